Source: an optimization exercise on an open RTL-to-GDS flow (aim: small area, a short achievable clock period and few clock cycles). Production flows keep margins and buffers that such runs may drop. RTL that was checked went through simulation tests only; none was proved equivalent to the original. The runs stand in the order in which they began. Some may have run side by side, so a run need not build on the results above it, and the first need not be the original design. The series may have gaps, and a smaller design here may also do less where the tests do not look. Function not checked in runs 1 to 5, 8, 10 to 13 and 15: the RTL went through the layout flow alone. No activity file was given, so power comes from the tool's default toggle rates.

## flow/design.v

```verilog
`timescale 1ns/ 1ns
module ALU(op1, op2, ALU_func, result, zero, pos);
    input signed [31:0] op1, op2;
    input [2:0] ALU_func;
    output zero, pos;
    output reg signed[31:0] result;
    parameter [2:0]
    ADD = 0, SUB = 1, AND = 2, OR = 3, SLT = 4, XOR = 5, SLTU = 6;
    assign zero = ~(|{result});
    assign pos = ~(op1 < op2);
    always @(ALU_func, op1, op2) begin
        case(ALU_func)
            ADD: result = op1 + op2;
            SUB: result = op1 - op2;
            AND: result = op1 & op2;
            OR: result = op1 | op2;
            SLT: result = (op1 < op2) ? 32'd1 : 32'd0;
            XOR: result = op1 ^ op2;
            SLTU: begin
                if ((op1[31] == 1) && (op2[31] == 0)) begin
                    result = 0;
                end
                else if ((op1[31] == 0) && (op2[31] == 1)) begin
                    result = 1;
                end
                else begin
                    result = (op1 < op2) ? 1 : 0;
                end
            end
            default: result = 32'b0;
        endcase
    end
endmodule
`timescale 1ns/1ns
module ALU_controller(ALU_opc, func3, func7, ALU_cntr);
    input [2:0] func3;
    input [1:0] ALU_opc;
    input [6:0] func7;
    output reg [2:0] ALU_cntr;
    parameter [2:0]
    ADD = 0, SUB = 1, AND = 2, OR = 3, SLT = 4, XOR = 5, SLTU = 6;
    always @(ALU_opc, func3, func7) begin
        case (ALU_opc)
            2'b00   : ALU_cntr <= ADD;
            2'b01   : ALU_cntr <= SUB;
            2'b10   : ALU_cntr <= (func3 == 3'h0 & func7 == 7'h00 ) ? ADD:
                                (func3 == 3'h0 & func7 == 7'h20) ? SUB:
                                (func3 == 3'h7) ? AND:
                                (func3 == 3'h6) ? OR:
                                (func3 == 3'h2) ? SLT:
                                (func3 == 3'h3) ? SLTU:3'b000;
            2'b11   : ALU_cntr <= (func3 == 3'h0) ? ADD:
                                (func3 == 3'h4) ? XOR:
                                (func3 == 3'h6) ? OR:
                                (func3 == 3'h2) ? SLT:
                                (func3 == 3'h3) ? SLTU:3'b000;
            default: ALU_cntr <= ADD;
        endcase
    end
endmodule
`timescale 1ns/1ns
module BranchController(JumpE, BranchE, zero, pos, PCSrcE);
    input zero, pos;
    input [1:0] JumpE;
    input [2:0] BranchE;
    output reg [1:0] PCSrcE;
    always @(JumpE, BranchE, zero, pos) begin
        case(BranchE)
            3'b000 : PCSrcE <= (JumpE == 2'b01)  ? 2'b01 :
                             (JumpE == 2'b10) ? 2'b10 : 2'b00;
            3'b001 : PCSrcE <= (zero) ? 2'b01 : 2'b00;
            3'b010 : PCSrcE <= (~zero) ? 2'b01 : 2'b00;
            3'b011 : PCSrcE <= (~pos & ~zero) ? 2'b01 : 2'b00;
            3'b100 : PCSrcE <= (zero | pos) ? 2'b01 : 2'b00;
            default: PCSrcE <= 2'b00;
        endcase
    end
endmodule
`timescale 1ns/1ns
module Controller(opc, func3, func7,
                  RegWriteD, ResultSrcD, MemWriteD, JumpD, BranchD, ALUControlD, ALUSrcD, ImmSrcD, luiD);
    input [6:0] opc, func7;
    input [2:0] func3;
    output ALUSrcD, MemWriteD, RegWriteD, luiD;
    output [1:0] ResultSrcD, JumpD;
    output [2:0] ALUControlD, ImmSrcD, BranchD;
    wire [1:0] ALU_opc;
    ALU_controller ALU_controller(.ALU_opc(ALU_opc), .func3(func3), .func7(func7), .ALU_cntr(ALUControlD));
    Main_controller Main_controller(.opc(opc), .func3(func3), .RegWriteD(RegWriteD), .MemWriteD(MemWriteD),
                                    .ALU_opc(ALU_opc),.ResultSrcD(ResultSrcD), .JumpD(JumpD), .BranchD(BranchD),
                                    .ALUSrcD(ALUSrcD), .ImmSrcD(ImmSrcD), .luiD(luiD));
endmodule
module Main_controller(opc, func3, RegWriteD, MemWriteD, ALU_opc,
                      ResultSrcD, JumpD, BranchD, ALUSrcD, ImmSrcD, luiD);
    input [2:0] func3;
    input [6:0] opc;
    output reg RegWriteD, MemWriteD, ALUSrcD, luiD;
    output reg [1:0] ResultSrcD, ALU_opc, JumpD;
    output reg [2:0] BranchD, ImmSrcD;
    always @(opc, func3) begin
        {ALU_opc, RegWriteD, MemWriteD, ALUSrcD, ResultSrcD, JumpD, BranchD, ImmSrcD, luiD} <= 16'b0;
        case (opc)
            7'b0110011: begin
                ALU_opc <= 2'b10;
                RegWriteD <= 1'b1;
            end
            7'b0010011: begin
                ALU_opc <= 2'b11;
                ImmSrcD <= 3'b000;
                ALUSrcD <= 1'b1;
                ResultSrcD <= 2'b00;
                RegWriteD  <= 1'b1;
            end
            7'b0100011: begin
                ALU_opc <= 2'b00;
                ImmSrcD <= 3'b001;
                ALUSrcD <= 1'b1;
                MemWriteD  <= 1'b1;
            end
            7'b1100011: begin
                ALU_opc <= 2'b01;
                ImmSrcD <= 3'b010;
                case(func3)
                    3'b000   : BranchD <= 3'b001;
                    3'b001   : BranchD <= 3'b010;
                    3'b100   : BranchD <= 3'b011;
                    3'b101   : BranchD <= 3'b100;
                    default: BranchD <= 3'b000;
                endcase
            end
            7'b1100111: begin
                ALU_opc <= 2'b00;
                ImmSrcD <= 3'b000;
                RegWriteD <= 1'b1;
                ALUSrcD <= 1'b1;
                JumpD <= 2'b10;
                ResultSrcD <= 2'b10;
            end
            7'b0000011: begin
                ALU_opc <= 2'b00;
                ImmSrcD <= 3'b000;
                ALUSrcD <= 1'b1;
                RegWriteD  <= 1'b1;
                ResultSrcD <= 2'b01;
            end
            7'b1101111: begin
                ResultSrcD <= 2'b10;
                RegWriteD <= 1'b1;
                ImmSrcD <= 3'b011;
                JumpD <= 2'b01;
            end
            7'b0110111: begin
                ImmSrcD <= 3'b100;
                ResultSrcD <= 2'b11;
                RegWriteD <= 1'b1;
                luiD <= 1'b1;
            end
        endcase
    end
endmodule
`timescale 1ns/1ns
module ImmExtension(Imm_in, Imm_src, result);
    input [24:0] Imm_in;
    input [2:0] Imm_src;
    output reg [31:0] result;
    parameter [2:0]
    I_type = 0, S_type = 1, B_type = 2, J_type = 3, U_type = 4;
    always @(Imm_in, Imm_src) begin
        case(Imm_src)
            I_type   : result <= {{20{Imm_in[24]}}, Imm_in[24:13]};
            S_type   : result <= {{20{Imm_in[24]}}, Imm_in[24:18], Imm_in[4:0]};
            B_type   : result <= {{20{Imm_in[24]}}, Imm_in[0], Imm_in[23:18], Imm_in[4:1], 1'b0};
            J_type   : result <= {{12{Imm_in[24]}}, Imm_in[12:5], Imm_in[13], Imm_in[23:14], 1'b0};
            U_type  : result <= {Imm_in[24:5], {12{1'b0}}};
            default: result <= 32'b0;
        endcase
    end
endmodule
`timescale 1ns/1ns
module Hazard_Unit(Rs1D, Rs2D, RdE, Rs2E, Rs1E, PCSrcE,
                   ResultSrcE0, RdM, RegWriteM, RdW, RegWriteW,
                   StallF, StallD, FlushD, FlushE, ForwardAE, ForwardBE);
    input ResultSrcE0, RegWriteM, RegWriteW;
    input [1:0] PCSrcE;
    input [4:0] Rs1D, Rs2D, RdE, Rs2E, Rs1E, RdM, RdW;
    output reg StallF, StallD, FlushD, FlushE;
    output reg [1:0] ForwardAE, ForwardBE;
    always @(RegWriteM, RegWriteW, Rs1E, RdM, RdW) begin
        if(((Rs1E == RdM) && RegWriteM) && Rs1E)
            ForwardAE <= 2'b10;
        else if(((Rs1E == RdW) && RegWriteW) && Rs1E)
            ForwardAE <= 2'b01;
        else
            ForwardAE <= 2'b00;
    end    
    always @(RegWriteM, RegWriteW, Rs2E, RdM, RdW) begin
        if(((Rs2E == RdM) && RegWriteM) && Rs2E)
            ForwardBE <= 2'b10;
        else if(((Rs2E == RdW) && RegWriteW) && Rs2E)
            ForwardBE <= 2'b01;
        else
            ForwardBE <= 2'b00;
    end    
    wire lwStall;
    assign lwStall = (((Rs1D == RdE) || (Rs2D == RdE)) && ResultSrcE0) ? 1'b1 : 1'b0;
    assign StallF = lwStall;
    assign StallD = lwStall;
    assign FlushD = (PCSrcE != 2'b00 ) ? 1'b1 : 1'b0;
    assign FlushE = lwStall || (PCSrcE != 2'b00);
endmodule
`timescale 1ns/ 1ns
module Adder(op1, op2, adder_res);
    parameter N = 32;
    input [N-1:0] op1, op2;
    output [N-1:0] adder_res;
    assign adder_res = op1 + op2;
endmodule
module Mux_2_to_1(op1, op2, select, result);
    input [31:0] op1, op2;
    input select;
    output [31:0] result;
    assign result = (select == 1'b1) ? op2 : op1;
endmodule
module Mux_4_to_1(op1, op2, op3, op4, select, result);
    input [31:0] op1, op2, op3, op4;
    input [1:0] select;
    output [31:0] result;
    assign result = (select == 2'b00) ? op1:
                    (select == 2'b01) ? op2:
                    (select == 2'b10) ? op3:
                    (select == 2'b11) ? op4:
                    op1;
endmodule
module Register_F(clk, rst, EN, CLR, PCF, InstrF, PCPlus4F, InstD, PCD, PCPlus4D);
    input clk, rst, EN, CLR;
    input [31:0] PCF, InstrF, PCPlus4F;
    output reg [31:0] InstD, PCD, PCPlus4D;
    always @(posedge clk, posedge rst) begin
        if(rst) begin
            InstD <= 32'b0;
            PCD <= 32'b0;
            PCPlus4D <= 3'b0;
        end 
        else if(CLR) begin
            InstD <= 32'b0;
            PCD <= 32'b0;
            PCPlus4D <= 3'b0;
        end 
        else if(EN) begin
            InstD <= InstrF;
            PCD <= PCF;
            PCPlus4D <= PCPlus4F;
        end
    end
endmodule
module Register_D(clk, rst, CLR, RegWriteD, ResultSrcD, MemWriteD, JumpD,
                BranchD, ALUControlD, ALUSrcD, luiD, RD1D, RD2D, PCD, Rs1D,
                Rs2D, RdD, ExtImmD, PCPlus4D, RegWriteE, ResultSrcE, MemWriteE, 
                JumpE, BranchE, ALUControlE, ALUSrcE, luiE, RD1E, RD2E, PCE, Rs1E, Rs2E,
                RdE, ExtImmE, PCPlus4E);
    input clk, rst, CLR, ALUSrcD, RegWriteD, MemWriteD, luiD;
    input [31:0] PCD, RD1D, RD2D, PCPlus4D, ExtImmD;
    input [4:0] Rs1D, Rs2D, RdD;
    input [2:0] BranchD, ALUControlD;
    input [1:0] JumpD, ResultSrcD;
    output reg ALUSrcE, RegWriteE, MemWriteE, luiE;
    output reg [31:0] RD1E, RD2E, PCE, PCPlus4E, ExtImmE;
    output reg [4:0] Rs1E, Rs2E, RdE;
    output reg [2:0] BranchE, ALUControlE;
    output reg [1:0] JumpE, ResultSrcE;
    always @(posedge clk or posedge rst) begin
        if (rst) begin
            luiE <= 1'b0;
            ALUSrcE <= 1'b0;
            RegWriteE <= 1'b0;
            MemWriteE <= 1'b0;
            RD1E <= 32'b0;
            RD2E <= 32'b0;
            PCE <= 32'b0;
            PCPlus4E <= 32'b0;
            ExtImmE <= 32'b0;
            Rs1E <= 5'b0;
            Rs2E <= 5'b0;
            RdE <= 5'b0;
            BranchE <= 3'b0;
            ALUControlE <= 3'b000;
            JumpE <= 2'b0;
            ResultSrcE <= 2'b00;
        end
        else if (CLR) begin
            luiE <= 1'b0;
            ALUSrcE <= 1'b0;
            RegWriteE <= 1'b0;
            MemWriteE <= 1'b0;
            RD1E <= 32'b0;
            RD2E <= 32'b0;
            PCE <= 32'b0;
            PCPlus4E <= 32'b0;
            ExtImmE <= 32'b0;
            Rs1E <= 5'b0;
            Rs2E <= 5'b0;
            RdE <= 5'b0;
            BranchE <= 3'b0;
            ALUControlE <= 3'b000;
            JumpE <= 2'b0;
            ResultSrcE <= 2'b00;
        end
        else begin
            luiE <= luiD;
            ALUSrcE <= ALUSrcD;
            RegWriteE <= RegWriteD;
            MemWriteE <= MemWriteD;
            ALUControlE <= ALUControlD;
            RD1E <= RD1D;
            RD2E <= RD2D;
            PCE <= PCD;
            PCPlus4E <= PCPlus4D;
            ExtImmE <= ExtImmD;
            Rs1E <= Rs1D;
            Rs2E <= Rs2D;
            RdE <= RdD;
            BranchE <= BranchD;
            JumpE <= JumpD;
            ResultSrcE <= ResultSrcD;
        end
    end
endmodule
module Register_EX(clk, rst, RegWriteE, ResultSrcE, MemWriteE, luiE, 
                 ALUResultE, WriteDataE, RdE, PCPlus4E, ExtImmE,
                 RegWriteM, ResultSrcM, MemWriteM, luiM, ALUResultM,
                 WriteDataM, RdM, PCPlus4M, ExtImmM);
    input clk, rst, RegWriteE, MemWriteE, luiE;
    input [1:0] ResultSrcE;
    input [4:0] RdE;
    input [31:0] ALUResultE, WriteDataE, PCPlus4E, ExtImmE;
    output reg RegWriteM, MemWriteM, luiM;
    output reg [1:0] ResultSrcM;
    output reg [4:0] RdM;
    output reg [31:0] ALUResultM, WriteDataM, PCPlus4M, ExtImmM;
    always @(posedge clk or posedge rst) begin
        if (rst) begin
            RdM <= 5'b0;
            ALUResultM <= 32'b0;
            WriteDataM <= 32'b0;
            PCPlus4M <= 32'b0;
            ExtImmM <= 32'b0;
            RegWriteM <= 1'b0;
            MemWriteM <= 1'b0;
            ResultSrcM <= 2'b0;
            luiM <= 1'b0;
        end 
        else begin
            RdM <= RdE;
            ALUResultM <= ALUResultE;
            WriteDataM <= WriteDataE;
            PCPlus4M <= PCPlus4E;
            RegWriteM <= RegWriteE;
            MemWriteM <= MemWriteE;
            ResultSrcM <= ResultSrcE;
            luiM <= luiE;
            ExtImmM <= ExtImmE;
        end
    end
endmodule
module Register_MEM(clk, rst, RegWriteM, ResultSrcM, ALUResultM, ReadDataM, RdM, ExtImmM, PCPlus4M,
                    RegWriteW, ResultSrcW, ALUResultW, ReadDataW, ExtImmW, PCPlus4W, RdW);
    input clk, rst, RegWriteM;
    input [1:0] ResultSrcM;
    input [4:0] RdM;
    input [31:0] ALUResultM, ReadDataM, ExtImmM, PCPlus4M;
    output reg RegWriteW;
    output reg [1:0] ResultSrcW;
    output reg [4:0] RdW;
    output reg [31:0] ALUResultW, ReadDataW, ExtImmW, PCPlus4W;
    always @(posedge clk, posedge rst) begin
        if (rst) begin
            RegWriteW <= 32'b0;
            ResultSrcW <= 2'b0;
            ALUResultW <= 32'b0;
            ReadDataW <= 32'b0;
            ExtImmW <= 32'b0;
            PCPlus4W <= 32'b0;
            RdW <= 5'b0;
        end 
        else begin
            RegWriteW <= RegWriteM; 
            ResultSrcW <= ResultSrcM;
            ALUResultW <= ALUResultM;
            ReadDataW <= ReadDataM;
            ExtImmW <= ExtImmM;
            PCPlus4W <= PCPlus4M;
            RdW <= RdM;
        end 
    end
endmodule
module reg_32_bit_load(clk, rst, load, reg_in, reg_out);
    input clk, rst, load;
    input [31:0] reg_in;
    output reg[31:0] reg_out;
    always @(posedge clk, posedge rst) begin
        if(rst)
            reg_out <= 32'b0;
        else if(load)
            reg_out <= reg_in;
    end
endmodule
module Register_file(clk, A1, A2, A3, WD, RD1, RD2, Reg_write);
    input clk, Reg_write;
    input [4:0] A1, A2, A3;
    input [31:0] WD;
    output [31:0] RD1, RD2;
    reg [31:0] register_file [1:31];
    always @(posedge clk) begin
        if(Reg_write) begin
            if(A3 != 5'b00000)
                register_file[A3] <= WD;
        end
    end
    assign RD1 = (A1 == 5'b00000) ? 32'd0 :
                 (Reg_write && (A3 == A1)) ? WD : register_file[A1];
    assign RD2 = (A2 == 5'b00000) ? 32'd0 :
                 (Reg_write && (A3 == A2)) ? WD : register_file[A2];
endmodule
`timescale 1ns/1ns
module Datapath(clk, rst, RegWriteD, ResultSrcD, MemWriteD, JumpD,
                BranchD, ALUControlD, ALUSrcD, ImmSrcD, luiD, opc, func3, func7,
                imem_addr, imem_rdata, dmem_addr, dmem_wdata, dmem_we, dmem_rdata);
    input clk, rst, RegWriteD, MemWriteD, ALUSrcD, luiD;
    input [1:0] ResultSrcD, JumpD;
    input [2:0] BranchD, ALUControlD, ImmSrcD;
    output [6:0] opc, func7;
    output [2:0] func3;
    output [31:0] imem_addr, dmem_addr, dmem_wdata;
    output dmem_we;
    input [31:0] imem_rdata, dmem_rdata;
    wire RegWriteE, MemWriteE, ALUSrcE, luiE, 
         RegWriteM, MemWriteM, luiM, RegWriteW,
         StallF, StallD, FlushD, FlushE,
         zero, pos;
    wire [1:0] ResultSrcE, JumpE, PCSrcE, ResultSrcM, ResultSrcW,
               ForwardAE, ForwardBE;
    wire [2:0] BranchE, ALUControlE;
    wire [4:0] Rs1D, Rs2D, RdD, Rs1E, Rs2E, RdE, RdM, RdW;
    wire [31:0] PCF, PCPlus4F, PCFprime, InstrF, PCTargetE, ALUResultE, InstD, PCD, PCPlus4D, ResultW, RD1D, RD2D, luiForward, 
                ExtImmD, RD1E, RD2E, PCE, ExtImmE, PCPlus4E, SrcAE, SrcBE, WriteDataE, ALUResultM, WriteDataM,
                PCPlus4M, ExtImmM, ReadDataM, ALUResultW, ReadDataW, ExtImmW, PCPlus4W;
    Mux_4_to_1 mux_PCF(.op1(PCPlus4F), .op2(PCTargetE), .op3(ALUResultE), .op4(32'b0), .select(PCSrcE), .result(PCFprime));
    reg_32_bit_load reg_PCF(.clk(clk), .rst(rst), .load(~StallF), .reg_in(PCFprime), .reg_out(PCF));
    Adder Adder_PCF(.op1(PCF), .op2(32'd4), .adder_res(PCPlus4F));
    assign imem_addr = PCF;
    assign InstrF = imem_rdata;
    Register_F Register_F(.clk(clk), .rst(rst), .EN(~StallD), .CLR(FlushD), .PCF(PCF), .InstrF(InstrF), .PCPlus4F(PCPlus4F), .InstD(InstD), .PCD(PCD), .PCPlus4D(PCPlus4D));
    assign opc = InstD[6:0];
    assign func3 = InstD[14:12];
    assign func7 = InstD[31:25];
    assign Rs1D = InstD[19:15];
    assign Rs2D = InstD[24:20];
    Register_file Register_file(.clk(clk), .A1(InstD[19:15]), .A2(InstD[24:20]), .A3(RdW), .WD(ResultW), .RD1(RD1D), .RD2(RD2D), .Reg_write(RegWriteW));
    ImmExtension ImmExtension(.Imm_in(InstD[31:7]), .Imm_src(ImmSrcD), .result(ExtImmD));
    Register_D Register_D(.clk(clk), .rst(rst), .CLR(FlushE), .RegWriteD(RegWriteD), .ResultSrcD(ResultSrcD), .MemWriteD(MemWriteD), .JumpD(JumpD),
                .BranchD(BranchD), .ALUControlD(ALUControlD), .ALUSrcD(ALUSrcD), .luiD(luiD), .RD1D(RD1D), .RD2D(RD2D), .PCD(PCD), .Rs1D(Rs1D),
                .Rs2D(Rs2D), .RdD(InstD[11:7]), .ExtImmD(ExtImmD), .PCPlus4D(PCPlus4D), .RegWriteE(RegWriteE), .ResultSrcE(ResultSrcE), .MemWriteE(MemWriteE), 
                .JumpE(JumpE), .BranchE(BranchE), .ALUControlE(ALUControlE), .ALUSrcE(ALUSrcE), .luiE(luiE), .RD1E(RD1E), .RD2E(RD2E), .PCE(PCE), .Rs1E(Rs1E), .Rs2E(Rs2E),
                .RdE(RdE), .ExtImmE(ExtImmE), .PCPlus4E(PCPlus4E));
    Mux_4_to_1 mux_A_EX(.op1(RD1E), .op2(ResultW), .op3(luiForward), .op4(32'b0), .select(ForwardAE), .result(SrcAE));
    Mux_4_to_1 mux_B_EX(.op1(RD2E), .op2(ResultW), .op3(luiForward), .op4(32'b0), .select(ForwardBE), .result(WriteDataE));
    Mux_2_to_1 mux_SrcB_EX(.op1(WriteDataE), .op2(ExtImmE), .select(ALUSrcE), .result(SrcBE));
    Adder Adder_PCE(.op1(PCE), .op2(ExtImmE), .adder_res(PCTargetE));
    ALU ALU(.op1(SrcAE), .op2(SrcBE), .ALU_func(ALUControlE), .result(ALUResultE), .zero(zero), .pos(pos));
    Register_EX Register_EX(.clk(clk), .rst(rst), .RegWriteE(RegWriteE), .ResultSrcE(ResultSrcE), .MemWriteE(MemWriteE), .luiE(luiE), 
                 .ALUResultE(ALUResultE), .WriteDataE(WriteDataE), .RdE(RdE), .PCPlus4E(PCPlus4E), .ExtImmE(ExtImmE),
                 .RegWriteM(RegWriteM), .ResultSrcM(ResultSrcM), .MemWriteM(MemWriteM), .luiM(luiM), .ALUResultM(ALUResultM),
                 .WriteDataM(WriteDataM), .RdM(RdM), .PCPlus4M(PCPlus4M), .ExtImmM(ExtImmM));
    Mux_2_to_1 lui_forward(.op1(ALUResultM), .op2(ExtImmM), .select(luiM), .result(luiForward));
    assign dmem_addr = ALUResultM;
    assign dmem_wdata = WriteDataM;
    assign dmem_we = MemWriteM;
    assign ReadDataM = dmem_rdata;
    Register_MEM Register_MEM(.clk(clk), .rst(rst), .RegWriteM(RegWriteM), .ResultSrcM(ResultSrcM), .ALUResultM(ALUResultM), .ReadDataM(ReadDataM), .RdM(RdM), .ExtImmM(ExtImmM), .PCPlus4M(PCPlus4M),
                    .RegWriteW(RegWriteW), .ResultSrcW(ResultSrcW), .ALUResultW(ALUResultW), .ReadDataW(ReadDataW), .ExtImmW(ExtImmW), .PCPlus4W(PCPlus4W), .RdW(RdW)); 
    Mux_4_to_1 mux_Res_WBop1(.op1(ALUResultW), .op2(ReadDataW), .op3(PCPlus4W), .op4(ExtImmW), .select(ResultSrcW), .result(ResultW));
    Hazard_Unit Hazard_Unit(.Rs1D(Rs1D), .Rs2D(Rs2D), .RdE(RdE), .Rs2E(Rs2E), .Rs1E(Rs1E), .PCSrcE(PCSrcE),
                   .ResultSrcE0(ResultSrcE[0]), .RdM(RdM), .RegWriteM(RegWriteM), .RdW(RdW), .RegWriteW(RegWriteW),
                   .StallF(StallF), .StallD(StallD), .FlushD(FlushD), .FlushE(FlushE), .ForwardAE(ForwardAE), .ForwardBE(ForwardBE));
    BranchController BranchController(.JumpE(JumpE), .BranchE(BranchE), .zero(zero), .pos(pos), .PCSrcE(PCSrcE));
endmodule
`timescale 1ns/1ns
module RISC_V_Pipeline(clk, rst, imem_addr, imem_rdata, dmem_addr, dmem_wdata, dmem_we, dmem_rdata);
    input clk, rst;
    output [31:0] imem_addr, dmem_addr, dmem_wdata;
    output dmem_we;
    input [31:0] imem_rdata, dmem_rdata;
    wire RegWriteD, MemWriteD, ALUSrcD, luiD;
    wire [1:0] ResultSrcD, JumpD;
    wire [2:0] BranchD, ALUControlD, ImmSrcD, func3; 
    wire [6:0] opc, func7;
    Datapath Datapath(.clk(clk), .rst(rst), .RegWriteD(RegWriteD), .ResultSrcD(ResultSrcD), .MemWriteD(MemWriteD), .JumpD(JumpD),
                      .BranchD(BranchD), .ALUControlD(ALUControlD), .ALUSrcD(ALUSrcD), .ImmSrcD(ImmSrcD), .luiD(luiD),
                      .opc(opc), .func3(func3), .func7(func7),
                      .imem_addr(imem_addr), .imem_rdata(imem_rdata), .dmem_addr(dmem_addr), .dmem_wdata(dmem_wdata),
                      .dmem_we(dmem_we), .dmem_rdata(dmem_rdata));
    Controller Controller(.opc(opc), .func3(func3), .func7(func7),
                          .RegWriteD(RegWriteD), .ResultSrcD(ResultSrcD), .MemWriteD(MemWriteD), .JumpD(JumpD), .BranchD(BranchD),
                          .ALUControlD(ALUControlD), .ALUSrcD(ALUSrcD), .ImmSrcD(ImmSrcD), .luiD(luiD));
endmodule
```

## flow/constraint.sdc

```tcl
create_clock -name core_clock -period 11.0 [get_ports {clk}]
set_input_delay 2.2000 -clock core_clock [delete_from_list [all_inputs] [get_ports {clk}]]
set_output_delay 2.2000 -clock core_clock [all_outputs]
set_load 0.01 [all_outputs]
```

## flow/config.mk

```make
export PLATFORM = sky130hd
export DESIGN_NAME = RISC_V_Pipeline
export DESIGN_NICKNAME = RISC_V_Pipeline
export VERILOG_FILES = /design/flow/design.v
export SDC_FILE = /design/flow/constraint.sdc
export NUM_CORES = 4
export LEC_CHECK = 0
export CAP_MARGIN = 20
export CORE_MARGIN = 2
export CORE_UTILIZATION = 40
export SLEW_MARGIN = 20
```

## flow/run.sh

```bash
#!/bin/bash
# synth_recipe.tcl (not shown) runs the flow's synth.tcl, then flattens the netlist and writes it again
# the make line also repeats each setting of config.mk as NAME=value (left out here)
make -C /OpenROAD-flow-scripts/flow DESIGN_CONFIG=/design/flow/config.mk WORK_HOME=/design/flow/orfs CLKGATE_MAP_FILE= SYNTH_SCRIPT=/design/flow/synth_recipe.tcl finish
```

==> results.ini, run 1 <==
[power]
power.static_leakage_nw = 30.84
total_power_mw = 16.92
cellPowerDensity_nw_per_um2 = 194.8
peak_supply_drop_v = 0.0001786

[min_path]
holdCritPathClass = reg -> reg

[finish]
layout.cells.most_common_list = sky130_fd_sc_hd__edfxtp_1, sky130_fd_sc_hd__dfrtp_1, sky130_fd_sc_hd__mux4_2
area_growth_pct = 13.87
sequential_cell_area_in_the_final_layout_um2 = 44520
multi_input_area_um2 = 30100
final_layout_size_suffix_gt1_frac = 0.2046
layout.nets = 5486
fin_cells = 7935
layout.filler_cells = 16450
mostFrequentLayoutCell = sky130_fd_sc_hd__edfxtp_1

[floorplan]
die_area_um2 = 194100
i_o_pins = 163
design.core.area_um2 = 189800
floorplan.die.height_um = 440.6
num_rows = 160
floorplan.die.width_um = 440.6
start_util = 0.4017

[timing]
final.period_utilization = 0.9559
finClkSkew_ns = 0.03830
maxSlewViolCount = 0
setup-violations-final = 0
min_period_ns = 10.51
worst_slack_ns = 0.4852
hold_slack_ns = 0.3462
rsz0062_at_grt = no
tightest_slew_ns = 1.073
report.final.hold_viol_count = 0
tns_setup_ns = 0
slew_headroom = 0.2731
clock.fmax_mhz = 95.10

[clocking]
clock_tree.buffer_depth = 3
ctsResizeCount = 0
clkLatencyLatePin_ns = 0.85
post-cts-setup-buffers = 0
cts-root-buf = sky130_fd_sc_hd__clkbuf_16
cts_sinks = 1579
cts.reportedPaths.clkPinSlew_ns = 0.07
max_h_tree_level = 4
tritoncts_clock_tree = done
cts_buffers = 169
ctsHoldBuffers = 0

[grt]
grt_start_max_net_pins = 151
first_global_vias = 48620
grt_usage = 0.2568
number_of_antenna_violations_at_the_first_check_in_global_routing = 8
global_route_wire_length_before_repair_um = 358000
global_route.overflow_total = 0

[critical_path]
cpMaxStageDelayCell = sky130_fd_sc_hd__a21oi_1
path_common_cell = sky130_fd_sc_hd__or4_1
kind_of_cell_adding_the_most_delay_to_the_critical_path = simple AND/OR/NAND/NOR gates
critical_path.max_stage_delay_ns = 0.66
worst_setup_path_start_kind = register
timing.setup.critical_path_class = reg -> reg
timing.critical_path.fanout_max = 69
worst-endpoint-required_ns = 11.71
timing.critical_path.buf_inv = 5
worst_ep_arrival_time_ns = 11.22
setup.worst_path.end_class = register

[synth]
synth_area_per_cell_um2 = 14.76
synth_warnings = 16
distinct_cell_type_count_of_the_synthesized_netlist = 94
synth-seq-area-share = 0.5834
post_synth_mux_area_share = 0.2049
synth_edf_count = 992
synth.ff_latch_count = 1579
largest_family_of_logic_cells_by_synthesized_area = multiplexers
adder_cell_share_of_the_synthesized_area = 0.02255
ys_async_sr_fraction = 0.3718
syn-instance-count = 5167
synth_simple_gate_area_share = 0.06581
synth_area_um2 = 76240
synth_top_flop_cell = sky130_fd_sc_hd__edfxtp_1
synth-compound-area-share = 0.08537
synth_xor_xnor_area_share = 0.01183

[flow_run]
max_cap_violations = 0

[placed_design]
pre_cts_slack_ns = 0.7508
placedCellCount = 7624
globalplace.congestion = 0.9751
dp_hpwl_um = 162500
io_buffer_count = 162

[detailed_routing]
route.final.wire_length_um = 249900
firstDrtPassIters = 5
viasPerCell = 6.169
drt-wirelength-per-cell_um = 31.49
antenna_violating_nets_post_route = 0
detailed_route_iter0_violations = 5488
num_vias = 48950
dr_drc_count = 0

[outcome]
status = finished clean

[per-layer routing]
metal | track usage | up-vias | wire length [um]
met1 | 0.3551 | 25850 | 103100
met4 | 0.1067 | 4 | 10970
met5 | 0 | - | 21
met2 | 0.4005 | 2197 | 116400
li1 | - | 20480 | -
met3 | 0.04702 | 431 | 19330
[stage by stage]
| step | util | area, um^2 |
|---|---|---|
| final | 0.4575 | 86820 |
| after global routing | 0.4574 | 86810 |
| after CTS | 0.4573 | 86780 |
| after detailed placement | 0.4288 | 81380 |
| after global placement | 0.4288 | 81380 |
| after floorplan | - | 76240 |
[cells in the mapped netlist, drive strengths merged, types with 74 or more instances]
cell type    n  area, um^2
edfxtp     992       29790
dfrtp      587       14690
mux4       564       12700
a21oi      306        1531
nor2       306        1151
clkbuf     268        1006
mux2i      265        2653
nand2      254       953.4
a211oi     243        1939
ha         131        1639
inv        130       488.0
buf        114       491.7
o21ai      104       524.3
and2       101       631.9
nand3       74       375.4
[layout make-up]
| class | count | area share |
|---|---|---|
| timing repair buffer | 329 | 0.03638 |
| inverter | 131 | 0.005707 |
| tap | 2511 | 0.03619 |
| antenna | 4 | 0.0001153 |
| clock buffer | 234 | 0.05281 |
| sequential | 1579 | 0.5128 |
| clock inverter | 72 | 0.009325 |
| multi-input combinational | 3075 | 0.3467 |
[power by group]
part | internal [mW] | total [mW] | switching, mW
Clock | 3.15 | 5.62 | 2.47
Sequential | 7.28 | 7.77 | 0.489
Combinational | 1.26 | 3.53 | 2.26
Total | 11.7 | 16.9 | 5.22
[worst paths after layout]
path / depth (start not counted) / to / from / slack (ns)
worst max-delay path: 38 / Datapath.Register_D.RD2E[5] / Datapath.Register_D.Rs2E[0] / 0.49
worst min-delay path: 0 / Datapath.Register_EX.PCPlus4M[25] / Datapath.Register_D.PCPlus4E[25] / 0.35
worst max register to register: 38 / Datapath.Register_D.RD2E[5] / Datapath.Register_D.Rs2E[0] / 0.49
worst min register to register: 0 / Datapath.Register_EX.PCPlus4M[25] / Datapath.Register_D.PCPlus4E[25] / 0.35
max in group asynchronous: 4 / Datapath.Register_D.RD2E[6] / rst / 6.91
min in group asynchronous: 2 / Datapath.Register_MEM.PCPlus4W[22] / rst / 1.87
[flip-flops by register name, summed over array words and instances, names as in the netlist, 5 cells and up]
register / cells
Datapath.Register_D.ExtImmE: 32
Datapath.Register_D.PCE: 32
Datapath.Register_D.PCPlus4E: 30
Datapath.Register_D.RD1E: 32
Datapath.Register_D.RD2E: 32
Datapath.Register_D.RdE: 5
Datapath.Register_D.Rs1E: 5
Datapath.Register_D.Rs2E: 5
Datapath.Register_EX.ALUResultM: 32
Datapath.Register_EX.ExtImmM: 32
Datapath.Register_EX.PCPlus4M: 32
Datapath.Register_EX.RdM: 5
Datapath.Register_EX.WriteDataM: 32
Datapath.Register_F.InstD: 32
Datapath.Register_F.PCD: 32
Datapath.Register_F.PCPlus4D: 30
Datapath.Register_MEM.ALUResultW: 32
Datapath.Register_MEM.ExtImmW: 32
Datapath.Register_MEM.PCPlus4W: 32
Datapath.Register_MEM.RdW: 5
Datapath.Register_MEM.ReadDataW: 32
Datapath.Register_file.register_file: 992
Datapath.reg_PCF.reg_out: 32
[kinds of logic (layout without fill, tap and decap cells)]
group           Yosys count  count (layout)
simple gates           1029            1029
other cells               0               4
mux                     853             853
buf+inv                 513             766
fa+ha+maj               135             135
xor+xnor                103             103
flops                  1579            1579
compound gates          955             955
==> inputs of run 2 (changes only) <==
==> flow/design.v (replaced) <==
`timescale 1ns/1ns
module RISC_V_Pipeline(clk, rst, imem_addr, imem_rdata, dmem_addr, dmem_wdata, dmem_we, dmem_rdata);
    input clk, rst;
    output [31:0] imem_addr, dmem_addr, dmem_wdata;
    output dmem_we;
    input [31:0] imem_rdata, dmem_rdata;
    reg [31:0] pcF;
    reg [31:0] irX;
    reg        vX;
    reg [31:0] mRes, mWdata;
    reg        mWe, mRegW, mLoad;
    reg [4:0]  mRd;
    reg [31:0] rf [1:31];
    assign imem_addr  = pcF;
    assign dmem_addr  = mRes;
    assign dmem_wdata = mWdata;
    assign dmem_we    = mWe;
    wire [31:0] wbData = mLoad ? dmem_rdata : mRes;
    always @(posedge clk) begin
        if (mRegW)
            rf[mRd] <= wbData;
    end
    wire [6:0] opc = irX[6:0];
    wire [2:0] f3  = irX[14:12];
    wire [4:0] rs1 = irX[19:15];
    wire [4:0] rs2 = irX[24:20];
    wire [4:0] rd  = irX[11:7];
    wire isR    = (opc == 7'b0110011);
    wire isI    = (opc == 7'b0010011);
    wire isLoad = (opc == 7'b0000011);
    wire isStore= (opc == 7'b0100011);
    wire isBr   = (opc == 7'b1100011);
    wire isJalr = (opc == 7'b1100111);
    wire isJal  = (opc == 7'b1101111);
    wire isLui  = (opc == 7'b0110111);
    wire useRs1 = ~(isLui | isJal);
    wire useRs2 = isR | isStore | isBr;
    wire writesRd = isR | isI | isLoad | isJalr | isJal | isLui;
    wire [31:0] immI = {{20{irX[31]}}, irX[31:20]};
    wire [31:0] immS = {{20{irX[31]}}, irX[31:25], irX[11:7]};
    wire [31:0] immB = {{20{irX[31]}}, irX[7], irX[30:25], irX[11:8], 1'b0};
    wire [31:0] immJ = {{12{irX[31]}}, irX[19:12], irX[20], irX[30:21], 1'b0};
    wire [31:0] immU = {irX[31:12], 12'b0};
    wire fwdA = mRegW & (mRd == rs1);
    wire fwdB = mRegW & (mRd == rs2);
    wire [31:0] rfA = (rs1 == 5'd0) ? 32'd0 : rf[rs1];
    wire [31:0] rfB = (rs2 == 5'd0) ? 32'd0 : rf[rs2];
    wire [31:0] a = fwdA ? mRes : rfA;
    wire [31:0] b = fwdB ? mRes : rfB;
    wire stall = vX & mLoad & ((useRs1 & (mRd == rs1)) | (useRs2 & (mRd == rs2)));
    wire go = vX & ~stall;
    wire immOp = isI | isLoad | isStore | isJalr;
    wire [31:0] opB = isStore ? immS : (immOp ? immI : b);
    wire isSub = isR & irX[30];
    wire [31:0] sum = isSub ? (a - opB) : (a + opB);
    wire ltu = a < opB;
    wire lts = (a[31] ^ opB[31]) ? a[31] : ltu;
    wire eq  = (a == opB);
    reg [31:0] aluRes;
    always @(*) begin
        case (f3)
            3'd2: aluRes = {31'd0, lts};
            3'd3: aluRes = {31'd0, ltu};
            3'd4: aluRes = a ^ opB;
            3'd6: aluRes = a | opB;
            3'd7: aluRes = a & opB;
            default: aluRes = sum;
        endcase
    end
    wire [31:0] result = isLui ? immU :
                         (isJal | isJalr) ? pcF :
                         (isR | isI) ? aluRes : sum;
    reg cond;
    always @(*) begin
        case (f3)
            3'd0: cond = eq;
            3'd1: cond = ~eq;
            3'd4: cond = lts;
            3'd5: cond = ~lts;
            default: cond = 1'b0;
        endcase
    end
    wire taken = go & ((isBr & cond) | isJal | isJalr);
    wire [31:0] pcX = pcF - 32'd4;
    wire [31:0] brTarget = pcX + (isJal ? immJ : immB);
    wire [31:0] target = isJalr ? sum : brTarget;
    always @(posedge clk or posedge rst) begin
        if (rst) begin
            pcF <= 32'd0;
            vX <= 1'b0;
            mWe <= 1'b0;
            mRegW <= 1'b0;
            mLoad <= 1'b0;
        end else begin
            if (taken) begin
                pcF <= target;
                vX <= 1'b0;
            end else if (!stall) begin
                pcF <= pcF + 32'd4;
                vX <= 1'b1;
            end
            mWe <= go & isStore;
            mRegW <= go & writesRd & (rd != 5'd0);
            mLoad <= go & isLoad & (rd != 5'd0);
        end
    end
    always @(posedge clk) begin
        if (!stall)
            irX <= imem_rdata;
        mRes <= result;
        mWdata <= b;
        mRd <= rd;
    end
endmodule
==> run 2 against run 1 <==
Effect of this change: combinational power is 11% lower; sequential power decreased by 26%; sequential cell count decreased by 440; core utilization is 0.36 points lower; critical path depth down 16; global-route usage rose by 0.50 points; sequential share of layout area decreased by 2.2 points; routed wire length shrank 19%; hold slack improved by 0.14 ns; fmax up 38%.
==> results.ini, run 2 <==
[flow_run]
max_cap_violations = 0

[timing]
final.period_utilization = 0.6925
setup-violations-final = 0
rsz0062_at_grt = no
finClkSkew_ns = 0.03520
tightest_slew_ns = 1.079
tns_setup_ns = 0
report.final.hold_viol_count = 0
min_period_ns = 7.618
maxSlewViolCount = 0
clock.fmax_mhz = 131.3
slew_headroom = 0.2728

[clocking]
cts.reportedPaths.clkPinSlew_ns = 0.07
post-cts-setup-buffers = 0
tritoncts_clock_tree = done
clock_tree.buffer_depth = 3
cts_buffers = 116
clkLatencyLatePin_ns = 0.76
cts_sinks = 1139
ctsHoldBuffers = 0
max_h_tree_level = 3
ctsResizeCount = 0
cts-root-buf = sky130_fd_sc_hd__clkbuf_16

[detailed_routing]
detail_route.wirelength.met1_um = 78810
detailed_route_iter0_violations = 4349
firstDrtPassIters = 5
route.final.wire_length_um = 202100
num_vias = 38770
antenna_violating_nets_post_route = 0
dr_drc_count = 0
drt-wirelength-per-cell_um = 32.83
wl_met2_um = 96980
wl_met3_um = 16650
top_signal_layer_used = met4
viasPerCell = 6.299

[floorplan]
start_util = 0.4013
i_o_pins = 163
floorplan.die.height_um = 391.2
floorplan.die.width_um = 391.2
design.core.area_um2 = 149400
die_area_um2 = 153000
num_rows = 142

[power]
power_report.internal_total_mw = 8.798
total_power_mw = 12.93
clock_power_share = 0.311
cellPowerDensity_nw_per_um2 = 190.6
sw_share = 0.3194
peak_supply_drop_v = 0.0001280
power.static_leakage_nw = 22.88
power_frac_seq = 0.446
switching_power_total_mw = 4.129
share_comb_of_total_power = 0.243

[min_path]
holdCritPathClass = reg -> reg
whs_endpoint = mRd[2]
whs_path_depth = 0
min_from = irX[9]

[synth]
yosys.cell_count.top_type = sky130_fd_sc_hd__edfxtp_1
synth.ff_latch_count = 1139
ys_top_cells_by_count = sky130_fd_sc_hd__edfxtp_1, sky130_fd_sc_hd__mux4_2, sky130_fd_sc_hd__nor2_1
synth_area_um2 = 59970
distinct_cell_type_count_of_the_synthesized_netlist = 93
ys_async_sr_fraction = 0.03161
synth_top_area_frac = 0.5128
netlist.top_cell.by_area = sky130_fd_sc_hd__edfxtp_1
syn-instance-count = 3958
synthTopCellsByArea = sky130_fd_sc_hd__edfxtp_1, sky130_fd_sc_hd__mux4_2, sky130_fd_sc_hd__ha_1
synth_area_per_cell_um2 = 15.15
synth_top_flop_cell = sky130_fd_sc_hd__edfxtp_1
synth_warnings = 1
synth_edf_count = 1024
synth-seq-area-share = 0.5542

[critical_path]
worst_setup_path_start_kind = register
setup.worst_path.end_class = register
timing.critical_path.fanout_max = 45
timing.setup.critical_path_class = reg -> reg
worst-endpoint-required_ns = 11.64
timing.rr.end = pcF[8]
cpMaxStageDelayCell = sky130_fd_sc_hd__nor2_1
critical_path.max_stage_delay_ns = 0.73
critical_path.reg2reg.startpoint = irX[5]
reg2reg_depth = 22
path_common_cell = sky130_fd_sc_hd__buf_4
timing.critical_path.cells = nor2b_1, nand3_1, buf_4, nor2_2, buf_4, nor2_1, o21ai_2, buf_4, nand2_1, o21ai_0, ha_1, nor4_1, and4_1, and3_1, a211oi_1, a21boi_1, a2bb2oi_2, mux2_4, nor2_8, inv_2, a31o_1, a22o_1
worst_ep_arrival_time_ns = 8.26
regToRegSetupSlack_ns = 3.38

[grt]
global_route.overflow_total = 0
first_global_vias = 37880
grt_start_max_net_pins = 101
number_of_antenna_violations_at_the_first_check_in_global_routing = 5
grt_usage = 0.2618
global_route_wire_length_before_repair_um = 283800

[finish]
layout.nets = 4267
final_cell_area_um2 = 67810
layout.cells.most_common_list = sky130_fd_sc_hd__edfxtp_1, sky130_fd_sc_hd__mux4_2, sky130_fd_sc_hd__nor2_1
mostFrequentLayoutCell = sky130_fd_sc_hd__edfxtp_1
register_with_the_highest_flop_count = rf
layout.filler_cells = 12950
final_layout_size_suffix_gt1_frac = 0.2260
largest_reg_flops = 992
area_growth_pct = 13.08

[placed_design]
globalplace.congestion = 1.004
placement.cell_area_um2 = 63990
dp_hpwl_um = 123800
io_buffer_count = 162

[outcome]
status = finished clean

[run 2: cell types whose count changed in the layout (fill, tap and decap cells not counted), moves of 53 or more]
cell                        before  now
sky130_fd_sc_hd__o21ai_0        93  153
sky130_fd_sc_hd__nand2_1       253  165
sky130_fd_sc_hd__mux2i_1       265  145
sky130_fd_sc_hd__buf_4         145   70
sky130_fd_sc_hd__a21oi_1       306  171
sky130_fd_sc_hd__dfxtp_1         0   69
sky130_fd_sc_hd__a211oi_1      220  102
sky130_fd_sc_hd__dfrtp_1       572   35
sky130_fd_sc_hd__clkbuf_16     170  117
sky130_fd_sc_hd__nor2_1        279  208
sky130_fd_sc_hd__and2_1        100    9
sky130_fd_sc_hd__inv_1         129  203
[run 2: kinds of logic after synthesis]
logic type      synth area share
mux                       0.2389
fa+ha+maj                0.03355
compound gates           0.08335
buf+inv                  0.03261
xor+xnor                 0.01154
flops                     0.5542
simple gates             0.04590
[run 2: worst max-delay path, delay by kind of cell, from the launching register on]
kind,cells,cell delay (ns)
multiplexers,1,0.37
adder cells (fa/ha/maj),1,0.66
AO/OA/AOI/OAI,7,1.95
flip-flops,1,0.52
buffers and inverters,4,1.39
AND/OR/NAND/NOR,9,2.54
[run 2: per-stage QoR]
step           hold WS (ns)  cells  setup slack, ns  utilization
3_5_place_dp         0.4681   5940            3.538       0.4283
2_1_floorplan        0.3790   3958            5.268            -
5_1_grt              0.5053   6154            3.029       0.4538
3_3_place_gp         0.4640   5940            3.655       0.4283
6_report             0.4860   6155            3.382       0.4538
4_1_cts              0.4882   6154            3.520       0.4538
[run 2: worst max-delay path by stage]
stage | startpoint | end | cells after the start
2_1_floorplan | register | pcF[9] | 21
3_3_place_gp | irX[5] | pcF[8] | 22
3_5_place_dp | register | pcF[8] | 21
4_1_cts | irX[5] | pcF[8] | 22
5_1_grt | register | pcF[8] | 18
6_report | irX[5] | pcF[8] | 22
[run 2: final cells by class]
cell class	instances	area, um^2	share of cell area
antenna	1	2.502	0.00003690
clock buffer	135	2995	0.04417
clock inverter	79	822.0	0.01212
inverter	207	777.0	0.01146
multi-input combinational	2335	25050	0.3695
sequential	1139	33270	0.4906
tap	2016	2522	0.03720
timing repair buffer	243	2367	0.03491
[run 2: per-layer routing]
layer | up-vias | GRT usage
met3 | 424 | 0.03827
met4 | 0 | 0.1183
met1 | 20230 | 0.3493
met2 | 2036 | 0.4254
met5 | - | 0
li1 | 16080 | -
[run 2: power by group through the flow]
stage	Clock [mW]	Sequential, mW	Combinational [mW]
after detailed placement	0	5.84	3.09
final	4.02	5.76	3.14
after global routing	4.24	5.76	3.38
after CTS	4.07	5.75	3.10
after global placement	0	5.84	3.07
after floorplan	0	5.64	1.91
==> inputs of run 3 (changes only) <==
==> flow/design.v (replaced) <==
`timescale 1ns/1ns
module RegReadAndOr(regs, sel, val);
    input [32*31-1:0] regs;    
    input [31:1] sel;
    output reg [31:0] val;
    integer i;
    always @(*) begin
        val = 32'd0;
        for (i = 1; i < 32; i = i + 1)
            val = val | (regs[32*(i-1) +: 32] & {32{sel[i]}});
    end
endmodule
module PrefixAdder(x, y, cin, s, cout);
    parameter N = 32;
    input [N-1:0] x, y;
    input cin;
    output reg [N-1:0] s;
    output reg cout;
    reg [N-1:0] g, p, gn, pn;
    integer k, j;
    always @(*) begin
        g = x & y;
        p = x ^ y;
        g[0] = g[0] | (p[0] & cin);
        for (k = 1; k < N; k = k * 2) begin
            gn = g;
            pn = p;
            for (j = 0; j < N; j = j + 1) begin
                if ((j / k) % 2 == 1) begin
                    gn[j] = g[j] | (p[j] & g[(j / k) * k - 1]);
                    pn[j] = p[j] & p[(j / k) * k - 1];
                end
            end
            g = gn;
            p = pn;
        end
        s = (x ^ y) ^ {g[N-2:0], cin};
        cout = g[N-1];
    end
endmodule
module IncDec(x, inc, dec);
    parameter N = 11;
    input [N-1:0] x;
    output [N-1:0] inc, dec;
    assign inc = x + 1'b1;
    assign dec = x - 1'b1;
endmodule
`timescale 1ns/1ns
module RISC_V_Pipeline(clk, rst, imem_addr, imem_rdata, dmem_addr, dmem_wdata, dmem_we, dmem_rdata);
    input clk, rst;
    output [31:0] imem_addr, dmem_addr, dmem_wdata;
    output dmem_we;
    input [31:0] imem_rdata, dmem_rdata;
    localparam OP_R    = 7'b0110011, OP_I    = 7'b0010011, OP_LOAD = 7'b0000011,
               OP_S    = 7'b0100011, OP_B    = 7'b1100011, OP_JALR = 7'b1100111,
               OP_JAL  = 7'b1101111, OP_LUI  = 7'b0110111;
    reg [31:0] pcF;
    reg        rdr;           
    reg [31:0] rdrT;
    reg [31:0] irX;
    reg        vX;
    reg [31:0] altX;          
    reg [31:1] selA, selB;    
    reg        fwdA, fwdB;    
    reg        fwdLA, fwdLB;  
    reg xLoad, xStore, xJalr, xImm, xWr;
    reg xAddB, xAddNB;        
    reg xEq, xNe, xLt, xGe;   
    reg rSum, rSlt, rSltu, rXor, rOr, rAnd, rLui, rLink;
    reg [31:0] mRes, mWdata;
    reg        mWe, mRegW, mLoad;
    reg [4:0]  mRd;
    reg [31:0] rf [1:31];
    wire [31:0] fa = rdr ? rdrT : pcF;
    assign imem_addr  = fa;
    assign dmem_addr  = mRes;
    assign dmem_wdata = mWdata;
    assign dmem_we    = mWe;
    wire [31:0] wbData = mLoad ? dmem_rdata : mRes;
    always @(posedge clk) begin
        if (mRegW)
            rf[mRd] <= wbData;
    end
    wire [4:0] rd = irX[11:7];
    wire [31:0] immI = {{20{irX[31]}}, irX[31:20]};
    wire [31:0] immS = {{20{irX[31]}}, irX[31:25], irX[11:7]};
    wire [31:0] immU = {irX[31:12], 12'b0};
    wire [31:0] imm = xStore ? immS : immI;
    wire [32*31-1:0] rfBits;
    genvar gi;
    generate
        for (gi = 1; gi < 32; gi = gi + 1) begin : rfb
            assign rfBits[32*(gi-1) +: 32] = rf[gi];
        end
    endgenerate
    wire [31:0] rdA, rdB;
    RegReadAndOr readA(.regs(rfBits), .sel(selA), .val(rdA));
    RegReadAndOr readB(.regs(rfBits), .sel(selB), .val(rdB));
    wire [31:0] aAdd = rdA | ({32{fwdA}} & mRes);
    wire [31:0] bAdd = rdB | ({32{fwdB}} & mRes);
    wire [31:0] a = aAdd | ({32{fwdLA}} & dmem_rdata);
    wire [31:0] b = bAdd | ({32{fwdLB}} & dmem_rdata);
    wire [31:0] opAdd = ({32{xImm}} & imm) | ({32{xAddB}} & bAdd) | ({32{xAddNB}} & ~bAdd);
    wire [31:0] sum;
    wire sumC;
    PrefixAdder #(32) adder(.x(aAdd), .y(opAdd), .cin(xAddNB), .s(sum), .cout(sumC));
    wire [31:0] opB = xImm ? imm : b;
    wire ltu = a < opB;
    wire lts = (a[31] ^ opB[31]) ? a[31] : ltu;
    wire [31:0] result = ({32{rSum}} & sum) |
                         ({32{rSlt}} & {31'd0, lts}) |
                         ({32{rSltu}} & {31'd0, ltu}) |
                         ({32{rXor}} & (a ^ opB)) |
                         ({32{rOr}} & (a | opB)) |
                         ({32{rAnd}} & (a & opB)) |
                         ({32{rLui}} & immU) |
                         ({32{rLink}} & altX);
    wire eqB = (a == b);
    wire ltB = $signed(a) < $signed(b);
    wire redirect = vX & (xJalr | (xEq & eqB) | (xNe & ~eqB) | (xLt & ltB) | (xGe & ~ltB));
    wire [31:0] target = xJalr ? sum : altX;
    wire [6:0] opcF = imem_rdata[6:0];
    wire [2:0] f3F  = imem_rdata[14:12];
    wire [4:0] rdF  = imem_rdata[11:7];
    wire [4:0] rs1F = imem_rdata[19:15];
    wire [4:0] rs2F = imem_rdata[24:20];
    wire fR = opcF == OP_R, fI = opcF == OP_I, fLoad = opcF == OP_LOAD, fS = opcF == OP_S,
         fB = opcF == OP_B, fJalr = opcF == OP_JALR, fJal = opcF == OP_JAL, fLui = opcF == OP_LUI;
    wire fAlu = fR | fI;
    wire fAdd = fAlu & (f3F == 3'd0);
    wire pJal = opcF[3];
    wire pB = opcF[6] & ~opcF[2];
    wire bwd = imem_rdata[31];
    wire predF = pJal | (pB & bwd);
    wire [20:0] offF = pJal ? {imem_rdata[31], imem_rdata[19:12], imem_rdata[20], imem_rdata[30:21], 1'b0}
                            : {{9{imem_rdata[31]}}, imem_rdata[7], imem_rdata[30:25], imem_rdata[11:8], 1'b0};
    wire [20:0] lowF;
    wire lowC;
    PrefixAdder #(21) tadder(.x(fa[20:0]), .y(offF), .cin(1'b0), .s(lowF), .cout(lowC));
    wire [10:0] hiInc, hiDec;
    IncDec #(11) hiIncDec(.x(fa[31:21]), .inc(hiInc), .dec(hiDec));
    wire [10:0] hiF = (lowC & ~bwd) ? hiInc :
                      (~lowC & bwd) ? hiDec : fa[31:21];
    wire [31:0] predTarget = {hiF, lowF};
    wire [31:0] fa4 = fa + 32'd4;
    wire xWrites = vX & xWr;
    wire matchA = xWrites & (rd == rs1F);
    wire matchB = xWrites & (rd == rs2F);
    wire hold = xLoad & ((matchA & (fAdd | fLoad | fS | fJalr)) | (matchB & fR & (f3F == 3'd0)));
    reg [31:1] selAF, selBF;
    integer k;
    always @(*) begin
        for (k = 1; k < 32; k = k + 1) begin
            selAF[k] = (rs1F == k) & ~matchA;
            selBF[k] = (rs2F == k) & ~matchB;
        end
    end
    always @(posedge clk or posedge rst) begin
        if (rst) begin
            pcF <= 32'd0;
            rdr <= 1'b0;
            vX <= 1'b0;
            mWe <= 1'b0;
            mRegW <= 1'b0;
            mLoad <= 1'b0;
        end else begin
            rdr <= redirect;
            vX <= ~redirect & ~hold;
            pcF <= hold ? fa : predF ? predTarget : fa4;
            mWe <= vX & xStore;
            mRegW <= xWrites;
            mLoad <= xWrites & xLoad;
        end
    end
    always @(posedge clk) begin
        irX <= imem_rdata;
        altX <= (pB & ~bwd) ? predTarget : fa4;
        selA <= selAF;
        selB <= selBF;
        fwdA <= matchA & ~xLoad;
        fwdB <= matchB & ~xLoad;
        fwdLA <= matchA & xLoad;
        fwdLB <= matchB & xLoad;
        xLoad <= fLoad;
        xStore <= fS;
        xJalr <= fJalr;
        xImm <= fI | fLoad | fS | fJalr;
        xAddB <= fR & ~imem_rdata[30];
        xAddNB <= fR & imem_rdata[30];
        xWr <= (fAlu | fLoad | fJalr | fJal | fLui) & (rdF != 5'd0);
        xEq <= fB & ((f3F == 3'd0) & ~bwd | (f3F == 3'd1) & bwd);
        xNe <= fB & ((f3F == 3'd1) & ~bwd | (f3F == 3'd0) & bwd);
        xLt <= fB & ((f3F == 3'd4) & ~bwd | (f3F == 3'd5) & bwd);
        xGe <= fB & ((f3F == 3'd5) & ~bwd | (f3F == 3'd4) & bwd);
        rSum <= fAdd | fLoad | fS;
        rSlt <= fAlu & (f3F == 3'd2);
        rSltu <= fAlu & (f3F == 3'd3);
        rXor <= fAlu & (f3F == 3'd4);
        rOr <= fAlu & (f3F == 3'd6);
        rAnd <= fAlu & (f3F == 3'd7);
        rLui <= fLui;
        rLink <= fJal | fJalr;
        rdrT <= target;
        mRes <= result;
        mWdata <= b;
        mRd <= rd;
    end
endmodule
==> flow/flow/run.sh (new file) <==
#!/bin/bash
set -euo pipefail
bash standard.sh SETUP_SLACK_MARGIN=7 'BUFFER_PORTS_ARGS=-buffer_cell sky130_fd_sc_hd__buf_2' finish > standard.log 2>&1
==> flow/standard.sh (new file) <==
#!/bin/bash
# synth_recipe.tcl (not shown) runs the flow's synth.tcl, then flattens the netlist and writes it again
# the make line also repeats each setting of config.mk as NAME=value (left out here)
make -C /OpenROAD-flow-scripts/flow DESIGN_CONFIG=/design/flow/config.mk WORK_HOME=/design/flow/orfs CLKGATE_MAP_FILE= SYNTH_SCRIPT=/design/flow/synth_recipe.tcl "${@:-finish}"
--- a/flow/config.mk
+++ b/flow/config.mk
@@ -9,3 +9,6 @@
 export CORE_MARGIN = 2
 export CORE_UTILIZATION = 40
+export PLACE_DENSITY = 0.5
+export SETUP_SLACK_MARGIN = 5
 export SLEW_MARGIN = 20
+export SYNTH_HIERARCHICAL = 1
removed: flow/run.sh
==> run 3 against run 2 <==
Effect of this change: hold slack worse by 0.030 ns; largest power group unchanged; final area increased by 4.0%; sequential cell count grew 133; register-to-register slack improved by 2.8 ns; die area fell by 2.3%; clock power up about 20%; combinational power shrank about 10%; clock skew down 0.0090 ns; first-iteration DRC count rose by 40%.
==> results.ini, run 3 <==
[placed_design]
pre_cts_slack_ns = 5.171
placedCellCount = 6489
io_buffer_count = 162
globalplace.congestion = 0.8866
dp_hpwl_um = 153200

[timing]
min_period_ns = 4.867
report.final.hold_viol_count = 0
slew_headroom = 0.1198
clock.fmax_mhz = 205.5
setup-violations-final = 0
finClkSkew_ns = 0.02618
tightest_slew_ns = 1.320
worst_slack_ns = 6.133
tns_setup_ns = 0
rsz0062_at_grt = yes
maxSlewViolCount = 0
final.period_utilization = 0.4424
hold_slack_ns = 0.4561

[critical_path]
worst_ep_arrival_time_ns = 5.50
cpMaxStageDelayCell = sky130_fd_sc_hd__or4_4
timing.rr.end = mRes[31]
critical_path.reg2reg.startpoint = selB[18]
worst-endpoint-required_ns = 11.64
reg2reg_depth = 18
critical_path.max_stage_delay_ns = 0.62
timing.critical_path.cells = buf_12, buf_6, a222oi_1, nand3_1, or4_4, a21oi_2, mux2i_1, nand2_1, ha_1, a21oi_1, o21ai_2, a2111oi_4, a21oi_4, a41o_1, a41o_1, xor2_1, a221oi_2, nand2_1
worst_setup_path_start_kind = register
regToRegSetupSlack_ns = 6.13
timing.critical_path.fanout_max = 8
timing.setup.critical_path_class = reg -> reg
setup.worst_path.end_class = register

[grt]
first_global_vias = 42760
number_of_antenna_violations_at_the_first_check_in_global_routing = 11
global_route_wire_length_before_repair_um = 327200
grt_start_max_net_pins = 40
global_route.overflow_total = 0
grt_usage = 0.3067

[clocking]
clkLatencyLatePin_ns = 0.77
clock_tree.buffer_depth = 3
cts_sinks = 1272
cts-root-buf = sky130_fd_sc_hd__clkbuf_16
cts_buffers = 145
cts.reportedPaths.clkPinSlew_ns = 0.06
max_h_tree_level = 4
tritoncts_clock_tree = done

[floorplan]
design.core.area_um2 = 145600
start_util = 0.4023
i_o_pins = 163
die_area_um2 = 149500
num_rows = 140
floorplan.die.width_um = 386.6
floorplan.die.height_um = 386.6

[flow_run]
max_cap_violations = 0

[detailed_routing]
dr_drc_count = 0
drt-wirelength-per-cell_um = 34.35
detailed_route_iter0_violations = 6068
firstDrtPassIters = 8
num_vias = 44920
route.final.wire_length_um = 237700
antenna_violating_nets_post_route = 0
viasPerCell = 6.491

[finish]
largest_reg_flops = 992
mostFrequentLayoutCell = sky130_fd_sc_hd__edfxtp_1
fin_cells = 6920
layout.nets = 5145
final_layout_size_suffix_gt1_frac = 0.2434
register_with_the_highest_flop_count = rf
layout.cells.most_common_list = sky130_fd_sc_hd__edfxtp_1, sky130_fd_sc_hd__a22oi_1, sky130_fd_sc_hd__nand2_1
area_growth_pct = 20.41

[min_path]
whs_endpoint = mRd[0]
min_from = irX[7]
holdCritPathClass = reg -> reg
whs_path_depth = 0

[power]
clock_power_share = 0.366
cellPowerDensity_nw_per_um2 = 187.3
power.static_leakage_nw = 25.63
peak_supply_drop_v = 0.0001206
sw_share = 0.2854
share_comb_of_total_power = 0.214
power_report.internal_total_mw = 9.439
switching_power_total_mw = 3.769
power_frac_seq = 0.420
total_power_mw = 13.21

[synth]
synth_area_um2 = 58560
synth_warnings = 10
synth_area_per_cell_um2 = 12.79
syn-instance-count = 4580

[outcome]
status = finished clean

run 3: cell count changes in the layout (fill, tap and decap cells not counted), sizes merged, moves of 98 or more:
cell / previous run / this run
a22oi: 46 / 799
mux4: 549 / 0
buf: 81 / 441
dfxtp: 79 / 243
clkdlybuf4s50: 162 / 0
nand3: 29 / 167
nand4: 15 / 142
o21ai: 178 / 80
run 3: power groups by stage:
| stage | logic (mW) | registers (mW) | clock network (mW) |
|---|---|---|---|
| 6_report | 2.82 | 5.55 | 4.84 |
| 3_5_place_dp | 2.05 | 5.61 | 0 |
| 5_1_grt | 3.00 | 5.56 | 5.09 |
| 3_3_place_gp | 2.05 | 5.61 | 0 |
| 4_1_cts | 2.54 | 5.55 | 4.89 |
| 2_1_floorplan | 1.37 | 5.53 | 0 |
run 3: worst max path at each step:
stage | start | endpoint | slack (ns) | depth (start not counted)
6_report | selB[18] | mRes[31] | 6.13 | 18
5_1_grt | selB[14] | mRes[23] | 6.04 | 23
4_1_cts | selB[2] | mRes[31] | 6.27 | 22
3_5_place_dp | imem_rdata[31] | pcF[22] | 5.17 | 18
3_3_place_gp | imem_rdata[31] | pcF[22] | 5.11 | 18
2_1_floorplan | imem_rdata[31] | pcF[21] | 6.15 | 19
run 3: critical path: cells and delay by family (launching register included):
family                   cells  cell delay [ns]
AND/OR/NAND/NOR              4             1.01
buffers and inverters        2             0.34
flip-flops                   1             0.35
multiplexers                 1             0.21
AO/OA/AOI/OAI                9             2.33
adder cells (fa/ha/maj)      1             0.31
XOR/XNOR                     1             0.18
run 3: area by class of cell:
class                   instances  area [um^2]
fillers                     12820        75050
repair buffers                447         3945
inverters                     174        684.4
well taps                    1917         2399
clock buffers                 194         4028
multi-input cells            2847        23100
flip-flops and latches       1272        35670
diodes                          2        5.005
clock inverters                67        679.4
run 3: metal layers:
metal | GRT usage | part of all wire
met5 | 0 | 0
met1 | 0.4246 | 0.41
met2 | 0.4684 | 0.44
met4 | 0.1383 | 0.050
met3 | 0.05663 | 0.095
run 3: timing repair:
| item | in CTS | in global routing |
|---|---|---|
| cloned | 5 | 4 |
| gates resized for setup | 368 | 202 |
| pin swaps | 73 | 109 |
| hold buffers | 0 | 0 |
| setup endpoints to repair | 145 | 138 |
| buffers inserted | 96 | 63 |
run 3: stage by stage:
stage	cell area [um^2]	util
floorplan	58710	-
global placement	61790	0.4245
detailed placement	61810	0.4246
CTS	69000	0.4740
global route	70510	0.4844
finish	70510	0.4844
==> inputs of run 4 (changes only) <==
==> flow/design.v (replaced) <==
`timescale 1ns/1ns
module G_INV(a, y);            input a;          output y; assign y = ~a; endmodule
module G_NAND2(a, b, y);       input a, b;       output y; assign y = ~(a & b); endmodule
module G_NAND3(a, b, c, y);    input a, b, c;    output y; assign y = ~(a & b & c); endmodule
module G_NAND4(a, b, c, d, y); input a, b, c, d; output y; assign y = ~(a & b & c & d); endmodule
module G_NOR2(a, b, y);        input a, b;       output y; assign y = ~(a | b); endmodule
module G_AOI21(a, b, c, y);    input a, b, c;    output y; assign y = ~((a & b) | c); endmodule
module G_OAI21(a, b, c, y);    input a, b, c;    output y; assign y = ~((a | b) & c); endmodule
module G_AOI22(a, b, c, d, y); input a, b, c, d; output y; assign y = ~((a & b) | (c & d)); endmodule
module G_AO21(a, b, c, y);     input a, b, c;    output y; assign y = (a & b) | c; endmodule
module G_XOR2(a, b, y);        input a, b;       output y; assign y = a ^ b; endmodule
module G_XNOR2(a, b, y);       input a, b;       output y; assign y = ~(a ^ b); endmodule
module G_ANDN(a, bn, y);       input a, bn;      output y; assign y = a & ~bn; endmodule
module G_MUX2I(a0, a1, s, y);  input a0, a1, s;  output y; assign y = ~(s ? a1 : a0); endmodule
module G_MUX2(a0, a1, s, y);   input a0, a1, s;  output y; assign y = s ? a1 : a0; endmodule
module G_NOR3(a, b, c, y);     input a, b, c;    output y; assign y = ~(a | b | c); endmodule
module ReadBit(r, s, n0, n1);
    input [30:0] r, s;
    output n0, n1;
    wire [30:0] m = r & s;
    assign n0 = ~(|m[15:0]);
    assign n1 = ~(|m[30:16]);
endmodule
module Inc4(x, y);
    input [31:0] x;
    output [31:0] y;
    assign y = x + 32'd4;
endmodule
module KSAdder(x, ny, cin, s, ncout, eq);
    parameter N = 32;    
    localparam L = 5;
    input [N-1:0] x, ny;
    input cin;
    output [N-1:0] s;
    output ncout, eq;
    wire [N-1:0] g [0:L];
    wire [N-1:0] p [0:L];
    wire [N-1:0] p0;
    genvar i, l;
    generate
        for (i = 0; i < N; i = i + 1) begin : pg
            G_XNOR2 px(.a(x[i]), .b(ny[i]), .y(p0[i]));
            if (i == 0) begin : c0
                wire gx;
                G_ANDN gn(.a(x[i]), .bn(ny[i]), .y(gx));
                G_AO21 gc(.a(p0[i]), .b(cin), .c(gx), .y(g[0][i]));
            end else begin : cn
                G_ANDN gn(.a(x[i]), .bn(ny[i]), .y(g[0][i]));
            end
            assign p[0][i] = p0[i];
        end
        for (l = 1; l <= L; l = l + 1) begin : lv
            for (i = 0; i < N; i = i + 1) begin : b
                if (i >= (1 << (l - 1))) begin : m
                    if (l % 2 == 1) begin : odd    
                        G_AOI21 gc(.a(p[l-1][i]), .b(g[l-1][i - (1 << (l - 1))]), .c(g[l-1][i]), .y(g[l][i]));
                        if (i >= (1 << l)) begin : pp
                            G_NAND2 pc(.a(p[l-1][i]), .b(p[l-1][i - (1 << (l - 1))]), .y(p[l][i]));
                        end else begin : pz
                            assign p[l][i] = 1'b1;
                        end
                    end else begin : even          
                        G_OAI21 gc(.a(p[l-1][i]), .b(g[l-1][i - (1 << (l - 1))]), .c(g[l-1][i]), .y(g[l][i]));
                        if (i >= (1 << l)) begin : pp
                            G_NOR2 pc(.a(p[l-1][i]), .b(p[l-1][i - (1 << (l - 1))]), .y(p[l][i]));
                        end else begin : pz
                            assign p[l][i] = 1'b0;
                        end
                    end
                end else begin : t
                    G_INV gc(.a(g[l-1][i]), .y(g[l][i]));
                    assign p[l][i] = (l % 2 == 1) ? 1'b1 : 1'b0;
                end
            end
        end
        for (i = 0; i < N; i = i + 1) begin : sm
            if (i == 0) begin : s0
                G_XOR2 sx(.a(p0[0]), .b(cin), .y(s[0]));
            end else begin : so
                G_XNOR2 sx(.a(p0[i]), .b(g[L][i-1]), .y(s[i]));
            end
        end
        wire [7:0] e1;
        wire [3:0] e2;
        wire ne;
        for (i = 0; i < 8; i = i + 1) begin : eq1
            G_NAND4 e(.a(p0[4*i]), .b(p0[4*i+1]), .c(p0[4*i+2]), .d(p0[4*i+3]), .y(e1[i]));
        end
        for (i = 0; i < 4; i = i + 1) begin : eq2
            G_NOR2 e(.a(e1[2*i]), .b(e1[2*i+1]), .y(e2[i]));
        end
        G_NAND4 eq3(.a(e2[0]), .b(e2[1]), .c(e2[2]), .d(e2[3]), .y(ne));
        G_INV eq4(.a(ne), .y(eq));
    endgenerate
    assign ncout = g[L][N-1];
endmodule
`timescale 1ns/1ns
module RISC_V_Pipeline(clk, rst, imem_addr, imem_rdata, dmem_addr, dmem_wdata, dmem_we, dmem_rdata);
    input clk, rst;
    output [31:0] imem_addr, dmem_addr, dmem_wdata;
    output dmem_we;
    input [31:0] imem_rdata, dmem_rdata;
    localparam OP_R    = 7'b0110011, OP_I    = 7'b0010011, OP_LOAD = 7'b0000011,
               OP_S    = 7'b0100011, OP_B    = 7'b1100011, OP_JALR = 7'b1100111,
               OP_JAL  = 7'b1101111, OP_LUI  = 7'b0110111;
    reg [31:0] pcF;
    reg        rdr;           
    reg        holdR;         
    reg [31:0] rdrT;
    reg [31:0] irX, pcX;
    reg        vX;
    reg [31:1] selA, selB;    
    reg        fwdA, fwdB;    
    reg        fwdSD;         
    reg xLoad, xStore, xJal, xJalr, xJmp, xImm, xWr;
    reg xAddB, xAddNB;        
    reg xAddNI;               
    reg xCin;                 
    reg xBeq, xBne, xBlt, xBge;
    reg rSum, rSlt, rSltu, rXor, rOr, rAnd, rLui, rLink;
    reg [31:0] mRes, mWdata;
    reg        mWe, mRegW, mLoad;
    reg [4:0]  mRd;
    reg [31:0] rf [1:31];
    wire [31:0] fa = rdr ? rdrT : holdR ? pcX : pcF;
    wire [31:0] fa4;
    Inc4 faInc(.x(fa), .y(fa4));
    assign imem_addr  = fa;
    assign dmem_addr  = mRes;
    assign dmem_wdata = mWdata;
    assign dmem_we    = mWe;
    wire [31:0] wbData = mLoad ? dmem_rdata : mRes;
    always @(posedge clk) begin
        if (mRegW)
            rf[mRd] <= wbData;
    end
    wire [4:0] rd = irX[11:7];
    wire [31:0] immI = {{20{irX[31]}}, irX[31:20]};
    wire [31:0] immS = {{20{irX[31]}}, irX[31:25], irX[11:7]};
    wire [31:0] immB = {{20{irX[31]}}, irX[7], irX[30:25], irX[11:8], 1'b0};
    wire [31:0] immJ = {{12{irX[31]}}, irX[19:12], irX[20], irX[30:21], 1'b0};
    wire [31:0] immU = {irX[31:12], 12'b0};
    wire [31:0] imm = xStore ? immS : immI;
    wire [31:0] a, b;
    genvar j, r;
    generate
        for (j = 0; j < 32; j = j + 1) begin : rdbit
            wire [30:0] col;
            for (r = 1; r < 32; r = r + 1) begin : c
                assign col[r-1] = rf[r][j];
            end
            wire a0, a1, b0, b1, fa_n, fb_n;
            ReadBit ra(.r(col), .s(selA), .n0(a0), .n1(a1));
            ReadBit rb(.r(col), .s(selB), .n0(b0), .n1(b1));
            G_NAND2 fan(.a(fwdA), .b(mRes[j]), .y(fa_n));
            G_NAND2 fbn(.a(fwdB), .b(mRes[j]), .y(fb_n));
            G_NAND3 ao(.a(a0), .b(a1), .c(fa_n), .y(a[j]));
            G_NAND3 bo(.a(b0), .b(b1), .c(fb_n), .y(b[j]));
        end
    endgenerate
    wire [31:0] tImm = ({32{xImm}} & imm) | ({32{xAddNI}} & ~imm);
    wire [31:0] uOp = tImm | {32{xAddB}};
    wire [31:0] vOp = tImm | {32{xAddNB}};
    wire [31:0] nOpAdd;
    wire [31:0] sum;
    wire nCout, eqB;
    generate
        for (j = 0; j < 32; j = j + 1) begin : opm
            G_MUX2I m(.a0(vOp[j]), .a1(uOp[j]), .s(b[j]), .y(nOpAdd[j]));
        end
    endgenerate
    KSAdder #(32) adder(.x(a), .ny(nOpAdd), .cin(xCin), .s(sum), .ncout(nCout), .eq(eqB));
    wire [31:0] opB = (xImm | xAddNI) ? imm : b;
    wire ltu = nCout;
    wire lts = (a[31] ^ opB[31]) ? a[31] : ltu;
    wire [31:0] pcX4 = pcX + 32'd4;
    wire [31:0] result = ({32{rSum}} & sum) |
                         ({32{rSlt}} & {31'd0, lts}) |
                         ({32{rSltu}} & {31'd0, ltu}) |
                         ({32{rXor}} & (a ^ opB)) |
                         ({32{rOr}} & (a | opB)) |
                         ({32{rAnd}} & (a & opB)) |
                         ({32{rLui}} & immU) |
                         ({32{rLink}} & pcX4);
    wire sgnDiff = a[31] ^ opB[31];
    wire ltIfC = sgnDiff ? (a[31] ? xBlt : xBge) : xBlt;    
    wire ltIfNC = sgnDiff ? (a[31] ? xBlt : xBge) : xBge;   
    wire tLt, tEq, nTaken;
    G_MUX2 mlt(.a0(ltIfNC), .a1(ltIfC), .s(nCout), .y(tLt));
    G_MUX2 meq(.a0(xBne), .a1(xBeq), .s(eqB), .y(tEq));
    G_NOR3 tk(.a(tLt), .b(tEq), .c(xJmp), .y(nTaken));
    wire taken = vX & ~nTaken;
    wire [31:0] brTarget = pcX + (xJal ? immJ : immB);
    wire [31:0] target = xJalr ? sum : brTarget;
    wire [6:0] opcF = imem_rdata[6:0];
    wire [2:0] f3F  = imem_rdata[14:12];
    wire [4:0] rdF  = imem_rdata[11:7];
    wire [4:0] rs1F = imem_rdata[19:15];
    wire [4:0] rs2F = imem_rdata[24:20];
    wire fR = opcF == OP_R, fI = opcF == OP_I, fLoad = opcF == OP_LOAD, fS = opcF == OP_S,
         fB = opcF == OP_B, fJalr = opcF == OP_JALR, fJal = opcF == OP_JAL, fLui = opcF == OP_LUI;
    wire fAlu = fR | fI;
    wire useRs1F = fAlu | fLoad | fS | fB | fJalr;
    wire useRs2F = fR | fB;            
    wire xWrites = vX & xWr;
    wire matchA = xWrites & (rd == rs1F);
    wire matchB = xWrites & (rd == rs2F);
    wire hold = xLoad & ((matchA & useRs1F) | (matchB & useRs2F));
    reg [31:1] selAF, selBF;
    integer k;
    always @(*) begin
        for (k = 1; k < 32; k = k + 1) begin
            selAF[k] = (rs1F == k) & ~matchA;
            selBF[k] = (rs2F == k) & ~matchB;
        end
    end
    always @(posedge clk or posedge rst) begin
        if (rst) begin
            pcF <= 32'd0;
            rdr <= 1'b0;
            holdR <= 1'b0;
            vX <= 1'b0;
            mWe <= 1'b0;
            mRegW <= 1'b0;
            mLoad <= 1'b0;
        end else begin
            rdr <= taken;
            vX <= ~taken & ~hold;
            holdR <= hold;
            pcF <= fa4;
            mWe <= vX & xStore;
            mRegW <= xWrites;
            mLoad <= xWrites & xLoad;
        end
    end
    always @(posedge clk) begin
        irX <= imem_rdata;
        pcX <= fa;
        selA <= selAF;
        selB <= selBF;
        fwdA <= matchA & ~xLoad;
        fwdB <= matchB & ~xLoad;
        fwdSD <= matchB & xLoad;
        xLoad <= fLoad;
        xStore <= fS;
        xJal <= fJal;
        xJalr <= fJalr;
        xJmp <= fJal | fJalr;
        xImm <= (fI & ~f3F[1]) | fLoad | fS | fJalr;
        xAddNI <= fI & f3F[1];
        xAddB <= fR & ~imem_rdata[30] & ~f3F[1];
        xAddNB <= (fR & (imem_rdata[30] | f3F[1])) | fB;
        xCin <= (fR & (imem_rdata[30] | f3F[1])) | (fI & f3F[1]) | fB;
        xWr <= (fAlu | fLoad | fJalr | fJal | fLui) & (rdF != 5'd0);
        xBeq <= fB & (f3F == 3'd0);
        xBne <= fB & (f3F == 3'd1);
        xBlt <= fB & (f3F == 3'd4);
        xBge <= fB & (f3F == 3'd5);
        rSum <= (fAlu & (f3F == 3'd0)) | fLoad | fS;
        rSlt <= fAlu & (f3F == 3'd2);
        rSltu <= fAlu & (f3F == 3'd3);
        rXor <= fAlu & (f3F == 3'd4);
        rOr <= fAlu & (f3F == 3'd6);
        rAnd <= fAlu & (f3F == 3'd7);
        rLui <= fLui;
        rLink <= fJal | fJalr;
        rdrT <= target;
        mRes <= result;
        mWdata <= fwdSD ? dmem_rdata : b;
        mRd <= rd;
    end
endmodule
==> run 4 against run 3 <==
Effect of this change: still clean; non-clock buffer count shrank 63; synthesized cell count fell by 5.7%; combinational power down 33%; critical path depth shrank 14; sequential cell count rose by 3; highest routed layer is now met5.
==> results.ini, run 4 <==
[clocking]
max_h_tree_level = 4
cts_sinks = 1275
tritoncts_clock_tree = done
cts-root-buf = sky130_fd_sc_hd__clkbuf_16
clkLatencyLatePin_ns = 0.80
clock_tree.buffer_depth = 3
cts_buffers = 143
cts.reportedPaths.clkPinSlew_ns = 0.06

[critical_path]
timing.critical_path.cells = clkbuf_16, mux2i_1, o21ai_2, buf_2
cpMaxStageDelayCell = sky130_fd_sc_hd__dfrtp_2
critical_path.max_stage_delay_ns = 0.50
timing.critical_path.buf_inv = 2
regToRegSetupSlack_ns = 7.06
kind_of_cell_adding_the_most_delay_to_the_critical_path = flip-flops
timing.setup.critical_path_class = reg -> out
timing.critical_path.fanout_max = 8
setup.worst_path.end_class = output pin
worst_ep_arrival_time_ns = 2.11
worst_setup_path_start_kind = register
worst-endpoint-required_ns = 8.80

[detailed_routing]
top_signal_layer_used = met5
wl_met2_um = 113700
wl_met3_um = 23810
num_vias = 44730
viasPerCell = 6.568
detail_route.wirelength.met1_um = 101200
detailed_route_iter0_violations = 5859
route.final.wire_length_um = 249900
drt-wirelength-per-cell_um = 36.70
antenna_violating_nets_post_route = 0
dr_drc_count = 0
firstDrtPassIters = 10

[finish]
area_growth_pct = 21.13
layout.cells.most_common_list = sky130_fd_sc_hd__edfxtp_1, sky130_fd_sc_hd__a22oi_1, sky130_fd_sc_hd__nand2_1
final_layout_size_suffix_gt1_frac = 0.2939
mostFrequentLayoutCell = sky130_fd_sc_hd__edfxtp_1
layout.filler_cells = 12810
antenna-diode-count = 0
multi_input_area_um2 = 24680
register_with_the_highest_flop_count = rf
largest_reg_flops = 992
layout.nets = 4936
sequential_cell_area_in_the_final_layout_um2 = 35730

[placed_design]
globalplace.congestion = 0.9732
io_buffer_count = 162
dp_hpwl_um = 155000

[power]
sw_share = 0.2688
peak_supply_drop_v = 0.0001361
share_comb_of_total_power = 0.151
switching_power_total_mw = 3.350
power_report.internal_total_mw = 9.112
power_frac_seq = 0.445
power.static_leakage_nw = 25.06
clock_power_share = 0.404
cellPowerDensity_nw_per_um2 = 175.3

[timing]
setup-violations-final = 0
clock.fmax_mhz = 232.0
final.period_utilization = 0.3918
min_period_ns = 4.310
tightest_slew_ns = 0.9901
finClkSkew_ns = 0.03485
slew_headroom = 0.3380
maxSlewViolCount = 0
hold_slack_ns = 0.4577
tns_setup_ns = 0
rsz0062_at_grt = yes
report.final.hold_viol_count = 0

[synth]
syn-instance-count = 4320
synthTopCellsByArea = sky130_fd_sc_hd__edfxtp_1, sky130_fd_sc_hd__dfxtp_1, sky130_fd_sc_hd__a221oi_2
ys_top_cells_by_count = sky130_fd_sc_hd__edfxtp_1, sky130_fd_sc_hd__a22oi_1, sky130_fd_sc_hd__nand2_1
synth_area_um2 = 58680
synth_edf_count = 992
distinct_cell_type_count_of_the_synthesized_netlist = 84
synth_top_flop_cell = sky130_fd_sc_hd__edfxtp_1
synth.ff_latch_count = 1275
synth_area_per_cell_um2 = 13.58
synth_top_area_frac = 0.5076
synth_warnings = 8
synth-seq-area-share = 0.6074
netlist.top_cell.by_area = sky130_fd_sc_hd__edfxtp_1
yosys.cell_count.top_type = sky130_fd_sc_hd__edfxtp_1
ys_async_sr_fraction = 0.02980

[grt]
number_of_antenna_violations_at_the_first_check_in_global_routing = 20
grt_usage = 0.3225
first_global_vias = 43040
grt_start_max_net_pins = 57
global_route_wire_length_before_repair_um = 339300
global_route.overflow_total = 0

[floorplan]
design.core.area_um2 = 145700
i_o_pins = 163
floorplan.die.height_um = 387.0
num_rows = 140
die_area_um2 = 149800
start_util = 0.4026
floorplan.die.width_um = 387.0

[min_path]
holdCritPathClass = reg -> reg

[flow_run]
max_cap_violations = 0

[outcome]
status = finished clean

run 4: per-stage QoR:
step | total power [mW] | worst slack (ns) | cells | cell area (um^2) | util
final | 12.46 | 6.690 | 6810 | 71080 | 0.4877
after floorplan | 6.522 | 7.015 | 4320 | 58680 | -
after global placement | 7.171 | 5.534 | 6439 | 62750 | 0.4306
after detailed placement | 7.169 | 5.677 | 6439 | 62750 | 0.4306
after global routing | 12.85 | 6.627 | 6810 | 71080 | 0.4877
after CTS | 12.37 | 6.705 | 6755 | 69740 | 0.4785
run 4: cell families (layout without fill, tap and decap cells):
kind of cell             Yosys count  count (layout)  share of synthesized area
AND/OR/NAND/NOR                 1054            1054                    0.09271
adder cells (fa/ha/maj)           97              97                    0.02081
XOR/XNOR                         143             143                    0.02134
flip-flops                      1275            1275                     0.6074
AO/OA/AOI/OAI                   1385            1385                     0.2151
multiplexers                     162             162                    0.02934
buffers and inverters            204             777                    0.01330
run 4: final cells by class:
cell class | instances | area share
Clock buffer | 198 | 0.05600
Clock inverter | 67 | 0.01299
Inverter | 128 | 0.006760
Multi-Input combinational cell | 2841 | 0.3472
Sequential cell | 1275 | 0.5027
Tap cell | 1917 | 0.03375
Timing Repair Buffer | 384 | 0.04061
run 4: power by group through the flow:
| stage | logic (mW) | clock network [mW] | registers [mW] |
|---|---|---|---|
| after floorplan | 0.952 | 0 | 5.57 |
| after global placement | 1.53 | 0 | 5.64 |
| after detailed placement | 1.53 | 0 | 5.64 |
| after CTS | 1.72 | 5.11 | 5.54 |
| after global routing | 2.00 | 5.29 | 5.55 |
| final | 1.88 | 5.04 | 5.54 |
run 4: what timing repair did:
item / in CTS / in global routing
gates resized for setup: 372 / 196
endpoints found under the hold margin: 0 / 0
setup endpoints to repair: 94 / 71
pin swaps: 38 / 70
hold buffers: 0 / 0
gates cloned: 0 / 3
setup buffers: 51 / 52
run 4: worst paths after layout:
check	cells after the start	end	from
max in group asynchronous	3	rdr	rst
hold / removal	1	fwdB	xLoad
setup / recovery	4	imem_addr[22]	holdR
min in group asynchronous	3	pcF[22]	rst
setup reg to reg	17	vX	selB[22]
hold reg to reg	1	fwdB	xLoad
run 4: per-module statistics from Yosys, one instance, submodules excluded, excerpt:
module   cell area (um^2)  flip-flops and latches  cells inside
G_AO21              7.507                       0             1
G_XNOR2             8.758                       0             1
G_MUX2              15.01                       0             1
G_NAND3             5.005                       0             1
G_XOR2              8.758                       0             1
G_ANDN              13.76                       0             1
G_MUX2I             10.01                       0             1
run 4: per-layer routing:
metal	vias to the layer above	global-route usage
met3	545	0.07971
met4	12	0.1413
met2	2527	0.5042
met1	22960	0.4253
met5	-	0
li1	18690	-
==> inputs of run 5 (changes only) <==
==> flow/flow/run.sh (replaced) <==
#!/bin/bash
set -euo pipefail
ARGS=(SETUP_SLACK_MARGIN=7 'BUFFER_PORTS_ARGS=-buffer_cell sky130_fd_sc_hd__buf_2')
bash standard.sh "${ARGS[@]}" synth > synth.log 2>&1
SYNTH_ODB=orfs/results/$FLOW_PLATFORM/RISC_V_Pipeline/base/1_synth.odb openroad -no_init -exit flow/downsize.tcl > downsize.log 2>&1
bash standard.sh "${ARGS[@]}" finish > standard.log 2>&1
==> flow/flow/downsize.tcl (new file) <==
# Set every combinational cell of the synthesized netlist to its drive
# strength 1 (where the library has one); placement and timing repair then
# size up only the cells that need it. Flip-flops are left as synthesized.
read_db $::env(SYNTH_ODB)
set db [ord::get_db]
set n 0
foreach inst [[ord::get_db_block] getInsts] {
    set name [[$inst getMaster] getName]
    if {[regexp {^sky130_fd_sc_hd__([a-z0-9]+)_([0-9]+)$} $name -> base drv]} {
        if {$drv > 1 && ![regexp {^(df|edf|sdf|dl|conb|tap|fill|decap|clk)} $base]} {
            set m [$db findMaster "sky130_fd_sc_hd__${base}_1"]
            if {$m ne "NULL"} {
                $inst swapMaster $m
                incr n
            }
        }
    }
}
puts "downsized $n cells"
write_db $::env(SYNTH_ODB)
==> run 5 against run 4 <==
Effect of this change: still clean; synthesized cell count unchanged; sequential power about the same; die area decreased by 3.8%; sequential cell count unchanged; critical endpoint is now imem_addr[27]; largest cell class unchanged.
==> results.ini, run 5 <==
[outcome]
status = finished clean

[min_path]
holdCritPathClass = reg -> reg

[critical_path]
critical_path.max_stage_delay_ns = 0.43
reg2reg_depth = 16
worst_ep_arrival_time_ns = 2.03
worst_setup_endpoint = imem_addr[27]
timing.rr.end = vX
worst-endpoint-required_ns = 8.80
timing.critical_path.buf_inv = 3
timing.critical_path.fanout_max = 15
kind_of_cell_adding_the_most_delay_to_the_critical_path = buffers and inverters
path_common_cell = sky130_fd_sc_hd__buf_12
startpoint = holdR
critical_path.reg2reg.startpoint = selB[7]
setup.worst_path.end_class = output pin
timing.setup.critical_path_class = reg -> out
worst_setup_path_start_kind = register
worstSetupPathDepth = 5
timing.critical_path.cells = buf_12, buf_12, mux2i_1, o21ai_2, buf_2
cpMaxStageDelayCell = sky130_fd_sc_hd__dfrtp_2
regToRegSetupSlack_ns = 7.07

[grt]
global_route_wire_length_before_repair_um = 330300
number_of_antenna_violations_at_the_first_check_in_global_routing = 20
grt_usage = 0.3249
first_global_vias = 42950
global_route.overflow_total = 0
grt_start_max_net_pins = 65

[detailed_routing]
detailed_route_iter0_violations = 6388
dr_drc_count = 0
route.final.wire_length_um = 243800
antenna_violating_nets_post_route = 0
num_vias = 44720
drt-wirelength-per-cell_um = 35.99
firstDrtPassIters = 9
viasPerCell = 6.601

[timing]
tightest_slew_ns = 1.169
setup-violations-final = 0
finClkSkew_ns = 0.02306
min_period_ns = 4.230
tns_setup_ns = 0
report.final.hold_viol_count = 0
hold_slack_ns = 0.4360
worst_slack_ns = 6.770
clock.fmax_mhz = 236.4
rsz0062_at_grt = yes
final.period_utilization = 0.3846
maxSlewViolCount = 0
slew_headroom = 0.2207

[finish]
final_layout_size_suffix_gt1_frac = 0.2118
largest_reg_flops = 992
layout.nets = 4941
layout.cells.most_common_list = sky130_fd_sc_hd__edfxtp_1, sky130_fd_sc_hd__a22oi_1, sky130_fd_sc_hd__nand2_1
register_with_the_highest_flop_count = rf
area_growth_pct = 21.75
mostFrequentLayoutCell = sky130_fd_sc_hd__edfxtp_1

[placed_design]
dp_hpwl_um = 151500
pre_cts_slack_ns = 6.059
globalplace.congestion = 0.9321
io_buffer_count = 162

[floorplan]
design.core.area_um2 = 139700
i_o_pins = 163
num_rows = 137
die_area_um2 = 144000
floorplan.die.width_um = 379.5
start_util = 0.4038
floorplan.die.height_um = 379.5

[synth]
synth_area_um2 = 56410
synth_area_per_cell_um2 = 13.06
syn-instance-count = 4320
synth_warnings = 8

[clocking]
cts_buffers = 145
clkLatencyLatePin_ns = 0.80
clock_tree.buffer_depth = 3
cts-root-buf = sky130_fd_sc_hd__clkbuf_16
tritoncts_clock_tree = done
cts_sinks = 1275
ctsHoldBuffers = 0
cts.reportedPaths.clkPinSlew_ns = 0.06
max_h_tree_level = 4

[power]
power.static_leakage_nw = 24.22
cellPowerDensity_nw_per_um2 = 177.2
peak_supply_drop_v = 0.0001312

[flow_run]
max_cap_violations = 0

## run 5: cell types whose count changed in the layout (fill, tap and decap cells not counted), moves of 12 or more
cell	change
sky130_fd_sc_hd__a21oi_1	+38
sky130_fd_sc_hd__o21ai_1	+12
sky130_fd_sc_hd__nor2b_1	+33
sky130_fd_sc_hd__a21oi_2	-29
sky130_fd_sc_hd__nor2b_4	-33
sky130_fd_sc_hd__and4_4	+14
sky130_fd_sc_hd__a221oi_2	-219
sky130_fd_sc_hd__mux2_1	+65
sky130_fd_sc_hd__a221oi_1	+222
sky130_fd_sc_hd__mux2_2	-63
## run 5: worst min-delay path by stage
stage	cells after the start	startpoint	end	slack, ns
after floorplan	0	irX[10]	mRd[3]	0.39
after global placement	1	xLoad	fwdB	0.43
after detailed placement	1	xLoad	fwdB	0.42
after CTS	1	xLoad	fwdB	0.43
after global routing	1	xLoad	fwdB	0.45
final	1	xLoad	fwdB	0.44
## run 5: routing by layer
metal,up-vias,track usage,share of wire
li1,18680,-,-
met1,22780,0.4296,0.40
met2,2655,0.4992,0.45
met3,595,0.07852,0.10
met4,8,0.1616,0.053
met5,-,0,0.00023
## run 5: metrics by stage
step | util | total power [mW] | instance area [um^2] | instances
global route | 0.4916 | 12.54 | 68670 | 6774
CTS | 0.4804 | 12.10 | 67110 | 6736
global placement | 0.4337 | 7.097 | 60580 | 6417
detailed placement | 0.4339 | 7.096 | 60610 | 6418
finish | 0.4916 | 12.17 | 68670 | 6775
floorplan | - | 6.454 | 56410 | 4320
## run 5: final cells by class
cell class                      instances  area [um^2]
Clock inverter                         64        656.9
Inverter                              128        480.5
Fill cell                           12360        71030
Sequential cell                      1275        35730
Multi-Input combinational cell       2842        22540
Tap cell                             1876         2347
Clock buffer                          202         4073
Timing Repair Buffer                  386         2840
Antenna cell                            2        5.005
## run 5: report_power, final
group | internal, mW | total [mW] | switching (mW) | leakage [nW]
registers | 5.34 | 5.53 | 0.186 | 12.3
logic | 0.691 | 1.77 | 1.08 | 9.67
clock network | 2.83 | 4.87 | 2.04 | 2.29
total | 8.87 | 12.2 | 3.30 | 24.2
## run 5: repair_timing
action                                  in CTS  in global routing
resized for setup                          336                265
endpoints found under the setup margin      96                 74
pin swaps                                   56                 82
cloned                                       2                  4
buffers inserted                            50                 32
==> inputs of run 6 (changes only) <==
--- a/flow/design.v
+++ b/flow/design.v
@@ -21,4 +21,11 @@
     assign n0 = ~(|m[15:0]);
     assign n1 = ~(|m[30:16]);
+endmodule
+module IncDec(x, inc, dec);
+    parameter N = 11;
+    input [N-1:0] x;
+    output [N-1:0] inc, dec;
+    assign inc = x + 1'b1;
+    assign dec = x - 1'b1;
 endmodule
 module Inc4(x, y);
@@ -81,4 +88,5 @@
             end
         end
+        if (N == 32) begin : eqt
         wire [7:0] e1;
         wire [3:0] e2;
@@ -92,4 +100,7 @@
         G_NAND4 eq3(.a(e2[0]), .b(e2[1]), .c(e2[2]), .d(e2[3]), .y(ne));
         G_INV eq4(.a(ne), .y(eq));
+        end else begin : noeq
+            assign eq = 1'b0;
+        end
     endgenerate
     assign ncout = g[L][N-1];
@@ -105,17 +116,17 @@
                OP_JAL  = 7'b1101111, OP_LUI  = 7'b0110111;
     reg [31:0] pcF;
-    reg        rdr;           
-    reg        holdR;         
+    reg        rdr, rdrO;     
     reg [31:0] rdrT;
-    reg [31:0] irX, pcX;
+    reg [31:0] irX;
     reg        vX;
+    reg [31:0] altX;          
     reg [31:1] selA, selB;    
     reg        fwdA, fwdB;    
     reg        fwdSD;         
-    reg xLoad, xStore, xJal, xJalr, xJmp, xImm, xWr;
+    reg xLoad, xStore, xJalr, xImm, xWr;
     reg xAddB, xAddNB;        
     reg xAddNI;               
     reg xCin;                 
-    reg xBeq, xBne, xBlt, xBge;
+    reg xEq, xNe, xLt, xGe;   
     reg rSum, rSlt, rSltu, rXor, rOr, rAnd, rLui, rLink;
     reg [31:0] mRes, mWdata;
@@ -123,8 +134,13 @@
     reg [4:0]  mRd;
     reg [31:0] rf [1:31];
-    wire [31:0] fa = rdr ? rdrT : holdR ? pcX : pcF;
+    wire [31:0] fa = rdr ? rdrT : pcF;
     wire [31:0] fa4;
     Inc4 faInc(.x(fa), .y(fa4));
-    assign imem_addr  = fa;
+    genvar j, r;
+    generate
+        for (j = 0; j < 32; j = j + 1) begin : fo
+            G_MUX2 m(.a0(pcF[j]), .a1(rdrT[j]), .s(rdrO), .y(imem_addr[j]));
+        end
+    endgenerate
     assign dmem_addr  = mRes;
     assign dmem_wdata = mWdata;
@@ -138,10 +154,7 @@
     wire [31:0] immI = {{20{irX[31]}}, irX[31:20]};
     wire [31:0] immS = {{20{irX[31]}}, irX[31:25], irX[11:7]};
-    wire [31:0] immB = {{20{irX[31]}}, irX[7], irX[30:25], irX[11:8], 1'b0};
-    wire [31:0] immJ = {{12{irX[31]}}, irX[19:12], irX[20], irX[30:21], 1'b0};
     wire [31:0] immU = {irX[31:12], 12'b0};
     wire [31:0] imm = xStore ? immS : immI;
     wire [31:0] a, b;
-    genvar j, r;
     generate
         for (j = 0; j < 32; j = j + 1) begin : rdbit
@@ -174,5 +187,4 @@
     wire ltu = nCout;
     wire lts = (a[31] ^ opB[31]) ? a[31] : ltu;
-    wire [31:0] pcX4 = pcX + 32'd4;
     wire [31:0] result = ({32{rSum}} & sum) |
                          ({32{rSlt}} & {31'd0, lts}) |
@@ -182,15 +194,16 @@
                          ({32{rAnd}} & (a & opB)) |
                          ({32{rLui}} & immU) |
-                         ({32{rLink}} & pcX4);
+                         ({32{rLink}} & altX);
     wire sgnDiff = a[31] ^ opB[31];
-    wire ltIfC = sgnDiff ? (a[31] ? xBlt : xBge) : xBlt;    
-    wire ltIfNC = sgnDiff ? (a[31] ? xBlt : xBge) : xBge;   
-    wire tLt, tEq, nTaken;
+    wire ltIfC = sgnDiff ? (a[31] ? xLt : xGe) : xLt;     
+    wire ltIfNC = sgnDiff ? (a[31] ? xLt : xGe) : xGe;    
+    wire tLt, tEq, nRedir;
     G_MUX2 mlt(.a0(ltIfNC), .a1(ltIfC), .s(nCout), .y(tLt));
-    G_MUX2 meq(.a0(xBne), .a1(xBeq), .s(eqB), .y(tEq));
-    G_NOR3 tk(.a(tLt), .b(tEq), .c(xJmp), .y(nTaken));
-    wire taken = vX & ~nTaken;
-    wire [31:0] brTarget = pcX + (xJal ? immJ : immB);
-    wire [31:0] target = xJalr ? sum : brTarget;
+    G_MUX2 meq(.a0(xNe), .a1(xEq), .s(eqB), .y(tEq));
+    G_NOR3 rd3(.a(tLt), .b(tEq), .c(xJalr), .y(nRedir));
+    wire redirect, redirectO;
+    G_ANDN rda(.a(vX), .bn(nRedir), .y(redirect));
+    G_ANDN rdb(.a(vX), .bn(nRedir), .y(redirectO));
+    wire [31:0] target = xJalr ? sum : altX;
     wire [6:0] opcF = imem_rdata[6:0];
     wire [2:0] f3F  = imem_rdata[14:12];
@@ -203,4 +216,24 @@
     wire useRs1F = fAlu | fLoad | fS | fB | fJalr;
     wire useRs2F = fR | fB;            
+    wire pJal = opcF[3];
+    wire pB = opcF[6] & ~opcF[2];
+    wire bwd = imem_rdata[31];
+    wire predF = pJal | (pB & bwd);
+    wire [20:0] offF = pJal ? {imem_rdata[31], imem_rdata[19:12], imem_rdata[20], imem_rdata[30:21], 1'b0}
+                            : {{9{imem_rdata[31]}}, imem_rdata[7], imem_rdata[30:25], imem_rdata[11:8], 1'b0};
+    wire [20:0] lowF;
+    wire lowNC;
+    KSAdder #(21) tadder(.x(fa[20:0]), .ny(~offF), .cin(1'b0), .s(lowF), .ncout(lowNC), .eq());
+    wire [10:0] hiInc, hiDec;
+    IncDec #(11) hiIncDec(.x(fa[31:21]), .inc(hiInc), .dec(hiDec));
+    wire [10:0] hiIfC = bwd ? fa[31:21] : hiInc;
+    wire [10:0] hiIfNC = bwd ? hiDec : fa[31:21];
+    wire [10:0] hiF;
+    generate
+        for (j = 0; j < 11; j = j + 1) begin : hs
+            G_MUX2 m(.a0(hiIfC[j]), .a1(hiIfNC[j]), .s(lowNC), .y(hiF[j]));
+        end
+    endgenerate
+    wire [31:0] predTarget = {hiF, lowF};
     wire xWrites = vX & xWr;
     wire matchA = xWrites & (rd == rs1F);
@@ -215,9 +248,17 @@
         end
     end
+    wire takeP = ~hold & predF;
+    wire [31:0] seqNext = hold ? fa : fa4;
+    wire [31:0] pcNext;
+    generate
+        for (j = 0; j < 32; j = j + 1) begin : pn
+            G_MUX2 m(.a0(seqNext[j]), .a1(predTarget[j]), .s(takeP), .y(pcNext[j]));
+        end
+    endgenerate
     always @(posedge clk or posedge rst) begin
         if (rst) begin
             pcF <= 32'd0;
             rdr <= 1'b0;
-            holdR <= 1'b0;
+            rdrO <= 1'b0;
             vX <= 1'b0;
             mWe <= 1'b0;
@@ -225,8 +266,8 @@
             mLoad <= 1'b0;
         end else begin
-            rdr <= taken;
-            vX <= ~taken & ~hold;
-            holdR <= hold;
-            pcF <= fa4;
+            rdr <= redirect;
+            rdrO <= redirectO;
+            vX <= ~redirect & ~hold;
+            pcF <= pcNext;
             mWe <= vX & xStore;
             mRegW <= xWrites;
@@ -236,5 +277,5 @@
     always @(posedge clk) begin
         irX <= imem_rdata;
-        pcX <= fa;
+        altX <= (pB & ~bwd) ? predTarget : fa4;
         selA <= selAF;
         selB <= selBF;
@@ -244,7 +285,5 @@
         xLoad <= fLoad;
         xStore <= fS;
-        xJal <= fJal;
         xJalr <= fJalr;
-        xJmp <= fJal | fJalr;
         xImm <= (fI & ~f3F[1]) | fLoad | fS | fJalr;
         xAddNI <= fI & f3F[1];
@@ -253,8 +292,8 @@
         xCin <= (fR & (imem_rdata[30] | f3F[1])) | (fI & f3F[1]) | fB;
         xWr <= (fAlu | fLoad | fJalr | fJal | fLui) & (rdF != 5'd0);
-        xBeq <= fB & (f3F == 3'd0);
-        xBne <= fB & (f3F == 3'd1);
-        xBlt <= fB & (f3F == 3'd4);
-        xBge <= fB & (f3F == 3'd5);
+        xEq <= fB & ((f3F == 3'd0) & ~bwd | (f3F == 3'd1) & bwd);
+        xNe <= fB & ((f3F == 3'd1) & ~bwd | (f3F == 3'd0) & bwd);
+        xLt <= fB & ((f3F == 3'd4) & ~bwd | (f3F == 3'd5) & bwd);
+        xGe <= fB & ((f3F == 3'd5) & ~bwd | (f3F == 3'd4) & bwd);
         rSum <= (fAlu & (f3F == 3'd0)) | fLoad | fS;
         rSlt <= fAlu & (f3F == 3'd2);
==> flow/flow/run.sh (replaced) <==
#!/bin/bash
set -euo pipefail
bash standard.sh SETUP_SLACK_MARGIN=7 'BUFFER_PORTS_ARGS=-buffer_cell sky130_fd_sc_hd__buf_2' finish > standard.log 2>&1
removed: flow/flow/downsize.tcl
==> run 6 against run 5 <==
Effect of this change: still clean; total power up 7.6%; via count decreased by 0.53%; clock skew grew 0.010 ns; non-clock buffer count fell by 59; global-route usage decreased by 0.35 points; clock power shrank 2%; combinational power grew 58%; final area increased by 4.8%; final cell count up 1.9%; core utilization down 1.1 points; synthesized cell count is 1.1% higher; largest cell class unchanged; highest routed layer unchanged.
==> results.ini, run 6 <==
[detailed_routing]
drt-wirelength-per-cell_um = 36.47
route.final.wire_length_um = 251900
dr_drc_count = 0
num_vias = 44490
antenna_violating_nets_post_route = 0
viasPerCell = 6.442
detailed_route_iter0_violations = 5732
firstDrtPassIters = 9

[clocking]
ctsHoldBuffers = 0
clock_tree.buffer_depth = 3
cts_buffers = 144
max_h_tree_level = 4
clkLatencyLatePin_ns = 0.78
cts-root-buf = sky130_fd_sc_hd__clkbuf_16
cts_sinks = 1274
tritoncts_clock_tree = done
cts.reportedPaths.clkPinSlew_ns = 0.06

[timing]
min_period_ns = 4.180
setup-violations-final = 0
tns_setup_ns = 0
maxSlewViolCount = 0
tightest_slew_ns = 0.9898
clock.fmax_mhz = 239.2
final.period_utilization = 0.3800
finClkSkew_ns = 0.03301
slew_headroom = 0.3381
rsz0062_at_grt = yes
report.final.hold_viol_count = 0

[critical_path]
timing.critical_path.fanout_max = 16
worst-endpoint-required_ns = 8.80
timing.setup.critical_path_class = reg -> out
worst_setup_path_start_kind = register
reg2reg_depth = 16
worst_ep_arrival_time_ns = 1.98
setup.worst_path.end_class = output pin

[finish]
fin_cells = 6906
layout.filler_cells = 13230
final_layout_size_suffix_gt1_frac = 0.3309
area_growth_pct = 19.39
largest_reg_flops = 992
register_with_the_highest_flop_count = rf
layout.cells.most_common_list = sky130_fd_sc_hd__edfxtp_1, sky130_fd_sc_hd__a22oi_1, sky130_fd_sc_hd__a221oi_2, sky130_fd_sc_hd__a22o_1, sky130_fd_sc_hd__nand2_1
final_cell_area_um2 = 71970
layout.nets = 4901
mostFrequentLayoutCell = sky130_fd_sc_hd__edfxtp_1

[power]
cellPowerDensity_nw_per_um2 = 182.1
peak_supply_drop_v = 0.0001521
total_power_mw = 13.10
power.static_leakage_nw = 25.12

[placed_design]
globalplace.congestion = 0.9855
io_buffer_count = 162
placedCellCount = 6582
dp_hpwl_um = 154900
placement.cell_area_um2 = 64690

[grt]
number_of_antenna_violations_at_the_first_check_in_global_routing = 12
first_global_vias = 42940
global_route.overflow_total = 0
grt_usage = 0.3214
grt_start_max_net_pins = 39
global_route_wire_length_before_repair_um = 342600

[outcome]
status = finished clean

[floorplan]
i_o_pins = 163
design.core.area_um2 = 149800
num_rows = 142
die_area_um2 = 153800
floorplan.die.width_um = 392.2
start_util = 0.4025
floorplan.die.height_um = 392.2

[min_path]
whs_path_depth = 0
holdCritPathClass = reg -> reg

[synth]
syn-instance-count = 4368
synth_area_per_cell_um2 = 13.80
synth_area_um2 = 60280
synth_warnings = 9

[flow_run]
max_cap_violations = 0

## run 6: repair_timing
action	in CTS	in global routing
cloned	2	3
pin swaps	33	31
buffers inserted	30	21
setup endpoints to repair	151	111
gates resized for setup	309	132
## run 6: critical path, stage by stage, from the launching register on
cell and delay [ns]:
sky130_fd_sc_hd__dfrtp_2 0.41, sky130_fd_sc_hd__buf_12 0.22, sky130_fd_sc_hd__mux2_4 0.39, sky130_fd_sc_hd__buf_2 0.17
## run 6: layout make-up
type                            instances  area [um^2]  share of cell area
Sequential cell                      1274        35750              0.4967
Multi-Input combinational cell       2874        26060              0.3620
Inverter                              147        564.3            0.007841
Clock buffer                          201         4036             0.05608
Antenna cell                            4        10.01           0.0001391
Tap cell                             2016         2522             0.03505
Clock inverter                         63        561.8            0.007806
Timing Repair Buffer                  327         2472             0.03435
## run 6: layer usage
layer,track usage,part of all wire,vias to the layer above
met4,0.1359,0.047,4
met5,0,0.00014,-
met2,0.4818,0.44,2376
li1,-,-,18630
met1,0.4504,0.42,23000
met3,0.06836,0.092,479
## run 6: through the flow
step                      utilization  setup WS [ns]  hold slack, ns
after global placement         0.4319          5.486          0.4330
after global routing           0.4805          6.795          0.4586
after detailed placement       0.4319          5.481          0.4388
after floorplan                     -          6.567          0.3845
final                          0.4805          6.820          0.4431
after CTS                      0.4754          6.782          0.4469
## run 6: where the power goes
| group | switching, mW | internal [mW] |
|---|---|---|
| Sequential | 0.179 | 5.38 |
| Combinational | 1.55 | 1.24 |
| Clock | 2.03 | 2.72 |
| Total | 3.76 | 9.34 |
## run 6: path summary, 6_finish.rpt
path,from,end,slack [ns]
max,rdrO,imem_addr[0],6.82
min,irX[8],mRd[1],0.44
max reg2reg,selB[1],vX,6.92
min reg2reg,irX[8],mRd[1],0.44
max in group asynchronous,rst,mLoad,8.87
min in group asynchronous,rst,pcF[28],1.62
Testbench counts for the RTL of run 6, summed over its fixed seeds: cycles 19,810.
==> inputs of run 7 (changes only) <==
==> flow/design.v (replaced) <==
`timescale 1ns/1ns
module RegReadAndOr(regs, sel, val);
    input [32*31-1:0] regs;    
    input [31:1] sel;
    output reg [31:0] val;
    integer i;
    always @(*) begin
        val = 32'd0;
        for (i = 1; i < 32; i = i + 1)
            val = val | (regs[32*(i-1) +: 32] & {32{sel[i]}});
    end
endmodule
module PrefixAdder(x, y, cin, s, cout);
    parameter N = 32;
    input [N-1:0] x, y;
    input cin;
    output reg [N-1:0] s;
    output reg cout;
    reg [N-1:0] g, p, gn, pn;
    integer k, j;
    always @(*) begin
        g = x & y;
        p = x ^ y;
        g[0] = g[0] | (p[0] & cin);
        for (k = 1; k < N; k = k * 2) begin
            gn = g;
            pn = p;
            for (j = 0; j < N; j = j + 1) begin
                if ((j / k) % 2 == 1) begin
                    gn[j] = g[j] | (p[j] & g[(j / k) * k - 1]);
                    pn[j] = p[j] & p[(j / k) * k - 1];
                end
            end
            g = gn;
            p = pn;
        end
        s = (x ^ y) ^ {g[N-2:0], cin};
        cout = g[N-1];
    end
endmodule
module IncDec(x, inc, dec);
    parameter N = 11;
    input [N-1:0] x;
    output [N-1:0] inc, dec;
    assign inc = x + 1'b1;
    assign dec = x - 1'b1;
endmodule
`timescale 1ns/1ns
module RISC_V_Pipeline(clk, rst, imem_addr, imem_rdata, dmem_addr, dmem_wdata, dmem_we, dmem_rdata);
    input clk, rst;
    output [31:0] imem_addr, dmem_addr, dmem_wdata;
    output dmem_we;
    input [31:0] imem_rdata, dmem_rdata;
    localparam OP_R    = 7'b0110011, OP_I    = 7'b0010011, OP_LOAD = 7'b0000011,
               OP_S    = 7'b0100011, OP_B    = 7'b1100011, OP_JALR = 7'b1100111,
               OP_JAL  = 7'b1101111, OP_LUI  = 7'b0110111;
    reg [31:0] pcF;
    reg        rdr;           
    reg [31:0] rdrT;
    reg [31:0] irX;
    reg        vX;
    reg [31:0] altX;          
    reg [31:1] selA, selB;    
    reg        fwdA, fwdB;    
    reg        fwdLA, fwdLB;  
    reg xLoad, xStore, xJalr, xImm, xWr;
    reg xAddB, xAddNB;        
    reg xEq, xNe, xLt, xGe;   
    reg rSum, rSlt, rSltu, rXor, rOr, rAnd, rLui, rLink;
    reg [31:0] mRes, mWdata;
    reg        mWe, mRegW, mLoad;
    reg [4:0]  mRd;
    reg [31:0] rf [1:31];
    wire [31:0] fa = rdr ? rdrT : pcF;
    assign imem_addr  = fa;
    assign dmem_addr  = mRes;
    assign dmem_wdata = mWdata;
    assign dmem_we    = mWe;
    wire [31:0] wbData = mLoad ? dmem_rdata : mRes;
    always @(posedge clk) begin
        if (mRegW)
            rf[mRd] <= wbData;
    end
    wire [4:0] rd = irX[11:7];
    wire [31:0] immI = {{20{irX[31]}}, irX[31:20]};
    wire [31:0] immS = {{20{irX[31]}}, irX[31:25], irX[11:7]};
    wire [31:0] immU = {irX[31:12], 12'b0};
    wire [31:0] imm = xStore ? immS : immI;
    wire [32*31-1:0] rfBits;
    genvar gi;
    generate
        for (gi = 1; gi < 32; gi = gi + 1) begin : rfb
            assign rfBits[32*(gi-1) +: 32] = rf[gi];
        end
    endgenerate
    wire [31:0] rdA, rdB;
    RegReadAndOr readA(.regs(rfBits), .sel(selA), .val(rdA));
    RegReadAndOr readB(.regs(rfBits), .sel(selB), .val(rdB));
    wire [31:0] aAdd = rdA | ({32{fwdA}} & mRes);
    wire [31:0] bAdd = rdB | ({32{fwdB}} & mRes);
    wire [31:0] a = aAdd | ({32{fwdLA}} & dmem_rdata);
    wire [31:0] b = bAdd | ({32{fwdLB}} & dmem_rdata);
    wire [31:0] opAdd = ({32{xImm}} & imm) | ({32{xAddB}} & bAdd) | ({32{xAddNB}} & ~bAdd);
    wire [31:0] sum;
    wire sumC;
    PrefixAdder #(32) adder(.x(aAdd), .y(opAdd), .cin(xAddNB), .s(sum), .cout(sumC));
    wire [31:0] opB = xImm ? imm : b;
    wire ltu = a < opB;
    wire lts = (a[31] ^ opB[31]) ? a[31] : ltu;
    wire [31:0] result = ({32{rSum}} & sum) |
                         ({32{rSlt}} & {31'd0, lts}) |
                         ({32{rSltu}} & {31'd0, ltu}) |
                         ({32{rXor}} & (a ^ opB)) |
                         ({32{rOr}} & (a | opB)) |
                         ({32{rAnd}} & (a & opB)) |
                         ({32{rLui}} & immU) |
                         ({32{rLink}} & altX);
    wire eqB = (a == b);
    wire ltB = (a[31] ^ b[31]) ? a[31] : (a < b);
    wire redirect = vX & (xJalr | (xEq & eqB) | (xNe & ~eqB) | (xLt & ltB) | (xGe & ~ltB));
    wire [31:0] target = xJalr ? sum : altX;
    wire [6:0] opcF = imem_rdata[6:0];
    wire [2:0] f3F  = imem_rdata[14:12];
    wire [4:0] rdF  = imem_rdata[11:7];
    wire [4:0] rs1F = imem_rdata[19:15];
    wire [4:0] rs2F = imem_rdata[24:20];
    wire fR = opcF == OP_R, fI = opcF == OP_I, fLoad = opcF == OP_LOAD, fS = opcF == OP_S,
         fB = opcF == OP_B, fJalr = opcF == OP_JALR, fJal = opcF == OP_JAL, fLui = opcF == OP_LUI;
    wire fAlu = fR | fI;
    wire fAdd = fAlu & (f3F == 3'd0);
    wire pJal = opcF[3];
    wire pB = opcF[6] & ~opcF[2];
    wire bwd = imem_rdata[31];
    wire predF = pJal | (pB & bwd);
    wire [20:0] offF = pJal ? {imem_rdata[31], imem_rdata[19:12], imem_rdata[20], imem_rdata[30:21], 1'b0}
                            : {{9{imem_rdata[31]}}, imem_rdata[7], imem_rdata[30:25], imem_rdata[11:8], 1'b0};
    wire [20:0] lowF;
    wire lowC;
    PrefixAdder #(21) tadder(.x(fa[20:0]), .y(offF), .cin(1'b0), .s(lowF), .cout(lowC));
    wire [10:0] hiInc, hiDec;
    IncDec #(11) hiIncDec(.x(fa[31:21]), .inc(hiInc), .dec(hiDec));
    wire [10:0] hiF = (lowC & ~bwd) ? hiInc :
                      (~lowC & bwd) ? hiDec : fa[31:21];
    wire [31:0] predTarget = {hiF, lowF};
    wire [31:0] fa4 = fa + 32'd4;
    wire xWrites = vX & xWr;
    wire matchA = xWrites & (rd == rs1F);
    wire matchB = xWrites & (rd == rs2F);
    wire hold = xLoad & ((matchA & (fAdd | fLoad | fS | fJalr)) | (matchB & fR & (f3F == 3'd0)));
    reg [31:1] selAF, selBF;
    integer k;
    always @(*) begin
        for (k = 1; k < 32; k = k + 1) begin
            selAF[k] = (rs1F == k) & ~matchA;
            selBF[k] = (rs2F == k) & ~matchB;
        end
    end
    always @(posedge clk or posedge rst) begin
        if (rst) begin
            pcF <= 32'd0;
            rdr <= 1'b0;
            vX <= 1'b0;
            mWe <= 1'b0;
            mRegW <= 1'b0;
            mLoad <= 1'b0;
        end else begin
            rdr <= redirect;
            vX <= ~redirect & ~hold;
            pcF <= hold ? fa : predF ? predTarget : fa4;
            mWe <= vX & xStore;
            mRegW <= xWrites;
            mLoad <= xWrites & xLoad;
        end
    end
    always @(posedge clk) begin
        irX <= imem_rdata;
        altX <= (pB & ~bwd) ? predTarget : fa4;
        selA <= selAF;
        selB <= selBF;
        fwdA <= matchA & ~xLoad;
        fwdB <= matchB & ~xLoad;
        fwdLA <= matchA & xLoad;
        fwdLB <= matchB & xLoad;
        xLoad <= fLoad;
        xStore <= fS;
        xJalr <= fJalr;
        xImm <= fI | fLoad | fS | fJalr;
        xAddB <= fR & ~imem_rdata[30];
        xAddNB <= fR & imem_rdata[30];
        xWr <= (fAlu | fLoad | fJalr | fJal | fLui) & (rdF != 5'd0);
        xEq <= fB & ((f3F == 3'd0) & ~bwd | (f3F == 3'd1) & bwd);
        xNe <= fB & ((f3F == 3'd1) & ~bwd | (f3F == 3'd0) & bwd);
        xLt <= fB & ((f3F == 3'd4) & ~bwd | (f3F == 3'd5) & bwd);
        xGe <= fB & ((f3F == 3'd5) & ~bwd | (f3F == 3'd4) & bwd);
        rSum <= fAdd | fLoad | fS;
        rSlt <= fAlu & (f3F == 3'd2);
        rSltu <= fAlu & (f3F == 3'd3);
        rXor <= fAlu & (f3F == 3'd4);
        rOr <= fAlu & (f3F == 3'd6);
        rAnd <= fAlu & (f3F == 3'd7);
        rLui <= fLui;
        rLink <= fJal | fJalr;
        rdrT <= target;
        mRes <= result;
        mWdata <= b;
        mRd <= rd;
    end
endmodule
==> run 7 against run 6 <==
Effect of this change: largest power group unchanged; largest cell class unchanged; global-route usage is 0.28 points higher; worst setup slack got worse by 0.62 ns; register-to-register slack worse by 0.72 ns; non-clock buffer count rose by 154; critical path type is now reg -> reg; still clean; core utilization up 0.83 points; synthesized area fell by 2.8%; synthesized cell count up 5.1%.
==> results.ini, run 7 <==
[grt]
grt_start_max_net_pins = 44
global_route.overflow_total = 0
global_route_wire_length_before_repair_um = 343700
number_of_antenna_violations_at_the_first_check_in_global_routing = 20
first_global_vias = 43960
grt_usage = 0.3242

[floorplan]
floorplan.die.width_um = 386.8
start_util = 0.4027
design.core.area_um2 = 145600
floorplan.die.height_um = 386.8
num_rows = 140
die_area_um2 = 149600
i_o_pins = 163

[detailed_routing]
antenna_violating_nets_post_route = 0
route.final.wire_length_um = 249500
detailed_route_iter0_violations = 6710
viasPerCell = 6.575
dr_drc_count = 0
firstDrtPassIters = 10
drt-wirelength-per-cell_um = 35.82
num_vias = 45790

[power]
cellPowerDensity_nw_per_um2 = 184.9
peak_supply_drop_v = 0.0001196
power.static_leakage_nw = 25.79

[critical_path]
timing.critical_path.fanout_max = 32
cpMaxStageDelayCell = sky130_fd_sc_hd__or4_4
critical_path.max_stage_delay_ns = 0.67
setup.worst_path.end_class = register
timing.critical_path.buf_inv = 1
worst-endpoint-required_ns = 11.66
timing.critical_path.cells = buf_6, a221oi_2, nand3_1, or4_4, a21oi_1, mux2i_1, nand2_1, ha_1, nand2_1, nor2_4, a2111oi_4, a21oi_4, a41o_1, a41o_1, xor2_2, mux2_2
worst_ep_arrival_time_ns = 5.47
timing.setup.critical_path_class = reg -> reg
worst_setup_path_start_kind = register
kind_of_cell_adding_the_most_delay_to_the_critical_path = compound AO/OA/AOI/OAI gates

[synth]
syn-instance-count = 4589
synth_area_um2 = 58620
synth_warnings = 10
synth_area_per_cell_um2 = 12.77

[timing]
tns_setup_ns = 0
hold_slack_ns = 0.4363
slew_headroom = 0.2734
finClkSkew_ns = 0.02857
report.final.hold_viol_count = 0
clock.fmax_mhz = 208.1
tightest_slew_ns = 1.087
setup-violations-final = 0
final.period_utilization = 0.4368
min_period_ns = 4.805
rsz0062_at_grt = yes
maxSlewViolCount = 0

[placed_design]
placement.cell_area_um2 = 61840
dp_hpwl_um = 155600
io_buffer_count = 162
globalplace.congestion = 0.8974

[finish]
layout.nets = 5184
final_layout_size_suffix_gt1_frac = 0.2568
register_with_the_highest_flop_count = rf
final_cell_area_um2 = 71150
area_growth_pct = 21.37
mostFrequentLayoutCell = sky130_fd_sc_hd__edfxtp_1
largest_reg_flops = 992
layout.cells.most_common_list = sky130_fd_sc_hd__edfxtp_1, sky130_fd_sc_hd__a22oi_1, sky130_fd_sc_hd__nand2_1

[clocking]
max_h_tree_level = 4
tritoncts_clock_tree = done
clock_tree.buffer_depth = 3
cts_buffers = 144
cts-root-buf = sky130_fd_sc_hd__clkbuf_16
cts.reportedPaths.clkPinSlew_ns = 0.06
clkLatencyLatePin_ns = 0.80
cts_sinks = 1272

[min_path]
holdCritPathClass = reg -> reg

[outcome]
status = finished clean

[flow_run]
max_cap_violations = 0

[run 7: changes by cell type in the layout (fill, tap and decap cells not counted), sizes merged, moves of 79 or more]
cell    before  now
mux2       281   78
a22oi      413  798
nor2       289  210
a22o       256   64
ha          67  180
a221oi     270   80
buf        324  478
[run 7: worst register-to-register path, stage by stage (launching register included)]
cell	delay, ns
sky130_fd_sc_hd__dfxtp_2	0.32
sky130_fd_sc_hd__buf_6	0.26
sky130_fd_sc_hd__a221oi_2	0.44
sky130_fd_sc_hd__nand3_1	0.23
sky130_fd_sc_hd__or4_4	0.67
sky130_fd_sc_hd__a21oi_1	0.27
sky130_fd_sc_hd__mux2i_1	0.22
sky130_fd_sc_hd__nand2_1	0.08
sky130_fd_sc_hd__ha_1	0.36
sky130_fd_sc_hd__nand2_1	0.14
sky130_fd_sc_hd__nor2_4	0.07
sky130_fd_sc_hd__a2111oi_4	0.50
sky130_fd_sc_hd__a21oi_4	0.17
sky130_fd_sc_hd__a41o_1	0.28
sky130_fd_sc_hd__a41o_1	0.23
sky130_fd_sc_hd__xor2_2	0.18
sky130_fd_sc_hd__mux2_2	0.27
[run 7: path summary, 6_finish.rpt]
kind / from / endpoint / slack [ns] / cells past startpoint
setup / recovery: selB[20] / rdrT[31] / 6.20 / 16
hold / removal: irX[7] / mRd[0] / 0.44 / 0
setup reg to reg: selB[20] / rdrT[31] / 6.20 / 16
hold reg to reg: irX[7] / mRd[0] / 0.44 / 0
max in group asynchronous: rst / rdr / 8.89 / 3
min in group asynchronous: rst / pcF[25] / 1.57 / 3
[run 7: through the flow]
| stage | util | instances | total power [mW] | worst slack [ns] |
|---|---|---|---|---|
| after global routing | 0.4888 | 6963 | 13.60 | 6.050 |
| final | 0.4888 | 6964 | 13.15 | 6.195 |
| after CTS | 0.4815 | 6898 | 12.92 | 6.344 |
| after global placement | 0.4249 | 6495 | 7.667 | 5.259 |
| after floorplan | - | 4590 | 6.909 | 6.185 |
| after detailed placement | 0.4249 | 6495 | 7.674 | 5.314 |
[run 7: layout make-up]
type	count	area [um^2]
multi-input combinational	2847	23540
sequential	1272	35690
tap	1917	2399
clock buffer	188	3881
clock inverter	75	629.4
antenna	4	10.01
inverter	180	723.2
timing repair buffer	481	4279
fill	12770	74410
[run 7: power by group]
group,switching (mW),total (mW),leakage [nW],internal (mW)
logic,1.64,2.93,11.9,1.29
clock network,2.03,4.68,2.19,2.64
registers,0.191,5.55,11.7,5.36
total,3.86,13.2,25.8,9.29
[run 7: repair_timing]
item | CTS | global route
setup endpoints to repair | 133 | 126
hold buffers | 0 | 0
hold endpoints to repair | 0 | 0
buffers inserted | 129 | 60
pin swaps | 114 | 57
gates cloned | 11 | 1
gates resized for setup | 549 | 110
[run 7: metal layers]
metal | global-route usage | share of wire | up-vias
met4 | 0.1661 | 0.059 | 10
met5 | 0 | 0.00032 | -
met2 | 0.4962 | 0.44 | 2788
met3 | 0.06940 | 0.098 | 596
li1 | - | - | 19070
met1 | 0.4343 | 0.40 | 23330
Testbench counts for the RTL of run 7, summed over its fixed seeds: cycles 18,798.
==> inputs of run 8 (changes only) <==
==> flow/design.v (replaced) <==
`timescale 1ns/1ns
module G_INV(a, y);            input a;          output y; assign y = ~a; endmodule
module G_NAND2(a, b, y);       input a, b;       output y; assign y = ~(a & b); endmodule
module G_NAND3(a, b, c, y);    input a, b, c;    output y; assign y = ~(a & b & c); endmodule
module G_NAND4(a, b, c, d, y); input a, b, c, d; output y; assign y = ~(a & b & c & d); endmodule
module G_NOR2(a, b, y);        input a, b;       output y; assign y = ~(a | b); endmodule
module G_AOI21(a, b, c, y);    input a, b, c;    output y; assign y = ~((a & b) | c); endmodule
module G_OAI21(a, b, c, y);    input a, b, c;    output y; assign y = ~((a | b) & c); endmodule
module G_AOI22(a, b, c, d, y); input a, b, c, d; output y; assign y = ~((a & b) | (c & d)); endmodule
module G_AO21(a, b, c, y);     input a, b, c;    output y; assign y = (a & b) | c; endmodule
module G_XOR2(a, b, y);        input a, b;       output y; assign y = a ^ b; endmodule
module G_XNOR2(a, b, y);       input a, b;       output y; assign y = ~(a ^ b); endmodule
module G_ANDN(a, bn, y);       input a, bn;      output y; assign y = a & ~bn; endmodule
module G_MUX2I(a0, a1, s, y);  input a0, a1, s;  output y; assign y = ~(s ? a1 : a0); endmodule
module G_MUX2(a0, a1, s, y);   input a0, a1, s;  output y; assign y = s ? a1 : a0; endmodule
module G_NOR3(a, b, c, y);     input a, b, c;    output y; assign y = ~(a | b | c); endmodule
module ReadBit(r, s, n0, n1);
    input [30:0] r, s;
    output n0, n1;
    wire [15:0] t;    
    wire [3:0] q;     
    genvar i;
    generate
        for (i = 0; i < 15; i = i + 1) begin : pr
            G_AOI22 g(.a(r[2*i]), .b(s[2*i]), .c(r[2*i+1]), .d(s[2*i+1]), .y(t[i]));
        end
    endgenerate
    G_NAND2 last(.a(r[30]), .b(s[30]), .y(t[15]));
    G_NAND4 q0(.a(t[0]),  .b(t[1]),  .c(t[2]),  .d(t[3]),  .y(q[0]));
    G_NAND4 q1(.a(t[4]),  .b(t[5]),  .c(t[6]),  .d(t[7]),  .y(q[1]));
    G_NAND4 q2(.a(t[8]),  .b(t[9]),  .c(t[10]), .d(t[11]), .y(q[2]));
    G_NAND4 q3(.a(t[12]), .b(t[13]), .c(t[14]), .d(t[15]), .y(q[3]));
    G_NOR2 h0(.a(q[0]), .b(q[1]), .y(n0));
    G_NOR2 h1(.a(q[2]), .b(q[3]), .y(n1));
endmodule
module IncDec(x, inc, dec);
    parameter N = 11;
    input [N-1:0] x;
    output [N-1:0] inc, dec;
    assign inc = x + 1'b1;
    assign dec = x - 1'b1;
endmodule
module Inc4(x, y);
    input [31:0] x;
    output [31:0] y;
    assign y = x + 32'd4;
endmodule
module KSAdder(x, ny, cin, s, ncout, eq);
    parameter N = 32;    
    localparam L = 5;
    input [N-1:0] x, ny;
    input cin;
    output [N-1:0] s;
    output ncout, eq;
    wire [N-1:0] g [0:L];
    wire [N-1:0] p [0:L];
    wire [N-1:0] p0;
    genvar i, l;
    generate
        for (i = 0; i < N; i = i + 1) begin : pg
            G_XNOR2 px(.a(x[i]), .b(ny[i]), .y(p0[i]));
            if (i == 0) begin : c0
                wire gx;
                G_ANDN gn(.a(x[i]), .bn(ny[i]), .y(gx));
                G_AO21 gc(.a(p0[i]), .b(cin), .c(gx), .y(g[0][i]));
            end else begin : cn
                G_ANDN gn(.a(x[i]), .bn(ny[i]), .y(g[0][i]));
            end
            assign p[0][i] = p0[i];
        end
        for (l = 1; l <= L; l = l + 1) begin : lv
            for (i = 0; i < N; i = i + 1) begin : b
                if (i >= (1 << (l - 1))) begin : m
                    if (l % 2 == 1) begin : odd    
                        G_AOI21 gc(.a(p[l-1][i]), .b(g[l-1][i - (1 << (l - 1))]), .c(g[l-1][i]), .y(g[l][i]));
                        if (i >= (1 << l)) begin : pp
                            G_NAND2 pc(.a(p[l-1][i]), .b(p[l-1][i - (1 << (l - 1))]), .y(p[l][i]));
                        end else begin : pz
                            assign p[l][i] = 1'b1;
                        end
                    end else begin : even          
                        G_OAI21 gc(.a(p[l-1][i]), .b(g[l-1][i - (1 << (l - 1))]), .c(g[l-1][i]), .y(g[l][i]));
                        if (i >= (1 << l)) begin : pp
                            G_NOR2 pc(.a(p[l-1][i]), .b(p[l-1][i - (1 << (l - 1))]), .y(p[l][i]));
                        end else begin : pz
                            assign p[l][i] = 1'b0;
                        end
                    end
                end else begin : t
                    G_INV gc(.a(g[l-1][i]), .y(g[l][i]));
                    assign p[l][i] = (l % 2 == 1) ? 1'b1 : 1'b0;
                end
            end
        end
        for (i = 0; i < N; i = i + 1) begin : sm
            if (i == 0) begin : s0
                G_XOR2 sx(.a(p0[0]), .b(cin), .y(s[0]));
            end else begin : so
                G_XNOR2 sx(.a(p0[i]), .b(g[L][i-1]), .y(s[i]));
            end
        end
        if (N == 32) begin : eqt
        wire [7:0] e1;
        wire [3:0] e2;
        wire ne;
        for (i = 0; i < 8; i = i + 1) begin : eq1
            G_NAND4 e(.a(p0[4*i]), .b(p0[4*i+1]), .c(p0[4*i+2]), .d(p0[4*i+3]), .y(e1[i]));
        end
        for (i = 0; i < 4; i = i + 1) begin : eq2
            G_NOR2 e(.a(e1[2*i]), .b(e1[2*i+1]), .y(e2[i]));
        end
        G_NAND4 eq3(.a(e2[0]), .b(e2[1]), .c(e2[2]), .d(e2[3]), .y(ne));
        G_INV eq4(.a(ne), .y(eq));
        end else begin : noeq
            assign eq = 1'b0;
        end
    endgenerate
    assign ncout = g[L][N-1];
endmodule
`timescale 1ns/1ns
module RISC_V_Pipeline(clk, rst, imem_addr, imem_rdata, dmem_addr, dmem_wdata, dmem_we, dmem_rdata);
    input clk, rst;
    output [31:0] imem_addr, dmem_addr, dmem_wdata;
    output dmem_we;
    input [31:0] imem_rdata, dmem_rdata;
    localparam OP_R    = 7'b0110011, OP_I    = 7'b0010011, OP_LOAD = 7'b0000011,
               OP_S    = 7'b0100011, OP_B    = 7'b1100011, OP_JALR = 7'b1100111,
               OP_JAL  = 7'b1101111, OP_LUI  = 7'b0110111;
    reg [31:0] pcF;
    reg        rdr, rdrO;     
    reg [31:0] rdrT;
    reg [31:0] irX;
    reg        vX;
    reg [31:0] altX;          
    reg [31:1] selA, selB;    
    reg        fwdA, fwdB;    
    reg        fwdSD;         
    reg xLoad, xStore, xJalr, xImm, xWr;
    reg xAddB, xAddNB;        
    reg xAddNI;               
    reg xCin;                 
    reg xEq, xNe, xLt, xGe;   
    reg rSum, rSlt, rSltu, rXor, rOr, rAnd, rLui, rLink;
    reg [31:0] mRes, mWdata;
    reg        mWe, mRegW, mLoad;
    reg [4:0]  mRd;
    reg [31:0] rf [1:31];
    wire [31:0] fa = rdr ? rdrT : pcF;
    wire [31:0] fa4;
    Inc4 faInc(.x(fa), .y(fa4));
    genvar j, r;
    generate
        for (j = 0; j < 32; j = j + 1) begin : fo
            G_MUX2 m(.a0(pcF[j]), .a1(rdrT[j]), .s(rdrO), .y(imem_addr[j]));
        end
    endgenerate
    assign dmem_addr  = mRes;
    assign dmem_wdata = mWdata;
    assign dmem_we    = mWe;
    wire [31:0] wbData = mLoad ? dmem_rdata : mRes;
    always @(posedge clk) begin
        if (mRegW)
            rf[mRd] <= wbData;
    end
    wire [4:0] rd = irX[11:7];
    wire [31:0] immI = {{20{irX[31]}}, irX[31:20]};
    wire [31:0] immS = {{20{irX[31]}}, irX[31:25], irX[11:7]};
    wire [31:0] immU = {irX[31:12], 12'b0};
    wire [31:0] imm = xStore ? immS : immI;
    wire [31:0] a, b;
    generate
        for (j = 0; j < 32; j = j + 1) begin : rdbit
            wire [30:0] col;
            for (r = 1; r < 32; r = r + 1) begin : c
                assign col[r-1] = rf[r][j];
            end
            wire a0, a1, b0, b1, fa_n, fb_n;
            ReadBit ra(.r(col), .s(selA), .n0(a0), .n1(a1));
            ReadBit rb(.r(col), .s(selB), .n0(b0), .n1(b1));
            G_NAND2 fan(.a(fwdA), .b(mRes[j]), .y(fa_n));
            G_NAND2 fbn(.a(fwdB), .b(mRes[j]), .y(fb_n));
            G_NAND3 ao(.a(a0), .b(a1), .c(fa_n), .y(a[j]));
            G_NAND3 bo(.a(b0), .b(b1), .c(fb_n), .y(b[j]));
        end
    endgenerate
    wire [31:0] tImm = ({32{xImm}} & imm) | ({32{xAddNI}} & ~imm);
    wire [31:0] uOp = tImm | {32{xAddB}};
    wire [31:0] vOp = tImm | {32{xAddNB}};
    wire [31:0] nOpAdd;
    wire [31:0] sum;
    wire nCout, eqB;
    generate
        for (j = 0; j < 32; j = j + 1) begin : opm
            G_MUX2I m(.a0(vOp[j]), .a1(uOp[j]), .s(b[j]), .y(nOpAdd[j]));
        end
    endgenerate
    KSAdder #(32) adder(.x(a), .ny(nOpAdd), .cin(xCin), .s(sum), .ncout(nCout), .eq(eqB));
    wire [31:0] opB = (xImm | xAddNI) ? imm : b;
    wire ltu = nCout;
    wire lts = (a[31] ^ opB[31]) ? a[31] : ltu;
    wire [31:0] resOther = ({32{rSlt}} & {31'd0, lts}) |
                         ({32{rSltu}} & {31'd0, ltu}) |
                         ({32{rXor}} & (a ^ opB)) |
                         ({32{rOr}} & (a | opB)) |
                         ({32{rAnd}} & (a & opB)) |
                         ({32{rLui}} & immU) |
                         ({32{rLink}} & altX);
    wire [31:0] result;
    generate
        for (j = 0; j < 32; j = j + 1) begin : rs
            G_AO21 m(.a(sum[j]), .b(rSum), .c(resOther[j]), .y(result[j]));
        end
    endgenerate
    wire sgnDiff = a[31] ^ opB[31];
    wire ltIfC = sgnDiff ? (a[31] ? xLt : xGe) : xLt;     
    wire ltIfNC = sgnDiff ? (a[31] ? xLt : xGe) : xGe;    
    wire tLt, tEq, nRedir;
    G_MUX2 mlt(.a0(ltIfNC), .a1(ltIfC), .s(nCout), .y(tLt));
    G_MUX2 meq(.a0(xNe), .a1(xEq), .s(eqB), .y(tEq));
    G_NOR3 rd3(.a(tLt), .b(tEq), .c(xJalr), .y(nRedir));
    wire redirect, redirectO;
    G_ANDN rda(.a(vX), .bn(nRedir), .y(redirect));
    G_ANDN rdb(.a(vX), .bn(nRedir), .y(redirectO));
    wire [31:0] target;
    generate
        for (j = 0; j < 32; j = j + 1) begin : tg
            G_MUX2 m(.a0(altX[j]), .a1(sum[j]), .s(xJalr), .y(target[j]));
        end
    endgenerate
    wire [6:0] opcF = imem_rdata[6:0];
    wire [2:0] f3F  = imem_rdata[14:12];
    wire [4:0] rdF  = imem_rdata[11:7];
    wire [4:0] rs1F = imem_rdata[19:15];
    wire [4:0] rs2F = imem_rdata[24:20];
    wire fR = opcF == OP_R, fI = opcF == OP_I, fLoad = opcF == OP_LOAD, fS = opcF == OP_S,
         fB = opcF == OP_B, fJalr = opcF == OP_JALR, fJal = opcF == OP_JAL, fLui = opcF == OP_LUI;
    wire fAlu = fR | fI;
    wire useRs1F = fAlu | fLoad | fS | fB | fJalr;
    wire useRs2F = fR | fB;            
    wire pJal = opcF[3];
    wire pB = opcF[6] & ~opcF[2];
    wire bwd = imem_rdata[31];
    wire predF = pJal | (pB & bwd);
    wire [20:0] offF = pJal ? {imem_rdata[31], imem_rdata[19:12], imem_rdata[20], imem_rdata[30:21], 1'b0}
                            : {{9{imem_rdata[31]}}, imem_rdata[7], imem_rdata[30:25], imem_rdata[11:8], 1'b0};
    wire [20:0] lowF;
    wire lowNC;
    KSAdder #(21) tadder(.x(fa[20:0]), .ny(~offF), .cin(1'b0), .s(lowF), .ncout(lowNC), .eq());
    wire [10:0] hiInc, hiDec;
    IncDec #(11) hiIncDec(.x(fa[31:21]), .inc(hiInc), .dec(hiDec));
    wire [10:0] hiIfC = bwd ? fa[31:21] : hiInc;
    wire [10:0] hiIfNC = bwd ? hiDec : fa[31:21];
    wire [10:0] hiF;
    generate
        for (j = 0; j < 11; j = j + 1) begin : hs
            G_MUX2 m(.a0(hiIfC[j]), .a1(hiIfNC[j]), .s(lowNC), .y(hiF[j]));
        end
    endgenerate
    wire [31:0] predTarget = {hiF, lowF};
    wire xWrites = vX & xWr;
    wire matchA = xWrites & (rd == rs1F);
    wire matchB = xWrites & (rd == rs2F);
    wire hold = xLoad & ((matchA & useRs1F) | (matchB & useRs2F));
    reg [31:1] selAF, selBF;
    integer k;
    always @(*) begin
        for (k = 1; k < 32; k = k + 1) begin
            selAF[k] = (rs1F == k) & ~matchA;
            selBF[k] = (rs2F == k) & ~matchB;
        end
    end
    wire takeP = ~hold & predF;
    wire [31:0] seqNext = hold ? fa : fa4;
    wire [31:0] pcNext;
    generate
        for (j = 0; j < 32; j = j + 1) begin : pn
            G_MUX2 m(.a0(seqNext[j]), .a1(predTarget[j]), .s(takeP), .y(pcNext[j]));
        end
    endgenerate
    always @(posedge clk or posedge rst) begin
        if (rst) begin
            pcF <= 32'd0;
            rdr <= 1'b0;
            rdrO <= 1'b0;
            vX <= 1'b0;
            mWe <= 1'b0;
            mRegW <= 1'b0;
            mLoad <= 1'b0;
        end else begin
            rdr <= redirect;
            rdrO <= redirectO;
            vX <= ~redirect & ~hold;
            pcF <= pcNext;
            mWe <= vX & xStore;
            mRegW <= xWrites;
            mLoad <= xWrites & xLoad;
        end
    end
    always @(posedge clk) begin
        irX <= imem_rdata;
        altX <= (pB & ~bwd) ? predTarget : fa4;
        selA <= selAF;
        selB <= selBF;
        fwdA <= matchA & ~xLoad;
        fwdB <= matchB & ~xLoad;
        fwdSD <= matchB & xLoad;
        xLoad <= fLoad;
        xStore <= fS;
        xJalr <= fJalr;
        xImm <= (fI & ~f3F[1]) | fLoad | fS | fJalr;
        xAddNI <= fI & f3F[1];
        xAddB <= fR & ~imem_rdata[30] & ~f3F[1];
        xAddNB <= (fR & (imem_rdata[30] | f3F[1])) | fB;
        xCin <= (fR & (imem_rdata[30] | f3F[1])) | (fI & f3F[1]) | fB;
        xWr <= (fAlu | fLoad | fJalr | fJal | fLui) & (rdF != 5'd0);
        xEq <= fB & ((f3F == 3'd0) & ~bwd | (f3F == 3'd1) & bwd);
        xNe <= fB & ((f3F == 3'd1) & ~bwd | (f3F == 3'd0) & bwd);
        xLt <= fB & ((f3F == 3'd4) & ~bwd | (f3F == 3'd5) & bwd);
        xGe <= fB & ((f3F == 3'd5) & ~bwd | (f3F == 3'd4) & bwd);
        rSum <= (fAlu & (f3F == 3'd0)) | fLoad | fS;
        rSlt <= fAlu & (f3F == 3'd2);
        rSltu <= fAlu & (f3F == 3'd3);
        rXor <= fAlu & (f3F == 3'd4);
        rOr <= fAlu & (f3F == 3'd6);
        rAnd <= fAlu & (f3F == 3'd7);
        rLui <= fLui;
        rLink <= fJal | fJalr;
        rdrT <= target;
        mRes <= result;
        mWdata <= fwdSD ? dmem_rdata : b;
        mRd <= rd;
    end
endmodule
==> flow/flow/run.sh (replaced) <==
#!/bin/bash
set -euo pipefail
ARGS=(SETUP_SLACK_MARGIN=7 'BUFFER_PORTS_ARGS=-buffer_cell sky130_fd_sc_hd__buf_2')
bash standard.sh "${ARGS[@]}" synth > synth.log 2>&1
SYNTH_ODB=orfs/results/$FLOW_PLATFORM/RISC_V_Pipeline/base/1_synth.odb openroad -no_init -exit flow/downsize.tcl > downsize.log 2>&1
bash standard.sh "${ARGS[@]}" finish > standard.log 2>&1
==> flow/flow/downsize.tcl (new file) <==
# Set every combinational cell of the synthesized netlist to its drive
# strength 1 (where the library has one); placement and timing repair then
# size up only the cells that need it. Flip-flops are left as synthesized.
read_db $::env(SYNTH_ODB)
set db [ord::get_db]
set n 0
foreach inst [[ord::get_db_block] getInsts] {
    set name [[$inst getMaster] getName]
    if {[regexp {^sky130_fd_sc_hd__([a-z0-9]+)_([0-9]+)$} $name -> base drv]} {
        if {$drv > 1 && ![regexp {^(df|edf|sdf|dl|conb|tap|fill|decap|clk)} $base]} {
            set m [$db findMaster "sky130_fd_sc_hd__${base}_1"]
            if {$m ne "NULL"} {
                $inst swapMaster $m
                incr n
            }
        }
    }
}
puts "downsized $n cells"
write_db $::env(SYNTH_ODB)
--- a/flow/config.mk
+++ b/flow/config.mk
@@ -9,4 +9,6 @@
 export CORE_MARGIN = 2
 export CORE_UTILIZATION = 40
+export CTS_CLUSTER_DIAMETER = 70
+export CTS_CLUSTER_SIZE = 26
 export PLACE_DENSITY = 0.5
 export SETUP_SLACK_MARGIN = 5
==> run 8 against run 7 <==
Effect of this change: clock skew up 0.016 ns; routed wire length down 1.6%; worst setup slack better by 0.61 ns; register-to-register slack gained 0.66 ns; final cell count is 0.95% lower; die area fell by 2.0%; via count shrank 1.4%; synthesized area down 2.0%; fmax is 15% higher; critical endpoint is now imem_addr[6].
==> results.ini, run 8 <==
[finish]
largest_reg_flops = 992
mostFrequentLayoutCell = sky130_fd_sc_hd__edfxtp_1
postLayoutCoreUtil = 0.4731
layout.nets = 5025
area_growth_pct = 17.90
register_with_the_highest_flop_count = rf
final_layout_size_suffix_gt1_frac = 0.1749
layout.cells.most_common_list = sky130_fd_sc_hd__edfxtp_1, sky130_fd_sc_hd__a22oi_1, sky130_fd_sc_hd__nand2_1
fin_cells = 6898

[critical_path]
timing.setup.critical_path_class = reg -> out
worst_ep_arrival_time_ns = 1.99
cpMaxStageDelayCell = sky130_fd_sc_hd__dfrtp_2
worst-endpoint-required_ns = 8.80
kind_of_cell_adding_the_most_delay_to_the_critical_path = flip-flops
timing.critical_path.cells = buf_12, buf_16, mux2_4, buf_6
timing.critical_path.fanout_max = 8
worst_setup_path_start_kind = register
critical_path.max_stage_delay_ns = 0.45
setup.worst_path.end_class = output pin
timing.critical_path.buf_inv = 3

[grt]
first_global_vias = 42760
grt_usage = 0.3246
global_route_wire_length_before_repair_um = 334000
number_of_antenna_violations_at_the_first_check_in_global_routing = 25
global_route.overflow_total = 0
grt_start_max_net_pins = 39

[clocking]
cts_sinks = 1274
cts.reportedPaths.clkPinSlew_ns = 0.09
ctsHoldBuffers = 0
max_h_tree_level = 3
clock_tree.buffer_depth = 3
clkLatencyLatePin_ns = 0.77
cts-root-buf = sky130_fd_sc_hd__clkbuf_16
cts_buffers = 100
tritoncts_clock_tree = done

[detailed_routing]
detailed_route_iter0_violations = 6225
num_vias = 45130
route.final.wire_length_um = 245300
detail_route.wirelength.met1_um = 100600
antenna_violating_nets_post_route = 0
dr_drc_count = 0
viasPerCell = 6.542
top_signal_layer_used = met5
wl_met3_um = 25930
firstDrtPassIters = 8
wl_met2_um = 107900
drt-wirelength-per-cell_um = 35.57

[flow_run]
max_cap_violations = 0

[timing]
setup-violations-final = 0
maxSlewViolCount = 0
tightest_slew_ns = 1.106
worst_slack_ns = 6.809
clock.fmax_mhz = 238.6
tns_setup_ns = 0
report.final.hold_viol_count = 0
min_period_ns = 4.191
rsz0062_at_grt = yes
final.period_utilization = 0.3810
slew_headroom = 0.2620
hold_slack_ns = 0.4396
finClkSkew_ns = 0.04425

[placed_design]
io_buffer_count = 162
pre_cts_slack_ns = 5.607
dp_hpwl_um = 150800
placedCellCount = 6672
globalplace.congestion = 0.9905

[synth]
syn-instance-count = 4540
synth_area_um2 = 57440
synth_area_per_cell_um2 = 12.65
synth_warnings = 9

[floorplan]
die_area_um2 = 146600
design.core.area_um2 = 143100
num_rows = 139
floorplan.die.width_um = 382.9
start_util = 0.4013
i_o_pins = 163
floorplan.die.height_um = 382.9

[power]
cellPowerDensity_nw_per_um2 = 178.0
peak_supply_drop_v = 0.0001483
power.static_leakage_nw = 23.55

[outcome]
status = finished clean

[min_path]
holdCritPathClass = reg -> reg

==> run 8: cell count changes in the layout (fill, tap and decap cells not counted), moves of 56 or more <==
cell and change:
sky130_fd_sc_hd__nand2_1 +61, sky130_fd_sc_hd__mux2_1 +216, sky130_fd_sc_hd__a22oi_1 +171, sky130_fd_sc_hd__a222oi_1 -56, sky130_fd_sc_hd__nor2_1 +67, sky130_fd_sc_hd__buf_4 -82, sky130_fd_sc_hd__ha_1 -93, sky130_fd_sc_hd__a22o_1 -64
sky130_fd_sc_hd__nand3_1 -89, sky130_fd_sc_hd__nand4_1 +133, sky130_fd_sc_hd__a221oi_2 -68
==> run 8: path summary, 6_finish.rpt <==
check	startpoint	endpoint	slack [ns]	depth (start not counted)
worst max register to register	selA[25]	rdrT[28]	6.86	13
min in group asynchronous	rst	pcF[0]	1.57	2
worst min register to register	xWr	mLoad	0.44	2
max in group asynchronous	rst	pcF[22]	8.85	2
worst min-delay path	xWr	mLoad	0.44	2
worst max-delay path	rdrO	imem_addr[6]	6.81	4
==> run 8: area by class of cell <==
| cell class | count | area, um^2 |
|---|---|---|
| clock inverters | 86 | 1096 |
| well taps | 1903 | 2381 |
| inverters | 147 | 553.0 |
| repair buffers | 318 | 2262 |
| flip-flops and latches | 1274 | 35640 |
| multi-input cells | 3051 | 23210 |
| diodes | 15 | 37.54 |
| clock buffers | 104 | 2539 |
| fillers | 12840 | 75420 |
==> run 8: power by group <==
group	total [mW]	leakage (nW)	internal (mW)	switching (mW)
clock network	4.04	1.76	1.96	2.07
registers	5.56	12.0	5.37	0.186
logic	2.46	9.79	0.993	1.46
total	12.1	23.5	8.33	3.72
==> run 8: metal layers <==
metal  vias to the layer above  GRT usage
met4                        10     0.1302
met2                      2794     0.4907
met5                         -   0.005952
met3                       535    0.08478
met1                     22910     0.4434
li1                      18880          -
==> run 8: worst min-delay path, stage by stage, from the launching register on <==
cell and delay (ns):
sky130_fd_sc_hd__dfxtp_1 0.31, sky130_fd_sc_hd__nand2_1 0.07, sky130_fd_sc_hd__nor2_1 0.04
==> run 8: stage by stage <==
stage | instance area [um^2] | power [mW]
after floorplan | 57790 | 7.015
after global placement | 61910 | 7.853
after detailed placement | 61910 | 7.855
after CTS | 66530 | 11.98
after global routing | 67680 | 12.46
final | 67710 | 12.05
==> run 8: what timing repair did <==
action / in CTS / in global routing
cloned: 2 / 1
gates resized for setup: 197 / 206
endpoints found under the setup margin: 144 / 129
setup buffers: 7 / 11
pin swaps: 5 / 35
==> inputs of run 9 (changes only) <==
--- a/flow/design.v
+++ b/flow/design.v
@@ -18,19 +18,7 @@
     input [30:0] r, s;
     output n0, n1;
-    wire [15:0] t;    
-    wire [3:0] q;     
-    genvar i;
-    generate
-        for (i = 0; i < 15; i = i + 1) begin : pr
-            G_AOI22 g(.a(r[2*i]), .b(s[2*i]), .c(r[2*i+1]), .d(s[2*i+1]), .y(t[i]));
-        end
-    endgenerate
-    G_NAND2 last(.a(r[30]), .b(s[30]), .y(t[15]));
-    G_NAND4 q0(.a(t[0]),  .b(t[1]),  .c(t[2]),  .d(t[3]),  .y(q[0]));
-    G_NAND4 q1(.a(t[4]),  .b(t[5]),  .c(t[6]),  .d(t[7]),  .y(q[1]));
-    G_NAND4 q2(.a(t[8]),  .b(t[9]),  .c(t[10]), .d(t[11]), .y(q[2]));
-    G_NAND4 q3(.a(t[12]), .b(t[13]), .c(t[14]), .d(t[15]), .y(q[3]));
-    G_NOR2 h0(.a(q[0]), .b(q[1]), .y(n0));
-    G_NOR2 h1(.a(q[2]), .b(q[3]), .y(n1));
+    wire [30:0] m = r & s;
+    assign n0 = ~(|m[15:0]);
+    assign n1 = ~(|m[30:16]);
 endmodule
 module IncDec(x, inc, dec);
@@ -199,5 +187,6 @@
     wire ltu = nCout;
     wire lts = (a[31] ^ opB[31]) ? a[31] : ltu;
-    wire [31:0] resOther = ({32{rSlt}} & {31'd0, lts}) |
+    wire [31:0] result = ({32{rSum}} & sum) |
+                         ({32{rSlt}} & {31'd0, lts}) |
                          ({32{rSltu}} & {31'd0, ltu}) |
                          ({32{rXor}} & (a ^ opB)) |
@@ -206,10 +195,4 @@
                          ({32{rLui}} & immU) |
                          ({32{rLink}} & altX);
-    wire [31:0] result;
-    generate
-        for (j = 0; j < 32; j = j + 1) begin : rs
-            G_AO21 m(.a(sum[j]), .b(rSum), .c(resOther[j]), .y(result[j]));
-        end
-    endgenerate
     wire sgnDiff = a[31] ^ opB[31];
     wire ltIfC = sgnDiff ? (a[31] ? xLt : xGe) : xLt;     
@@ -222,10 +205,5 @@
     G_ANDN rda(.a(vX), .bn(nRedir), .y(redirect));
     G_ANDN rdb(.a(vX), .bn(nRedir), .y(redirectO));
-    wire [31:0] target;
-    generate
-        for (j = 0; j < 32; j = j + 1) begin : tg
-            G_MUX2 m(.a0(altX[j]), .a1(sum[j]), .s(xJalr), .y(target[j]));
-        end
-    endgenerate
+    wire [31:0] target = xJalr ? sum : altX;
     wire [6:0] opcF = imem_rdata[6:0];
     wire [2:0] f3F  = imem_rdata[14:12];
==> run 9 against run 8 <==
Effect of this change: still clean on timing, DRC and antenna; die area barely moved; fmax increased by 0.12%; critical path depth is the same; clock-buffer cell count unchanged; hold slack improved by 0.031 ns; first-iteration DRC count unchanged; largest cell class unchanged; largest power group unchanged.
==> results.ini, run 9 <==
[outcome]
status = finished clean

[finish]
final_cell_area_um2 = 68910
layout.nets = 4892
fin_cells = 6751
layout.filler_cells = 12760
multi_input_area_um2 = 23610
register_with_the_highest_flop_count = rf
area_growth_pct = 20.04
largest_reg_flops = 992
layout.cells.most_common_list = sky130_fd_sc_hd__edfxtp_1, sky130_fd_sc_hd__a22oi_1, sky130_fd_sc_hd__a22o_1
final_layout_size_suffix_gt1_frac = 0.2204
sequential_cell_area_in_the_final_layout_um2 = 35690
mostFrequentLayoutCell = sky130_fd_sc_hd__edfxtp_1

[placed_design]
pre_cts_slack_ns = 5.227
placement.cell_area_um2 = 61890
io_buffer_count = 162
globalplace.congestion = 0.9709
dp_hpwl_um = 148200
placedCellCount = 6492

[critical_path]
timing.setup.critical_path_class = reg -> out
worst-endpoint-required_ns = 8.80
cpMaxStageDelayCell = sky130_fd_sc_hd__dfrtp_2
worst_setup_path_start_kind = register
critical_path.max_stage_delay_ns = 0.44
timing.critical_path.cells = buf_6, buf_16, mux2_4, buf_6
setup.worst_path.end_class = output pin
timing.critical_path.fanout_max = 8
worst_ep_arrival_time_ns = 1.99
path_common_cell = sky130_fd_sc_hd__buf_6

[grt]
global_route.overflow_total = 0
global_route_wire_length_before_repair_um = 333700
groute.layer.met2.usage = 0.4930
grt_start_max_net_pins = 39
grt_usage = 0.3256
grt_util_met3 = 0.08231
met1_usage = 0.4444
number_of_antenna_violations_at_the_first_check_in_global_routing = 18
first_global_vias = 42210
gr-max-usage-layer = met2

[floorplan]
start_util = 0.4015
floorplan.die.height_um = 382.8
i_o_pins = 163
die_area_um2 = 146600
design.core.area_um2 = 143000
floorplan.die.width_um = 382.8
num_rows = 139

[clocking]
ctsHoldBuffers = 0
cts-root-buf = sky130_fd_sc_hd__clkbuf_16
cts_sinks = 1274
tritoncts_clock_tree = done
clkLatencyLatePin_ns = 0.78
cts.reportedPaths.clkPinSlew_ns = 0.10
max_h_tree_level = 3
clock_tree.buffer_depth = 3
cts_buffers = 99

[detailed_routing]
antenna_violating_nets_post_route = 0
dr_drc_count = 0
detailed_route_iter0_violations = 6225
firstDrtPassIters = 7
viasPerCell = 6.576
route.final.wire_length_um = 245100
drt-wirelength-per-cell_um = 36.30
num_vias = 44400

[synth]
syn-instance-count = 4368
synth_area_um2 = 57400
synth_area_per_cell_um2 = 13.14
synth_warnings = 9

[power]
peak_supply_drop_v = 0.0001395
clock_power_share = 0.334
switching_power_total_mw = 3.983
power_frac_seq = 0.447
power_report.internal_total_mw = 8.436
cellPowerDensity_nw_per_um2 = 180.2
sw_share = 0.3207
power.static_leakage_nw = 24.10
share_comb_of_total_power = 0.219

[timing]
maxSlewViolCount = 0
tightest_slew_ns = 1.091
setup-violations-final = 0
finClkSkew_ns = 0.06719
report.final.hold_viol_count = 0
final.period_utilization = 0.3805
hold_slack_ns = 0.4709
slew_headroom = 0.2728
clock.fmax_mhz = 238.9
tns_setup_ns = 0
rsz0062_at_grt = yes
worst_slack_ns = 6.814
min_period_ns = 4.186

[flow_run]
max_cap_violations = 0

[min_path]
holdCritPathClass = reg -> reg

[run 9: path summary, 6_finish.rpt]
path                                from             to  slack [ns]  cells past startpoint
worst max register to register  selB[20]        mRes[8]        6.99                     16
worst min register to register   altX[1]        rdrT[1]        0.47                      1
min in group asynchronous            rst        pcF[30]        1.60                      3
worst min-delay path             altX[1]        rdrT[1]        0.47                      1
max in group asynchronous            rst          mLoad        8.87                      3
worst max-delay path                rdrO  imem_addr[13]        6.81                      4
[run 9: per-stage QoR]
| step | util | total power [mW] |
|---|---|---|
| final | 0.4820 | 12.42 |
| after global routing | 0.4820 | 12.82 |
| after CTS | 0.4729 | 12.29 |
| after detailed placement | 0.4329 | 7.910 |
| after global placement | 0.4329 | 7.910 |
| after floorplan | - | 7.019 |
[run 9: final cells by class]
| cell class | count | share of cell area |
|---|---|---|
| diodes | 2 | 0.00007263 |
| clock buffers | 104 | 0.03729 |
| clock inverters | 84 | 0.01803 |
| inverters | 147 | 0.008062 |
| multi-input cells | 2872 | 0.3427 |
| flip-flops and latches | 1274 | 0.5179 |
| well taps | 1903 | 0.03455 |
| repair buffers | 364 | 0.04134 |
| repair inverters | 1 | 0.00007263 |
[run 9: power by group through the flow]
stage / clock network (mW) / logic (mW) / registers (mW)
floorplan: 0 / 1.44 / 5.58
global placement: 0 / 2.25 / 5.66
detailed placement: 0 / 2.25 / 5.66
CTS: 4.22 / 2.51 / 5.56
global route: 4.39 / 2.87 / 5.57
finish: 4.15 / 2.71 / 5.55
[run 9: per-layer routing]
metal,share of wire,vias up
li1,-,18600
met1,0.41,22760
met2,0.44,2539
met3,0.11,487
met4,0.045,6
met5,0.00017,-
[run 9: critical path, delay by kind of cell, from the launching register on]
kind / cells / cell delay (ns)
multiplexers: 1 / 0.34
flip-flops: 1 / 0.44
buffers and inverters: 3 / 0.44
[run 9: repair_timing]
action | CTS | global route
setup endpoints to repair | 152 | 113
setup buffers | 32 | 31
gates cloned | 5 | 1
pin swaps | 34 | 67
resized for setup | 378 | 230
Testbench counts for the RTL of run 9, summed over its fixed seeds: cycles 19,810.
==> inputs of run 10 (changes only) <==
--- a/flow/design.v
+++ b/flow/design.v
@@ -18,7 +18,19 @@
     input [30:0] r, s;
     output n0, n1;
-    wire [30:0] m = r & s;
-    assign n0 = ~(|m[15:0]);
-    assign n1 = ~(|m[30:16]);
+    wire [15:0] t;    
+    wire [3:0] q;     
+    genvar i;
+    generate
+        for (i = 0; i < 15; i = i + 1) begin : pr
+            G_AOI22 g(.a(r[2*i]), .b(s[2*i]), .c(r[2*i+1]), .d(s[2*i+1]), .y(t[i]));
+        end
+    endgenerate
+    G_NAND2 last(.a(r[30]), .b(s[30]), .y(t[15]));
+    G_NAND4 q0(.a(t[0]),  .b(t[1]),  .c(t[2]),  .d(t[3]),  .y(q[0]));
+    G_NAND4 q1(.a(t[4]),  .b(t[5]),  .c(t[6]),  .d(t[7]),  .y(q[1]));
+    G_NAND4 q2(.a(t[8]),  .b(t[9]),  .c(t[10]), .d(t[11]), .y(q[2]));
+    G_NAND4 q3(.a(t[12]), .b(t[13]), .c(t[14]), .d(t[15]), .y(q[3]));
+    G_NOR2 h0(.a(q[0]), .b(q[1]), .y(n0));
+    G_NOR2 h1(.a(q[2]), .b(q[3]), .y(n1));
 endmodule
 module IncDec(x, inc, dec);
@@ -116,5 +128,6 @@
                OP_JAL  = 7'b1101111, OP_LUI  = 7'b0110111;
     reg [31:0] pcF;
-    reg        rdr, rdrO;     
+    reg        rdr;           
+    reg [3:0]  rdrO;          
     reg [31:0] rdrT;
     reg [31:0] irX;
@@ -140,5 +153,5 @@
     generate
         for (j = 0; j < 32; j = j + 1) begin : fo
-            G_MUX2 m(.a0(pcF[j]), .a1(rdrT[j]), .s(rdrO), .y(imem_addr[j]));
+            G_MUX2 m(.a0(pcF[j]), .a1(rdrT[j]), .s(rdrO[j / 8]), .y(imem_addr[j]));
         end
     endgenerate
@@ -187,6 +200,5 @@
     wire ltu = nCout;
     wire lts = (a[31] ^ opB[31]) ? a[31] : ltu;
-    wire [31:0] result = ({32{rSum}} & sum) |
-                         ({32{rSlt}} & {31'd0, lts}) |
+    wire [31:0] resOther = ({32{rSlt}} & {31'd0, lts}) |
                          ({32{rSltu}} & {31'd0, ltu}) |
                          ({32{rXor}} & (a ^ opB)) |
@@ -195,4 +207,10 @@
                          ({32{rLui}} & immU) |
                          ({32{rLink}} & altX);
+    wire [31:0] result;
+    generate
+        for (j = 0; j < 32; j = j + 1) begin : rs
+            G_AO21 m(.a(sum[j]), .b(rSum), .c(resOther[j]), .y(result[j]));
+        end
+    endgenerate
     wire sgnDiff = a[31] ^ opB[31];
     wire ltIfC = sgnDiff ? (a[31] ? xLt : xGe) : xLt;     
@@ -202,8 +220,18 @@
     G_MUX2 meq(.a0(xNe), .a1(xEq), .s(eqB), .y(tEq));
     G_NOR3 rd3(.a(tLt), .b(tEq), .c(xJalr), .y(nRedir));
-    wire redirect, redirectO;
+    wire redirect;
+    wire [3:0] redirectO;
     G_ANDN rda(.a(vX), .bn(nRedir), .y(redirect));
-    G_ANDN rdb(.a(vX), .bn(nRedir), .y(redirectO));
-    wire [31:0] target = xJalr ? sum : altX;
+    generate
+        for (j = 0; j < 4; j = j + 1) begin : rdo
+            G_ANDN rdb(.a(vX), .bn(nRedir), .y(redirectO[j]));
+        end
+    endgenerate
+    wire [31:0] target;
+    generate
+        for (j = 0; j < 32; j = j + 1) begin : tg
+            G_MUX2 m(.a0(altX[j]), .a1(sum[j]), .s(xJalr), .y(target[j]));
+        end
+    endgenerate
     wire [6:0] opcF = imem_rdata[6:0];
     wire [2:0] f3F  = imem_rdata[14:12];
@@ -229,11 +257,4 @@
     wire [10:0] hiIfC = bwd ? fa[31:21] : hiInc;
     wire [10:0] hiIfNC = bwd ? hiDec : fa[31:21];
-    wire [10:0] hiF;
-    generate
-        for (j = 0; j < 11; j = j + 1) begin : hs
-            G_MUX2 m(.a0(hiIfC[j]), .a1(hiIfNC[j]), .s(lowNC), .y(hiF[j]));
-        end
-    endgenerate
-    wire [31:0] predTarget = {hiF, lowF};
     wire xWrites = vX & xWr;
     wire matchA = xWrites & (rd == rs1F);
@@ -249,9 +270,19 @@
     end
     wire takeP = ~hold & predF;
+    wire takeA = pB & ~bwd;
     wire [31:0] seqNext = hold ? fa : fa4;
-    wire [31:0] pcNext;
+    wire [10:0] pcHiC = takeP ? hiIfC : seqNext[31:21];
+    wire [10:0] pcHiNC = takeP ? hiIfNC : seqNext[31:21];
+    wire [10:0] altHiC = takeA ? hiIfC : fa4[31:21];
+    wire [10:0] altHiNC = takeA ? hiIfNC : fa4[31:21];
+    wire [31:0] pcNext, altNext;
     generate
-        for (j = 0; j < 32; j = j + 1) begin : pn
-            G_MUX2 m(.a0(seqNext[j]), .a1(predTarget[j]), .s(takeP), .y(pcNext[j]));
+        for (j = 0; j < 21; j = j + 1) begin : pn
+            G_MUX2 m(.a0(seqNext[j]), .a1(lowF[j]), .s(takeP), .y(pcNext[j]));
+            G_MUX2 n(.a0(fa4[j]), .a1(lowF[j]), .s(takeA), .y(altNext[j]));
+        end
+        for (j = 21; j < 32; j = j + 1) begin : ph
+            G_MUX2 m(.a0(pcHiC[j-21]), .a1(pcHiNC[j-21]), .s(lowNC), .y(pcNext[j]));
+            G_MUX2 n(.a0(altHiC[j-21]), .a1(altHiNC[j-21]), .s(lowNC), .y(altNext[j]));
         end
     endgenerate
@@ -260,5 +291,5 @@
             pcF <= 32'd0;
             rdr <= 1'b0;
-            rdrO <= 1'b0;
+            rdrO <= 4'd0;
             vX <= 1'b0;
             mWe <= 1'b0;
@@ -277,5 +308,5 @@
     always @(posedge clk) begin
         irX <= imem_rdata;
-        altX <= (pB & ~bwd) ? predTarget : fa4;
+        altX <= altNext;
         selA <= selAF;
         selB <= selBF;
==> run 10 against run 9 <==
Effect of this change: still clean on timing, DRC and antenna; final area is 0.72% lower; fmax is 2.1% higher; sequential share of layout area increased by 0.41 points; sequential power hardly changed; critical path type is now reg -> reg; largest cell class unchanged.
==> results.ini, run 10 <==
[critical_path]
timing.critical_path.fanout_max = 33
worst_ep_arrival_time_ns = 4.77
setup.worst_path.end_class = register
timing.setup.critical_path_class = reg -> reg
worst_setup_path_start_kind = register
critical_path.reg2reg.startpoint = selB[1]
worst-endpoint-required_ns = 11.67
timing.rr.end = vX
regToRegSetupSlack_ns = 6.90
reg2reg_depth = 16

[finish]
layout.filler_cells = 12830
layout.nets = 5088
sequential_cell_area_in_the_final_layout_um2 = 35720
multi_input_area_um2 = 23570
largest_reg_flops = 992
register_with_the_highest_flop_count = rf
layout.cells.most_common_list = sky130_fd_sc_hd__edfxtp_1, sky130_fd_sc_hd__a22oi_1, sky130_fd_sc_hd__nand2_1
mostFrequentLayoutCell = sky130_fd_sc_hd__edfxtp_1
final_layout_size_suffix_gt1_frac = 0.1875
area_growth_pct = 18.82

[grt]
global_route.overflow_total = 0
grt_usage = 0.3255
first_global_vias = 42970
number_of_antenna_violations_at_the_first_check_in_global_routing = 17
global_route_wire_length_before_repair_um = 335700
grt_start_max_net_pins = 42

[floorplan]
num_rows = 139
start_util = 0.4018
i_o_pins = 163
floorplan.die.width_um = 383.4
design.core.area_um2 = 143300
floorplan.die.height_um = 383.4
die_area_um2 = 147000

[synth]
synth_area_um2 = 57580
synth_warnings = 9
syn-instance-count = 4584
synth_area_per_cell_um2 = 12.56

[clocking]
cts-root-buf = sky130_fd_sc_hd__clkbuf_16
clock_tree.buffer_depth = 3
cts_sinks = 1277
cts_buffers = 97
clkLatencyLatePin_ns = 0.79
tritoncts_clock_tree = done
max_h_tree_level = 3
cts.reportedPaths.clkPinSlew_ns = 0.10

[detailed_routing]
dr_drc_count = 0
drt-wirelength-per-cell_um = 35.46
firstDrtPassIters = 8
route.final.wire_length_um = 246600
num_vias = 45670
viasPerCell = 6.566
antenna_violating_nets_post_route = 0
detailed_route_iter0_violations = 6402

[timing]
slew_headroom = 0.2760
tns_setup_ns = 0
tightest_slew_ns = 1.086
rsz0062_at_grt = yes
setup-violations-final = 0
report.final.hold_viol_count = 0
finClkSkew_ns = 0.07742
final.period_utilization = 0.3726
min_period_ns = 4.098
maxSlewViolCount = 0
clock.fmax_mhz = 244.0
hold_slack_ns = 0.5330

[min_path]
min_from = altX[25]
whs_path_depth = 1
whs_endpoint = rdrT[25]
holdCritPathClass = reg -> reg

[placed_design]
dp_hpwl_um = 152800
io_buffer_count = 162
globalplace.congestion = 1.001

[power]
power.static_leakage_nw = 23.76
peak_supply_drop_v = 0.0001588
cellPowerDensity_nw_per_um2 = 176.9

[flow_run]
max_cap_violations = 0

[outcome]
status = finished clean

-- run 10: cell types whose count changed in the layout (fill, tap and decap cells not counted), sizes merged, moves of 17 or more --
cell | previous run | this run
a22oi | 413 | 983
mux2 | 281 | 237
a222oi | 75 | 21
o22ai | 0 | 22
mux2i | 54 | 71
a22o | 256 | 0
a21oi | 128 | 150
nand2 | 251 | 315
nor2 | 289 | 315
buf | 361 | 343
nand3 | 151 | 84
a221oi | 270 | 0
and4 | 70 | 8
nand4 | 86 | 280
-- run 10: layout make-up --
class / instances / share of cell area
Inverter: 155 / 0.008504
Clock inverter: 77 / 0.01635
Sequential cell: 1277 / 0.5221
Timing Repair Buffer: 344 / 0.03685
Tap cell: 1903 / 0.03480
Multi-Input combinational cell: 3080 / 0.3445
Clock buffer: 107 / 0.03650
Antenna cell: 12 / 0.0004389
-- run 10: power breakdown --
group          internal [mW]  total, mW  switching [mW]
sequential              5.38       5.58           0.200
clock                   1.90       4.00            2.10
combinational           1.04       2.53            1.49
-- run 10: per-layer routing --
metal	up-vias	GRT usage	routed length (um)
met5	-	0	224
met1	23240	0.4342	99050
met2	2833	0.4931	109000
met3	505	0.1020	27400
met4	4	0.1292	10930
li1	19080	-	-
-- run 10: through the flow --
step	setup slack, ns	util	instances	power, mW	area (um^2)
6_report	6.902	0.4774	6955	12.10	68410
5_1_grt	6.897	0.4772	6944	12.50	68390
3_3_place_gp	5.765	0.4329	6715	7.838	62040
4_1_cts	6.919	0.4678	6909	11.97	67040
3_5_place_dp	5.694	0.4329	6715	7.843	62040
2_1_floorplan	6.707	-	4586	7.008	57940
-- run 10: worst max-delay path, cell delays in order, from the launching register on --
cell and delay, ns:
sky130_fd_sc_hd__dfxtp_1 0.32, sky130_fd_sc_hd__buf_6 0.21, sky130_fd_sc_hd__a22oi_1 0.29, sky130_fd_sc_hd__nand4_1 0.18, sky130_fd_sc_hd__nor2_2 0.31, sky130_fd_sc_hd__nand3_4 0.23, sky130_fd_sc_hd__mux2i_4 0.27, sky130_fd_sc_hd__xnor2_4 0.21
sky130_fd_sc_hd__a21oi_1 0.26, sky130_fd_sc_hd__o21ai_2 0.12, sky130_fd_sc_hd__a21oi_1 0.21, sky130_fd_sc_hd__o21ai_1 0.12, sky130_fd_sc_hd__a21oi_2 0.24, sky130_fd_sc_hd__mux2_2 0.40, sky130_fd_sc_hd__nor3_4 0.30, sky130_fd_sc_hd__nor2b_1 0.10
sky130_fd_sc_hd__nor2_1 0.11
-- run 10: worst max-delay path by stage --
stage          cells after the start       to     startpoint
2_1_floorplan                     10  pcF[31]  imem_rdata[3]
3_3_place_gp                       9  pcF[26]  imem_rdata[3]
3_5_place_dp                       9  pcF[27]  imem_rdata[3]
4_1_cts                           16       vX       selB[10]
5_1_grt                           16       vX       selB[19]
6_report                          16       vX        selB[1]
-- run 10: timing repair --
| action | in CTS | in global routing |
|---|---|---|
| gates cloned | 1 | 0 |
| setup endpoints to repair | 140 | 112 |
| gates resized for setup | 312 | 209 |
| pin swaps | 16 | 78 |
| hold buffers | 0 | 0 |
| setup buffers | 9 | 34 |
==> inputs of run 11 (changes only) <==
--- a/flow/design.v
+++ b/flow/design.v
@@ -135,4 +135,5 @@
     reg [31:0] altX;          
     reg [31:1] selA, selB;    
+    reg [31:1] selA2, selB2;  
     reg        fwdA, fwdB;    
     reg        fwdSD;         
@@ -177,6 +178,6 @@
             end
             wire a0, a1, b0, b1, fa_n, fb_n;
-            ReadBit ra(.r(col), .s(selA), .n0(a0), .n1(a1));
-            ReadBit rb(.r(col), .s(selB), .n0(b0), .n1(b1));
+            ReadBit ra(.r(col), .s(j < 16 ? selA : selA2), .n0(a0), .n1(a1));
+            ReadBit rb(.r(col), .s(j < 16 ? selB : selB2), .n0(b0), .n1(b1));
             G_NAND2 fan(.a(fwdA), .b(mRes[j]), .y(fa_n));
             G_NAND2 fbn(.a(fwdB), .b(mRes[j]), .y(fb_n));
@@ -261,12 +262,21 @@
     wire matchB = xWrites & (rd == rs2F);
     wire hold = xLoad & ((matchA & useRs1F) | (matchB & useRs2F));
-    reg [31:1] selAF, selBF;
+    reg [31:1] selAF, selBF, decA, decB;
     integer k;
     always @(*) begin
         for (k = 1; k < 32; k = k + 1) begin
-            selAF[k] = (rs1F == k) & ~matchA;
-            selBF[k] = (rs2F == k) & ~matchB;
+            decA[k] = (rs1F == k);
+            decB[k] = (rs2F == k);
+            selAF[k] = decA[k] & ~matchA;
+            selBF[k] = decB[k] & ~matchB;
         end
     end
+    wire [31:1] selAF2, selBF2;
+    generate
+        for (j = 1; j < 32; j = j + 1) begin : sd
+            G_ANDN ga(.a(decA[j]), .bn(matchA), .y(selAF2[j]));
+            G_ANDN gb(.a(decB[j]), .bn(matchB), .y(selBF2[j]));
+        end
+    endgenerate
     wire takeP = ~hold & predF;
     wire takeA = pB & ~bwd;
@@ -311,4 +321,6 @@
         selA <= selAF;
         selB <= selBF;
+        selA2 <= selAF2;
+        selB2 <= selBF2;
         fwdA <= matchA & ~xLoad;
         fwdB <= matchB & ~xLoad;
==> run 11 against run 10 <==
Effect of this change: combinational power fell by 6%; via count rose by 2.3%; clock power rose by 9.2%.
==> results.ini, run 11 <==
[floorplan]
start_util = 0.4040
i_o_pins = 163
die_area_um2 = 152800
design.core.area_um2 = 148200
floorplan.die.height_um = 390.9
floorplan.die.width_um = 390.9
num_rows = 141

[finish]
area_growth_pct = 16.87
fin_cells = 7202
final_cell_area_um2 = 69980
layout.nets = 5313
layout.cells.most_common_list = sky130_fd_sc_hd__edfxtp_1, sky130_fd_sc_hd__a22oi_1, sky130_fd_sc_hd__nand2_1
mostFrequentLayoutCell = sky130_fd_sc_hd__edfxtp_1
largest_reg_flops = 992
register_with_the_highest_flop_count = rf
antenna-diode-count = 0
final_layout_size_suffix_gt1_frac = 0.1736
layout.filler_cells = 13450

[grt]
grt_usage = 0.3135
gr-max-usage-layer = met2
global_route_wire_length_before_repair_um = 337700
grt_util_met3 = 0.05805
global_route.overflow_total = 0
grt_start_max_net_pins = 42
first_global_vias = 43340
number_of_antenna_violations_at_the_first_check_in_global_routing = 13
met1_usage = 0.4379
groute.layer.met2.usage = 0.4801

[synth]
syn-instance-count = 4861
synth_area_per_cell_um2 = 12.32
synth_area_um2 = 59870
synth_warnings = 9

[clocking]
cts.reportedPaths.clkPinSlew_ns = 0.09
clkLatencyLatePin_ns = 0.77
clock_tree.buffer_depth = 3
cts-root-buf = sky130_fd_sc_hd__clkbuf_16
cts_buffers = 104
cts_sinks = 1339
max_h_tree_level = 3
tritoncts_clock_tree = done
ctsHoldBuffers = 0

[outcome]
status = finished clean

[timing]
clock.fmax_mhz = 247.7
rsz0062_at_grt = yes
setup-violations-final = 0
maxSlewViolCount = 0
slew_headroom = 0.2726
tns_setup_ns = 0
min_period_ns = 4.038
finClkSkew_ns = 0.04811
tightest_slew_ns = 1.090
report.final.hold_viol_count = 0
final.period_utilization = 0.3671

[power]
cellPowerDensity_nw_per_um2 = 179.5
peak_supply_drop_v = 0.0001235
power_frac_seq = 0.464
sw_share = 0.3085
switching_power_total_mw = 3.874
power.static_leakage_nw = 24.75
share_comb_of_total_power = 0.189
power_report.internal_total_mw = 8.683
clock_power_share = 0.348

[critical_path]
worst_setup_path_start_kind = register
setup.worst_path.end_class = register
worst_ep_arrival_time_ns = 4.69
timing.critical_path.fanout_max = 16
timing.setup.critical_path_class = reg -> reg
reg2reg_depth = 15
worst-endpoint-required_ns = 11.65

[min_path]
whs_path_depth = 1
holdCritPathClass = reg -> reg

[detailed_routing]
drt-wirelength-per-cell_um = 34.31
detailed_route_iter0_violations = 6961
dr_drc_count = 0
firstDrtPassIters = 7
num_vias = 46700
viasPerCell = 6.485
antenna_violating_nets_post_route = 0
route.final.wire_length_um = 247100

[placed_design]
placement.cell_area_um2 = 64050
globalplace.congestion = 0.9904
dp_hpwl_um = 164500
placedCellCount = 6972
io_buffer_count = 162

[flow_run]
max_cap_violations = 0

run 11: worst paths after layout:
| check | startpoint | to | slack, ns |
|---|---|---|---|
| worst max-delay path | selB2[27] | rdrO[3] | 6.96 |
| worst min-delay path | altX[10] | rdrT[10] | 0.48 |
| worst max register to register | selB2[27] | rdrO[3] | 6.96 |
| worst min register to register | altX[10] | rdrT[10] | 0.48 |
| max in group asynchronous | rst | mLoad | 8.93 |
| min in group asynchronous | rst | pcF[8] | 1.59 |
run 11: power groups by stage:
stage               combinational [mW]  clock [mW]  sequential, mW
global route                      2.53        4.61            5.84
detailed placement                2.06           0            5.94
floorplan                         1.38           0            5.81
global placement                  2.05           0            5.94
finish                            2.37        4.37            5.82
CTS                               2.25        4.42            5.83
run 11: per-stage QoR:
step                      setup slack, ns    util  total power, mW  hold slack [ns]
after CTS                           6.941  0.4677            12.50           0.4802
after floorplan                     6.511       -            7.193           0.3847
final                               6.962  0.4722            12.56           0.4798
after detailed placement            5.416  0.4322            7.997           0.4627
after global routing                6.928  0.4722            12.98           0.4960
after global placement              5.477  0.4322            7.990           0.4654
run 11: final cells by class:
cell class / count / area [um^2] / area share
tap: 1930 / 2415 / 0.03451
multi-input combinational: 3273 / 23680 / 0.3385
clock inverter: 84 / 1294 / 0.01849
sequential: 1339 / 37090 / 0.5300
clock buffer: 114 / 2746 / 0.03925
timing repair buffer: 305 / 2152 / 0.03075
inverter: 157 / 598.1 / 0.008547
run 11: layer usage:
layer | vias up | wire (um) | share of wire
met5 | - | 106 | 0.00043
met4 | 18 | 11550 | 0.047
met3 | 447 | 22870 | 0.093
met2 | 2747 | 110300 | 0.45
met1 | 23680 | 102200 | 0.41
li1 | 19810 | - | -
run 11: worst max-delay path, cell delays in order (launching register included):
cell,delay (ns)
sky130_fd_sc_hd__dfxtp_2,0.50
sky130_fd_sc_hd__a22oi_1,0.31
sky130_fd_sc_hd__nand4_1,0.26
sky130_fd_sc_hd__nor2_2,0.29
sky130_fd_sc_hd__nand3_2,0.25
sky130_fd_sc_hd__mux2i_2,0.25
sky130_fd_sc_hd__xnor2_2,0.31
sky130_fd_sc_hd__nand2_1,0.16
sky130_fd_sc_hd__nor2_2,0.22
sky130_fd_sc_hd__nand2_1,0.16
sky130_fd_sc_hd__nor2_1,0.23
sky130_fd_sc_hd__a21oi_4,0.11
sky130_fd_sc_hd__mux2_1,0.37
sky130_fd_sc_hd__nor3_4,0.25
sky130_fd_sc_hd__buf_4,0.17
sky130_fd_sc_hd__nor2b_1,0.05
run 11: what timing repair did:
| item | CTS | global route |
|---|---|---|
| pin swaps | 19 | 30 |
| resized for setup | 304 | 120 |
| endpoints found under the hold margin | 0 | 0 |
| cloned | 2 | 1 |
| endpoints found under the setup margin | 150 | 112 |
| setup buffers | 14 | 15 |
==> inputs of run 12 (changes only) <==
--- a/flow/design.v
+++ b/flow/design.v
@@ -217,14 +217,13 @@
     wire ltIfC = sgnDiff ? (a[31] ? xLt : xGe) : xLt;     
     wire ltIfNC = sgnDiff ? (a[31] ? xLt : xGe) : xGe;    
-    wire tLt, tEq, nRedir;
-    G_MUX2 mlt(.a0(ltIfNC), .a1(ltIfC), .s(nCout), .y(tLt));
-    G_MUX2 meq(.a0(xNe), .a1(xEq), .s(eqB), .y(tEq));
-    G_NOR3 rd3(.a(tLt), .b(tEq), .c(xJalr), .y(nRedir));
-    wire redirect;
-    wire [3:0] redirectO;
-    G_ANDN rda(.a(vX), .bn(nRedir), .y(redirect));
+    wire tEq = eqB ? xEq : xNe;
+    wire redirIfC = vX & (xJalr | tEq | ltIfC);
+    wire redirIfNC = vX & (xJalr | tEq | ltIfNC);
+    wire rdrNext;
+    wire [3:0] rdrONext;
+    G_MUX2I rda(.a0(~redirIfNC), .a1(~redirIfC), .s(nCout), .y(rdrNext));
     generate
         for (j = 0; j < 4; j = j + 1) begin : rdo
-            G_ANDN rdb(.a(vX), .bn(nRedir), .y(redirectO[j]));
+            G_MUX2I rdb(.a0(~redirIfNC), .a1(~redirIfC), .s(nCout), .y(rdrONext[j]));
         end
     endgenerate
@@ -297,4 +296,6 @@
         end
     endgenerate
+    wire vXNext;
+    G_MUX2I mvx(.a0(redirIfNC | hold), .a1(redirIfC | hold), .s(nCout), .y(vXNext));
     always @(posedge clk or posedge rst) begin
         if (rst) begin
@@ -307,7 +308,7 @@
             mLoad <= 1'b0;
         end else begin
-            rdr <= redirect;
-            rdrO <= redirectO;
-            vX <= ~redirect & ~hold;
+            rdr <= rdrNext;
+            rdrO <= rdrONext;
+            vX <= vXNext;
             pcF <= pcNext;
             mWe <= vX & xStore;
--- a/flow/config.mk
+++ b/flow/config.mk
@@ -8,8 +8,8 @@
 export CAP_MARGIN = 20
 export CORE_MARGIN = 2
-export CORE_UTILIZATION = 40
+export CORE_UTILIZATION = 45
 export CTS_CLUSTER_DIAMETER = 70
 export CTS_CLUSTER_SIZE = 26
-export PLACE_DENSITY = 0.5
+export PLACE_DENSITY = 0.62
 export SETUP_SLACK_MARGIN = 5
 export SLEW_MARGIN = 20
==> run 12 against run 11 <==
Effect of this change: still clean; hold slack worse by 0.052 ns; global-route usage up 0.64 points; final cell count shrank 3.3%; via count fell by 0.69%; synthesized cell count fell by 0.10%.
==> results.ini, run 12 <==
[outcome]
status = finished clean

[critical_path]
setup.worst_path.end_class = register
timing.rr.end = mRes[0]
timing.critical_path.fanout_max = 16
worst_ep_arrival_time_ns = 4.69
reg2reg_depth = 17
timing.critical_path.cells = buf_4, a22oi_1, nand4_1, nor2_1, nand3_2, mux2i_2, xnor2_2, a21o_1, a21oi_1, o21ai_1, a21oi_1, o21ai_1, a21oi_4, mux2_1, nand2_1, o2111ai_1, a21o_1
timing.setup.critical_path_class = reg -> reg
regToRegSetupSlack_ns = 6.93
cpMaxStageDelayCell = sky130_fd_sc_hd__mux2_1
worst_setup_path_start_kind = register
critical_path.reg2reg.startpoint = selB[21]
worst-endpoint-required_ns = 11.62
critical_path.max_stage_delay_ns = 0.33

[timing]
report.final.hold_viol_count = 0
tightest_slew_ns = 1.172
maxSlewViolCount = 0
final.period_utilization = 0.3700
worst_slack_ns = 6.930
clock.fmax_mhz = 245.7
min_period_ns = 4.070
tns_setup_ns = 0
setup-violations-final = 0
slew_headroom = 0.2189
rsz0062_at_grt = yes
finClkSkew_ns = 0.03896

[finish]
final_layout_size_suffix_gt1_frac = 0.1674
mostFrequentLayoutCell = sky130_fd_sc_hd__edfxtp_1
register_with_the_highest_flop_count = rf
sequential_cell_area_in_the_final_layout_um2 = 37120
largest_reg_flops = 992
area_growth_pct = 14.93
layout.nets = 5269
postLayoutCoreUtil = 0.5217
final_cell_area_um2 = 68760
layout.cells.most_common_list = sky130_fd_sc_hd__edfxtp_1, sky130_fd_sc_hd__a22oi_1, sky130_fd_sc_hd__nand2_1
multi_input_area_um2 = 23710
layout.filler_cells = 11450

[clocking]
max_h_tree_level = 3
clock_tree.buffer_depth = 3
clkLatencyLatePin_ns = 0.76
tritoncts_clock_tree = done
cts-root-buf = sky130_fd_sc_hd__clkbuf_16
cts_sinks = 1339
cts.reportedPaths.clkPinSlew_ns = 0.10
cts_buffers = 86

[min_path]
min_from = irX[9]
whs_path_depth = 0
whs_endpoint = mRd[2]
holdCritPathClass = reg -> reg

[grt]
global_route.overflow_total = 0
grt_usage = 0.3199
first_global_vias = 43310
grt_start_max_net_pins = 65
number_of_antenna_violations_at_the_first_check_in_global_routing = 16
global_route_wire_length_before_repair_um = 313600

[detailed_routing]
drt-wirelength-per-cell_um = 32.32
num_vias = 46380
route.final.wire_length_um = 225200
dr_drc_count = 0
firstDrtPassIters = 9
detailed_route_iter0_violations = 6290
antenna_violating_nets_post_route = 0
viasPerCell = 6.658

[placed_design]
io_buffer_count = 162
globalplace.congestion = 0.9906
dp_hpwl_um = 150200
pre_cts_slack_ns = 5.061
placement.cell_area_um2 = 63410

[floorplan]
die_area_um2 = 135900
design.core.area_um2 = 131800
floorplan.die.width_um = 368.6
floorplan.die.height_um = 368.6
start_util = 0.4540
i_o_pins = 163
num_rows = 133

[power]
cellPowerDensity_nw_per_um2 = 173.9
peak_supply_drop_v = 0.0001391
power.static_leakage_nw = 23.98

[synth]
synth_warnings = 9
synth_area_um2 = 59830
syn-instance-count = 4856
synth_area_per_cell_um2 = 12.32

[flow_run]
max_cap_violations = 0

==> run 12: metrics by stage <==
| step | hold WS, ns | cells | total power [mW] |
|---|---|---|---|
| finish | 0.4273 | 6966 | 11.96 |
| global route | 0.4249 | 6965 | 12.33 |
| CTS | 0.4220 | 6931 | 11.81 |
| detailed placement | 0.4402 | 6746 | 8.015 |
| global placement | 0.4379 | 6746 | 7.989 |
| floorplan | 0.3847 | 4858 | 7.237 |
==> run 12: how the worst max path moves through the flow <==
stage | start | endpoint | slack, ns | depth (start not counted)
floorplan | imem_rdata[3] | pcF[26] | 6.61 | 11
global placement | imem_rdata[31] | altX[23] | 5.12 | 11
detailed placement | imem_rdata[31] | altX[22] | 5.06 | 11
CTS | rdrO[3] | imem_addr[31] | 6.90 | 3
global route | selB[21] | mRes[0] | 6.81 | 17
finish | selB[21] | mRes[0] | 6.93 | 17
==> run 12: final cells by class <==
class / count / area share
clock inverters: 65 / 0.01257
repair buffers: 279 / 0.02931
multi-input cells: 3273 / 0.3448
diodes: 1 / 0.00003639
clock buffers: 97 / 0.03281
well taps: 1755 / 0.03193
flip-flops and latches: 1339 / 0.5398
inverters: 156 / 0.008625
repair inverters: 1 / 0.00007279
==> run 12: layer usage <==
layer	routed length, um	global-route usage	vias to the layer above
li1	-	-	19700
met1	88540	0.4340	23200
met2	99140	0.4885	2980
met3	25220	0.07526	479
met4	12110	0.1435	26
met5	161	0	-
==> run 12: report_power, final <==
group / total, mW / internal (mW) / leakage (nW) / switching (mW)
registers: 5.85 / 5.60 / 12.5 / 0.252
clock network: 3.67 / 1.66 / 1.49 / 2.01
logic: 2.43 / 1.02 / 9.94 / 1.41
==> run 12: timing repair <==
item,in CTS,in global routing
setup endpoints to repair,156,95
hold endpoints to repair,0,0
pin swaps,6,61
gates resized for setup,282,186
hold buffers,0,0
gates cloned,4,1
buffers inserted,19,33
==> run 12: worst max-delay path, delay by kind of cell, from the launching register on <==
kind | cells | cell delay [ns]
AOI/OAI and AO/OA | 9 | 1.71
xor gates and xnor gates | 1 | 0.18
buffers and inverters | 1 | 0.21
DFF | 1 | 0.31
muxes | 2 | 0.64
and+or+nand+nor | 4 | 0.86
==> inputs of run 13 (changes only) <==
--- a/flow/design.v
+++ b/flow/design.v
@@ -135,5 +135,4 @@
     reg [31:0] altX;          
     reg [31:1] selA, selB;    
-    reg [31:1] selA2, selB2;  
     reg        fwdA, fwdB;    
     reg        fwdSD;         
@@ -178,6 +177,6 @@
             end
             wire a0, a1, b0, b1, fa_n, fb_n;
-            ReadBit ra(.r(col), .s(j < 16 ? selA : selA2), .n0(a0), .n1(a1));
-            ReadBit rb(.r(col), .s(j < 16 ? selB : selB2), .n0(b0), .n1(b1));
+            ReadBit ra(.r(col), .s(selA), .n0(a0), .n1(a1));
+            ReadBit rb(.r(col), .s(selB), .n0(b0), .n1(b1));
             G_NAND2 fan(.a(fwdA), .b(mRes[j]), .y(fa_n));
             G_NAND2 fbn(.a(fwdB), .b(mRes[j]), .y(fb_n));
@@ -199,9 +198,6 @@
     KSAdder #(32) adder(.x(a), .ny(nOpAdd), .cin(xCin), .s(sum), .ncout(nCout), .eq(eqB));
     wire [31:0] opB = (xImm | xAddNI) ? imm : b;
-    wire ltu = nCout;
-    wire lts = (a[31] ^ opB[31]) ? a[31] : ltu;
-    wire [31:0] resOther = ({32{rSlt}} & {31'd0, lts}) |
-                         ({32{rSltu}} & {31'd0, ltu}) |
-                         ({32{rXor}} & (a ^ opB)) |
+    wire sgnDiff = a[31] ^ opB[31];
+    wire [31:0] resOther = ({32{rXor}} & (a ^ opB)) |
                          ({32{rOr}} & (a | opB)) |
                          ({32{rAnd}} & (a & opB)) |
@@ -210,9 +206,11 @@
     wire [31:0] result;
     generate
-        for (j = 0; j < 32; j = j + 1) begin : rs
+        for (j = 1; j < 32; j = j + 1) begin : rs
             G_AO21 m(.a(sum[j]), .b(rSum), .c(resOther[j]), .y(result[j]));
         end
     endgenerate
-    wire sgnDiff = a[31] ^ opB[31];
+    wire res0Base = (rSum & sum[0]) | resOther[0] | (rSlt & sgnDiff & a[31]);
+    wire res0IfC = res0Base | (rSlt & ~sgnDiff) | rSltu;    
+    G_MUX2 mr0(.a0(res0Base), .a1(res0IfC), .s(nCout), .y(result[0]));
     wire ltIfC = sgnDiff ? (a[31] ? xLt : xGe) : xLt;     
     wire ltIfNC = sgnDiff ? (a[31] ? xLt : xGe) : xGe;    
@@ -261,21 +259,12 @@
     wire matchB = xWrites & (rd == rs2F);
     wire hold = xLoad & ((matchA & useRs1F) | (matchB & useRs2F));
-    reg [31:1] selAF, selBF, decA, decB;
+    reg [31:1] selAF, selBF;
     integer k;
     always @(*) begin
         for (k = 1; k < 32; k = k + 1) begin
-            decA[k] = (rs1F == k);
-            decB[k] = (rs2F == k);
-            selAF[k] = decA[k] & ~matchA;
-            selBF[k] = decB[k] & ~matchB;
+            selAF[k] = (rs1F == k) & ~matchA;
+            selBF[k] = (rs2F == k) & ~matchB;
         end
     end
-    wire [31:1] selAF2, selBF2;
-    generate
-        for (j = 1; j < 32; j = j + 1) begin : sd
-            G_ANDN ga(.a(decA[j]), .bn(matchA), .y(selAF2[j]));
-            G_ANDN gb(.a(decB[j]), .bn(matchB), .y(selBF2[j]));
-        end
-    endgenerate
     wire takeP = ~hold & predF;
     wire takeA = pB & ~bwd;
@@ -322,6 +311,4 @@
         selA <= selAF;
         selB <= selBF;
-        selA2 <= selAF2;
-        selB2 <= selBF2;
         fwdA <= matchA & ~xLoad;
         fwdB <= matchB & ~xLoad;
==> run 13 against run 12 <==
Effect of this change: synthesized cell count decreased by 5.4%; worst setup slack got worse by 0.078 ns; via count decreased by 0.52%; fmax decreased by 1.9%.
==> results.ini, run 13 <==
[clocking]
cts-root-buf = sky130_fd_sc_hd__clkbuf_16
cts_sinks = 1277
clkLatencyLatePin_ns = 0.76
cts.reportedPaths.clkPinSlew_ns = 0.10
max_h_tree_level = 3
cts_buffers = 88
tritoncts_clock_tree = done
clock_tree.buffer_depth = 3

[floorplan]
i_o_pins = 163
floorplan.die.width_um = 361.8
design.core.area_um2 = 127400
floorplan.die.height_um = 361.8
die_area_um2 = 130900
start_util = 0.4524
num_rows = 131

[power]
cellPowerDensity_nw_per_um2 = 175.1
peak_supply_drop_v = 0.0001288
power.static_leakage_nw = 23.18

[timing]
maxSlewViolCount = 0
final.period_utilization = 0.3772
slew_headroom = 0.2109
setup-violations-final = 0
tightest_slew_ns = 1.182
finClkSkew_ns = 0.05608
rsz0062_at_grt = yes
tns_setup_ns = 0
min_period_ns = 4.149
clock.fmax_mhz = 241.0
report.final.hold_viol_count = 0

[critical_path]
worst_setup_path_start_kind = register
timing.rr.end = rdrT[26]
setup.worst_path.end_class = register
worst-endpoint-required_ns = 11.59
regToRegSetupSlack_ns = 6.85
critical_path.reg2reg.startpoint = selA[23]
timing.setup.critical_path_class = reg -> reg
reg2reg_depth = 13
worst_ep_arrival_time_ns = 4.74
timing.critical_path.fanout_max = 32

[placed_design]
dp_hpwl_um = 142500
globalplace.congestion = 0.9756
io_buffer_count = 162

[flow_run]
max_cap_violations = 0

[detailed_routing]
antenna_violating_nets_post_route = 0
viasPerCell = 6.922
dr_drc_count = 0
firstDrtPassIters = 10
num_vias = 46140
route.final.wire_length_um = 233500
drt-wirelength-per-cell_um = 35.03
detailed_route_iter0_violations = 7729

[finish]
mostFrequentLayoutCell = sky130_fd_sc_hd__edfxtp_1
register_with_the_highest_flop_count = rf
area_growth_pct = 15.75
layout.filler_cells = 10870
largest_reg_flops = 992
layout.nets = 5056
postLayoutCoreUtil = 0.5237
layout.cells.most_common_list = sky130_fd_sc_hd__edfxtp_1, sky130_fd_sc_hd__a22oi_1, sky130_fd_sc_hd__nand2_1
final_layout_size_suffix_gt1_frac = 0.1627

[synth]
syn-instance-count = 4592
synth_warnings = 9
synth_area_um2 = 57620
synth_area_per_cell_um2 = 12.55

[min_path]
whs_path_depth = 1
min_from = altX[23]
holdCritPathClass = reg -> reg
whs_endpoint = rdrT[23]

[outcome]
status = finished clean

[grt]
global_route_wire_length_before_repair_um = 319600
global_route.overflow_total = 0
first_global_vias = 43450
number_of_antenna_violations_at_the_first_check_in_global_routing = 25
grt_usage = 0.3448
grt_start_max_net_pins = 42

run 13: changes by cell type in the layout (fill, tap and decap cells not counted), sizes merged, moves of 8 or more:
| cell | delta |
|---|---|
| mux2i | -11 |
| dfxtp | -62 |
| nor2b | -66 |
| nor2 | -76 |
| buf | +36 |
| nand2 | -16 |
| nor3 | -23 |
| nand3b | +8 |
| o22ai | +11 |
| a22oi | +22 |
| a21oi | -22 |
run 13: worst max path at each step:
stage / slack (ns) / to / startpoint
4_1_cts: 6.91 / imem_addr[8] / rdrO[1]
6_report: 6.85 / rdrT[26] / selA[23]
3_3_place_gp: 5.74 / pcF[26] / imem_rdata[3]
3_5_place_dp: 5.79 / pcF[29] / imem_rdata[3]
2_1_floorplan: 6.71 / pcF[31] / imem_rdata[3]
5_1_grt: 6.94 / imem_addr[15] / rdrO[1]
run 13: timing repair:
action / 4_1_cts / 5_1_grt
hold buffers: 0 / 0
gates resized for setup: 180 / 158
cloned: 1 / 0
setup buffers: 9 / 14
pin swaps: 3 / 35
setup endpoints to repair: 160 / 118
run 13: metrics by stage:
stage / instances / setup WS, ns / power, mW / hold slack (ns) / area [um^2]
final: 6665 / 6.851 / 11.68 / 0.5052 / 66700
after global routing: 6659 / 6.938 / 12.03 / 0.5263 / 66680
after CTS: 6643 / 6.908 / 11.56 / 0.5117 / 65780
after detailed placement: 6470 / 5.788 / 7.780 / 0.4747 / 61660
after global placement: 6468 / 5.741 / 7.758 / 0.4789 / 61630
after floorplan: 4594 / 6.713 / 6.990 / 0.3847 / 57910
run 13: layer usage:
metal	part of all wire	wire length [um]	vias up	GRT usage
li1	-	-	19010	-
met1	0.38	88440	22910	0.4514
met2	0.43	101000	3558	0.5087
met3	0.14	32230	648	0.1179
met4	0.050	11740	12	0.1751
met5	0.00030	69	-	0
run 13: critical path, cell delays in order, from the launching register on:
cell,delay (ns)
sky130_fd_sc_hd__dfxtp_1,0.31
sky130_fd_sc_hd__buf_4,0.29
sky130_fd_sc_hd__a22oi_1,0.27
sky130_fd_sc_hd__nand4_1,0.20
sky130_fd_sc_hd__nor2_2,0.45
sky130_fd_sc_hd__nand3_1,0.38
sky130_fd_sc_hd__xnor2_2,0.41
sky130_fd_sc_hd__nand2_1,0.18
sky130_fd_sc_hd__nor2_1,0.26
sky130_fd_sc_hd__nand2_1,0.13
sky130_fd_sc_hd__o21ai_1,0.35
sky130_fd_sc_hd__a21oi_2,0.15
sky130_fd_sc_hd__xnor2_1,0.20
sky130_fd_sc_hd__mux2_1,0.34
run 13: layout make-up:
type	instances	area (um^2)	area share
flip-flops and latches	1277	35710	0.5354
diodes	7	17.52	0.0002626
well taps	1662	2079	0.03118
multi-input cells	3087	22890	0.3433
clock buffers	98	2303	0.03454
inverters	155	583.1	0.008742
clock inverters	65	937.1	0.01405
repair buffers	314	2170	0.03253
run 13: power by group:
group          internal [mW]  leakage [nW]  switching [mW]
registers               5.37          12.0           0.189
clock network           1.71          1.55            2.00
logic                  0.968          9.63            1.43
==> inputs of run 14 (changes only) <==
--- a/flow/design.v
+++ b/flow/design.v
@@ -135,4 +135,5 @@
     reg [31:0] altX;          
     reg [31:1] selA, selB;    
+    reg [31:1] selA2, selB2;  
     reg        fwdA, fwdB;    
     reg        fwdSD;         
@@ -177,6 +178,6 @@
             end
             wire a0, a1, b0, b1, fa_n, fb_n;
-            ReadBit ra(.r(col), .s(selA), .n0(a0), .n1(a1));
-            ReadBit rb(.r(col), .s(selB), .n0(b0), .n1(b1));
+            ReadBit ra(.r(col), .s(j < 16 ? selA : selA2), .n0(a0), .n1(a1));
+            ReadBit rb(.r(col), .s(j < 16 ? selB : selB2), .n0(b0), .n1(b1));
             G_NAND2 fan(.a(fwdA), .b(mRes[j]), .y(fa_n));
             G_NAND2 fbn(.a(fwdB), .b(mRes[j]), .y(fb_n));
@@ -259,12 +260,21 @@
     wire matchB = xWrites & (rd == rs2F);
     wire hold = xLoad & ((matchA & useRs1F) | (matchB & useRs2F));
-    reg [31:1] selAF, selBF;
+    reg [31:1] selAF, selBF, decA, decB;
     integer k;
     always @(*) begin
         for (k = 1; k < 32; k = k + 1) begin
-            selAF[k] = (rs1F == k) & ~matchA;
-            selBF[k] = (rs2F == k) & ~matchB;
+            decA[k] = (rs1F == k);
+            decB[k] = (rs2F == k);
+            selAF[k] = decA[k] & ~matchA;
+            selBF[k] = decB[k] & ~matchB;
         end
     end
+    wire [31:1] selAF2, selBF2;
+    generate
+        for (j = 1; j < 32; j = j + 1) begin : sd
+            G_ANDN ga(.a(decA[j]), .bn(matchA), .y(selAF2[j]));
+            G_ANDN gb(.a(decB[j]), .bn(matchB), .y(selBF2[j]));
+        end
+    endgenerate
     wire takeP = ~hold & predF;
     wire takeA = pB & ~bwd;
@@ -311,4 +321,6 @@
         selA <= selAF;
         selB <= selBF;
+        selA2 <= selAF2;
+        selB2 <= selBF2;
         fwdA <= matchA & ~xLoad;
         fwdB <= matchB & ~xLoad;
==> run 14 against run 13 <==
Effect of this change: clock-buffer cell count rose by 7; critical endpoint is now rdrT[10]; clock power fell by 5%; core utilization fell by 0.89 points; final cell count rose by 4.2%; synthesized area rose by 3.9%.
==> results.ini, run 14 <==
[placed_design]
pre_cts_slack_ns = 5.257
io_buffer_count = 162
placement.cell_area_um2 = 63560
globalplace.congestion = 0.9998
dp_hpwl_um = 151600

[timing]
report.final.hold_viol_count = 0
final.period_utilization = 0.3720
rsz0062_at_grt = yes
min_period_ns = 4.091
clock.fmax_mhz = 244.4
finClkSkew_ns = 0.04430
setup-violations-final = 0
hold_slack_ns = 0.4782
tns_setup_ns = 0
worst_slack_ns = 6.909
maxSlewViolCount = 0
tightest_slew_ns = 1.152
slew_headroom = 0.2309

[finish]
multi_input_area_um2 = 23390
layout.cells.most_common_list = sky130_fd_sc_hd__edfxtp_1, sky130_fd_sc_hd__a22oi_1, sky130_fd_sc_hd__nand2_1
register_with_the_highest_flop_count = rf
mostFrequentLayoutCell = sky130_fd_sc_hd__edfxtp_1
layout.nets = 5249
final_layout_size_suffix_gt1_frac = 0.1535
postLayoutCoreUtil = 0.5148
layout.filler_cells = 11470
area_growth_pct = 13.32
final_cell_area_um2 = 67850
largest_reg_flops = 992
sequential_cell_area_in_the_final_layout_um2 = 37070

[clocking]
cts.reportedPaths.clkPinSlew_ns = 0.10
clock_tree.buffer_depth = 3
ctsHoldBuffers = 0
clkLatencyLatePin_ns = 0.74
tritoncts_clock_tree = done
cts_buffers = 83
cts_sinks = 1339
max_h_tree_level = 3
cts-root-buf = sky130_fd_sc_hd__clkbuf_16

[detailed_routing]
viasPerCell = 6.669
drt-wirelength-per-cell_um = 32.56
antenna_violating_nets_post_route = 0
detailed_route_iter0_violations = 6927
num_vias = 46310
firstDrtPassIters = 9
route.final.wire_length_um = 226100
dr_drc_count = 0

[critical_path]
regToRegSetupSlack_ns = 6.91
setup.worst_path.end_class = register
worst_setup_path_start_kind = register
timing.critical_path.fanout_max = 16
timing.setup.critical_path_class = reg -> reg
worst-endpoint-required_ns = 11.59
worst_ep_arrival_time_ns = 4.68

[floorplan]
start_util = 0.4543
design.core.area_um2 = 131800
die_area_um2 = 136000
floorplan.die.height_um = 368.8
i_o_pins = 163
floorplan.die.width_um = 368.8
num_rows = 133

[grt]
number_of_antenna_violations_at_the_first_check_in_global_routing = 8
global_route_wire_length_before_repair_um = 315100
first_global_vias = 43210
global_route.overflow_total = 0
grt_start_max_net_pins = 42
grt_usage = 0.3215

[min_path]
holdCritPathClass = reg -> reg

[synth]
synth_area_um2 = 59870
synth_area_per_cell_um2 = 12.29
syn-instance-count = 4870
synth_warnings = 9

[power]
power.static_leakage_nw = 24.03
cellPowerDensity_nw_per_um2 = 172.1
peak_supply_drop_v = 0.0001183

[outcome]
status = finished clean

[flow_run]
max_cap_violations = 0

==> run 14: area by class of cell <==
type	count	area share
sequential	1339	0.5464
multi-input combinational	3280	0.3448
clock buffer	105	0.03321
tap	1755	0.03236
timing repair buffer	253	0.02438
clock inverter	48	0.009885
inverter	159	0.008833
antenna	4	0.0001475
==> run 14: stage by stage <==
step | std cells | power (mW)
floorplan | 4872 | 7.233
global placement | 6761 | 7.994
detailed placement | 6762 | 8.005
CTS | 6922 | 11.59
global route | 6939 | 12.03
finish | 6943 | 11.68
==> run 14: routing by layer <==
metal	GRT usage	wire length, um	vias up
met5	0	33	-
met4	0.1528	12520	6
met3	0.07374	25400	479
met2	0.4911	100300	3090
met1	0.4334	87820	23040
li1	-	-	19690
==> run 14: worst paths after layout <==
path | start | endpoint | cells after the start
max in group asynchronous | rst | rdrO[3] | 3
min in group asynchronous | rst | pcF[3] | 3
setup / recovery | selB[15] | rdrT[10] | 13
hold reg to reg | altX[22] | rdrT[22] | 1
hold / removal | altX[22] | rdrT[22] | 1
setup reg to reg | selB[15] | rdrT[10] | 13
==> run 14: worst max-delay path, stage by stage (launching register included) <==
cell and delay, ns:
sky130_fd_sc_hd__dfxtp_2 0.49, sky130_fd_sc_hd__a22oi_1 0.26, sky130_fd_sc_hd__nand4_1 0.26, sky130_fd_sc_hd__nor2_2 0.34, sky130_fd_sc_hd__nand3_2 0.25, sky130_fd_sc_hd__mux2i_2 0.24, sky130_fd_sc_hd__xnor2_2 0.31, sky130_fd_sc_hd__nand2_1 0.17
sky130_fd_sc_hd__nor2_1 0.29, sky130_fd_sc_hd__nand2_1 0.17, sky130_fd_sc_hd__o21ai_1 0.47, sky130_fd_sc_hd__inv_1 0.17, sky130_fd_sc_hd__xnor2_1 0.21, sky130_fd_sc_hd__mux2_1 0.31
==> run 14: repair_timing <==
action / CTS / global route
hold endpoints to repair: 0 / 0
setup buffers: 5 / 15
gates resized for setup: 205 / 137
cloned: 2 / 1
endpoints found under the setup margin: 141 / 110
pin swaps: 3 / 22
==> run 14: power breakdown <==
| group | leakage [nW] | total [mW] | internal [mW] | switching (mW) |
|---|---|---|---|---|
| Combinational | 9.96 | 2.29 | 0.947 | 1.35 |
| Sequential | 12.6 | 5.84 | 5.60 | 0.242 |
| Clock | 1.42 | 3.54 | 1.60 | 1.94 |
Testbench counts for the RTL of run 14, summed over its fixed seeds: cycles 19,810.
==> inputs of run 15 (changes only) <==
--- a/flow/design.v
+++ b/flow/design.v
@@ -134,8 +134,7 @@
     reg        vX;
     reg [31:0] altX;          
-    reg [31:1] selA, selB;    
-    reg [31:1] selA2, selB2;  
+    reg [31:0] srcA, srcB;    
     reg        fwdA, fwdB;    
-    reg        fwdSD;         
+    reg        fwdLA, fwdLB;  
     reg xLoad, xStore, xJalr, xImm, xWr;
     reg xAddB, xAddNB;        
@@ -172,16 +171,12 @@
     wire [31:0] a, b;
     generate
-        for (j = 0; j < 32; j = j + 1) begin : rdbit
-            wire [30:0] col;
-            for (r = 1; r < 32; r = r + 1) begin : c
-                assign col[r-1] = rf[r][j];
-            end
-            wire a0, a1, b0, b1, fa_n, fb_n;
-            ReadBit ra(.r(col), .s(j < 16 ? selA : selA2), .n0(a0), .n1(a1));
-            ReadBit rb(.r(col), .s(j < 16 ? selB : selB2), .n0(b0), .n1(b1));
+        for (j = 0; j < 32; j = j + 1) begin : opx
+            wire fa_n, fb_n, la_n, lb_n;
             G_NAND2 fan(.a(fwdA), .b(mRes[j]), .y(fa_n));
             G_NAND2 fbn(.a(fwdB), .b(mRes[j]), .y(fb_n));
-            G_NAND3 ao(.a(a0), .b(a1), .c(fa_n), .y(a[j]));
-            G_NAND3 bo(.a(b0), .b(b1), .c(fb_n), .y(b[j]));
+            G_NAND2 lan(.a(fwdLA), .b(dmem_rdata[j]), .y(la_n));
+            G_NAND2 lbn(.a(fwdLB), .b(dmem_rdata[j]), .y(lb_n));
+            G_NAND3 ao(.a(~srcA[j]), .b(fa_n), .c(la_n), .y(a[j]));
+            G_NAND3 bo(.a(~srcB[j]), .b(fb_n), .c(lb_n), .y(b[j]));
         end
     endgenerate
@@ -241,6 +236,4 @@
          fB = opcF == OP_B, fJalr = opcF == OP_JALR, fJal = opcF == OP_JAL, fLui = opcF == OP_LUI;
     wire fAlu = fR | fI;
-    wire useRs1F = fAlu | fLoad | fS | fB | fJalr;
-    wire useRs2F = fR | fB;            
     wire pJal = opcF[3];
     wire pB = opcF[6] & ~opcF[2];
@@ -259,25 +252,33 @@
     wire matchA = xWrites & (rd == rs1F);
     wire matchB = xWrites & (rd == rs2F);
-    wire hold = xLoad & ((matchA & useRs1F) | (matchB & useRs2F));
-    reg [31:1] selAF, selBF, decA, decB;
+    wire mMatchA = mRegW & (mRd == rs1F) & ~matchA;
+    wire mMatchB = mRegW & (mRd == rs2F) & ~matchB;
+    reg [31:1] selAF, selBF;
     integer k;
     always @(*) begin
         for (k = 1; k < 32; k = k + 1) begin
-            decA[k] = (rs1F == k);
-            decB[k] = (rs2F == k);
-            selAF[k] = decA[k] & ~matchA;
-            selBF[k] = decB[k] & ~matchB;
+            selAF[k] = (rs1F == k) & ~matchA & ~mMatchA;
+            selBF[k] = (rs2F == k) & ~matchB & ~mMatchB;
         end
     end
-    wire [31:1] selAF2, selBF2;
+    wire [31:0] srcAF, srcBF;
     generate
-        for (j = 1; j < 32; j = j + 1) begin : sd
-            G_ANDN ga(.a(decA[j]), .bn(matchA), .y(selAF2[j]));
-            G_ANDN gb(.a(decB[j]), .bn(matchB), .y(selBF2[j]));
+        for (j = 0; j < 32; j = j + 1) begin : rdbit
+            wire [30:0] col;
+            for (r = 1; r < 32; r = r + 1) begin : c
+                assign col[r-1] = rf[r][j];
+            end
+            wire a0, a1, b0, b1, wa_n, wb_n;
+            ReadBit ra(.r(col), .s(selAF), .n0(a0), .n1(a1));
+            ReadBit rb(.r(col), .s(selBF), .n0(b0), .n1(b1));
+            G_NAND2 wan(.a(mMatchA), .b(wbData[j]), .y(wa_n));
+            G_NAND2 wbn(.a(mMatchB), .b(wbData[j]), .y(wb_n));
+            G_NAND3 ao(.a(a0), .b(a1), .c(wa_n), .y(srcAF[j]));
+            G_NAND3 bo(.a(b0), .b(b1), .c(wb_n), .y(srcBF[j]));
         end
     endgenerate
-    wire takeP = ~hold & predF;
+    wire takeP = predF;
     wire takeA = pB & ~bwd;
-    wire [31:0] seqNext = hold ? fa : fa4;
+    wire [31:0] seqNext = fa4;
     wire [10:0] pcHiC = takeP ? hiIfC : seqNext[31:21];
     wire [10:0] pcHiNC = takeP ? hiIfNC : seqNext[31:21];
@@ -296,5 +297,5 @@
     endgenerate
     wire vXNext;
-    G_MUX2I mvx(.a0(redirIfNC | hold), .a1(redirIfC | hold), .s(nCout), .y(vXNext));
+    G_MUX2I mvx(.a0(redirIfNC), .a1(redirIfC), .s(nCout), .y(vXNext));
     always @(posedge clk or posedge rst) begin
         if (rst) begin
@@ -319,11 +320,10 @@
         irX <= imem_rdata;
         altX <= altNext;
-        selA <= selAF;
-        selB <= selBF;
-        selA2 <= selAF2;
-        selB2 <= selBF2;
+        srcA <= srcAF;
+        srcB <= srcBF;
         fwdA <= matchA & ~xLoad;
         fwdB <= matchB & ~xLoad;
-        fwdSD <= matchB & xLoad;
+        fwdLA <= matchA & xLoad;
+        fwdLB <= matchB & xLoad;
         xLoad <= fLoad;
         xStore <= fS;
@@ -349,5 +349,5 @@
         rdrT <= target;
         mRes <= result;
-        mWdata <= fwdSD ? dmem_rdata : b;
+        mWdata <= b;
         mRd <= rd;
     end
==> run 15 against run 14 <==
Effect of this change: now fails the layout checks on antenna rules; largest cell class unchanged; critical endpoint is now srcA[21]; worst setup slack got worse by 0.52 ns; synthesized cell count decreased by 0.18%; critical path type is now in -> reg; global-route usage increased by 4.0 points; first-iteration DRC count increased by 31%; synthesized area decreased by 2.3%; die area decreased by 2.3%; highest routed layer unchanged; core utilization increased by 6.2 points.
==> results.ini, run 15 <==
[outcome]
status = finished with violations
violatedChecks = antenna rules

[grt]
grt_usage = 0.3615
first_global_vias = 44820
global_route.overflow_total = 0
number_of_antenna_violations_at_the_first_check_in_global_routing = 11
grt_start_max_net_pins = 42
global_route_wire_length_before_repair_um = 339700

[critical_path]
timing.setup.critical_path_class = in -> reg
worst-endpoint-required_ns = 11.61
startpoint = imem_rdata[15]
worstSetupPathDepth = 14
kind_of_cell_adding_the_most_delay_to_the_critical_path = simple AND/OR/NAND/NOR gates
timing.critical_path.buf_inv = 6
worst_ep_arrival_time_ns = 5.22
timing.critical_path.fanout_max = 8
critical_path.reg2reg.startpoint = mRd[4]
cpMaxStageDelayCell = sky130_fd_sc_hd__nor2_4
timing.rr.end = srcA[21]
worst_setup_endpoint = srcA[21]
worst_setup_path_start_kind = primary input
regToRegSetupSlack_ns = 7.26
reg2reg_depth = 13
setup.worst_path.end_class = register
timing.critical_path.cells = buf_12, xor2_4, nor4_2, and3_4, buf_6, buf_12, buf_16, nor4_4, buf_4, buf_6, a22oi_2, nand4_1, nor2_4, nand3_2
critical_path.max_stage_delay_ns = 0.61

[timing]
slew_headroom = 0.1861
hold_slack_ns = 0.4935
clock.fmax_mhz = 216.7
tns_setup_ns = 0
tightest_slew_ns = 1.219
rsz0062_at_grt = yes
final.period_utilization = 0.4195
report.final.hold_viol_count = 0
finClkSkew_ns = 0.04804
maxSlewViolCount = 0
min_period_ns = 4.615
worst_slack_ns = 6.385
setup-violations-final = 0

[synth]
synth_warnings = 9
syn-instance-count = 4861
synth_area_per_cell_um2 = 12.03
synth_area_um2 = 58470

[placed_design]
placement.cell_area_um2 = 63690
io_buffer_count = 162
dp_hpwl_um = 149400
pre_cts_slack_ns = 5.195
globalplace.congestion = 0.9872
placedCellCount = 6805

[clocking]
cts_buffers = 82
cts.reportedPaths.clkPinSlew_ns = 0.10
max_h_tree_level = 3
tritoncts_clock_tree = done
clkLatencyLatePin_ns = 0.75
cts_sinks = 1280
clock_tree.buffer_depth = 3
cts-root-buf = sky130_fd_sc_hd__clkbuf_16

[floorplan]
design.core.area_um2 = 129200
start_util = 0.4527
floorplan.die.height_um = 364.5
floorplan.die.width_um = 364.5
num_rows = 132
die_area_um2 = 132800
i_o_pins = 163

[detailed_routing]
dr_drc_count = 0
firstDrtPassIters = 7
drt-wirelength-per-cell_um = 37.48
detailed_route_iter0_violations = 9073
route.final.wire_length_um = 272200
num_vias = 51410
viasPerCell = 7.077
antenna_violating_nets_post_route = 1

[finish]
largest_reg_flops = 992
fin_cells = 7264
final_cell_area_um2 = 74520
sequential_cell_area_in_the_final_layout_um2 = 35770
mostFrequentLayoutCell = sky130_fd_sc_hd__edfxtp_1
layout.cells.most_common_list = sky130_fd_sc_hd__edfxtp_1, sky130_fd_sc_hd__a22oi_1, sky130_fd_sc_hd__nand2_1
postLayoutCoreUtil = 0.5770
layout.filler_cells = 10310
register_with_the_highest_flop_count = rf
area_growth_pct = 27.45
final_layout_size_suffix_gt1_frac = 0.2620
layout.nets = 5575
multi_input_area_um2 = 25970

[min_path]
whs_path_depth = 1
holdCritPathClass = reg -> reg

[power]
peak_supply_drop_v = 0.0001387
switching_power_total_mw = 3.769
power_report.internal_total_mw = 7.971
power_frac_seq = 0.480
total_power_mw = 11.74
sw_share = 0.3210
cellPowerDensity_nw_per_um2 = 157.5
share_comb_of_total_power = 0.217
power.static_leakage_nw = 25.58
clock_power_share = 0.303

[flow_run]
max_cap_violations = 0

## run 15: cell types whose count changed in the layout (fill, tap and decap cells not counted), sizes merged, moves of 53 or more
cell and delta:
buf +276, dfxtp -59, inv +58, mux2 -53
nand2 +146, nor2 -110, nor2b -68, nor4 +66
## run 15: how the worst min path moves through the flow
stage             from      end  slack [ns]
6_report       altX[8]  rdrT[8]        0.49
2_1_floorplan   irX[8]   mRd[1]        0.39
3_3_place_gp   altX[8]  rdrT[8]        0.47
4_1_cts        altX[8]  rdrT[8]        0.49
3_5_place_dp   altX[8]  rdrT[8]        0.45
5_1_grt            xWr    mLoad        0.52
## run 15: power by group through the flow
stage,Clock [mW],Combinational (mW),Sequential [mW]
after floorplan,0,1.39,5.60
after global placement,0,2.11,5.72
after detailed placement,0,2.12,5.72
after CTS,3.55,2.31,5.62
after global routing,3.72,2.66,5.64
final,3.56,2.55,5.63
## run 15: layout make-up
cell class,instances,share of cell area
antenna,14,0.0004701
clock buffer,88,0.02869
clock inverter,62,0.01185
inverter,221,0.01130
multi-input combinational,3270,0.3484
sequential,1280,0.4800
tap,1742,0.02925
timing repair buffer,587,0.08999
## run 15: repair_timing
item                                    CTS  global route
gates cloned                             34            53
hold buffers                              0             0
resized for setup                       441           540
setup buffers                            32           175
pin swaps                                93           272
endpoints found under the hold margin     0             0
endpoints found under the setup margin  206           180
## run 15: layer usage
metal	vias up	share of wire	wire length, um	global-route usage
met3	1123	0.15	40380	0.09458
met5	-	0.00057	155	0
met2	4744	0.42	113500	0.5391
li1	20370	-	-	-
met4	8	0.090	24560	0.2275
met1	25170	0.34	93610	0.4697
==> inputs of run 16 (changes only) <==
--- a/flow/design.v
+++ b/flow/design.v
@@ -129,5 +129,5 @@
     reg [31:0] pcF;
     reg        rdr;           
-    reg [3:0]  rdrO;          
+    reg [3:0]  rdrO, rdrON;   
     reg [31:0] rdrT;
     reg [31:0] irX;
@@ -153,5 +153,8 @@
     generate
         for (j = 0; j < 32; j = j + 1) begin : fo
-            G_MUX2 m(.a0(pcF[j]), .a1(rdrT[j]), .s(rdrO[j / 8]), .y(imem_addr[j]));
+            wire t_n, p_n;
+            G_NAND2 mt(.a(rdrT[j]), .b(rdrO[j / 8]), .y(t_n));
+            G_NAND2 mp(.a(pcF[j]), .b(rdrON[j / 8]), .y(p_n));
+            G_NAND2 mo(.a(t_n), .b(p_n), .y(imem_addr[j]));
         end
     endgenerate
@@ -215,9 +218,10 @@
     wire redirIfNC = vX & (xJalr | tEq | ltIfNC);
     wire rdrNext;
-    wire [3:0] rdrONext;
+    wire [3:0] rdrONext, rdrONNext;
     G_MUX2I rda(.a0(~redirIfNC), .a1(~redirIfC), .s(nCout), .y(rdrNext));
     generate
         for (j = 0; j < 4; j = j + 1) begin : rdo
             G_MUX2I rdb(.a0(~redirIfNC), .a1(~redirIfC), .s(nCout), .y(rdrONext[j]));
+            G_MUX2I rdc(.a0(redirIfNC), .a1(redirIfC), .s(nCout), .y(rdrONNext[j]));
         end
     endgenerate
@@ -258,8 +262,10 @@
     always @(*) begin
         for (k = 1; k < 32; k = k + 1) begin
-            selAF[k] = (rs1F == k) & ~matchA & ~mMatchA;
-            selBF[k] = (rs2F == k) & ~matchB & ~mMatchB;
+            selAF[k] = (rs1F == k);
+            selBF[k] = (rs2F == k);
         end
     end
+    wire keepA = ~matchA & ~mMatchA;
+    wire keepB = ~matchB & ~mMatchB;
     wire [31:0] srcAF, srcBF;
     generate
@@ -269,11 +275,9 @@
                 assign col[r-1] = rf[r][j];
             end
-            wire a0, a1, b0, b1, wa_n, wb_n;
+            wire a0, a1, b0, b1;
             ReadBit ra(.r(col), .s(selAF), .n0(a0), .n1(a1));
             ReadBit rb(.r(col), .s(selBF), .n0(b0), .n1(b1));
-            G_NAND2 wan(.a(mMatchA), .b(wbData[j]), .y(wa_n));
-            G_NAND2 wbn(.a(mMatchB), .b(wbData[j]), .y(wb_n));
-            G_NAND3 ao(.a(a0), .b(a1), .c(wa_n), .y(srcAF[j]));
-            G_NAND3 bo(.a(b0), .b(b1), .c(wb_n), .y(srcBF[j]));
+            assign srcAF[j] = (~(a0 & a1) & keepA) | (mMatchA & wbData[j]);
+            assign srcBF[j] = (~(b0 & b1) & keepB) | (mMatchB & wbData[j]);
         end
     endgenerate
@@ -303,4 +307,5 @@
             rdr <= 1'b0;
             rdrO <= 4'd0;
+            rdrON <= 4'hf;
             vX <= 1'b0;
             mWe <= 1'b0;
@@ -310,4 +315,5 @@
             rdr <= rdrNext;
             rdrO <= rdrONext;
+            rdrON <= rdrONNext;
             vX <= vXNext;
             pcF <= pcNext;
==> run 16 against run 15 <==
Effect of this change: now clean on timing, DRC and antenna; routed wire length shrank 11%; final cell count decreased by 0.22%; clock power grew 3%; critical path type unchanged.
==> results.ini, run 16 <==
[clocking]
max_h_tree_level = 3
cts.reportedPaths.clkPinSlew_ns = 0.08
ctsHoldBuffers = 0
cts_sinks = 1284
clock_tree.buffer_depth = 3
cts_buffers = 88
tritoncts_clock_tree = done
cts-root-buf = sky130_fd_sc_hd__clkbuf_16
clkLatencyLatePin_ns = 0.76

[min_path]
holdCritPathClass = reg -> reg

[synth]
synth_warnings = 9
synth_area_per_cell_um2 = 11.70
syn-instance-count = 5052
synth_area_um2 = 59100

[flow_run]
max_cap_violations = 0

[timing]
slew_headroom = 0.1410
min_period_ns = 4.064
finClkSkew_ns = 0.07062
tightest_slew_ns = 1.253
maxSlewViolCount = 0
tns_setup_ns = 0
worst_slack_ns = 6.936
rsz0062_at_grt = yes
clock.fmax_mhz = 246.1
final.period_utilization = 0.3694
setup-violations-final = 0
report.final.hold_viol_count = 0

[finish]
layout.nets = 5560
area_growth_pct = 17.50
final_layout_size_suffix_gt1_frac = 0.1696
mostFrequentLayoutCell = sky130_fd_sc_hd__edfxtp_1
postLayoutCoreUtil = 0.5342
layout.cells.most_common_list = sky130_fd_sc_hd__edfxtp_1, sky130_fd_sc_hd__a22oi_1, sky130_fd_sc_hd__nand2_1
largest_reg_flops = 992
register_with_the_highest_flop_count = rf

[critical_path]
worst_setup_path_start_kind = primary input
regToRegSetupSlack_ns = 7.33
startpoint = dmem_rdata[13]
worst_ep_arrival_time_ns = 4.66
timing.rr.end = rdrT[17]
reg2reg_depth = 12
worst-endpoint-required_ns = 11.59
setup.worst_path.end_class = register
timing.critical_path.fanout_max = 5
critical_path.reg2reg.startpoint = xImm
worst_setup_endpoint = rdrT[17]
timing.setup.critical_path_class = in -> reg

[detailed_routing]
route.final.wire_length_um = 243000
viasPerCell = 6.760
num_vias = 49000
antenna_violating_nets_post_route = 0
drt-wirelength-per-cell_um = 33.53
firstDrtPassIters = 9
detailed_route_iter0_violations = 7885
dr_drc_count = 0

[floorplan]
design.core.area_um2 = 130000
i_o_pins = 163
num_rows = 132
die_area_um2 = 134200
floorplan.die.width_um = 366.4
floorplan.die.height_um = 366.4
start_util = 0.4547

[power]
peak_supply_drop_v = 0.0001384
power.static_leakage_nw = 23.95
cellPowerDensity_nw_per_um2 = 169.2

[placed_design]
io_buffer_count = 162
dp_hpwl_um = 153300
pre_cts_slack_ns = 5.565
globalplace.congestion = 0.9809

[outcome]
status = finished clean

[grt]
number_of_antenna_violations_at_the_first_check_in_global_routing = 21
global_route_wire_length_before_repair_um = 336400
grt_usage = 0.3479
grt_start_max_net_pins = 46
global_route.overflow_total = 0
first_global_vias = 45210

run 16: worst max-delay path: stages:
cell and delay (ns):
sky130_fd_sc_hd__buf_2 0.14, sky130_fd_sc_hd__nand2_1 0.08, sky130_fd_sc_hd__nand3_2 0.20, sky130_fd_sc_hd__mux2i_2 0.24, sky130_fd_sc_hd__xnor2_2 0.33, sky130_fd_sc_hd__nand2_1 0.18, sky130_fd_sc_hd__nor2_2 0.25, sky130_fd_sc_hd__nand2_1 0.15
sky130_fd_sc_hd__o21ai_1 0.18, sky130_fd_sc_hd__a21oi_2 0.09, sky130_fd_sc_hd__xnor2_2 0.20, sky130_fd_sc_hd__mux2_1 0.39
run 16: worst min path at each step:
stage / startpoint / end / slack (ns) / cells past startpoint
floorplan: irX[9] / mRd[2] / 0.38 / 0
global placement: irX[11] / mRd[4] / 0.41 / 0
detailed placement: irX[7] / mRd[0] / 0.41 / 0
CTS: irX[7] / mRd[0] / 0.42 / 0
global route: irX[8] / mRd[1] / 0.45 / 0
finish: irX[7] / mRd[0] / 0.43 / 0
run 16: power by group:
| part | internal, mW | leakage [nW] | switching [mW] |
|---|---|---|---|
| Combinational | 0.880 | 11.0 | 1.55 |
| Sequential | 5.43 | 11.4 | 0.214 |
| Clock | 1.68 | 1.53 | 1.99 |
run 16: through the flow:
stage | total power, mW | hold slack, ns | cells | cell area, um^2
2_1_floorplan | 7.044 | 0.3847 | 5054 | 60060
6_report | 11.75 | 0.4290 | 7248 | 69440
4_1_cts | 11.57 | 0.4242 | 7183 | 67960
3_3_place_gp | 7.854 | 0.4129 | 6963 | 63670
3_5_place_dp | 7.875 | 0.4125 | 6964 | 63710
5_1_grt | 12.11 | 0.4468 | 7245 | 69430
run 16: routing by layer:
layer	share of wire	wire, um	up-vias	global-route usage
met2	0.43	104200	3749	0.5156
met4	0.044	10720	24	0.1323
li1	-	-	20450	-
met5	0.00087	212	-	0
met1	0.37	90090	24170	0.4681
met3	0.16	37780	604	0.1226
run 16: final cells by class:
cell class,instances,area (um^2)
Timing Repair Buffer,380,3008
Sequential cell,1284,35870
Clock inverter,65,919.6
Fill cell,11110,60540
Clock buffer,98,2260
Multi-Input combinational cell,3419,24230
Tap cell,1742,2180
Antenna cell,6,15.01
Inverter,254,958.4
run 16: repair_timing:
item                       CTS  global route
buffers inserted            45            48
pin swaps                   22            38
resized for setup          106           191
hold endpoints to repair     0             0
setup endpoints to repair  169           164
cloned                      11             0
Testbench counts for the RTL of run 16, summed over its fixed seeds: cycles 18,670.
==> inputs of run 17 (changes only) <==
--- a/flow/config.mk
+++ b/flow/config.mk
@@ -8,8 +8,8 @@
 export CAP_MARGIN = 20
 export CORE_MARGIN = 2
-export CORE_UTILIZATION = 45
+export CORE_UTILIZATION = 50
 export CTS_CLUSTER_DIAMETER = 70
 export CTS_CLUSTER_SIZE = 26
-export PLACE_DENSITY = 0.62
+export PLACE_DENSITY = 0.66
 export SETUP_SLACK_MARGIN = 5
 export SLEW_MARGIN = 20
==> run 17 against run 16 <==
Effect of this change: sequential share of layout area about the same; fmax down 0.93%; final area about the same; synthesized cell count unchanged; critical path type unchanged; first-iteration DRC count up 16%; critical path depth down 2; largest cell class unchanged; routed wire length about the same.
==> results.ini, run 17 <==
[outcome]
status = finished clean

[finish]
area_growth_pct = 17.60
register_with_the_highest_flop_count = rf
final_layout_size_suffix_gt1_frac = 0.1766
multi_input_area_um2 = 24510
postLayoutCoreUtil = 0.5909
layout.cells.most_common_list = sky130_fd_sc_hd__edfxtp_1, sky130_fd_sc_hd__a22oi_1, sky130_fd_sc_hd__nand2_1
layout.filler_cells = 9460
layout.nets = 5574
largest_reg_flops = 992
sequential_cell_area_in_the_final_layout_um2 = 35870
mostFrequentLayoutCell = sky130_fd_sc_hd__edfxtp_1

[critical_path]
timing.setup.critical_path_class = in -> reg
cpMaxStageDelayCell = sky130_fd_sc_hd__nor2_1
critical_path.reg2reg.startpoint = xAddNI
critical_path.max_stage_delay_ns = 0.44
timing.critical_path.fanout_max = 32
worst_setup_path_start_kind = primary input
timing.critical_path.cells = buf_2, nand2b_4, nor2_2, buf_4, a22oi_1, nand4_1, nor2_1, nand2_1, a21oi_1, a211oi_1
worst-endpoint-required_ns = 11.58
setup.worst_path.end_class = register
worst_ep_arrival_time_ns = 4.68
startpoint = imem_rdata[22]

[grt]
number_of_antenna_violations_at_the_first_check_in_global_routing = 24
global_route.overflow_total = 0
global_route_wire_length_before_repair_um = 334900
first_global_vias = 47070
grt_start_max_net_pins = 46
grt_usage = 0.3866

[timing]
rsz0062_at_grt = yes
tns_setup_ns = 0
clock.fmax_mhz = 243.8
report.final.hold_viol_count = 0
slew_headroom = 0.2144
tightest_slew_ns = 1.146
setup-violations-final = 0
final.period_utilization = 0.3729
min_period_ns = 4.102
finClkSkew_ns = 0.07573
maxSlewViolCount = 0

[detailed_routing]
route.final.wire_length_um = 243000
viasPerCell = 7.129
drt-wirelength-per-cell_um = 34.43
antenna_violating_nets_post_route = 0
dr_drc_count = 0
wl_met3_um = 38340
detailed_route_iter0_violations = 9127
firstDrtPassIters = 16
top_signal_layer_used = met5
wl_met2_um = 103500
detail_route.wirelength.met1_um = 86490
num_vias = 50310

[min_path]
min_from = irX[10]
holdCritPathClass = reg -> reg

[clocking]
cts_sinks = 1284
tritoncts_clock_tree = done
cts.reportedPaths.clkPinSlew_ns = 0.10
max_h_tree_level = 3
cts-root-buf = sky130_fd_sc_hd__clkbuf_16
clock_tree.buffer_depth = 3
cts_buffers = 83
clkLatencyLatePin_ns = 0.73
ctsHoldBuffers = 0

[placed_design]
globalplace.congestion = 0.9821
io_buffer_count = 162
dp_hpwl_um = 152800

[floorplan]
floorplan.die.height_um = 347.8
design.core.area_um2 = 117600
i_o_pins = 163
num_rows = 126
start_util = 0.5025
die_area_um2 = 121000
floorplan.die.width_um = 347.8

[synth]
syn-instance-count = 5052
synth_area_per_cell_um2 = 11.70
synth_area_um2 = 59100
synth_warnings = 9

[power]
sw_share = 0.3184
power_report.internal_total_mw = 7.947
switching_power_total_mw = 3.712
power.static_leakage_nw = 24.07
cellPowerDensity_nw_per_um2 = 167.8
power_frac_seq = 0.484
clock_power_share = 0.306
share_comb_of_total_power = 0.210
peak_supply_drop_v = 0.0001195

[flow_run]
max_cap_violations = 0

==> run 17: changes by cell type in the layout (fill, tap and decap cells not counted), moves of 10 or more <==
cell and delta:
sky130_fd_sc_hd__buf_4 +27, sky130_fd_sc_hd__buf_6 -21, sky130_fd_sc_hd__nor2_1 -12, sky130_fd_sc_hd__nand2_1 +11, sky130_fd_sc_hd__nand2_2 -11, sky130_fd_sc_hd__nand3_1 -10
==> run 17: per-layer routing <==
layer	up-vias	GRT usage
li1	20470	-
met1	24620	0.5018
met2	4286	0.5697
met3	911	0.1389
met4	18	0.1992
met5	-	0
==> run 17: timing repair <==
action,CTS,global route
pin swaps,25,57
gates cloned,15,1
resized for setup,150,182
setup endpoints to repair,173,216
buffers inserted,63,49
hold endpoints to repair,0,0
==> run 17: final timing paths <==
path / endpoint / slack [ns] / cells after the start
max: srcB[27] / 6.90 / 10
min: mRd[3] / 0.43 / 0
max reg2reg: mRes[13] / 7.07 / 9
min reg2reg: mRd[3] / 0.43 / 0
max in group asynchronous: mLoad / 8.71 / 3
min in group asynchronous: mRegW / 1.68 / 3
==> run 17: cell type report <==
cell class / instances / share of cell area
flip-flops and latches: 1284 / 0.5161
multi-input cells: 3423 / 0.3527
clock buffers: 94 / 0.03048
well taps: 1536 / 0.02765
repair buffers: 394 / 0.04544
diodes: 10 / 0.0003601
clock inverters: 61 / 0.01311
inverters: 254 / 0.01395
repair inverters: 1 / 0.0001080
==> run 17: power by group through the flow <==
stage | sequential, mW | combinational [mW] | clock [mW]
floorplan | 5.63 | 1.42 | 0
global placement | 5.75 | 2.10 | 0
detailed placement | 5.75 | 2.12 | 0
CTS | 5.64 | 2.25 | 3.57
global route | 5.65 | 2.60 | 3.75
finish | 5.64 | 2.45 | 3.57
==> run 17: critical path, delay by kind of cell <==
kind | cells | cell delay, ns
AND/OR/NAND/NOR | 5 | 1.31
buffers and inverters | 2 | 0.63
AO/OA/AOI/OAI | 3 | 0.48
==> run 17: metrics by stage <==
step,cell area [um^2],worst slack [ns],hold WS [ns],power (mW),cells
global placement,63340,5.484,0.4032,7.849,6748
finish,69500,6.898,0.4330,11.66,7057
CTS,67960,6.836,0.4263,11.46,6988
floorplan,60060,6.659,0.3847,7.044,5054
global route,69470,6.947,0.4396,11.99,7048
detailed placement,63520,5.400,0.3994,7.871,6755
==> inputs of run 18 (changes only) <==
--- a/flow/design.v
+++ b/flow/design.v
@@ -214,13 +214,20 @@
     wire ltIfC = sgnDiff ? (a[31] ? xLt : xGe) : xLt;     
     wire ltIfNC = sgnDiff ? (a[31] ? xLt : xGe) : xGe;    
-    wire tEq = eqB ? xEq : xNe;
-    wire redirIfC = vX & (xJalr | tEq | ltIfC);
-    wire redirIfNC = vX & (xJalr | tEq | ltIfNC);
+    wire rEC = vX & (xJalr | xEq | ltIfC);       
+    wire rENC = vX & (xJalr | xEq | ltIfNC);     
+    wire rNC = vX & (xJalr | xNe | ltIfC);       
+    wire rNNC = vX & (xJalr | xNe | ltIfNC);     
+    wire redirIfC, redirIfNC;
+    G_MUX2 mec(.a0(rNC), .a1(rEC), .s(eqB), .y(redirIfC));
+    G_MUX2 menc(.a0(rNNC), .a1(rENC), .s(eqB), .y(redirIfNC));
+    wire nRedirIfC, nRedirIfNC;
+    G_MUX2I mecn(.a0(rNC), .a1(rEC), .s(eqB), .y(nRedirIfC));
+    G_MUX2I mencn(.a0(rNNC), .a1(rENC), .s(eqB), .y(nRedirIfNC));
     wire rdrNext;
     wire [3:0] rdrONext, rdrONNext;
-    G_MUX2I rda(.a0(~redirIfNC), .a1(~redirIfC), .s(nCout), .y(rdrNext));
+    G_MUX2I rda(.a0(nRedirIfNC), .a1(nRedirIfC), .s(nCout), .y(rdrNext));
     generate
         for (j = 0; j < 4; j = j + 1) begin : rdo
-            G_MUX2I rdb(.a0(~redirIfNC), .a1(~redirIfC), .s(nCout), .y(rdrONext[j]));
+            G_MUX2I rdb(.a0(nRedirIfNC), .a1(nRedirIfC), .s(nCout), .y(rdrONext[j]));
             G_MUX2I rdc(.a0(redirIfNC), .a1(redirIfC), .s(nCout), .y(rdrONNext[j]));
         end
--- a/flow/config.mk
+++ b/flow/config.mk
@@ -8,8 +8,8 @@
 export CAP_MARGIN = 20
 export CORE_MARGIN = 2
-export CORE_UTILIZATION = 50
+export CORE_UTILIZATION = 45
 export CTS_CLUSTER_DIAMETER = 70
 export CTS_CLUSTER_SIZE = 26
-export PLACE_DENSITY = 0.66
+export PLACE_DENSITY = 0.62
 export SETUP_SLACK_MARGIN = 5
 export SLEW_MARGIN = 20
==> run 18 against run 17 <==
Effect of this change: still clean; synthesized area is essentially flat; hold slack gained 0.024 ns; synthesized cell count is the same; die area grew 11%; largest cell class unchanged; highest routed layer unchanged.
==> results.ini, run 18 <==
[finish]
fin_cells = 7219
register_with_the_highest_flop_count = rf
layout.cells.most_common_list = sky130_fd_sc_hd__edfxtp_1, sky130_fd_sc_hd__a22oi_1, sky130_fd_sc_hd__nand2_1
final_layout_size_suffix_gt1_frac = 0.1586
mostFrequentLayoutCell = sky130_fd_sc_hd__edfxtp_1
final_cell_area_um2 = 68900
postLayoutCoreUtil = 0.5261
layout.nets = 5520
largest_reg_flops = 992
area_growth_pct = 16.52

[timing]
report.final.hold_viol_count = 0
maxSlewViolCount = 0
rsz0062_at_grt = yes
min_period_ns = 4.037
clock.fmax_mhz = 247.7
setup-violations-final = 0
final.period_utilization = 0.3670
tns_setup_ns = 0
tightest_slew_ns = 1.216
slew_headroom = 0.1664
finClkSkew_ns = 0.07543

[grt]
grt_util_met3 = 0.1015
met1_usage = 0.4633
groute.layer.met2.usage = 0.5135
first_global_vias = 45410
global_route_wire_length_before_repair_um = 333200
global_route.overflow_total = 0
number_of_antenna_violations_at_the_first_check_in_global_routing = 6
grt_start_max_net_pins = 46
grt_usage = 0.3434
gr-max-usage-layer = met2

[clocking]
clock_tree.buffer_depth = 3
ctsHoldBuffers = 0
clkLatencyLatePin_ns = 0.78
cts.reportedPaths.clkPinSlew_ns = 0.10
max_h_tree_level = 3
tritoncts_clock_tree = done
cts-root-buf = sky130_fd_sc_hd__clkbuf_16
cts_buffers = 85
cts_sinks = 1284

[detailed_routing]
antenna_violating_nets_post_route = 0
detailed_route_iter0_violations = 8726
viasPerCell = 6.824
num_vias = 49270
dr_drc_count = 0
firstDrtPassIters = 8
route.final.wire_length_um = 239900
drt-wirelength-per-cell_um = 33.23

[floorplan]
design.core.area_um2 = 131000
die_area_um2 = 134300
i_o_pins = 163
floorplan.die.width_um = 366.5
num_rows = 133
floorplan.die.height_um = 366.5
start_util = 0.4515

[synth]
synth_warnings = 9
syn-instance-count = 5052
synth_area_um2 = 59140
synth_area_per_cell_um2 = 11.71

[placed_design]
globalplace.congestion = 0.9846
placedCellCount = 6996
io_buffer_count = 162
placement.cell_area_um2 = 63900
dp_hpwl_um = 154400

[power]
peak_supply_drop_v = 0.0001163
cellPowerDensity_nw_per_um2 = 169.7
power_report.internal_total_mw = 7.962
clock_power_share = 0.316
switching_power_total_mw = 3.730
sw_share = 0.3190
power.static_leakage_nw = 23.77
share_comb_of_total_power = 0.198
power_frac_seq = 0.486

[critical_path]
worst_setup_path_start_kind = primary input
timing.critical_path.fanout_max = 5
setup.worst_path.end_class = register
worst_ep_arrival_time_ns = 4.67
timing.setup.critical_path_class = in -> reg
worst-endpoint-required_ns = 11.63

[flow_run]
max_cap_violations = 0

[outcome]
status = finished clean

[min_path]
holdCritPathClass = reg -> reg

[run 18: area by class of cell]
class                           count  area (um^2)
Fill cell                       11300        62060
Sequential cell                  1284        35870
Multi-Input combinational cell   3410        24130
Timing Repair Buffer              353         2547
Tap cell                         1755         2196
Clock buffer                       92         2173
Clock inverter                     67         1021
Inverter                          253        954.7
Antenna cell                        5        12.51
[run 18: power by group through the flow]
| stage | combinational, mW | clock, mW | sequential (mW) |
|---|---|---|---|
| after global routing | 2.48 | 3.88 | 5.69 |
| after detailed placement | 2.09 | 0 | 5.78 |
| after CTS | 2.18 | 3.70 | 5.67 |
| after floorplan | 1.41 | 0 | 5.63 |
| after global placement | 2.07 | 0 | 5.78 |
| final | 2.32 | 3.69 | 5.68 |
[run 18: stage by stage]
| step | hold WS, ns | total power, mW | worst slack (ns) |
|---|---|---|---|
| 2_1_floorplan | 0.3847 | 7.039 | 6.669 |
| 3_3_place_gp | 0.4509 | 7.855 | 5.549 |
| 3_5_place_dp | 0.4478 | 7.872 | 5.524 |
| 6_report | 0.4571 | 11.69 | 6.963 |
| 5_1_grt | 0.4685 | 12.05 | 6.938 |
| 4_1_cts | 0.4565 | 11.56 | 6.946 |
[run 18: path summary, 6_finish.rpt]
check | from | slack (ns) | depth (start not counted) | to
setup / recovery | dmem_rdata[15] | 6.96 | 12 | rdrT[20]
hold / removal | irX[9] | 0.46 | 0 | mRd[2]
setup reg to reg | xAddNI | 7.33 | 11 | rdrON[0]
hold reg to reg | irX[9] | 0.46 | 0 | mRd[2]
max in group asynchronous | rst | 8.76 | 3 | pcF[7]
min in group asynchronous | rst | 1.66 | 3 | rdr
[run 18: timing repair]
action | in CTS | in global routing
cloned | 1 | 0
endpoints found under the hold margin | 0 | 0
resized for setup | 93 | 159
endpoints found under the setup margin | 164 | 149
pin swaps | 23 | 28
buffers inserted | 31 | 22
[run 18: worst max-delay path: stages]
cell                      delay, ns
sky130_fd_sc_hd__buf_2         0.15
sky130_fd_sc_hd__nand2_1       0.09
sky130_fd_sc_hd__nand3_2       0.19
sky130_fd_sc_hd__mux2i_2       0.31
sky130_fd_sc_hd__xnor2_2       0.17
sky130_fd_sc_hd__a21oi_2       0.22
sky130_fd_sc_hd__o21ai_1       0.14
sky130_fd_sc_hd__a21oi_1       0.25
sky130_fd_sc_hd__o21ai_1       0.10
sky130_fd_sc_hd__a21oi_1       0.26
sky130_fd_sc_hd__xnor2_1       0.22
sky130_fd_sc_hd__mux2_1        0.34
[run 18: layer usage]
metal | vias up | share of wire
li1 | 20320 | -
met1 | 24480 | 0.37
met2 | 3870 | 0.44
met3 | 589 | 0.14
met4 | 10 | 0.046
met5 | - | 0.0012
Testbench counts for the RTL of run 18, summed over its fixed seeds: cycles 18,670.
==> inputs of run 19 (changes only) <==
==> flow/flow/run.sh (replaced) <==
#!/bin/bash
set -euo pipefail
ARGS=(SETUP_SLACK_MARGIN=7.3 'BUFFER_PORTS_ARGS=-buffer_cell sky130_fd_sc_hd__buf_2')
bash standard.sh "${ARGS[@]}" synth > synth.log 2>&1
SYNTH_ODB=orfs/results/$FLOW_PLATFORM/RISC_V_Pipeline/base/1_synth.odb openroad -no_init -exit flow/downsize.tcl > downsize.log 2>&1
bash standard.sh "${ARGS[@]}" finish > standard.log 2>&1
==> run 19 against run 18 <==
Effect of this change: still clean; final area rose by 5.5%; non-clock buffer count rose by 98; clock-buffer cell count fell by 3; final cell count rose by 1.3%; fmax rose by 3.1%; hold slack improved by 0.039 ns; worst setup slack improved by 0.12 ns; routed wire length rose by 2.3%; largest cell class unchanged.
==> results.ini, run 19 <==
[outcome]
status = finished clean

[min_path]
whs_path_depth = 1
min_from = xWr
holdCritPathClass = reg -> reg
whs_endpoint = mLoad

[critical_path]
setup.worst_path.end_class = output pin
worst_ep_arrival_time_ns = 1.72
startpoint = rdrON[2]
worst-endpoint-required_ns = 8.80
timing.setup.critical_path_class = reg -> out
reg2reg_depth = 12
critical_path.reg2reg.startpoint = xImm
timing.rr.end = rdrO[0]
worst_setup_path_start_kind = register
regToRegSetupSlack_ns = 7.29
timing.critical_path.fanout_max = 8

[timing]
tns_setup_ns = 0
min_period_ns = 3.916
maxSlewViolCount = 0
setup-violations-final = 0
report.final.hold_viol_count = 0
final.period_utilization = 0.3560
tightest_slew_ns = 1.145
finClkSkew_ns = 0.06636
clock.fmax_mhz = 255.3
slew_headroom = 0.2360
rsz0062_at_grt = yes

[synth]
synth_area_um2 = 59140
synth_area_per_cell_um2 = 11.71
syn-instance-count = 5052
synth_warnings = 9

[floorplan]
num_rows = 133
i_o_pins = 163
start_util = 0.4515
floorplan.die.width_um = 366.5
floorplan.die.height_um = 366.5
design.core.area_um2 = 131000
die_area_um2 = 134300

[detailed_routing]
num_vias = 49980
viasPerCell = 6.833
dr_drc_count = 0
firstDrtPassIters = 6
route.final.wire_length_um = 245500
detailed_route_iter0_violations = 8070
drt-wirelength-per-cell_um = 33.56
antenna_violating_nets_post_route = 0

[grt]
global_route_wire_length_before_repair_um = 340800
number_of_antenna_violations_at_the_first_check_in_global_routing = 6
grt_start_max_net_pins = 46
global_route.overflow_total = 0
grt_usage = 0.3505
first_global_vias = 47630

[clocking]
cts_buffers = 84
ctsHoldBuffers = 0
clkLatencyLatePin_ns = 0.77
tritoncts_clock_tree = done
cts-root-buf = sky130_fd_sc_hd__clkbuf_16
clock_tree.buffer_depth = 3
cts.reportedPaths.clkPinSlew_ns = 0.10
cts_sinks = 1284
max_h_tree_level = 3

[finish]
register_with_the_highest_flop_count = rf
final_layout_size_suffix_gt1_frac = 0.2355
largest_reg_flops = 992
area_growth_pct = 22.88
layout.filler_cells = 10900
layout.nets = 5618
layout.cells.most_common_list = sky130_fd_sc_hd__edfxtp_1, sky130_fd_sc_hd__a22oi_1, sky130_fd_sc_hd__nand2_1
mostFrequentLayoutCell = sky130_fd_sc_hd__edfxtp_1
postLayoutCoreUtil = 0.5548

[power]
sw_share = 0.3209
power.static_leakage_nw = 25.44
switching_power_total_mw = 3.864
share_comb_of_total_power = 0.228
power_report.internal_total_mw = 8.176
power_frac_seq = 0.474
total_power_mw = 12.04
cellPowerDensity_nw_per_um2 = 165.7
peak_supply_drop_v = 0.0001033
clock_power_share = 0.299

[placed_design]
globalplace.congestion = 0.9959
dp_hpwl_um = 150300
io_buffer_count = 162

[flow_run]
max_cap_violations = 0

## run 19: layer usage
| layer | global-route usage | routed length [um] |
|---|---|---|
| met5 | 0.001425 | 11 |
| met4 | 0.1967 | 16280 |
| met3 | 0.1053 | 32920 |
| met2 | 0.5446 | 109400 |
| met1 | 0.4363 | 86890 |
## run 19: worst max-delay path by stage
stage / slack [ns] / end / depth (start not counted)
after global placement: 5.66 / srcB[14] / 10
after detailed placement: 5.63 / srcB[14] / 10
after floorplan: 6.67 / pcF[31] / 10
final: 7.08 / imem_addr[20] / 3
after CTS: 7.03 / imem_addr[7] / 3
after global routing: 7.05 / imem_addr[20] / 3
## run 19: cell type report
class / instances / area [um^2] / area share
sequential: 1284 / 35880 / 0.4937
multi-input combinational: 3411 / 26690 / 0.3673
timing repair buffer: 451 / 3839 / 0.05283
tap: 1755 / 2196 / 0.03022
clock buffer: 89 / 2142 / 0.02948
inverter: 253 / 973.4 / 0.01340
clock inverter: 66 / 933.4 / 0.01285
antenna: 5 / 12.51 / 0.0001722
## run 19: metrics by stage
step | cell area [um^2] | setup slack, ns | std cells | hold WS, ns
after CTS | 70180 | 7.033 | 7223 | 0.4973
after floorplan | 60950 | 6.669 | 5054 | 0.3847
after global placement | 64540 | 5.663 | 6982 | 0.4589
after detailed placement | 64540 | 5.634 | 6982 | 0.4723
after global routing | 72660 | 7.047 | 7312 | 0.5086
final | 72660 | 7.084 | 7314 | 0.4958
## run 19: power groups by stage
stage / clock network (mW) / logic (mW) / registers, mW
6_report: 3.60 / 2.74 / 5.70
5_1_grt: 3.79 / 2.90 / 5.71
4_1_cts: 3.62 / 2.48 / 5.69
3_5_place_dp: 0 / 2.21 / 5.80
3_3_place_gp: 0 / 2.19 / 5.80
2_1_floorplan: 0 / 1.52 / 5.63
## run 19: repair_timing
item,CTS,global route
endpoints found under the setup margin,218,212
buffers inserted,84,83
gates cloned,2,1
pin swaps,112,172
gates resized for setup,392,407
## run 19: worst max-delay path, stage by stage, from the launching register on
cell and delay [ns]:
sky130_fd_sc_hd__dfstp_2 0.69, sky130_fd_sc_hd__nand2_1 0.09, sky130_fd_sc_hd__nand2_1 0.09, sky130_fd_sc_hd__buf_2 0.13
==> inputs of run 20 (changes only) <==
==> flow/flow/run.sh (replaced) <==
#!/bin/bash
set -euo pipefail
ARGS=(SETUP_SLACK_MARGIN=7 'BUFFER_PORTS_ARGS=-buffer_cell sky130_fd_sc_hd__buf_2')
bash standard.sh "${ARGS[@]}" synth > synth.log 2>&1
SYNTH_ODB=orfs/results/$FLOW_PLATFORM/RISC_V_Pipeline/base/1_synth.odb openroad -no_init -exit flow/downsize.tcl > downsize.log 2>&1
bash standard.sh "${ARGS[@]}" finish > standard.log 2>&1
--- a/flow/config.mk
+++ b/flow/config.mk
@@ -9,6 +9,6 @@
 export CORE_MARGIN = 2
 export CORE_UTILIZATION = 45
-export CTS_CLUSTER_DIAMETER = 70
-export CTS_CLUSTER_SIZE = 26
+export CTS_CLUSTER_DIAMETER = 80
+export CTS_CLUSTER_SIZE = 30
 export PLACE_DENSITY = 0.62
 export SETUP_SLACK_MARGIN = 5
==> run 20 against run 19 <==
Effect of this change: sequential share of layout area increased by 3.4 points; highest routed layer unchanged; routed wire length decreased by 2.9%; still clean on timing, DRC and antenna; final cell count decreased by 2.0%; global-route usage decreased by 0.96 points; clock skew increased by 0.038 ns; critical path depth increased by 10; largest cell class unchanged; core utilization decreased by 3.6 points.
==> results.ini, run 20 <==
[grt]
number_of_antenna_violations_at_the_first_check_in_global_routing = 7
first_global_vias = 45060
global_route_wire_length_before_repair_um = 331200
global_route.overflow_total = 0
grt_usage = 0.3409
grt_start_max_net_pins = 46

[clocking]
cts-root-buf = sky130_fd_sc_hd__clkbuf_16
tritoncts_clock_tree = done
ctsHoldBuffers = 0
cts_sinks = 1284
cts.reportedPaths.clkPinSlew_ns = 0.11
max_h_tree_level = 2
clock_tree.buffer_depth = 3
cts_buffers = 61
clkLatencyLatePin_ns = 0.81

[floorplan]
floorplan.die.height_um = 366.5
num_rows = 133
i_o_pins = 163
floorplan.die.width_um = 366.5
design.core.area_um2 = 131000
start_util = 0.4515
die_area_um2 = 134300

[timing]
finClkSkew_ns = 0.1039
slew_headroom = 0.2186
setup-violations-final = 0
min_period_ns = 4.028
tightest_slew_ns = 1.140
report.final.hold_viol_count = 0
tns_setup_ns = 0
clock.fmax_mhz = 248.3
final.period_utilization = 0.3662
maxSlewViolCount = 0
rsz0062_at_grt = yes

[placed_design]
io_buffer_count = 162
dp_hpwl_um = 154400
placedCellCount = 6996
globalplace.congestion = 0.9846

[detailed_routing]
dr_drc_count = 0
num_vias = 48730
detailed_route_iter0_violations = 8815
viasPerCell = 6.798
route.final.wire_length_um = 238400
firstDrtPassIters = 6
drt-wirelength-per-cell_um = 33.26
antenna_violating_nets_post_route = 0

[finish]
layout.nets = 5487
layout.cells.most_common_list = sky130_fd_sc_hd__edfxtp_1, sky130_fd_sc_hd__a22oi_1, sky130_fd_sc_hd__nand2_1
largest_reg_flops = 992
postLayoutCoreUtil = 0.5190
fin_cells = 7168
mostFrequentLayoutCell = sky130_fd_sc_hd__edfxtp_1
area_growth_pct = 14.94
final_layout_size_suffix_gt1_frac = 0.1487
register_with_the_highest_flop_count = rf

[synth]
synth_warnings = 9
synth_area_per_cell_um2 = 11.71
synth_area_um2 = 59140
syn-instance-count = 5052

[critical_path]
timing.rr.end = rdrO[0]
timing.critical_path.buf_inv = 2
worst_ep_arrival_time_ns = 4.68
worst-endpoint-required_ns = 11.66
worst_setup_path_start_kind = primary input
timing.critical_path.cells = buf_2, nand2_1, nand3_2, mux2i_2, xnor2_2, buf_4, nand2_1, o21ai_1, a21oi_2, o21ai_1, a21oi_2, xnor2_2, mux2_1
critical_path.max_stage_delay_ns = 0.34
kind_of_cell_adding_the_most_delay_to_the_critical_path = compound AO/OA/AOI/OAI gates
cpMaxStageDelayCell = sky130_fd_sc_hd__xnor2_2
timing.setup.critical_path_class = in -> reg
critical_path.reg2reg.startpoint = xImm
regToRegSetupSlack_ns = 7.22
timing.critical_path.fanout_max = 5
setup.worst_path.end_class = register
reg2reg_depth = 11

[min_path]
whs_endpoint = mRd[1]
min_from = irX[8]
whs_path_depth = 0
holdCritPathClass = reg -> reg

[flow_run]
max_cap_violations = 0

[power]
peak_supply_drop_v = 0.0001634
cellPowerDensity_nw_per_um2 = 162.6
power.static_leakage_nw = 23.30

[outcome]
status = finished clean

[run 20: changes by cell type in the layout (fill, tap and decap cells not counted), moves of 39 or more]
cell and delta:
sky130_fd_sc_hd__a21oi_1 +42, sky130_fd_sc_hd__buf_4 -59, sky130_fd_sc_hd__buf_6 -59, sky130_fd_sc_hd__nand2_1 +80, sky130_fd_sc_hd__nand2_4 -41, sky130_fd_sc_hd__nor2_1 +55, sky130_fd_sc_hd__nor2_4 -39
[run 20: area by class of cell]
type                       instances  area (um^2)
clock buffer                      83         1682
sequential                      1284        35870
timing repair buffer             344         2516
multi-input combinational       3410        24130
antenna                            6        15.01
tap                             1755         2196
fill                           11370        62990
clock inverter                    33        609.3
inverter                         253        954.7
[run 20: per-stage QoR]
stage,total power [mW],hold WS (ns),setup slack [ns],cell area [um^2]
floorplan,7.039,0.3847,6.669,60090
global placement,7.855,0.4509,5.549,63840
detailed placement,7.872,0.4478,5.524,63900
CTS,10.91,0.4570,6.969,66860
global route,11.39,0.4637,6.933,67960
finish,11.05,0.4651,6.972,67970
[run 20: timing repair]
item                       4_1_cts  5_1_grt
setup buffers                   23       21
resized for setup               89      171
hold endpoints to repair         0        0
cloned                           1        0
setup endpoints to repair      163      158
pin swaps                       18       28
[run 20: per-layer routing]
layer	part of all wire	global-route usage	vias to the layer above
li1	-	-	20230
met1	0.38	0.4616	24210
met2	0.44	0.5056	3693
met3	0.14	0.1004	582
met4	0.048	0.1511	14
met5	0.0014	0.01389	-
[run 20: worst max-delay path by stage]
stage | slack, ns | end | cells after the start | start
after floorplan | 6.67 | pcF[31] | 10 | imem_rdata[3]
after detailed placement | 5.52 | pcF[29] | 11 | imem_rdata[31]
after global placement | 5.55 | pcF[29] | 11 | imem_rdata[31]
after global routing | 6.93 | rdrT[28] | 13 | dmem_rdata[14]
final | 6.97 | rdrT[24] | 13 | dmem_rdata[14]
after CTS | 6.97 | imem_addr[5] | 4 | rdrON[0]
[run 20: power by group]
group,switching (mW),internal [mW]
sequential,0.252,5.43
clock,1.77,1.27
combinational,1.47,0.859
total,3.49,7.56

## afterwards: timing with drivers on the ports
The flow's constraints put no driver on any port. The routed layouts listed below were extracted and timed again, unchanged, in two steps.
Step 1: set_driving_cell puts a clkbuf_16 on clk and a buf_2 on each other input, an assumption about the parent block.
Step 2, shift: input delay + t, output delay - t, t = (earliest + latest rising clock arrival at the registers) / 2. This alone moves slack from input paths to output paths.
a / b / c = no drivers / after step 1 / after step 2; a / b = the first two.
| run | t (ns) | setup slack, ns | worst setup path after step 2 | latest minus earliest clock arrival (ns) | slew at the worst register clock pin (ns) |
|---|---|---|---|---|---|
| run 1 | 0.919 | 0.485 / 0.485 / 0.485 | register to register | 0.038 / 0.038 | 0.07 / 0.07 |
| run 2 | 0.827 | 3.382 / 3.382 / 3.382 | register to register | 0.037 / 0.037 | 0.08 / 0.08 |
| run 3 | 0.839 | 6.133 / 6.133 / 5.843 | input to register | 0.030 / 0.030 | 0.07 / 0.07 |
| run 4 | 0.863 | 6.690 / 6.606 / 6.882 | input to register | 0.037 / 0.036 | 0.07 / 0.07 |
| run 5 | 0.867 | 6.770 / 6.686 / 6.562 | input to register | 0.028 / 0.027 | 0.07 / 0.07 |
| run 6 | 0.843 | 6.820 / 6.740 / 6.260 | input to register | 0.033 / 0.033 | 0.07 / 0.07 |
| run 7 | 0.859 | 6.195 / 6.195 / 5.752 | input to register | 0.036 / 0.036 | 0.07 / 0.07 |
| run 8 | 0.829 | 6.809 / 6.735 / 6.248 | input to register | 0.049 / 0.049 | 0.10 / 0.10 |
| run 9 | 0.822 | 6.814 / 6.736 / 6.161 | input to register | 0.067 / 0.067 | 0.10 / 0.10 |
| run 10 | 0.831 | 6.902 / 6.902 / 6.274 | input to register | 0.078 / 0.078 | 0.11 / 0.11 |
| run 11 | 0.826 | 6.962 / 6.909 / 6.279 | input to register | 0.051 / 0.051 | 0.10 / 0.10 |
| run 12 | 0.808 | 6.930 / 6.862 / 6.175 | input to register | 0.046 / 0.046 | 0.11 / 0.11 |
| run 13 | 0.816 | 6.851 / 6.851 / 6.241 | input to register | 0.071 / 0.071 | 0.10 / 0.10 |
| run 14 | 0.793 | 6.909 / 6.909 / 6.212 | input to register | 0.046 / 0.047 | 0.10 / 0.10 |
| run 15 | 0.811 | 6.385 / 6.421 / 5.609 | input to register | 0.053 / 0.053 | 0.11 / 0.11 |
| run 16 | 0.798 | 6.936 / 6.877 / 6.078 | input to register | 0.080 / 0.079 | 0.10 / 0.10 |
| run 17 | 0.768 | 6.898 / 6.830 / 6.062 | input to register | 0.076 / 0.076 | 0.10 / 0.10 |
| run 18 | 0.810 | 6.963 / 6.923 / 6.145 | input to register | 0.081 / 0.081 | 0.10 / 0.10 |
| run 19 | 0.814 | 7.084 / 7.005 / 6.310 | input to register | 0.069 / 0.070 | 0.10 / 0.10 |
| run 20 | 0.827 | 6.972 / 6.912 / 6.150 | input to register | 0.105 / 0.105 | 0.12 / 0.12 |
For run 16, which loses most, drivers alone change the setup slack by -0.059 ns; drivers and shift together by -0.858 ns.
